Source: an optimization exercise on an open RTL-to-GDS flow (aim: small area). Production flows keep margins and buffers that such runs may drop. RTL that was checked went through simulation tests only; none was proved equivalent to the original. Runs are listed by start time; runs that overlapped did not see each other's results, and the first one shown may already differ from the original design. Some runs may be left out. An edit can pass the tests and still lose a function that they never use. No functional check of the RTL was part of runs 3 to 6, 13, 20 and 21.

[flow/constraint.sdc]
create_clock -name core_clock -period 10.0 [get_ports {Clock}]
set_input_delay 2.0000 -clock core_clock [delete_from_list [all_inputs] [get_ports {Clock}]]
set_output_delay 2.0000 -clock core_clock [all_outputs]
set_load 0.01 [all_outputs]
[flow/run.sh]
#!/bin/bash
# synth_recipe.tcl (not shown) runs the flow's synth.tcl, then flattens the netlist and writes it again
# the make line also repeats each setting of config.mk as NAME=value (left out here)
make -C /OpenROAD-flow-scripts/flow DESIGN_CONFIG=/design/flow/config.mk WORK_HOME=/design/flow/orfs CLKGATE_MAP_FILE= SYNTH_SCRIPT=/design/flow/synth_recipe.tcl finish
[flow/design.v]
module uart_rx 
  #(parameter CLKS_PER_BIT = 87)
  (
   input        i_Clock,  
   input        i_Reset,  
   input        i_Rx_Serial,  
   output       o_Rx_DV,  
   output [7:0] o_Rx_Byte  
   );
  parameter s_IDLE         = 3'b000;
  parameter s_RX_START_BIT = 3'b001;
  parameter s_RX_DATA_BITS = 3'b010;
  parameter s_RX_STOP_BIT  = 3'b011;
  parameter s_CLEANUP      = 3'b100;
  reg           r_Rx_Data_R;
  reg           r_Rx_Data;
  reg [7:0]     r_Clock_Count;
  reg [2:0]     r_Bit_Index;  
  reg [7:0]     r_Rx_Byte;
  reg           r_Rx_DV;  
  reg [2:0]     r_SM_Main;  
  always @(posedge i_Clock)
    begin
      if (i_Reset)
        begin
          r_Rx_Data_R <= 1'b1;
          r_Rx_Data   <= 1'b1;
        end
      else
        begin
          r_Rx_Data_R <= i_Rx_Serial;
          r_Rx_Data   <= r_Rx_Data_R;
        end
    end
  always @(posedge i_Clock)
    begin
      if (i_Reset)
        begin
          r_Clock_Count <= 0;
          r_Bit_Index   <= 0;
          r_Rx_Byte     <= 0;
          r_Rx_DV       <= 1'b0;
          r_SM_Main     <= s_IDLE;
        end
      else
      case (r_SM_Main)
        s_IDLE :
          begin
            r_Rx_DV       <= 1'b0;
            r_Clock_Count <= 0;
            r_Bit_Index   <= 0;
            if (r_Rx_Data == 1'b0)           
              r_SM_Main <= s_RX_START_BIT;
            else
              r_SM_Main <= s_IDLE;
          end
        s_RX_START_BIT :
          begin
            if (r_Clock_Count == (CLKS_PER_BIT-1)/2)
              begin
                if (r_Rx_Data == 1'b0)
                  begin
                    r_Clock_Count <= 0;   
                    r_SM_Main     <= s_RX_DATA_BITS;
                  end
                else
                  r_SM_Main <= s_IDLE;
              end
            else
              begin
                r_Clock_Count <= r_Clock_Count + 1;
                r_SM_Main     <= s_RX_START_BIT;
              end
          end  
        s_RX_DATA_BITS :
          begin
            if (r_Clock_Count < CLKS_PER_BIT-1)
              begin
                r_Clock_Count <= r_Clock_Count + 1;
                r_SM_Main     <= s_RX_DATA_BITS;
              end
            else
              begin
                r_Clock_Count          <= 0;
                r_Rx_Byte[r_Bit_Index] <= r_Rx_Data;
                if (r_Bit_Index < 7)
                  begin
                    r_Bit_Index <= r_Bit_Index + 1;
                    r_SM_Main   <= s_RX_DATA_BITS;
                  end
                else
                  begin
                    r_Bit_Index <= 0;
                    r_SM_Main   <= s_RX_STOP_BIT;
                  end
              end
          end  
        s_RX_STOP_BIT :
          begin
            if (r_Clock_Count < CLKS_PER_BIT-1)
              begin
                r_Clock_Count <= r_Clock_Count + 1;
                r_SM_Main     <= s_RX_STOP_BIT;
              end
            else
              begin
                r_Rx_DV       <= 1'b1;
                r_Clock_Count <= 0;
                r_SM_Main     <= s_CLEANUP;
              end
          end  
        s_CLEANUP :
          begin
            r_SM_Main <= s_IDLE;
            r_Rx_DV   <= 1'b0;
          end
        default :
          r_SM_Main <= s_IDLE;
      endcase
    end   
  assign o_Rx_DV   = r_Rx_DV;
  assign o_Rx_Byte = r_Rx_Byte;
endmodule  
module uart_tx 
  #(parameter CLKS_PER_BIT = 87)
  (
   input       i_Clock,
   input       i_Reset,  
   input       i_Tx_DV,  
   input [7:0] i_Tx_Byte, 
   output      o_Tx_Active,
   output reg  o_Tx_Serial,
   output      o_Tx_Done
   );
  parameter s_IDLE         = 3'b000;
  parameter s_TX_START_BIT = 3'b001;
  parameter s_TX_DATA_BITS = 3'b010;
  parameter s_TX_STOP_BIT  = 3'b011;
  parameter s_CLEANUP      = 3'b100;
  reg [2:0]    r_SM_Main;
  reg [7:0]    r_Clock_Count;
  reg [2:0]    r_Bit_Index;
  reg [7:0]    r_Tx_Data;
  reg          r_Tx_Done;
  reg          r_Tx_Active;
  always @(posedge i_Clock)
    begin
      if (i_Reset)
        begin
          o_Tx_Serial   <= 1'b1;
          r_SM_Main     <= s_IDLE;
          r_Clock_Count <= 0;
          r_Bit_Index   <= 0;
          r_Tx_Data     <= 0;
          r_Tx_Done     <= 1'b0;
          r_Tx_Active   <= 1'b0;
        end
      else
      case (r_SM_Main)
        s_IDLE :
          begin
            o_Tx_Serial   <= 1'b1;          
            r_Tx_Done     <= 1'b0;
            r_Clock_Count <= 0;
            r_Bit_Index   <= 0;
            if (i_Tx_DV == 1'b1)
              begin
                r_Tx_Active <= 1'b1;
                r_Tx_Data   <= i_Tx_Byte;
                r_SM_Main   <= s_TX_START_BIT;
              end
            else
              r_SM_Main <= s_IDLE;
          end  
        s_TX_START_BIT :
          begin
            o_Tx_Serial <= 1'b0;
            if (r_Clock_Count < CLKS_PER_BIT-1)
              begin
                r_Clock_Count <= r_Clock_Count + 1;
                r_SM_Main     <= s_TX_START_BIT;
              end
            else
              begin
                r_Clock_Count <= 0;
                r_SM_Main     <= s_TX_DATA_BITS;
              end
          end  
        s_TX_DATA_BITS :
          begin
            o_Tx_Serial <= r_Tx_Data[r_Bit_Index];
            if (r_Clock_Count < CLKS_PER_BIT-1)
              begin
                r_Clock_Count <= r_Clock_Count + 1;
                r_SM_Main     <= s_TX_DATA_BITS;
              end
            else
              begin
                r_Clock_Count <= 0;
                if (r_Bit_Index < 7)
                  begin
                    r_Bit_Index <= r_Bit_Index + 1;
                    r_SM_Main   <= s_TX_DATA_BITS;
                  end
                else
                  begin
                    r_Bit_Index <= 0;
                    r_SM_Main   <= s_TX_STOP_BIT;
                  end
              end
          end  
        s_TX_STOP_BIT :
          begin
            o_Tx_Serial <= 1'b1;
            if (r_Clock_Count < CLKS_PER_BIT-1)
              begin
                r_Clock_Count <= r_Clock_Count + 1;
                r_SM_Main     <= s_TX_STOP_BIT;
              end
            else
              begin
                r_Tx_Done     <= 1'b1;
                r_Clock_Count <= 0;
                r_SM_Main     <= s_CLEANUP;
                r_Tx_Active   <= 1'b0;
              end
          end  
        s_CLEANUP :
          begin
            r_Tx_Done <= 1'b1;
            r_SM_Main <= s_IDLE;
          end
        default :
          r_SM_Main <= s_IDLE;
      endcase
    end
  assign o_Tx_Active = r_Tx_Active;
  assign o_Tx_Done   = r_Tx_Done;
endmodule
`timescale 1ns / 1ps
module synq_fifo #(parameter data_width = 8, depth = 32)
    (clk, rst, wr_en, wr_data, rd_en, rd_data, f_empty, f_full);
    input clk;
    input rst;
    input wr_en;
    input [data_width-1:0] wr_data;
    input rd_en;
    output [data_width-1:0] rd_data; 
    output f_empty;
    output f_full;
    reg [data_width-1:0] r_rd_data;
    reg [$clog2(depth)-1:0] wr_ptr, rd_ptr;
    reg [data_width-1:0] fifo [depth-1:0];
    integer count;
    always @(posedge clk)
    begin
        if(rst)
        begin
            r_rd_data <= 0;
            wr_ptr <= 0;
            rd_ptr <= 0;
            count <= 0;
        end
        else if(wr_en && !f_full && rd_en && !f_empty)
        begin
            fifo[wr_ptr] <= wr_data;
            wr_ptr <= wr_ptr+1;
            count <= count;
            r_rd_data <= fifo[rd_ptr];
            rd_ptr <= rd_ptr+1;
            fifo[rd_ptr] <= 0;
        end
        else if(wr_en && !f_full)
        begin
            fifo[wr_ptr] <= wr_data;
            wr_ptr <= wr_ptr+1;
            count <= count + 1'b1;
        end
        else if(rd_en && !f_empty)
        begin
            r_rd_data <= fifo[rd_ptr];
            rd_ptr <= rd_ptr+1;
            count <= count - 1'b1;
            fifo[rd_ptr] <= 0;
        end
        else
            r_rd_data <= 0;
    end
    assign rd_data = r_rd_data;
    assign f_full = (count == depth);
    assign f_empty = (count ==0);
endmodule
module control_logic(
    input i_Clock,
    input i_Reset,
    input [7:0] i_Byte,
    input i_DV,
    output o_wr_en,
    output o_rd_en,
    output [7:0] o_wr_Byte
    );
    reg [7:0] r_i_Byte;
    reg r_wr_en;
    reg r_rd_en;
    reg [7:0] r_wr_Byte;
    always @(posedge i_Clock)
    begin
        if (i_Reset)
        begin
            r_i_Byte  <= 0;
            r_wr_en   <= 0;
            r_rd_en   <= 0;
            r_wr_Byte <= 0;
        end
        else begin
        r_i_Byte[7:0] <= i_Byte[7:0];
        if(!i_DV)
        begin
            r_wr_en <= 0;
            r_rd_en <= 0;
            r_wr_Byte <= 0;
        end
        else begin
            if (r_i_Byte[7:0] == 8'h5C)
            begin
                r_rd_en <= 1;
            end
            else begin
                r_wr_en <= 1;
                r_wr_Byte <= i_Byte;
            end
        end
        end
     end
    assign o_wr_en = r_wr_en;
    assign o_rd_en = r_rd_en;
    assign o_wr_Byte = r_wr_Byte;
endmodule
module top(
    input Clock,
    input Reset,
    input Rx_Serial,
    output f_full,
    output f_empty,
    output Tx_Active,
    output Tx_Serial,
    output Tx_Done
    );
    wire DV,rd,wr;
    wire [7:0] Byte,rd_dt,wr_dt;
    reg tx_dv;
    always @(posedge Clock)
        if (Reset) tx_dv <= 1'b0;
        else       tx_dv <= rd;
uart_rx uart_rx_inst(
   .i_Clock(Clock),
   .i_Reset(Reset),
   .i_Rx_Serial(Rx_Serial), 
   .o_Rx_DV(DV), 
   .o_Rx_Byte(Byte) 
   );
uart_tx uart_tx_inst(
   .i_Clock(Clock),
   .i_Reset(Reset),
   .i_Tx_DV(tx_dv),
   .i_Tx_Byte(rd_dt), 
   .o_Tx_Active(Tx_Active),
   .o_Tx_Serial(Tx_Serial),
   .o_Tx_Done(Tx_Done)
   );
synq_fifo synq_fifo_inst(
    .clk(Clock), 
    .rst(Reset), 
    .wr_en(wr), 
    .wr_data(wr_dt), 
    .rd_en(rd), 
    .rd_data(rd_dt), 
    .f_empty(f_empty), 
    .f_full(f_full)
    );
control_logic control_logic_inst(
    .i_Clock(Clock),
   .i_Reset(Reset),
    .i_Byte(Byte),
    .i_DV(DV),
    .o_wr_en(wr),
    .o_rd_en(rd),
    .o_wr_Byte(wr_dt)
    ); 
endmodule
[flow/config.mk]
export PLATFORM = sky130hd
export DESIGN_NAME = top
export DESIGN_NICKNAME = top
export VERILOG_FILES = /design/flow/design.v
export SDC_FILE = /design/flow/constraint.sdc
export NUM_CORES = 4
export LEC_CHECK = 0
export CAP_MARGIN = 20
export CORE_MARGIN = 2
export CORE_UTILIZATION = 40
export SLEW_MARGIN = 20
==> results of run 1 <==
## synth_stat cells, types with 3 or more instances
cell / instances
nand3b_1: 10
xor2_1: 22
a22oi_1: 6
and2_1: 4
nand4_1: 20
nor4_1: 7
a211oi_2: 6
clkbuf_1: 84
nor2b_1: 13
nor2_1: 160
o21bai_1: 4
xnor2_1: 19
a311oi_1: 3
nand3_1: 25
a21o_1: 21
a211oi_1: 3
a31oi_1: 9
buf_1: 42
nand2b_1: 3
and3_1: 9
nand2_1: 369
inv_1: 18
nor4b_1: 5
nor3_1: 12
or3b_2: 4
dfxtp_1: 380
buf_6: 5
o21ai_0: 284
or3_1: 8
ha_1: 45
mux4_2: 82
o211ai_1: 4
o31ai_1: 3
mux2i_1: 22
a21oi_1: 341
buf_2: 16
nor2_2: 4
## cell type report
| class | instances | area share, % |
|---|---|---|
| multi-input combinational | 1555 | 48.55 |
| sequential | 380 | 38.56 |
| tap | 592 | 3.751 |
| clock buffer | 61 | 6.463 |
| timing repair buffer | 29 | 1.198 |
| inverter | 19 | 0.3675 |
| clock inverter | 15 | 1.115 |
## flip-flops by register name, summed over array words and instances, names as in the netlist, 3 cells and up, named ones only
register                      flops
uart_rx_inst.r_Rx_Byte            8
uart_tx_inst.r_SM_Main            3
control_logic_inst.r_i_Byte       8
synq_fifo_inst.rd_ptr             5
uart_rx_inst.r_Clock_Count        8
synq_fifo_inst.wr_ptr             5
uart_rx_inst.r_Bit_Index          3
uart_tx_inst.r_Clock_Count        8
synq_fifo_inst.r_rd_data          8
control_logic_inst.r_wr_Byte      8
uart_tx_inst.r_Tx_Data            8
uart_rx_inst.r_SM_Main            3
synq_fifo_inst.fifo             256
synq_fifo_inst.count             32
uart_tx_inst.r_Bit_Index          3
## metrics by stage
step	setup WS (ns)	instances	area [sq um]	hold WS, ns
2_1_floorplan	6.141	2101	17870	0.3895
3_3_place_gp	5.461	2574	18240	0.3914
3_5_place_dp	5.399	2574	18240	0.3933
4_1_cts	5.160	2650	19730	0.4076
5_1_grt	4.830	2651	19750	0.4368
6_report	5.187	2651	19750	0.4054
## per-layer routing
metal / routed length [microns] / vias up / GRT usage, %
met1: 22160 / 7195 / 28.07
met4: 1192 / 0 / 6.621
met3: 2856 / 77 / 3.609
li1: - / 7288 / -
met5: 0 / - / 0
met2: 21390 / 427 / 32.14
## worst paths after layout
| path | slack, ns | from | end |
|---|---|---|---|
| max | 5.19 | synq_fifo_inst.count[14] | f_empty |
| min | 0.41 | uart_rx_inst.r_Rx_Data_R | uart_rx_inst.r_Rx_Data |
| max reg2reg | 5.33 | synq_fifo_inst.count[14] | synq_fifo_inst.count[29] |
| min reg2reg | 0.41 | uart_rx_inst.r_Rx_Data_R | uart_rx_inst.r_Rx_Data |
## cells by family after synthesis
| logic type | share of synthesized area, % |
|---|---|
| flops | 42.58 |
| fa+ha+maj | 3.264 |
| mux | 11.57 |
| simple gates | 16.01 |
| compound gates | 20.75 |
| xor+xnor | 2.010 |
| buf+inv | 3.817 |
==> results.yml, run 1 <==
hold_path:
  min_path_cells: 1
  hold_path_class: "flip-flop to flip-flop"
floorplanning:
  die_w_microns: 215.3
  rows: 77
  io_pins: 8
  chipHeight_microns: 215.3
  coreArea_sq_mm: 0.04412
  initial_utilization_pct: 40.49
  dieArea_sq_mm: 0.04637
timing:
  setup_violations: 0
  grt_setup_unrepaired: "false"
  fin_crit_ns: 4.813
  finalMaxSlewViolations: 0
  finalSetupTns_ns: 0
  min_period_over_period_pct: 48.13
  worst_pin_slew_ns: 1.006
  fin_skew_ns: 0.02401
  hold_viol: 0
  max_freq_mhz: 207.8
  timing.slew.headroom_pct: 32.91
final_layout:
  finalCoreUtilization_pct: 44.75
  fillerInstances: 4293
  layout_commonest_cell: "dfxtp_1"
  insertedDiodeCount: 0
  layout_common_cells: "377 x dfxtp_1, 365 x nand2_1, 341 x a21oi_1"
  seqCellArea_sq_mm: 0.007614
  syn2layout_area_growth_pct: 10.53
  multi_input_area_sq_mm: 0.009587
  layout-drive-gt1-share_pct: 9.811
  layout.nets: 2076
setup_path:
  critPathCaptureType: "primary output"
  crit_buf_inv: 1
  cpMaxStageDelayCell: "clkdlybuf4s50_1"
  rr_worst_depth: 15
  crit_chain: "nor4_1 -> nand4_1 -> nor4_2 -> clkdlybuf4s50_1"
  path_max_fanout: 3
  crit_required_ns: 8.00
  arrival_ns: 2.81
  path_depth: 4
  slowest_delay_ns: 0.65
  critPathLaunchType: "flip-flop"
  critPathKind: "flip-flop to primary output"
  crit_family: "simple AND/OR/NAND/NOR gates"
cts:
  h-tree-depth: 2
  clk_path_buf_depth: 3
  cts_setup_buffers: 0
  numCtsBuffers: 42
  post_cts_resized: 0
  worstSkewPairLatency_ns: 0.58
  cts.clk_slew.worst_paths_ns: 0.06
  cts_tree: "done"
  cts.sink_count: 380
  cts_root_buffer: "clkbuf_16"
  hold_buffers: 0
global_routing:
  grt_pass1_wl_microns: 76900
  antenna_found_initial: 0
  grt_max_degree: 73
  grt_usage_pct: 20.30
  grt_pass1_vias: 14150
  grt-ovfl-total: 0
detailed_routing:
  drt_pass1_iterations: 5
  drtAntennaViolNets: 0
  wirelength_microns: 47590
  num_vias: 14990
  drc_errors: 0
  drt-vias-per-instance: 5.653
  wl_per_cell_microns: 17.95
  dr.first_iter.drc_count: 1490
logic_synthesis:
  yosysUniqueCellTypes: 56
  synth_edf_count: 0
  ys.flop_type: "dfxtp_1"
  synth_top_area_share_pct: 42.58
  synth_warnings: 5
  syn-mean-instance-area_sq_um: 8.504
  synthArstFlopShare_pct: 0
  ys_ff_latch: 380
  ys_top_cells_by_area: "dfxtp_1 43%, mux4_2 10%, a21oi_1 9.6%"
  synth_area_sq_mm: 0.01787
  ys_seq_area_share_pct: 42.58
  synth_fp_nets: 2150
  syn_inst: 2101
  yosysTopAreaCell: "dfxtp_1"
placed_design:
  routabilityCongestion: 0.8433
  hpwl_microns: 29840
  io_buffers: 7
flow_run:
  cap_violations: 0
status:
  outcome: "complete, no violations"
Power of run 1 is not shown: the default activity estimate is doubtful for this run.
==> inputs of run 2 (changes only) <==
==> flow/design.v (replaced) <==
module uart_rx (
   input        i_Clock,
   input        i_Reset,
   input        i_Rx_Serial,
   output       o_Cmd,       
   output       o_Pop,       
   output       o_Hold,      
   output       o_Wr_Win,    
   output [7:0] o_Lane       
   );
  localparam s_IDLE  = 3'b000;
  localparam s_CMD   = 3'b001;   
  localparam s_CLEAN = 3'b010;   
  localparam s_START = 3'b100;
  localparam s_DATA  = 3'b101;
  localparam s_STOP  = 3'b110;
  reg       r_Rx_Data_R;
  reg       r_Rx_Data;
  reg [2:0] r_SM;
  reg [6:0] r_Cnt;
  reg [2:0] r_Idx;
  reg       r_Hold;
  reg       r_Miss;
  wire w_Busy  = r_SM[2];
  wire w_Data  = (r_SM == s_DATA);
  wire w_Half  = r_Cnt[5] & r_Cnt[3] & r_Cnt[1] & r_Cnt[0];    
  wire w_Full  = r_Cnt[6] & r_Cnt[4] & r_Cnt[2] & r_Cnt[1];    
  wire w_Start = (r_SM == s_START);
  wire w_End   = w_Start ? w_Half : w_Full;
  wire w_Samp  = w_Data & w_Full;
  wire [7:0] c_Cmd = 8'h5C;
  wire w_Exp = c_Cmd[r_Idx];
  always @(posedge i_Clock)
    begin
      if (i_Reset)
        begin
          r_Rx_Data_R <= 1'b1;
          r_Rx_Data   <= 1'b1;
        end
      else
        begin
          r_Rx_Data_R <= i_Rx_Serial;
          r_Rx_Data   <= r_Rx_Data_R;
        end
    end
  always @(posedge i_Clock)
    begin
      if (!w_Busy || w_End)
        r_Cnt <= 0;
      else
        r_Cnt <= r_Cnt + 1;
      if (w_Samp)
        begin
          r_Hold <= r_Rx_Data;
          r_Miss <= ((r_Idx != 0) & r_Miss) | (r_Rx_Data ^ w_Exp);
        end
    end
  always @(posedge i_Clock)
    begin
      if (i_Reset)
        begin
          r_SM  <= s_IDLE;
          r_Idx <= 0;
        end
      else
        begin
          if (w_Samp)
            r_Idx <= r_Idx + 1;
          case (r_SM)
            s_START :
              if (w_Half)
                r_SM <= r_Rx_Data ? s_IDLE : s_DATA;
            s_DATA :
              if (w_Full && r_Idx == 7)
                r_SM <= s_STOP;
            s_STOP :
              if (w_Full)
                r_SM <= s_CLEAN;
            s_CLEAN :
              r_SM <= s_CMD;
            default :
              r_SM <= r_Rx_Data ? s_IDLE : s_START;
          endcase
        end
    end
  assign o_Cmd    = (r_SM == s_CMD);
  assign o_Pop    = !r_Miss;
  assign o_Hold   = r_Hold;
  assign o_Wr_Win = (r_Cnt[6:5] == 2'b00) &
                    ((w_Data & (r_Idx != 0)) | (r_SM == s_STOP));
  genvar g;
  generate
    for (g = 0; g < 8; g = g + 1)
      begin : lane
        assign o_Lane[g] = (r_Idx == ((g + 1) % 8));
      end
  endgenerate
endmodule
module uart_tx (
   input        i_Clock,
   input        i_Reset,
   input        i_Tx_DV,
   input        i_Zero,      
   input        i_Hit,       
   input        i_Bit,       
   output [2:0] o_Lane,
   output       o_Tx_Active,
   output reg   o_Tx_Serial,
   output       o_Tx_Done
   );
  localparam s_IDLE  = 3'b000;
  localparam s_IDLED = 3'b001;   
  localparam s_CLEAN = 3'b011;
  localparam s_START = 3'b100;
  localparam s_DATA  = 3'b101;
  localparam s_STOP  = 3'b110;
  reg [2:0] r_SM;
  reg [6:0] r_Cnt;
  reg [2:0] r_Idx;    
  reg       r_Next;
  reg       r_Zero;
  wire w_Busy  = r_SM[2];
  wire w_Idle  = ~r_SM[2] & ~r_SM[1];
  wire w_Data  = (r_SM == s_DATA);
  wire w_Full  = r_Cnt[6] & r_Cnt[4] & r_Cnt[2] & r_Cnt[1];    
  wire w_Fetch = (r_SM == s_START || w_Data) && (r_Cnt[6:5] == 2'b01) && i_Hit;
  always @(posedge i_Clock)
    begin
      if (!w_Busy || w_Full)
        r_Cnt <= 0;
      else
        r_Cnt <= r_Cnt + 1;
      if (w_Fetch)
        r_Next <= i_Bit;
      if (w_Idle)
        r_Zero <= i_Zero;
    end
  always @(posedge i_Clock)
    begin
      if (i_Reset)
        begin
          r_SM        <= s_IDLE;
          r_Idx       <= 0;
          o_Tx_Serial <= 1'b1;
        end
      else
        begin
          if (w_Full && (r_SM == s_START || (w_Data && r_Idx != 0)))
            r_Idx <= r_Idx + 1;
          if (r_SM == s_START)
            o_Tx_Serial <= 1'b0;
          else if (w_Data)
            begin
              if (r_Cnt == 0)
                o_Tx_Serial <= r_Next & ~r_Zero;
            end
          else
            o_Tx_Serial <= 1'b1;
          case (r_SM)
            s_START :
              if (w_Full)
                r_SM <= s_DATA;
            s_DATA :
              if (w_Full && r_Idx == 0)
                r_SM <= s_STOP;
            s_STOP :
              if (w_Full)
                r_SM <= s_CLEAN;
            s_CLEAN :
              r_SM <= s_IDLED;
            default :
              r_SM <= i_Tx_DV ? s_START : s_IDLE;
          endcase
        end
    end
  assign o_Lane      = r_Idx;
  assign o_Tx_Active = r_SM[2];
  assign o_Tx_Done   = ~r_SM[2] & r_SM[0];
endmodule
module synq_fifo (
    input        clk,
    input        rst,
    input        wr_en,      
    input        rd_en,      
    input        lane_wr,    
    input  [7:0] lane_sel,
    input        lane_bit,
    input  [2:0] rd_lane,    
    output       rd_hit,     
    output       rd_bit,
    output       f_empty,
    output       f_full
    );
    reg [7:0] r_Ring [0:31];
    reg [4:0] a_pos, b_pos;
    reg       r_full;
    wire w_eq   = (a_pos == b_pos);
    wire w_pop  = rd_en & ~f_empty;
    wire w_push = wr_en & ~r_full;
    wire w_wr   = lane_wr & (b_pos == 5'd0) & ~r_full;
    integer i;
    always @(posedge clk)
    begin
        for (i = 0; i < 31; i = i + 1)
            r_Ring[i] <= r_Ring[i+1];
        r_Ring[31] <= (w_wr ? lane_sel : 8'h00) & {8{lane_bit}} |
                      (w_wr ? ~lane_sel : 8'hFF) & r_Ring[0];
    end
    always @(posedge clk)
    begin
        if (rst)
        begin
            a_pos  <= 0;
            b_pos  <= 0;
            r_full <= 0;
        end
        else
        begin
            if (!w_pop)
                a_pos <= a_pos - 1;
            if (!w_push)
                b_pos <= b_pos - 1;
            if (w_pop)
                r_full <= 0;
            else if (w_push)
                r_full <= (a_pos == b_pos + 5'd1);
        end
    end
    assign rd_hit  = (a_pos == 5'd1);
    assign rd_bit  = r_Ring[0][rd_lane];
    assign f_empty = w_eq & ~r_full;
    assign f_full  = r_full;
endmodule
module control_logic(
    input  i_Clock,
    input  i_Reset,
    input  i_Cmd,
    input  i_Pop,
    input  i_Empty,
    output o_wr_en,
    output o_rd_en,
    output o_Tx_DV,
    output o_Tx_Zero
    );
    reg r_Tx_DV;
    reg r_Zero;
    always @(posedge i_Clock)
    begin
        if (i_Reset)
            r_Tx_DV <= 1'b0;
        else
            r_Tx_DV <= i_Cmd & i_Pop;
        r_Zero <= i_Empty;
    end
    assign o_wr_en   = i_Cmd & ~i_Pop;
    assign o_rd_en   = i_Cmd & i_Pop;
    assign o_Tx_DV   = r_Tx_DV;
    assign o_Tx_Zero = r_Zero;
endmodule
module top(
    input Clock,
    input Reset,
    input Rx_Serial,
    output f_full,
    output f_empty,
    output Tx_Active,
    output Tx_Serial,
    output Tx_Done
    );
    wire       cmd, pop, hold, wr_win, rd, wr, tx_dv, tx_zero, hit, rbit;
    wire [7:0] lane;
    wire [2:0] tx_lane;
uart_rx uart_rx_inst(
   .i_Clock(Clock),
   .i_Reset(Reset),
   .i_Rx_Serial(Rx_Serial),
   .o_Cmd(cmd),
   .o_Pop(pop),
   .o_Hold(hold),
   .o_Wr_Win(wr_win),
   .o_Lane(lane)
   );
control_logic control_logic_inst(
    .i_Clock(Clock),
    .i_Reset(Reset),
    .i_Cmd(cmd),
    .i_Pop(pop),
    .i_Empty(f_empty),
    .o_wr_en(wr),
    .o_rd_en(rd),
    .o_Tx_DV(tx_dv),
    .o_Tx_Zero(tx_zero)
    );
synq_fifo synq_fifo_inst(
    .clk(Clock),
    .rst(Reset),
    .wr_en(wr),
    .rd_en(rd),
    .lane_wr(wr_win),
    .lane_sel(lane),
    .lane_bit(hold),
    .rd_lane(tx_lane),
    .rd_hit(hit),
    .rd_bit(rbit),
    .f_empty(f_empty),
    .f_full(f_full)
    );
uart_tx uart_tx_inst(
   .i_Clock(Clock),
   .i_Reset(Reset),
   .i_Tx_DV(tx_dv),
   .i_Zero(tx_zero),
   .i_Hit(hit),
   .i_Bit(rbit),
   .o_Lane(tx_lane),
   .o_Tx_Active(Tx_Active),
   .o_Tx_Serial(Tx_Serial),
   .o_Tx_Done(Tx_Done)
   );
endmodule
==> results.yml, run 2 <==
status:
  outcome: "complete, no violations"
final_layout:
  syn2layout_area_growth_pct: 15.84
  largest_register: "synq_fifo_inst.r_Ring"
  layout.nets: 580
  largest_reg_flops: 256
  layout_commonest_cell: "dfxtp_1"
  insertedDiodeCount: 0
  layout_common_cells: "298 x dfxtp_1, 38 x nor2_1, 29 x clkbuf_16"
  finalCoreUtilization_pct: 47.49
  layout-drive-gt1-share_pct: 10.69
  largestRegisters: "synq_fifo_inst.r_Ring (256), uart_rx_inst.r_Cnt (7), uart_tx_inst.r_Cnt (7)"
  fillerInstances: 1637
floorplanning:
  rows: 50
  die_w_microns: 142.7
  chipHeight_microns: 142.7
  initial_utilization_pct: 40.99
  io_pins: 8
  coreArea_sq_mm: 0.01877
  dieArea_sq_mm: 0.02036
cts:
  clk_path_buf_depth: 3
  hold_buffers: 0
  worstSkewPairLatency_ns: 0.51
  cts.clk_slew.worst_paths_ns: 0.06
  cts_root_buffer: "clkbuf_16"
  numCtsBuffers: 27
  cts.sink_count: 302
  cts_tree: "done"
  h-tree-depth: 1
  post_cts_resized: 0
  cts_setup_buffers: 0
setup_path:
  r2r_end: "synq_fifo_inst.r_Ring[31][3]"
  r2r_setup_slack_ns: 8.00
  critPathKind: "flip-flop to primary output"
  rr_startpoint: "synq_fifo_inst.r_full"
  path_max_fanout: 7
  arrival_ns: 2.31
  rr_worst_depth: 4
  critPathLaunchType: "flip-flop"
  critPathCaptureType: "primary output"
  crit_required_ns: 8.00
logic_synthesis:
  ys_seq_area_share_pct: 79.10
  ys.flop_type: "dfxtp_1"
  synth_warnings: 5
  synth_area_sq_mm: 0.007694
  yosysUniqueCellTypes: 45
  synth_most_common_cell: "dfxtp_1"
  yosysTopAreaCell: "dfxtp_1"
  syn-mean-instance-area_sq_um: 14.38
  ys_top_cells_by_area: "dfxtp_1 78%, ha_1 2.6%, xnor2_1 1.9%"
  synthArstFlopShare_pct: 0
  synth_fp_nets: 554
  synth_edf_count: 4
  ys_ff_latch: 302
  ys_top_cells_by_count: "298 x dfxtp_1, 38 x nor2_1, 17 x xnor2_1"
  synth_top_area_share_pct: 77.54
  syn_inst: 535
global_routing:
  antenna_found_initial: 0
  grt_pass1_wl_microns: 17240
  grt_max_degree: 33
  grt_pass1_vias: 3669
  grt_usage_pct: 10.26
  grt-ovfl-total: 0
timing:
  timing.slew.headroom_pct: 40.63
  fin_skew_ns: 0.01149
  min_period_over_period_pct: 43.06
  worst_pin_slew_ns: 0.8767
  grt_setup_unrepaired: "false"
  hold_viol: 0
  fin_crit_ns: 4.306
  setup_violations: 0
  fin_hold_ws_ns: 0.3179
  max_freq_mhz: 232.2
  finalMaxSlewViolations: 0
  finalSetupTns_ns: 0
  worst_slack_ns: 5.694
detailed_routing:
  num_vias: 3621
  drt_pass1_iterations: 4
  drtAntennaViolNets: 0
  drc_errors: 0
  drt-vias-per-instance: 4.448
  wirelength_microns: 9933
  wl_per_cell_microns: 12.20
  dr.first_iter.drc_count: 170
hold_path:
  worstHoldStart: "synq_fifo_inst.r_Ring[9][1]"
  min_to: "synq_fifo_inst.r_Ring[8][1]"
  min_path_cells: 0
  hold_path_class: "flip-flop to flip-flop"
placed_design:
  routabilityCongestion: 0.7672
  post-place-ws_ns: 6.227
  hpwl_microns: 5734
  io_buffers: 7
flow_run:
  cap_violations: 0
## run 2: cell types whose count changed in the layout (fill, tap and decap cells not counted), moves of 10 or more
| cell | previous run | this run |
|---|---|---|
| xor2_1 | 22 | 11 |
| nand4_1 | 20 | 10 |
| nor2_1 | 160 | 38 |
| o21ai_0 | 284 | 8 |
| a21oi_1 | 341 | 6 |
| mux2i_1 | 22 | 3 |
| buf_4 | 22 | 0 |
| nand2_1 | 365 | 10 |
| clkbuf_16 | 45 | 29 |
| mux4_2 | 82 | 2 |
| dfxtp_1 | 377 | 298 |
| ha_1 | 45 | 16 |
| a21o_1 | 21 | 1 |
## run 2: metal layers
metal,routed length [microns],global-route usage [%],vias up
met2,4093,14.78,58
li1,-,-,1814
met1,5066,14.48,1717
met4,389,4.429,0
met3,384,2.817,32
met5,0,0,-
## run 2: logic make-up (layout without fill, tap and decap cells)
logic type / after synthesis / count (layout) / synth area share [%]
DFF: 302 / 302 / 79.10
and+or+nand+nor: 116 / 116 / 8.229
AOI/OAI and AO/OA: 28 / 28 / 2.375
xor gates and xnor gates: 28 / 28 / 3.187
buffers and inverters: 26 / 71 / 1.480
muxes: 19 / 19 / 3.025
adders and majority gates: 16 / 16 / 2.602
## run 2: layout make-up
type / instances / area [sq um] / share of cell area, %
Clock buffer: 39 / 813.3 / 9.125
Multi-Input combinational cell: 207 / 1494 / 16.76
Sequential cell: 302 / 6086 / 68.29
Timing Repair Buffer: 7 / 65.06 / 0.7300
Tap cell: 234 / 292.8 / 3.285
Inverter: 16 / 60.06 / 0.6739
Clock inverter: 9 / 101.3 / 1.137
## run 2: worst max-delay path by stage
stage | from | endpoint | cells after the start
after global routing | synq_fifo_inst.b_pos[2] | f_empty | 4
final | synq_fifo_inst.b_pos[2] | f_empty | 4
after global placement | Reset | synq_fifo_inst.a_pos[4] | 3
after detailed placement | Reset | synq_fifo_inst.a_pos[3] | 3
after CTS | synq_fifo_inst.b_pos[2] | f_empty | 4
after floorplan | synq_fifo_inst.b_pos[2] | f_empty | 4
## run 2: worst max-delay path, stage by stage, from the launching register on
cell and delay, ns:
dfxtp_1 0.47, xnor2_1 0.20, nand4_1 0.24, nor3_1 0.29
clkdlybuf4s50_1 0.59
## run 2: stage by stage
step                instance area [sq um]  std cells
floorplan                            7694        535
global placement                     8003        766
detailed placement                   8003        766
CTS                                  8917        814
global route                         8912        814
finish                               8912        814
Power of run 2 is not shown: the default activity estimate is doubtful for this run.
==> inputs of run 3 (changes only) <==
--- a/flow/design.v
+++ b/flow/design.v
@@ -99,8 +99,8 @@
 module uart_tx (
    input        i_Clock,
    input        i_Reset,
-   input        i_Tx_DV,
-   input        i_Zero,      
+   input        i_Rd,        
+   input        i_Empty,     
    input        i_Hit,       
    input        i_Bit,       
    output [2:0] o_Lane,
@@ -110,20 +110,23 @@
    );
   localparam s_IDLE  = 3'b000;
   localparam s_IDLED = 3'b001;   
-  localparam s_CLEAN = 3'b011;
-  localparam s_START = 3'b100;
+  localparam s_CLEAN = 3'b010;
+  localparam s_PRED  = 3'b011;
+  localparam s_PRE   = 3'b100;
   localparam s_DATA  = 3'b101;
-  localparam s_STOP  = 3'b110;
+  localparam s_START = 3'b110;
+  localparam s_STOP  = 3'b111;
   reg [2:0] r_SM;
   reg [6:0] r_Cnt;
   reg [2:0] r_Idx;    
   reg       r_Next;
   reg       r_Zero;
-  wire w_Busy  = r_SM[2];
-  wire w_Idle  = ~r_SM[2] & ~r_SM[1];
+  wire w_Busy  = r_SM[2] & (r_SM[1] | r_SM[0]);
+  wire w_Ready = ~r_SM[2] & ~(r_SM[1] & r_SM[0]);
   wire w_Data  = (r_SM == s_DATA);
+  wire w_Start = (r_SM == s_START);
   wire w_Full  = r_Cnt[6] & r_Cnt[4] & r_Cnt[2] & r_Cnt[1];    
-  wire w_Fetch = (r_SM == s_START || w_Data) && (r_Cnt[6:5] == 2'b01) && i_Hit;
+  wire w_Fetch = (w_Start | w_Data) & (r_Cnt[6:5] == 2'b01) & i_Hit;
   always @(posedge i_Clock)
     begin
       if (!w_Busy || w_Full)
@@ -132,8 +135,8 @@
         r_Cnt <= r_Cnt + 1;
       if (w_Fetch)
         r_Next <= i_Bit;
-      if (w_Idle)
-        r_Zero <= i_Zero;
+      if (w_Ready & i_Rd)
+        r_Zero <= i_Empty;
     end
   always @(posedge i_Clock)
     begin
@@ -145,9 +148,9 @@
         end
       else
         begin
-          if (w_Full && (r_SM == s_START || (w_Data && r_Idx != 0)))
+          if (w_Full && (w_Start || (w_Data && r_Idx != 0)))
             r_Idx <= r_Idx + 1;
-          if (r_SM == s_START)
+          if (w_Start)
             o_Tx_Serial <= 1'b0;
           else if (w_Data)
             begin
@@ -157,6 +160,12 @@
           else
             o_Tx_Serial <= 1'b1;
           case (r_SM)
+            s_IDLE, s_IDLED :
+              r_SM <= i_Rd ? s_PRE : s_IDLE;
+            s_CLEAN :
+              r_SM <= i_Rd ? s_PRED : s_IDLED;
+            s_PRE, s_PRED :
+              r_SM <= s_START;
             s_START :
               if (w_Full)
                 r_SM <= s_DATA;
@@ -166,16 +175,12 @@
             s_STOP :
               if (w_Full)
                 r_SM <= s_CLEAN;
-            s_CLEAN :
-              r_SM <= s_IDLED;
-            default :
-              r_SM <= i_Tx_DV ? s_START : s_IDLE;
           endcase
         end
     end
   assign o_Lane      = r_Idx;
-  assign o_Tx_Active = r_SM[2];
-  assign o_Tx_Done   = ~r_SM[2] & r_SM[0];
+  assign o_Tx_Active = w_Busy;
+  assign o_Tx_Done   = ~r_SM[2] & (r_SM[1] | r_SM[0]);
 endmodule
 module synq_fifo (
     input        clk,
@@ -193,11 +198,11 @@
     );
     reg [7:0] r_Ring [0:31];
     reg [4:0] a_pos, b_pos;
-    reg       r_full;
+    reg       r_last_push;    
     wire w_eq   = (a_pos == b_pos);
     wire w_pop  = rd_en & ~f_empty;
-    wire w_push = wr_en & ~r_full;
-    wire w_wr   = lane_wr & (b_pos == 5'd0) & ~r_full;
+    wire w_push = wr_en & ~f_full;
+    wire w_wr   = lane_wr & (b_pos == 5'd0) & ~f_full;
     integer i;
     always @(posedge clk)
     begin
@@ -212,7 +217,7 @@
         begin
             a_pos  <= 0;
             b_pos  <= 0;
-            r_full <= 0;
+            r_last_push <= 0;
         end
         else
         begin
@@ -221,41 +226,24 @@
             if (!w_push)
                 b_pos <= b_pos - 1;
             if (w_pop)
-                r_full <= 0;
+                r_last_push <= 0;
             else if (w_push)
-                r_full <= (a_pos == b_pos + 5'd1);
+                r_last_push <= 1;
         end
     end
     assign rd_hit  = (a_pos == 5'd1);
     assign rd_bit  = r_Ring[0][rd_lane];
-    assign f_empty = w_eq & ~r_full;
-    assign f_full  = r_full;
+    assign f_empty = w_eq & ~r_last_push;
+    assign f_full  = w_eq & r_last_push;
 endmodule
 module control_logic(
-    input  i_Clock,
-    input  i_Reset,
     input  i_Cmd,
     input  i_Pop,
-    input  i_Empty,
     output o_wr_en,
-    output o_rd_en,
-    output o_Tx_DV,
-    output o_Tx_Zero
+    output o_rd_en
     );
-    reg r_Tx_DV;
-    reg r_Zero;
-    always @(posedge i_Clock)
-    begin
-        if (i_Reset)
-            r_Tx_DV <= 1'b0;
-        else
-            r_Tx_DV <= i_Cmd & i_Pop;
-        r_Zero <= i_Empty;
-    end
-    assign o_wr_en   = i_Cmd & ~i_Pop;
-    assign o_rd_en   = i_Cmd & i_Pop;
-    assign o_Tx_DV   = r_Tx_DV;
-    assign o_Tx_Zero = r_Zero;
+    assign o_wr_en = i_Cmd & ~i_Pop;
+    assign o_rd_en = i_Cmd & i_Pop;
 endmodule
 module top(
     input Clock,
@@ -267,7 +255,7 @@
     output Tx_Serial,
     output Tx_Done
     );
-    wire       cmd, pop, hold, wr_win, rd, wr, tx_dv, tx_zero, hit, rbit;
+    wire       cmd, pop, hold, wr_win, rd, wr, hit, rbit;
     wire [7:0] lane;
     wire [2:0] tx_lane;
 uart_rx uart_rx_inst(
@@ -281,15 +269,10 @@
    .o_Lane(lane)
    );
 control_logic control_logic_inst(
-    .i_Clock(Clock),
-    .i_Reset(Reset),
     .i_Cmd(cmd),
     .i_Pop(pop),
-    .i_Empty(f_empty),
     .o_wr_en(wr),
-    .o_rd_en(rd),
-    .o_Tx_DV(tx_dv),
-    .o_Tx_Zero(tx_zero)
+    .o_rd_en(rd)
     );
 synq_fifo synq_fifo_inst(
     .clk(Clock),
@@ -308,8 +291,8 @@
 uart_tx uart_tx_inst(
    .i_Clock(Clock),
    .i_Reset(Reset),
-   .i_Tx_DV(tx_dv),
-   .i_Zero(tx_zero),
+   .i_Rd(rd),
+   .i_Empty(f_empty),
    .i_Hit(hit),
    .i_Bit(rbit),
    .o_Lane(tx_lane),
--- a/flow/config.mk
+++ b/flow/config.mk
@@ -7,5 +7,8 @@
 export LEC_CHECK = 0
 export CAP_MARGIN = 20
 export CORE_MARGIN = 2
-export CORE_UTILIZATION = 40
+export CORE_UTILIZATION = 60
+export CTS_BUF_LIST = sky130_fd_sc_hd__clkbuf_8
+export CTS_CLUSTER_DIAMETER = 50
+export CTS_CLUSTER_SIZE = 15
 export SLEW_MARGIN = 20
==> results.yml, run 3 <==
status:
  outcome: "complete, no violations"
detailed_routing:
  num_vias: 3432
  drt_pass1_iterations: 6
  drt-vias-per-instance: 4.708
  wl_per_cell_microns: 12.19
  drc_errors: 0
  dr.first_iter.drc_count: 175
  wirelength_microns: 8884
  drtAntennaViolNets: 0
global_routing:
  grt_pass1_wl_microns: 15080
  grt_usage_pct: 13.73
  antenna_found_initial: 0
  grt_pass1_vias: 3283
  grt_max_degree: 33
  grt-ovfl-total: 0
timing:
  grt_setup_unrepaired: "false"
  hold_viol: 0
  fin_skew_ns: 0.01115
  worst_pin_slew_ns: 0.7806
  fin_crit_ns: 4.210
  timing.slew.headroom_pct: 47.14
  min_period_over_period_pct: 42.10
  finalSetupTns_ns: 0
  worst_slack_ns: 5.790
  setup_violations: 0
  finalMaxSlewViolations: 0
  max_freq_mhz: 237.5
setup_path:
  path_max_fanout: 5
  arrival_ns: 2.21
  crit_buf_inv: 1
  crit_chain: "xnor2_1 -> nand4_1 -> nor3_1 -> clkdlybuf4s50_1"
  crit_required_ns: 8.00
  critPathKind: "flip-flop to primary output"
  critPathLaunchType: "flip-flop"
  cpMaxStageDelayCell: "clkdlybuf4s50_1"
  slowest_delay_ns: 0.61
  critPathCaptureType: "primary output"
  r2r_setup_slack_ns: 8.05
  crit_end: "f_empty"
  r2r_end: "synq_fifo_inst.r_Ring[31][3]"
  rr_startpoint: "uart_rx_inst.r_Idx[0]"
  path_depth: 4
  crit_start: "synq_fifo_inst.a_pos[0]"
  crit_family: "buffers and inverters"
  rr_worst_depth: 7
logic_synthesis:
  ys.flop_type: "dfxtp_1"
  ys_ff_latch: 300
  ys_seq_area_share_pct: 79.93
  synth_most_common_cell: "dfxtp_1"
  ys_top_cells_by_count: "296 x dfxtp_1, 43 x nor2_1, 17 x inv_1"
  yosysUniqueCellTypes: 50
  ys_top_cells_by_area: "dfxtp_1 78%, ha_1 2.5%, nor2_1 2.1%"
  syn-mean-instance-area_sq_um: 14.35
  syn_inst: 527
  synth_area_sq_mm: 0.007564
  synth_fp_nets: 545
  synth_top_area_share_pct: 78.35
  synthArstFlopShare_pct: 0
  synth_warnings: 4
  synth_edf_count: 4
  yosysTopAreaCell: "dfxtp_1"
floorplanning:
  rows: 41
  io_pins: 8
  coreArea_sq_mm: 0.01247
  initial_utilization_pct: 60.67
  chipHeight_microns: 116.3
  dieArea_sq_mm: 0.01352
  die_w_microns: 116.3
final_layout:
  largest_register: "synq_fifo_inst.r_Ring"
  largest_reg_flops: 256
  layout_commonest_cell: "dfxtp_1"
  largestRegisters: "synq_fifo_inst.r_Ring (256), uart_rx_inst.r_Cnt (7), uart_tx_inst.r_Cnt (7)"
  layout-drive-gt1-share_pct: 8.977
  fillerInstances: 916
  layout_common_cells: "296 x dfxtp_1, 43 x nor2_1, 25 x clkbuf_8"
  insertedDiodeCount: 0
  layout.nets: 570
  syn2layout_area_growth_pct: 8.718
flow_run:
  cap_violations: 0
placed_design:
  routabilityCongestion: 0.7692
  io_buffers: 7
  post-place-ws_ns: 6.195
  hpwl_microns: 5191
cts:
  cts.sink_count: 300
  hold_buffers: 0
  cts_tree: "done"
  cts_setup_buffers: 0
  clk_path_buf_depth: 3
  worstSkewPairLatency_ns: 0.52
  h-tree-depth: 1
  numCtsBuffers: 25
  cts.clk_slew.worst_paths_ns: 0.08
  post_cts_resized: 0
  cts_root_buffer: "clkbuf_8"
hold_path:
  hold_path_class: "flip-flop to flip-flop"
-- run 3: final cells by class --
class,count,area (sq um),share of cell area [%]
Sequential cell,300,6046,73.52
Clock inverter,7,76.32,0.9282
Clock buffer,25,344.1,4.184
Tap cell,172,215.2,2.617
Multi-Input combinational cell,201,1413,17.18
Inverter,17,63.81,0.7760
Timing Repair Buffer,7,65.06,0.7912
-- run 3: worst min path at each step --
stage	startpoint	endpoint	slack, ns	cells after the start
floorplan	synq_fifo_inst.r_Ring[1][0]	synq_fifo_inst.r_Ring[0][0]	0.31	0
global placement	synq_fifo_inst.r_Ring[5][2]	synq_fifo_inst.r_Ring[4][2]	0.31	0
detailed placement	synq_fifo_inst.r_Ring[12][1]	synq_fifo_inst.r_Ring[11][1]	0.31	0
CTS	synq_fifo_inst.r_Ring[13][2]	synq_fifo_inst.r_Ring[12][2]	0.32	0
global route	synq_fifo_inst.r_Ring[15][2]	synq_fifo_inst.r_Ring[14][2]	0.33	0
finish	synq_fifo_inst.r_Ring[1][6]	synq_fifo_inst.r_Ring[0][6]	0.33	0
-- run 3: through the flow --
step                      hold slack (ns)  utilization (%)  instance area, sq um  cells
after global placement             0.3101            62.63                  7807    697
after CTS                          0.3245            66.00                  8228    729
after global routing               0.3267            65.96                  8223    729
final                              0.3261            65.96                  8223    729
after floorplan                    0.3096                -                  7564    527
after detailed placement           0.3121            62.63                  7807    697
-- run 3: per-layer routing --
metal / routed length, microns / global-route usage, %
met1: 4780 / 20.05
met2: 3624 / 20.04
met3: 244 / 3.010
met4: 235 / 5.476
met5: 0 / 0
-- run 3: kinds of logic (layout without fill, tap and decap cells) --
family	Yosys count	in the layout	synth area share, %
simple gates	114	114	7.891
xor+xnor	21	21	2.531
flops	300	300	79.93
buf+inv	26	56	1.389
compound gates	38	38	3.573
mux	13	13	2.200
fa+ha+maj	15	15	2.481
Power of run 3 is not shown: the default activity estimate is doubtful for this run.
==> inputs of run 4 (changes only) <==
--- a/flow/config.mk
+++ b/flow/config.mk
@@ -8,7 +8,7 @@
 export CAP_MARGIN = 20
 export CORE_MARGIN = 2
 export CORE_UTILIZATION = 60
-export CTS_BUF_LIST = sky130_fd_sc_hd__clkbuf_8
-export CTS_CLUSTER_DIAMETER = 50
-export CTS_CLUSTER_SIZE = 15
+export CTS_BUF_LIST = sky130_fd_sc_hd__clkbuf_4
+export CTS_CLUSTER_DIAMETER = 30
+export CTS_CLUSTER_SIZE = 8
 export SLEW_MARGIN = 20
==> results.yml, run 4 <==
status:
  outcome: "complete, no violations"
setup_path:
  rr_worst_depth: 7
  path_max_fanout: 5
  crit_required_ns: 8.00
  critPathKind: "flip-flop to primary output"
  rr_startpoint: "uart_rx_inst.r_Idx[0]"
  crit_chain: "xnor2_1 -> nand4_1 -> nor3_1 -> clkdlybuf4s50_1"
  cpMaxStageDelayCell: "clkdlybuf4s50_1"
  r2r_end: "synq_fifo_inst.r_Ring[31][3]"
  slowest_delay_ns: 0.60
  critPathCaptureType: "primary output"
  arrival_ns: 2.29
  critPathLaunchType: "flip-flop"
  r2r_setup_slack_ns: 8.06
cts:
  hold_buffers: 0
  worstSkewPairLatency_ns: 0.61
  numCtsBuffers: 48
  cts.clk_slew.worst_paths_ns: 0.08
  cts_root_buffer: "clkbuf_4"
  h-tree-depth: 2
  post_cts_resized: 0
  cts_tree: "done"
  cts_setup_buffers: 0
  cts.sink_count: 300
  clk_path_buf_depth: 3
logic_synthesis:
  syn_inst: 527
  yosysUniqueCellTypes: 50
  ys_ff_latch: 300
  synth_edf_count: 4
  syn-mean-instance-area_sq_um: 14.35
  ys.flop_type: "dfxtp_1"
  yosysTopAreaCell: "dfxtp_1"
  ys_top_cells_by_area: "dfxtp_1 78%, ha_1 2.5%, nor2_1 2.1%"
  ys_top_cells_by_count: "296 x dfxtp_1, 43 x nor2_1, 17 x inv_1"
  synth_area_sq_mm: 0.007564
  synth_most_common_cell: "dfxtp_1"
  synth_fp_nets: 545
  synth_top_area_share_pct: 78.35
  ys_seq_area_share_pct: 79.93
  synthArstFlopShare_pct: 0
  synth_warnings: 4
final_layout:
  layout_commonest_cell: "dfxtp_1"
  layout_common_cells: "296 x dfxtp_1, 50 x clkbuf_4, 43 x nor2_1"
  syn2layout_area_growth_pct: 10.06
  largest_reg_flops: 256
  fillerInstances: 917
  largestRegisters: "synq_fifo_inst.r_Ring (256), uart_rx_inst.r_Cnt (7), uart_tx_inst.r_Cnt (7)"
  seqCellArea_sq_mm: 0.006046
  largest_register: "synq_fifo_inst.r_Ring"
  layout.nets: 593
  layout-drive-gt1-share_pct: 13.78
  multi_input_area_sq_mm: 0.001413
  insertedDiodeCount: 0
global_routing:
  grt_pass1_wl_microns: 15630
  antenna_found_initial: 0
  grt-ovfl-total: 0
  grt_usage_pct: 14.50
  grt_pass1_vias: 3494
  grt_max_degree: 33
placed_design:
  routabilityCongestion: 0.7692
  hpwl_microns: 5191
  io_buffers: 7
hold_path:
  min_path_cells: 0
  worstHoldStart: "synq_fifo_inst.r_Ring[15][2]"
  hold_path_class: "flip-flop to flip-flop"
  min_to: "synq_fifo_inst.r_Ring[14][2]"
detailed_routing:
  drt-vias-per-instance: 4.707
  drt_pass1_iterations: 4
  num_vias: 3577
  drc_errors: 0
  wl_per_cell_microns: 11.99
  dr.first_iter.drc_count: 175
  drtAntennaViolNets: 0
  wirelength_microns: 9112
timing:
  fin_skew_ns: 0.01735
  max_freq_mhz: 233.2
  fin_crit_ns: 4.288
  grt_setup_unrepaired: "false"
  hold_viol: 0
  setup_violations: 0
  worst_pin_slew_ns: 0.7872
  finalSetupTns_ns: 0
  finalMaxSlewViolations: 0
  timing.slew.headroom_pct: 46.69
  min_period_over_period_pct: 42.88
floorplanning:
  chipHeight_microns: 116.3
  io_pins: 8
  die_w_microns: 116.3
  coreArea_sq_mm: 0.01247
  dieArea_sq_mm: 0.01352
  rows: 41
  initial_utilization_pct: 60.67
flow_run:
  cap_violations: 0
==> run 4: area by class of cell <==
class / count / area share (%)
clock buffer: 50 / 4.509
clock inverter: 13 / 1.759
inverter: 17 / 0.7666
multi-input combinational: 201 / 16.97
sequential: 300 / 72.63
tap: 172 / 2.585
timing repair buffer: 7 / 0.7816
==> run 4: cell families (layout without fill, tap and decap cells) <==
| group | count (synthesis) | after routing | synth area share (%) |
|---|---|---|---|
| flip-flops | 300 | 300 | 79.93 |
| AND/OR/NAND/NOR | 114 | 114 | 7.891 |
| adder cells (fa/ha/maj) | 15 | 15 | 2.481 |
| multiplexers | 13 | 13 | 2.200 |
| AO/OA/AOI/OAI | 38 | 38 | 3.573 |
| buffers and inverters | 26 | 87 | 1.389 |
| XOR/XNOR | 21 | 21 | 2.531 |
==> run 4: stage by stage <==
step           cell area (sq um)  hold slack, ns  setup slack (ns)  std cells  util [%]
6_report                    8324          0.3201             5.712        760     66.78
5_1_grt                     8324          0.3101             5.546        760     66.78
4_1_cts                     8329          0.3177             5.654        760     66.82
3_5_place_dp                7807          0.3121             6.195        697     62.63
3_3_place_gp                7807          0.3101             6.240        697     62.63
2_1_floorplan               7564          0.3096             6.962        527         -
==> run 4: worst max-delay path by stage <==
stage / slack (ns) / to / startpoint
floorplan: 6.96 / f_empty / synq_fifo_inst.a_pos[0]
global placement: 6.24 / synq_fifo_inst.a_pos[3] / Reset
detailed placement: 6.19 / synq_fifo_inst.a_pos[3] / Reset
CTS: 5.65 / f_empty / synq_fifo_inst.a_pos[0]
global route: 5.55 / f_empty / synq_fifo_inst.a_pos[0]
finish: 5.71 / f_empty / synq_fifo_inst.a_pos[0]
==> run 4: per-layer routing <==
layer | vias to the layer above | part of all wire [%] | track usage, %
met5 | - | 0 | 0
met4 | 0 | 2.2 | 7.302
met3 | 21 | 4.5 | 5.034
met2 | 59 | 40 | 20.23
met1 | 1661 | 53 | 20.12
li1 | 1836 | - | -
==> run 4: critical path: cells and delay by family (launching register included) <==
kind,cells,cell delay (ns)
XOR/XNOR,1,0.17
buffers and inverters,1,0.60
flip-flops,1,0.44
AND/OR/NAND/NOR,2,0.46
Power of run 4 is not shown: the default activity estimate is doubtful for this run.
==> inputs of run 5 (changes only) <==
--- a/flow/design.v
+++ b/flow/design.v
@@ -8,13 +8,14 @@
    output       o_Wr_Win,    
    output [7:0] o_Lane       
    );
-  localparam s_IDLE  = 3'b000;
-  localparam s_CMD   = 3'b001;   
-  localparam s_CLEAN = 3'b010;   
-  localparam s_START = 3'b100;
-  localparam s_DATA  = 3'b101;
-  localparam s_STOP  = 3'b110;
-  reg       r_Rx_Data_R;
+  localparam s_IDLE   = 3'b000;
+  localparam s_CMD2   = 3'b001;   
+  localparam s_CLEAN  = 3'b010;   
+  localparam s_CMD1   = 3'b011;   
+  localparam s_START  = 3'b100;
+  localparam s_STARTC = 3'b101;   
+  localparam s_STOP   = 3'b110;
+  localparam s_DATA   = 3'b111;
   reg       r_Rx_Data;
   reg [2:0] r_SM;
   reg [6:0] r_Cnt;
@@ -22,10 +23,10 @@
   reg       r_Hold;
   reg       r_Miss;
   wire w_Busy  = r_SM[2];
+  wire w_Start = r_SM[2] & ~r_SM[1];
   wire w_Data  = (r_SM == s_DATA);
   wire w_Half  = r_Cnt[5] & r_Cnt[3] & r_Cnt[1] & r_Cnt[0];    
   wire w_Full  = r_Cnt[6] & r_Cnt[4] & r_Cnt[2] & r_Cnt[1];    
-  wire w_Start = (r_SM == s_START);
   wire w_End   = w_Start ? w_Half : w_Full;
   wire w_Samp  = w_Data & w_Full;
   wire [7:0] c_Cmd = 8'h5C;
@@ -33,15 +34,9 @@
   always @(posedge i_Clock)
     begin
       if (i_Reset)
-        begin
-          r_Rx_Data_R <= 1'b1;
-          r_Rx_Data   <= 1'b1;
-        end
+        r_Rx_Data <= 1'b1;
       else
-        begin
-          r_Rx_Data_R <= i_Rx_Serial;
-          r_Rx_Data   <= r_Rx_Data_R;
-        end
+        r_Rx_Data <= i_Rx_Serial;
     end
   always @(posedge i_Clock)
     begin
@@ -67,9 +62,11 @@
           if (w_Samp)
             r_Idx <= r_Idx + 1;
           case (r_SM)
-            s_START :
+            s_START, s_STARTC :
               if (w_Half)
                 r_SM <= r_Rx_Data ? s_IDLE : s_DATA;
+              else
+                r_SM <= s_START;
             s_DATA :
               if (w_Full && r_Idx == 7)
                 r_SM <= s_STOP;
@@ -77,13 +74,15 @@
               if (w_Full)
                 r_SM <= s_CLEAN;
             s_CLEAN :
-              r_SM <= s_CMD;
+              r_SM <= s_CMD1;
+            s_CMD1 :
+              r_SM <= r_Rx_Data ? s_CMD2 : s_STARTC;
             default :
               r_SM <= r_Rx_Data ? s_IDLE : s_START;
           endcase
         end
     end
-  assign o_Cmd    = (r_SM == s_CMD);
+  assign o_Cmd    = r_SM[0] & ~r_SM[1];
   assign o_Pop    = !r_Miss;
   assign o_Hold   = r_Hold;
   assign o_Wr_Win = (r_Cnt[6:5] == 2'b00) &
==> flow/config.mk (replaced) <==
export PLATFORM = sky130hd
export DESIGN_NAME = top
export DESIGN_NICKNAME = top
export VERILOG_FILES = /design/flow/design.v
export SDC_FILE = /design/flow/constraint.sdc
export NUM_CORES = 4
export LEC_CHECK = 0
export CAP_MARGIN = 20
export CORE_MARGIN = 2
export CORE_UTILIZATION = 70
export CTS_BUF_LIST = sky130_fd_sc_hd__clkbuf_8
export CTS_CLUSTER_DIAMETER = 40
export CTS_CLUSTER_SIZE = 25
export PLACE_DENSITY = 0.85
export SLEW_MARGIN = 20
==> results.yml, run 5 <==
cts:
  cts_setup_buffers: 0
  worstSkewPairLatency_ns: 0.54
  cts_tree: "done"
  post_cts_resized: 0
  cts.sink_count: 299
  cts.clk_slew.worst_paths_ns: 0.09
  hold_buffers: 0
  h-tree-depth: 1
  numCtsBuffers: 25
  clk_path_buf_depth: 3
  cts_root_buffer: "clkbuf_8"
final_layout:
  fillerInstances: 617
  layout_common_cells: "295 x dfxtp_1, 38 x nor2_1, 26 x clkbuf_8"
  largest_register: "synq_fifo_inst.r_Ring"
  largest_reg_flops: 256
  layout-drive-gt1-share_pct: 11.71
  largestRegisters: "synq_fifo_inst.r_Ring (256), uart_rx_inst.r_Cnt (7), uart_tx_inst.r_Cnt (7)"
  seqCellArea_sq_mm: 0.006026
  layout.nets: 588
  multi_input_area_sq_mm: 0.001530
  layout_commonest_cell: "dfxtp_1"
  insertedDiodeCount: 0
  syn2layout_area_growth_pct: 10.05
detailed_routing:
  drt_pass1_iterations: 4
  drtAntennaViolNets: 0
  wl_per_cell_microns: 14.66
  wirelength_microns: 10690
  drt-vias-per-instance: 5.014
  dr.first_iter.drc_count: 243
  drc_errors: 0
  num_vias: 3655
logic_synthesis:
  ys.flop_type: "dfxtp_1"
  synth_top_area_share_pct: 77.12
  ys_ff_latch: 299
  synth_fp_nets: 564
  synth_edf_count: 4
  ys_top_cells_by_area: "dfxtp_1 77%, mux2_2 2.5%, ha_1 2.5%"
  syn_inst: 546
  synthArstFlopShare_pct: 0
  syn-mean-instance-area_sq_um: 14.02
  synth_most_common_cell: "dfxtp_1"
  synth_warnings: 4
  ys_seq_area_share_pct: 78.69
  yosysUniqueCellTypes: 42
  synth_area_sq_mm: 0.007657
  ys_top_cells_by_count: "295 x dfxtp_1, 38 x nor2_1, 20 x nand2_1"
  yosysTopAreaCell: "dfxtp_1"
timing:
  grt_setup_unrepaired: "false"
  max_freq_mhz: 218.5
  hold_viol: 0
  worst_pin_slew_ns: 0.6196
  setup_violations: 0
  fin_crit_ns: 4.576
  fin_skew_ns: 0.02217
  min_period_over_period_pct: 45.76
  timing.slew.headroom_pct: 58.70
  finalSetupTns_ns: 0
  finalMaxSlewViolations: 0
floorplanning:
  dieArea_sq_mm: 0.01179
  die_w_microns: 108.6
  coreArea_sq_mm: 0.01075
  chipHeight_microns: 108.6
  io_pins: 8
  initial_utilization_pct: 71.26
  rows: 38
placed_design:
  hpwl_microns: 6823
  io_buffers: 7
  routabilityCongestion: 0.8124
hold_path:
  min_path_cells: 0
  hold_path_class: "flip-flop to flip-flop"
  worstHoldStart: "synq_fifo_inst.r_Ring[1][6]"
  min_to: "synq_fifo_inst.r_Ring[0][6]"
setup_path:
  rr_startpoint: "synq_fifo_inst.b_pos[0]"
  rr_worst_depth: 6
  critPathCaptureType: "primary output"
  crit_chain: "xnor2_1 -> nand3_1 -> nor3_1 -> clkdlybuf4s50_1"
  arrival_ns: 2.58
  crit_buf_inv: 1
  cpMaxStageDelayCell: "clkdlybuf4s50_1"
  slowest_delay_ns: 0.60
  r2r_setup_slack_ns: 7.79
  r2r_end: "synq_fifo_inst.r_Ring[31][1]"
  crit_family: "simple AND/OR/NAND/NOR gates"
  crit_required_ns: 8.00
  critPathLaunchType: "flip-flop"
  critPathKind: "flip-flop to primary output"
  path_max_fanout: 18
flow_run:
  cap_violations: 0
status:
  outcome: "complete, no violations"
global_routing:
  grt_max_degree: 36
  grt_pass1_vias: 3562
  grt_pass1_wl_microns: 17640
  grt-ovfl-total: 0
  grt_usage_pct: 19.21
  antenna_found_initial: 0
-- run 5: cell type report --
class	count	share of cell area (%)
clock inverter	20	2.480
clock buffer	26	4.246
sequential	299	71.51
timing repair buffer	7	0.7721
inverter	17	0.7572
tap	140	2.079
multi-input combinational	220	18.16
-- run 5: per-stage QoR --
| stage | hold slack [ns] | util (%) | setup slack, ns | std cells | instance area (sq um) |
|---|---|---|---|---|---|
| after floorplan | 0.3096 | - | 6.725 | 546 | 7657 |
| after global placement | 0.3106 | 73.20 | 6.057 | 683 | 7865 |
| after detailed placement | 0.3121 | 73.20 | 6.014 | 683 | 7865 |
| after CTS | 0.3228 | 78.47 | 5.427 | 729 | 8432 |
| after global routing | 0.3208 | 78.42 | 5.208 | 729 | 8427 |
| final | 0.3205 | 78.42 | 5.424 | 729 | 8427 |
-- run 5: how the worst max path moves through the flow --
stage,from,end,slack [ns],cells after the start
final,synq_fifo_inst.b_pos[3],f_empty,5.42,4
after floorplan,synq_fifo_inst.b_pos[3],f_empty,6.73,4
after global routing,synq_fifo_inst.a_pos[3],f_empty,5.21,4
after CTS,synq_fifo_inst.b_pos[3],f_empty,5.43,4
after detailed placement,synq_fifo_inst.b_pos[3],f_empty,6.01,4
after global placement,synq_fifo_inst.b_pos[3],f_empty,6.06,4
-- run 5: layer usage --
layer  vias to the layer above  part of all wire, %  global-route usage [%]
li1                       1857                    -                       -
met1                      1710                   48                   27.39
met2                        71                   46                   30.04
met3                        17                  4.1                   4.039
met4                         0                  1.6                   5.311
met5                         -                    0                       0
-- run 5: logic make-up after synthesis --
family,count (synthesis),synth area share [%]
buffers and inverters,27,1.323
xor gates and xnor gates,17,1.944
DFF,299,78.69
muxes,22,3.513
AOI/OAI and AO/OA,45,3.938
and+or+nand+nor,121,8.137
adders and majority gates,15,2.451
Power of run 5 is not shown: the default activity estimate is doubtful for this run.
==> inputs of run 6 (changes only) <==
--- a/flow/config.mk
+++ b/flow/config.mk
@@ -9,7 +9,7 @@
 export CORE_MARGIN = 2
 export CORE_UTILIZATION = 70
 export CTS_BUF_LIST = sky130_fd_sc_hd__clkbuf_8
-export CTS_CLUSTER_DIAMETER = 40
-export CTS_CLUSTER_SIZE = 25
+export CTS_CLUSTER_DIAMETER = 50
+export CTS_CLUSTER_SIZE = 20
 export PLACE_DENSITY = 0.85
 export SLEW_MARGIN = 20
==> results.yml, run 6 <==
status:
  outcome: "complete, no violations"
timing:
  setup_violations: 0
  finalMaxSlewViolations: 0
  timing.slew.headroom_pct: 59.71
  max_freq_mhz: 219.5
  hold_viol: 0
  worst_pin_slew_ns: 0.6027
  fin_crit_ns: 4.555
  worst_slack_ns: 5.445
  grt_setup_unrepaired: "false"
  min_period_over_period_pct: 45.55
  finalSetupTns_ns: 0
  fin_skew_ns: 0.01214
setup_path:
  critPathLaunchType: "flip-flop"
  crit_buf_inv: 1
  critPathKind: "flip-flop to primary output"
  crit_family: "simple AND/OR/NAND/NOR gates"
  r2r_setup_slack_ns: 7.80
  cpMaxStageDelayCell: "clkdlybuf4s50_1"
  crit_required_ns: 8.00
  crit_end: "f_empty"
  crit_chain: "xnor2_1 -> nand3_1 -> nor3_1 -> clkdlybuf4s50_1"
  critPathCaptureType: "primary output"
  arrival_ns: 2.56
  path_depth: 4
  crit_start: "synq_fifo_inst.b_pos[3]"
  r2r_end: "synq_fifo_inst.r_Ring[31][1]"
  rr_startpoint: "synq_fifo_inst.b_pos[0]"
  slowest_delay_ns: 0.60
  rr_worst_depth: 6
  path_max_fanout: 18
final_layout:
  layout-drive-gt1-share_pct: 8.787
  largestRegisters: "synq_fifo_inst.r_Ring (256), uart_rx_inst.r_Cnt (7), uart_tx_inst.r_Cnt (7)"
  insertedDiodeCount: 0
  largest_reg_flops: 256
  layout_commonest_cell: "dfxtp_1"
  syn2layout_area_growth_pct: 6.961
  largest_register: "synq_fifo_inst.r_Ring"
  layout_common_cells: "295 x dfxtp_1, 38 x nor2_1, 20 x nand2_1"
  layout.nets: 582
placed_design:
  io_buffers: 7
  hpwl_microns: 6823
  post-place-ws_ns: 6.014
  routabilityCongestion: 0.8124
logic_synthesis:
  synthSimpleGateAreaFrac_pct: 8.137
  synth_area_sq_mm: 0.007657
  synth_top_area_share_pct: 77.12
  yosysTopAreaCell: "dfxtp_1"
  synthArstFlopShare_pct: 0
  synth_top_family_by_area: "simple AND/OR/NAND/NOR gates"
  synth-compound-area-share_pct: 3.938
  synth_warnings: 4
  synth_edf_count: 4
  ys_top_cells_by_count: "295 x dfxtp_1, 38 x nor2_1, 20 x nand2_1"
  synth_most_common_cell: "dfxtp_1"
  ys_top_cells_by_area: "dfxtp_1 77%, mux2_2 2.5%, ha_1 2.5%"
  ys.flop_type: "dfxtp_1"
  syn-mean-instance-area_sq_um: 14.02
  synth.area.mux_share_pct: 3.513
  synth_fp_nets: 564
  yosysUniqueCellTypes: 42
  synthAdderAreaFrac_pct: 2.451
  ys_ff_latch: 299
  ys_seq_area_share_pct: 78.69
  synth_xor_area_share_pct: 1.944
  syn_inst: 546
detailed_routing:
  drt-vias-per-instance: 5.151
  drtAntennaViolNets: 0
  wl_per_cell_microns: 15.37
  dr.first_iter.drc_count: 233
  drc_errors: 0
  num_vias: 3652
  wirelength_microns: 10900
  drt_pass1_iterations: 4
cts:
  worstSkewPairLatency_ns: 0.51
  cts_tree: "done"
  hold_buffers: 0
  cts_root_buffer: "clkbuf_8"
  clk_path_buf_depth: 3
  numCtsBuffers: 19
  cts.clk_slew.worst_paths_ns: 0.11
  cts.sink_count: 299
  cts_setup_buffers: 0
  h-tree-depth: 1
  post_cts_resized: 0
floorplanning:
  chipHeight_microns: 108.6
  initial_utilization_pct: 71.26
  rows: 38
  die_w_microns: 108.6
  io_pins: 8
  dieArea_sq_mm: 0.01179
  coreArea_sq_mm: 0.01075
global_routing:
  grt_max_degree: 36
  grt-ovfl-total: 0
  grt_pass1_wl_microns: 17720
  grt_pass1_vias: 3587
  grt_usage_pct: 19.40
  antenna_found_initial: 0
flow_run:
  cap_violations: 0
hold_path:
  hold_path_class: "flip-flop to flip-flop"
[run 6: cell counts after synthesis]
No cell type changed its count.
[run 6: area by class of cell]
cell class | instances | area [sq um]
sequential | 299 | 6026
fill | 638 | 2555
multi-input combinational | 220 | 1530
clock buffer | 19 | 261.5
tap | 140 | 175.2
clock inverter | 7 | 68.82
timing repair buffer | 7 | 65.06
inverter | 17 | 63.81
[run 6: kinds of logic (layout without fill, tap and decap cells)]
group / count (synthesis) / in the layout
flip-flops: 299 / 299
AND/OR/NAND/NOR: 121 / 121
AO/OA/AOI/OAI: 45 / 45
buffers and inverters: 27 / 50
multiplexers: 22 / 22
XOR/XNOR: 17 / 17
adder cells (fa/ha/maj): 15 / 15
[run 6: per-layer routing]
metal | track usage (%) | share of wire [%] | up-vias | wire [microns]
met5 | 0 | 0 | - | 0
met4 | 5.128 | 1.7 | 0 | 189
met3 | 3.978 | 4.2 | 23 | 453
met2 | 31.56 | 47 | 87 | 5151
met1 | 26.73 | 47 | 1717 | 5106
li1 | - | - | 1825 | -
[run 6: how the worst min path moves through the flow]
stage                                             from                      endpoint  depth (start not counted)
after floorplan            synq_fifo_inst.r_Ring[1][0]   synq_fifo_inst.r_Ring[0][0]                          0
after global placement    synq_fifo_inst.r_Ring[26][0]  synq_fifo_inst.r_Ring[25][0]                          0
after detailed placement  synq_fifo_inst.r_Ring[15][0]  synq_fifo_inst.r_Ring[14][0]                          0
after CTS                 synq_fifo_inst.r_Ring[18][7]  synq_fifo_inst.r_Ring[17][7]                          0
after global routing       synq_fifo_inst.r_Ring[1][6]   synq_fifo_inst.r_Ring[0][6]                          0
final                     synq_fifo_inst.r_Ring[18][7]  synq_fifo_inst.r_Ring[17][7]                          0
[run 6: through the flow]
stage,std cells,utilization [%],hold WS [ns],instance area (sq um)
after global routing,709,76.22,0.3357,8190
after detailed placement,683,73.20,0.3121,7865
final,709,76.22,0.3318,8190
after CTS,709,76.27,0.3317,8195
after global placement,683,73.20,0.3106,7865
after floorplan,546,-,0.3096,7657
[run 6: worst reg2reg max path, delay by kind of cell (launching register included)]
kind                       cells  cell delay [ns]
AOI/OAI and AO/OA              2             0.66
adders and majority gates      1             0.15
muxes                          1             0.35
buffers and inverters          1             0.11
DFF                            1             0.36
and+or+nand+nor                1             0.48
Power of run 6 is not shown: the default activity estimate is doubtful for this run.
==> inputs of run 7 (changes only) <==
--- a/flow/design.v
+++ b/flow/design.v
@@ -31,6 +31,15 @@
   wire w_Samp  = w_Data & w_Full;
   wire [7:0] c_Cmd = 8'h5C;
   wire w_Exp = c_Cmd[r_Idx];
+  wire [7:0] w_Cry;
+  assign w_Cry[0] = 1'b1;
+  genvar c;
+  generate
+    for (c = 0; c < 7; c = c + 1)
+      begin : inc
+        assign w_Cry[c+1] = w_Cry[c] & r_Cnt[c];
+      end
+  endgenerate
   always @(posedge i_Clock)
     begin
       if (i_Reset)
@@ -40,10 +49,7 @@
     end
   always @(posedge i_Clock)
     begin
-      if (!w_Busy || w_End)
-        r_Cnt <= 0;
-      else
-        r_Cnt <= r_Cnt + 1;
+      r_Cnt <= {7{w_Busy & ~w_End}} & (r_Cnt ^ w_Cry[6:0]);
       if (w_Samp)
         begin
           r_Hold <= r_Rx_Data;
@@ -126,12 +132,18 @@
   wire w_Start = (r_SM == s_START);
   wire w_Full  = r_Cnt[6] & r_Cnt[4] & r_Cnt[2] & r_Cnt[1];    
   wire w_Fetch = (w_Start | w_Data) & (r_Cnt[6:5] == 2'b01) & i_Hit;
+  wire [7:0] w_Cry;
+  assign w_Cry[0] = 1'b1;
+  genvar c;
+  generate
+    for (c = 0; c < 7; c = c + 1)
+      begin : inc
+        assign w_Cry[c+1] = w_Cry[c] & r_Cnt[c];
+      end
+  endgenerate
   always @(posedge i_Clock)
     begin
-      if (!w_Busy || w_Full)
-        r_Cnt <= 0;
-      else
-        r_Cnt <= r_Cnt + 1;
+      r_Cnt <= {7{w_Busy & ~w_Full}} & (r_Cnt ^ w_Cry[6:0]);
       if (w_Fetch)
         r_Next <= i_Bit;
       if (w_Ready & i_Rd)
@@ -202,6 +214,17 @@
     wire w_pop  = rd_en & ~f_empty;
     wire w_push = wr_en & ~f_full;
     wire w_wr   = lane_wr & (b_pos == 5'd0) & ~f_full;
+    wire [5:0] a_bor, b_bor;
+    assign a_bor[0] = ~w_pop;
+    assign b_bor[0] = ~w_push;
+    genvar g;
+    generate
+        for (g = 0; g < 5; g = g + 1)
+        begin : dec
+            assign a_bor[g+1] = a_bor[g] & ~a_pos[g];
+            assign b_bor[g+1] = b_bor[g] & ~b_pos[g];
+        end
+    endgenerate
     integer i;
     always @(posedge clk)
     begin
@@ -220,10 +243,8 @@
         end
         else
         begin
-            if (!w_pop)
-                a_pos <= a_pos - 1;
-            if (!w_push)
-                b_pos <= b_pos - 1;
+            a_pos <= a_pos ^ a_bor[4:0];
+            b_pos <= b_pos ^ b_bor[4:0];
             if (w_pop)
                 r_last_push <= 0;
             else if (w_push)
--- a/flow/config.mk
+++ b/flow/config.mk
@@ -8,8 +8,8 @@
 export CAP_MARGIN = 20
 export CORE_MARGIN = 2
 export CORE_UTILIZATION = 70
-export CTS_BUF_LIST = sky130_fd_sc_hd__clkbuf_8
-export CTS_CLUSTER_DIAMETER = 50
-export CTS_CLUSTER_SIZE = 20
+export CTS_BUF_LIST = sky130_fd_sc_hd__clkbuf_16
+export CTS_CLUSTER_DIAMETER = 60
+export CTS_CLUSTER_SIZE = 35
 export PLACE_DENSITY = 0.85
 export SLEW_MARGIN = 20
==> results.yml, run 7 <==
floorplanning:
  io_pins: 8
  dieArea_sq_mm: 0.01155
  coreArea_sq_mm: 0.01037
  chipHeight_microns: 107.5
  die_w_microns: 107.5
  initial_utilization_pct: 72.25
  rows: 37
cts:
  cts.clk_slew.worst_paths_ns: 0.12
  cts_setup_buffers: 0
  h-tree-depth: 1
  cts_tree: "done"
  worstSkewPairLatency_ns: 0.48
  numCtsBuffers: 13
  post_cts_resized: 0
  clk_path_buf_depth: 3
  cts_root_buffer: "clkbuf_16"
  cts.sink_count: 299
  hold_buffers: 0
logic_synthesis:
  synth_edf_count: 4
  ys_ff_latch: 299
  synth_most_common_cell: "dfxtp_1"
  synth_area_sq_mm: 0.007492
  yosysUniqueCellTypes: 42
  syn-mean-instance-area_sq_um: 14.66
  synth_top_area_share_pct: 78.82
  ys.flop_type: "dfxtp_1"
  syn_inst: 511
  ys_top_cells_by_area: "dfxtp_1 79%, ha_1 4.5%, edfxtp_1 1.6%"
  synth_fp_nets: 541
  synth_warnings: 4
  yosysTopAreaCell: "dfxtp_1"
  ys_top_cells_by_count: "295 x dfxtp_1, 27 x ha_1, 25 x inv_1"
  ys_seq_area_share_pct: 80.43
  synthArstFlopShare_pct: 0
final_layout:
  largest_reg_flops: 256
  largest_register: "synq_fifo_inst.r_Ring"
  fillerInstances: 589
  insertedDiodeCount: 0
  layout.nets: 553
  layout_commonest_cell: "dfxtp_1"
  layout-drive-gt1-share_pct: 4.373
  layout_common_cells: "295 x dfxtp_1, 27 x ha_1, 26 x inv_1"
  largestRegisters: "synq_fifo_inst.r_Ring (256), uart_rx_inst.r_Cnt (7), uart_tx_inst.r_Cnt (7)"
  final_cells: 662
  syn2layout_area_growth_pct: 7.782
placed_design:
  io_buffers: 7
  dp.cells: 644
  routabilityCongestion: 0.8316
  hpwl_microns: 6664
  post-place-ws_ns: 5.961
hold_path:
  hold_path_class: "flip-flop to flip-flop"
  worstHoldStart: "synq_fifo_inst.r_Ring[14][3]"
  min_path_cells: 0
timing:
  grt_setup_unrepaired: "false"
  setup_violations: 0
  fin_crit_ns: 4.623
  max_freq_mhz: 216.3
  worst_pin_slew_ns: 0.9794
  fin_hold_ws_ns: 0.3268
  finalSetupTns_ns: 0
  fin_skew_ns: 0.01803
  min_period_over_period_pct: 46.23
  worst_slack_ns: 5.377
  finalMaxSlewViolations: 0
  timing.slew.headroom_pct: 34.50
  hold_viol: 0
detailed_routing:
  wirelength_microns: 10780
  drt-vias-per-instance: 5.242
  drtAntennaViolNets: 0
  drc_errors: 0
  dr.first_iter.drc_count: 192
  wl_per_cell_microns: 16.28
  drt_pass1_iterations: 4
  num_vias: 3470
setup_path:
  r2r_end: "synq_fifo_inst.b_pos[4]"
  critPathKind: "flip-flop to primary output"
  crit_required_ns: 8.00
  rr_startpoint: "synq_fifo_inst.b_pos[1]"
  arrival_ns: 2.62
  r2r_setup_slack_ns: 7.38
  rr_worst_depth: 10
  crit_start: "synq_fifo_inst.b_pos[1]"
  critPathLaunchType: "flip-flop"
  path_max_fanout: 9
  crit_end: "f_empty"
  critPathCaptureType: "primary output"
status:
  outcome: "complete, no violations"
global_routing:
  grt_pass1_vias: 3495
  grt-ovfl-total: 0
  antenna_found_initial: 1
  grt_pass1_wl_microns: 17610
  grt_usage_pct: 19.63
  grt_max_degree: 37
flow_run:
  cap_violations: 0
-- run 7: changes by cell type in the layout (fill, tap and decap cells not counted), moves of 7 or more --
cell / previous run / this run
ha_1: 15 / 27
nand3_1: 13 / 4
clkbuf_8: 19 / 0
mux2_2: 17 / 1
clkbuf_16: 0 / 13
inv_1: 19 / 26
and2_1: 2 / 13
a311oi_1: 0 / 8
nor2_1: 38 / 23
-- run 7: worst min path at each step --
stage	endpoint	slack [ns]
finish	synq_fifo_inst.r_Ring[13][3]	0.33
global route	synq_fifo_inst.r_Ring[22][7]	0.33
CTS	synq_fifo_inst.r_Ring[22][7]	0.33
detailed placement	synq_fifo_inst.r_Ring[0][4]	0.31
global placement	synq_fifo_inst.r_Ring[0][2]	0.31
floorplan	synq_fifo_inst.r_Ring[0][0]	0.31
-- run 7: critical path, stage by stage, from the launching register on --
cell and delay, ns:
dfxtp_1 0.43, inv_1 0.10, a221oi_2 0.65, nand2_1 0.23
nor2_1 0.19, clkdlybuf4s50_1 0.56
-- run 7: stage by stage --
stage	utilization (%)	cell area (sq um)
floorplan	-	7492
global placement	74.14	7689
detailed placement	74.14	7689
CTS	77.87	8075
global route	77.87	8075
finish	77.87	8075
-- run 7: kinds of logic (layout without fill, tap and decap cells) --
family                   after synthesis  count (layout)  synth area share [%]
AO/OA/AOI/OAI                         44              44                 4.125
AND/OR/NAND/NOR                       85              85                 5.962
multiplexers                          12              12                 2.088
flip-flops                           299             299                 80.43
adder cells (fa/ha/maj)               27              27                 4.509
XOR/XNOR                               9               9                 1.052
buffers and inverters                 35              50                 1.837
-- run 7: cell type report --
cell class | instances | area (sq um) | share of cell area, %
clock buffer | 13 | 325.3 | 4.029
clock inverter | 5 | 61.31 | 0.7592
inverter | 25 | 93.84 | 1.162
multi-input combinational | 177 | 1329 | 16.45
sequential | 299 | 6026 | 74.62
tap | 136 | 170.2 | 2.107
timing repair buffer | 7 | 70.07 | 0.8677
-- run 7: per-layer routing --
layer,vias to the layer above,wire length [microns],part of all wire [%],GRT usage [%]
met1,1695,5006,46,26.32
met2,55,5172,48,33.00
met4,2,286,2.7,5.769
met5,-,13,0.12,0
met3,24,300,2.8,3.571
li1,1694,-,-,-
Power of run 7 is not shown: the default activity estimate is doubtful for this run.
==> inputs of run 8 (changes only) <==
==> flow/flow/run.sh (new file) <==
#!/bin/bash
# Standard layout, with the clock tree built without dummy loads.
cat standard.sh > standard_sh_copy.log
export CTS_ARGS="-sink_clustering_enable -repair_clock_nets -sink_clustering_size 22 -sink_clustering_max_diameter 45 -buf_list sky130_fd_sc_hd__clkbuf_8 -dont_use_dummy_load"
bash standard.sh > standard.log 2>&1
==> flow/standard.sh (new file) <==
#!/bin/bash
# synth_recipe.tcl (not shown) runs the flow's synth.tcl, then flattens the netlist and writes it again
# the make line also repeats each setting of config.mk as NAME=value (left out here)
make -C /OpenROAD-flow-scripts/flow DESIGN_CONFIG=/design/flow/config.mk WORK_HOME=/design/flow/orfs CLKGATE_MAP_FILE= SYNTH_SCRIPT=/design/flow/synth_recipe.tcl "${@:-finish}"
--- a/flow/config.mk
+++ b/flow/config.mk
@@ -8,8 +8,8 @@
 export CAP_MARGIN = 20
 export CORE_MARGIN = 2
 export CORE_UTILIZATION = 70
-export CTS_BUF_LIST = sky130_fd_sc_hd__clkbuf_16
-export CTS_CLUSTER_DIAMETER = 60
-export CTS_CLUSTER_SIZE = 35
+export CTS_BUF_LIST = sky130_fd_sc_hd__clkbuf_8
+export CTS_CLUSTER_DIAMETER = 45
+export CTS_CLUSTER_SIZE = 22
 export PLACE_DENSITY = 0.85
 export SLEW_MARGIN = 20
removed: flow/run.sh
==> results.yml, run 8 <==
floorplanning:
  die_w_microns: 107.5
  dieArea_sq_mm: 0.01155
  chipHeight_microns: 107.5
  initial_utilization_pct: 72.25
  io_pins: 8
  rows: 37
  coreArea_sq_mm: 0.01037
final_layout:
  layout-drive-gt1-share_pct: 4.744
  largestRegisters: "synq_fifo_inst.r_Ring (256), uart_rx_inst.r_Cnt (7), uart_tx_inst.r_Cnt (7)"
  largest_reg_flops: 256
  insertedDiodeCount: 0
  layout.nets: 559
  layout_commonest_cell: "dfxtp_1"
  largest_register: "synq_fifo_inst.r_Ring"
  syn2layout_area_growth_pct: 6.112
  fillerInstances: 614
  layout_common_cells: "295 x dfxtp_1, 27 x ha_1, 25 x inv_1"
  multi_input_area_sq_mm: 0.001329
  seqCellArea_sq_mm: 0.006026
logic_synthesis:
  synth_top_area_share_pct: 78.82
  synth_area_sq_mm: 0.007492
  synth_fp_nets: 541
  ys_top_cells_by_count: "295 x dfxtp_1, 27 x ha_1, 25 x inv_1"
  ys_ff_latch: 299
  yosysUniqueCellTypes: 42
  ys.flop_type: "dfxtp_1"
  syn_inst: 511
  synthArstFlopShare_pct: 0
  synth_most_common_cell: "dfxtp_1"
  synth_warnings: 4
  syn-mean-instance-area_sq_um: 14.66
  yosysTopAreaCell: "dfxtp_1"
  ys_top_cells_by_area: "dfxtp_1 79%, ha_1 4.5%, edfxtp_1 1.6%"
  synth_edf_count: 4
  ys_seq_area_share_pct: 80.43
global_routing:
  grt-ovfl-total: 0
  grt_usage_pct: 18.94
  antenna_found_initial: 1
  grt_pass1_vias: 3520
  grt_pass1_wl_microns: 17050
  grt_max_degree: 26
flow_run:
  cap_violations: 0
setup_path:
  arrival_ns: 2.62
  critPathCaptureType: "primary output"
  path_max_fanout: 9
  crit_required_ns: 8.00
  critPathKind: "flip-flop to primary output"
  critPathLaunchType: "flip-flop"
  crit_buf_inv: 2
  cpMaxStageDelayCell: "a221oi_2"
  crit_chain: "inv_1 -> a221oi_2 -> nand2_1 -> nor2_1 -> clkdlybuf4s50_1"
  slowest_delay_ns: 0.64
  crit_family: "buffers and inverters"
detailed_routing:
  drt_pass1_iterations: 4
  drt-vias-per-instance: 5.201
  dr.first_iter.drc_count: 160
  drc_errors: 0
  wl_per_cell_microns: 15.52
  drtAntennaViolNets: 0
  wirelength_microns: 10290
  num_vias: 3448
timing:
  hold_viol: 0
  fin_crit_ns: 4.621
  min_period_over_period_pct: 46.21
  fin_skew_ns: 0.04246
  timing.slew.headroom_pct: 38.45
  worst_pin_slew_ns: 0.9203
  grt_setup_unrepaired: "false"
  finalSetupTns_ns: 0
  setup_violations: 0
  finalMaxSlewViolations: 0
  max_freq_mhz: 216.4
cts:
  clk_path_buf_depth: 3
  numCtsBuffers: 19
  cts.clk_slew.worst_paths_ns: 0.11
  hold_buffers: 0
  h-tree-depth: 1
  cts.sink_count: 299
  worstSkewPairLatency_ns: 0.51
  cts_setup_buffers: 0
  cts_root_buffer: "clkbuf_8"
  cts_tree: "done"
  post_cts_resized: 0
placed_design:
  hpwl_microns: 6664
  routabilityCongestion: 0.8316
  io_buffers: 7
status:
  outcome: "complete, no violations"
hold_path:
  hold_path_class: "flip-flop to flip-flop"
-- run 8: cell counts after synthesis --
Identical to the previous run, type by type.
-- run 8: cell type report --
cell class / count / area share (%)
inverters: 25 / 1.180
clock buffers: 19 / 3.289
multi-input cells: 177 / 16.71
well taps: 136 / 2.140
flip-flops and latches: 299 / 75.79
repair buffers: 7 / 0.8813
-- run 8: path summary, 6_finish.rpt --
| check | startpoint | slack (ns) | cells after the start | end |
|---|---|---|---|---|
| worst max register to register | synq_fifo_inst.b_pos[1] | 7.38 | 10 | synq_fifo_inst.b_pos[4] |
| worst max-delay path | synq_fifo_inst.b_pos[1] | 5.38 | 5 | f_empty |
| worst min-delay path | synq_fifo_inst.r_Ring[25][0] | 0.29 | 0 | synq_fifo_inst.r_Ring[24][0] |
| worst min register to register | synq_fifo_inst.r_Ring[25][0] | 0.29 | 0 | synq_fifo_inst.r_Ring[24][0] |
-- run 8: stage by stage --
| stage | area (sq um) | util, % | hold slack, ns | setup slack (ns) | cells |
|---|---|---|---|---|---|
| final | 7950 | 76.67 | 0.2879 | 5.379 | 663 |
| after global routing | 7950 | 76.67 | 0.2932 | 5.187 | 663 |
| after CTS | 7950 | 76.67 | 0.2860 | 5.363 | 663 |
| after detailed placement | 7689 | 74.14 | 0.3121 | 5.961 | 644 |
| after global placement | 7689 | 74.14 | 0.3112 | 6.107 | 644 |
| after floorplan | 7492 | - | 0.3096 | 6.672 | 511 |
-- run 8: metal layers --
metal  vias to the layer above  wire, microns  track usage (%)
li1                       1687              -                -
met1                      1666           4740            25.12
met2                        64           4850            31.28
met3                        29            412            3.935
met4                         2            272            6.502
met5                         -             13                0
-- run 8: cell families (layout without fill, tap and decap cells) --
kind of cell / count (synthesis) / after routing / synth area share [%]
simple gates: 85 / 85 / 5.962
fa+ha+maj: 27 / 27 / 4.509
buf+inv: 35 / 51 / 1.837
xor+xnor: 9 / 9 / 1.052
flops: 299 / 299 / 80.43
mux: 12 / 12 / 2.088
compound gates: 44 / 44 / 4.125
Power of run 8 is not shown: the default activity estimate is doubtful for this run.
==> inputs of run 9 (changes only) <==
==> flow/run.sh (new file) <==
#!/bin/bash
# synth_recipe.tcl (not shown) runs the flow's synth.tcl, then flattens the netlist and writes it again
# the make line also repeats each setting of config.mk as NAME=value (left out here)
make -C /OpenROAD-flow-scripts/flow DESIGN_CONFIG=/design/flow/config.mk WORK_HOME=/design/flow/orfs CLKGATE_MAP_FILE= SYNTH_SCRIPT=/design/flow/synth_recipe.tcl finish
--- a/flow/config.mk
+++ b/flow/config.mk
@@ -9,7 +9,7 @@
 export CORE_MARGIN = 2
 export CORE_UTILIZATION = 70
 export CTS_BUF_LIST = sky130_fd_sc_hd__clkbuf_8
-export CTS_CLUSTER_DIAMETER = 45
-export CTS_CLUSTER_SIZE = 22
+export CTS_CLUSTER_DIAMETER = 50
+export CTS_CLUSTER_SIZE = 20
 export PLACE_DENSITY = 0.85
 export SLEW_MARGIN = 20
removed: flow/flow/run.sh
removed: flow/standard.sh
==> results.yml, run 9 <==
logic_synthesis:
  ys_top_cells_by_count: "295 x dfxtp_1, 27 x ha_1, 25 x inv_1"
  ys.flop_type: "dfxtp_1"
  syn_inst: 511
  yosysUniqueCellTypes: 42
  synth_most_common_cell: "dfxtp_1"
  ys_top_cells_by_area: "dfxtp_1 79%, ha_1 4.5%, edfxtp_1 1.6%"
  synth_edf_count: 4
  synth_warnings: 4
  ys_ff_latch: 299
  synth_top_area_share_pct: 78.82
  yosysTopAreaCell: "dfxtp_1"
  ys_seq_area_share_pct: 80.43
  synth_area_sq_mm: 0.007492
  synth_fp_nets: 541
  syn-mean-instance-area_sq_um: 14.66
  synthArstFlopShare_pct: 0
setup_path:
  arrival_ns: 2.62
  critPathCaptureType: "primary output"
  crit_required_ns: 8.00
  rr_startpoint: "synq_fifo_inst.b_pos[1]"
  r2r_end: "synq_fifo_inst.b_pos[4]"
  path_max_fanout: 9
  crit_start: "synq_fifo_inst.b_pos[1]"
  critPathKind: "flip-flop to primary output"
  r2r_setup_slack_ns: 7.43
  rr_worst_depth: 10
  critPathLaunchType: "flip-flop"
timing:
  worst_pin_slew_ns: 0.9366
  setup_violations: 0
  hold_viol: 0
  min_period_over_period_pct: 46.24
  timing.slew.headroom_pct: 37.36
  fin_crit_ns: 4.624
  max_freq_mhz: 216.3
  grt_setup_unrepaired: "false"
  finalSetupTns_ns: 0
  fin_skew_ns: 0.01305
  finalMaxSlewViolations: 0
final_layout:
  largest_register: "synq_fifo_inst.r_Ring"
  layout_commonest_cell: "dfxtp_1"
  final_cells: 669
  syn2layout_area_growth_pct: 6.981
  insertedDiodeCount: 0
  final_area_sq_mm: 0.008015
  layout-drive-gt1-share_pct: 5.441
  layout_common_cells: "295 x dfxtp_1, 27 x inv_1, 27 x ha_1"
  largestRegisters: "synq_fifo_inst.r_Ring (256), uart_rx_inst.r_Cnt (7), uart_tx_inst.r_Cnt (7)"
  largest_reg_flops: 256
  layout.nets: 559
cts:
  cts.clk_slew.worst_paths_ns: 0.11
  cts_root_buffer: "clkbuf_8"
  cts.sink_count: 299
  clk_path_buf_depth: 3
  worstSkewPairLatency_ns: 0.51
  h-tree-depth: 1
  post_cts_resized: 0
  hold_buffers: 0
  cts_tree: "done"
  numCtsBuffers: 19
  cts_setup_buffers: 0
detailed_routing:
  drt_pass1_iterations: 4
  wirelength_microns: 10170
  wl_per_cell_microns: 15.20
  dr.first_iter.drc_count: 153
  drtAntennaViolNets: 0
  drt-vias-per-instance: 5.132
  num_vias: 3433
  drc_errors: 0
placed_design:
  routabilityCongestion: 0.8316
  io_buffers: 7
  hpwl_microns: 6664
  dp.cells: 644
  placed_area_sq_mm: 0.007689
global_routing:
  grt-ovfl-total: 0
  antenna_found_initial: 1
  grt_pass1_wl_microns: 16850
  grt_max_degree: 26
  grt_pass1_vias: 3486
  grt_usage_pct: 18.71
floorplanning:
  die_w_microns: 107.5
  rows: 37
  io_pins: 8
  coreArea_sq_mm: 0.01037
  initial_utilization_pct: 72.25
  dieArea_sq_mm: 0.01155
  chipHeight_microns: 107.5
hold_path:
  min_path_cells: 0
  worstHoldStart: "synq_fifo_inst.r_Ring[13][7]"
  min_to: "synq_fifo_inst.r_Ring[12][7]"
  hold_path_class: "flip-flop to flip-flop"
status:
  outcome: "complete, no violations"
flow_run:
  cap_violations: 0
==> run 9: final cells by class <==
cell class | count | area, sq um
Clock buffer | 19 | 261.5
Multi-Input combinational cell | 177 | 1329
Clock inverter | 6 | 65.06
Fill cell | 610 | 2355
Tap cell | 136 | 170.2
Sequential cell | 299 | 6026
Timing Repair Buffer | 7 | 70.07
Inverter | 25 | 93.84
==> run 9: cells by family (layout without fill, tap and decap cells) <==
| kind of cell | after synthesis | in the layout | synth area share, % |
|---|---|---|---|
| fa+ha+maj | 27 | 27 | 4.509 |
| simple gates | 85 | 85 | 5.962 |
| xor+xnor | 9 | 9 | 1.052 |
| buf+inv | 35 | 57 | 1.837 |
| mux | 12 | 12 | 2.088 |
| compound gates | 44 | 44 | 4.125 |
| flops | 299 | 299 | 80.43 |
==> run 9: worst max-delay path by stage <==
stage	to	slack (ns)	cells after the start
CTS	f_empty	5.36	5
detailed placement	f_empty	5.96	5
finish	f_empty	5.38	5
global route	f_empty	5.20	5
global placement	f_empty	6.11	5
floorplan	f_empty	6.67	4
==> run 9: worst max-delay path: stages, from the launching register on <==
cell and delay [ns]:
dfxtp_1 0.43, inv_1 0.11, a221oi_2 0.60, nand2_1 0.22, nor2_1 0.19, clkdlybuf4s50_1 0.56
==> run 9: per-stage QoR <==
step / hold slack, ns / util [%] / setup slack (ns)
finish: 0.3184 / 77.29 / 5.376
global route: 0.3207 / 77.29 / 5.196
CTS: 0.3196 / 77.29 / 5.356
detailed placement: 0.3121 / 74.14 / 5.961
global placement: 0.3112 / 74.14 / 6.107
floorplan: 0.3096 / - / 6.672
==> run 9: routing by layer <==
| layer | up-vias | global-route usage [%] | routed length [microns] |
|---|---|---|---|
| met1 | 1642 | 24.87 | 4816 |
| met2 | 59 | 30.15 | 4648 |
| met5 | - | 0 | 13 |
| met4 | 2 | 7.875 | 336 |
| li1 | 1699 | - | - |
| met3 | 31 | 3.874 | 351 |
Power of run 9 is not shown: the default activity estimate is doubtful for this run.
==> inputs of run 10 (changes only) <==
--- a/flow/design.v
+++ b/flow/design.v
@@ -25,9 +25,7 @@
   wire w_Busy  = r_SM[2];
   wire w_Start = r_SM[2] & ~r_SM[1];
   wire w_Data  = (r_SM == s_DATA);
-  wire w_Half  = r_Cnt[5] & r_Cnt[3] & r_Cnt[1] & r_Cnt[0];    
   wire w_Full  = r_Cnt[6] & r_Cnt[4] & r_Cnt[2] & r_Cnt[1];    
-  wire w_End   = w_Start ? w_Half : w_Full;
   wire w_Samp  = w_Data & w_Full;
   wire [7:0] c_Cmd = 8'h5C;
   wire w_Exp = c_Cmd[r_Idx];
@@ -49,7 +47,7 @@
     end
   always @(posedge i_Clock)
     begin
-      r_Cnt <= {7{w_Busy & ~w_End}} & (r_Cnt ^ w_Cry[6:0]);
+      r_Cnt <= w_Busy ? ({7{~w_Full}} & (r_Cnt ^ w_Cry[6:0])) : 7'd43;
       if (w_Samp)
         begin
           r_Hold <= r_Rx_Data;
@@ -69,7 +67,7 @@
             r_Idx <= r_Idx + 1;
           case (r_SM)
             s_START, s_STARTC :
-              if (w_Half)
+              if (w_Full)
                 r_SM <= r_Rx_Data ? s_IDLE : s_DATA;
               else
                 r_SM <= s_START;
@@ -165,7 +163,7 @@
             o_Tx_Serial <= 1'b0;
           else if (w_Data)
             begin
-              if (r_Cnt == 0)
+              if (r_Cnt[6:5] == 2'b00)
                 o_Tx_Serial <= r_Next & ~r_Zero;
             end
           else
==> results.yml, run 10 <==
global_routing:
  antenna_found_initial: 0
  grt-ovfl-total: 0
  grt_pass1_vias: 3317
  grt_max_degree: 26
  grt_usage_pct: 18.16
  grt_pass1_wl_microns: 16200
cts:
  worstSkewPairLatency_ns: 0.51
  cts_root_buffer: "clkbuf_8"
  cts_tree: "done"
  cts_setup_buffers: 0
  clk_path_buf_depth: 3
  post_cts_resized: 0
  h-tree-depth: 1
  hold_buffers: 0
  cts.clk_slew.worst_paths_ns: 0.11
  cts.sink_count: 299
  numCtsBuffers: 19
setup_path:
  crit_required_ns: 8.00
  r2r_end: "synq_fifo_inst.a_pos[4]"
  path_max_fanout: 11
  crit_chain: "xnor2_1 -> nand3_1 -> nand3b_1 -> nor2_1 -> clkdlybuf4s50_1"
  rr_worst_depth: 8
  r2r_setup_slack_ns: 7.60
  cpMaxStageDelayCell: "clkdlybuf4s50_1"
  slowest_delay_ns: 0.56
  rr_startpoint: "uart_rx_inst.r_SM[0]"
  critPathLaunchType: "flip-flop"
  critPathCaptureType: "primary output"
  critPathKind: "flip-flop to primary output"
  arrival_ns: 2.35
detailed_routing:
  dr.first_iter.drc_count: 157
  num_vias: 3264
  drc_errors: 0
  drtAntennaViolNets: 0
  drt_pass1_iterations: 5
  drt-vias-per-instance: 4.998
  wirelength_microns: 9753
  wl_per_cell_microns: 14.94
final_layout:
  insertedDiodeCount: 0
  largest_register: "synq_fifo_inst.r_Ring"
  layout-drive-gt1-share_pct: 6.383
  largest_reg_flops: 256
  layout.nets: 543
  layout_common_cells: "295 x dfxtp_1, 26 x ha_1, 22 x nor2_1, 22 x inv_1, 19 x clkbuf_8"
  layout_commonest_cell: "dfxtp_1"
  largestRegisters: "synq_fifo_inst.r_Ring (256), uart_rx_inst.r_Cnt (7), uart_tx_inst.r_Cnt (7)"
  syn2layout_area_growth_pct: 7.192
  finalCoreUtilization_pct: 77.11
floorplanning:
  io_pins: 8
  coreArea_sq_mm: 0.01028
  dieArea_sq_mm: 0.01140
  rows: 37
  chipHeight_microns: 106.8
  die_w_microns: 106.8
  initial_utilization_pct: 71.94
logic_synthesis:
  ys_top_cells_by_count: "295 x dfxtp_1, 26 x ha_1, 22 x nor2_1"
  synthArstFlopShare_pct: 0
  yosysUniqueCellTypes: 40
  ys_seq_area_share_pct: 81.50
  ys.flop_type: "dfxtp_1"
  synth_edf_count: 4
  syn-mean-instance-area_sq_um: 14.94
  synth_area_sq_mm: 0.007393
  ys_top_cells_by_area: "dfxtp_1 80%, ha_1 4.4%, edfxtp_1 1.6%"
  syn_inst: 495
  ys_ff_latch: 299
  yosysTopAreaCell: "dfxtp_1"
  synth_most_common_cell: "dfxtp_1"
  synth_fp_nets: 524
  synth_top_area_share_pct: 79.88
  synth_warnings: 4
timing:
  timing.slew.headroom_pct: 40.47
  hold_viol: 0
  grt_setup_unrepaired: "false"
  min_period_over_period_pct: 43.46
  setup_violations: 0
  worst_pin_slew_ns: 0.8901
  finalSetupTns_ns: 0
  max_freq_mhz: 230.1
  fin_skew_ns: 0.01454
  fin_crit_ns: 4.346
  finalMaxSlewViolations: 0
placed_design:
  routabilityCongestion: 0.7669
  hpwl_microns: 6116
  io_buffers: 7
hold_path:
  worstHoldStart: "synq_fifo_inst.r_Ring[13][6]"
  min_path_cells: 0
  hold_path_class: "flip-flop to flip-flop"
  min_to: "synq_fifo_inst.r_Ring[12][6]"
flow_run:
  cap_violations: 0
status:
  outcome: "complete, no violations"
[run 10: changes by cell type after synthesis, moves of 4 or more]
cell,change
a21oi_1,-4
nor2b_1,-4
a311oi_1,-8
o2111ai_1,+4
clkbuf_1,+4
and2_1,-6
xnor2_1,+5
inv_1,-4
[run 10: worst max path at each step]
stage                                  startpoint      end  slack, ns  depth (start not counted)
after floorplan           synq_fifo_inst.b_pos[4]  f_empty       6.87                          5
after detailed placement  synq_fifo_inst.b_pos[4]  f_empty       6.19                          5
after global routing      synq_fifo_inst.b_pos[4]  f_empty       5.46                          5
after CTS                 synq_fifo_inst.b_pos[4]  f_empty       5.63                          5
after global placement    synq_fifo_inst.b_pos[0]  f_empty       6.27                          5
final                     synq_fifo_inst.b_pos[4]  f_empty       5.65                          5
[run 10: cells by family (layout without fill, tap and decap cells)]
group,after synthesis,count (layout),synth area share [%]
adder cells (fa/ha/maj),26,26,4.400
flip-flops,299,299,81.50
buffers and inverters,30,52,1.523
AND/OR/NAND/NOR,74,74,5.229
XOR/XNOR,11,11,1.303
multiplexers,12,12,2.115
AO/OA/AOI/OAI,43,43,3.926
[run 10: per-stage QoR]
stage          setup WS (ns)  cell area [sq um]  std cells  hold slack [ns]
2_1_floorplan          6.867               7393        495           0.3096
4_1_cts                5.635               7925        653           0.3173
3_3_place_gp           6.266               7600        629           0.3107
6_report               5.654               7925        653           0.3233
3_5_place_dp           6.187               7600        629           0.3121
5_1_grt                5.457               7925        653           0.3174
[run 10: worst max-delay path: cells and delay by family (launching register included)]
family | cells | cell delay [ns]
simple gates | 3 | 0.75
buf+inv | 1 | 0.56
flops | 1 | 0.40
xor+xnor | 1 | 0.14
[run 10: layout make-up]
| class | instances | area, sq um |
|---|---|---|
| Sequential cell | 299 | 6026 |
| Timing Repair Buffer | 7 | 70.07 |
| Clock inverter | 5 | 63.81 |
| Tap cell | 136 | 170.2 |
| Inverter | 21 | 78.83 |
| Clock buffer | 19 | 261.5 |
| Multi-Input combinational cell | 166 | 1255 |
| Fill cell | 595 | 2352 |
[run 10: layer usage]
metal	vias up	routed length, microns	GRT usage, %
met1	1538	4409	24.09
met5	-	0	0
li1	1646	-	-
met2	53	4734	30.25
met4	0	300	6.308
met3	27	310	3.404
Power of run 10 is not shown: the default activity estimate is doubtful for this run.
==> inputs of run 11 (changes only) <==
==> flow/flow/run.sh (new file) <==
#!/bin/bash
# Standard layout; the clock tree is built without dummy loads and the
# ports get the smallest buffer.
export CTS_ARGS="-sink_clustering_enable -repair_clock_nets -sink_clustering_size 40 -sink_clustering_max_diameter 50 -buf_list sky130_fd_sc_hd__clkbuf_16 -dont_use_dummy_load"
export BUFFER_PORTS_ARGS="-buffer_cell sky130_fd_sc_hd__buf_1"
bash standard.sh > standard.log 2>&1
==> flow/standard.sh (new file) <==
#!/bin/bash
# synth_recipe.tcl (not shown) runs the flow's synth.tcl, then flattens the netlist and writes it again
# the make line also repeats each setting of config.mk as NAME=value (left out here)
make -C /OpenROAD-flow-scripts/flow DESIGN_CONFIG=/design/flow/config.mk WORK_HOME=/design/flow/orfs CLKGATE_MAP_FILE= SYNTH_SCRIPT=/design/flow/synth_recipe.tcl "${@:-finish}"
removed: flow/run.sh
==> results.yml, run 11 <==
logic_synthesis:
  yosysUniqueCellTypes: 40
  synth_area_sq_mm: 0.007393
  synth_warnings: 4
  synth_edf_count: 4
  syn_inst: 495
  ys_seq_area_share_pct: 81.50
  synth_top_area_share_pct: 79.88
  synth_fp_nets: 524
  ys.flop_type: "dfxtp_1"
  ys_top_cells_by_area: "dfxtp_1 80%, ha_1 4.4%, edfxtp_1 1.6%"
  synth_most_common_cell: "dfxtp_1"
  ys_ff_latch: 299
  syn-mean-instance-area_sq_um: 14.94
  synthArstFlopShare_pct: 0
  yosysTopAreaCell: "dfxtp_1"
  ys_top_cells_by_count: "295 x dfxtp_1, 26 x ha_1, 22 x nor2_1"
placed_design:
  routabilityCongestion: 0.7732
  hpwl_microns: 6204
  io_buffers: 7
global_routing:
  antenna_found_initial: 0
  grt_pass1_vias: 3314
  grt_usage_pct: 18.62
  grt-ovfl-total: 0
  grt_pass1_wl_microns: 16580
  grt_max_degree: 41
detailed_routing:
  drtAntennaViolNets: 0
  drc_errors: 0
  drt_pass1_iterations: 4
  dr.first_iter.drc_count: 118
  wl_per_cell_microns: 15.57
  wirelength_microns: 10030
  drt-vias-per-instance: 5.006
  num_vias: 3224
final_layout:
  insertedDiodeCount: 0
  layout.nets: 539
  layout-drive-gt1-share_pct: 4.921
  layout_commonest_cell: "dfxtp_1"
  fillerInstances: 602
  syn2layout_area_growth_pct: 7.277
  multi_input_area_sq_mm: 0.001255
  seqCellArea_sq_mm: 0.006026
  layout_common_cells: "295 x dfxtp_1, 26 x ha_1, 22 x nor2_1"
  largest_reg_flops: 256
  largest_register: "synq_fifo_inst.r_Ring"
  largestRegisters: "synq_fifo_inst.r_Ring (256), uart_rx_inst.r_Cnt (7), uart_tx_inst.r_Cnt (7)"
setup_path:
  rr_startpoint: "uart_rx_inst.r_SM[0]"
  critPathKind: "flip-flop to primary output"
  r2r_end: "synq_fifo_inst.a_pos[4]"
  crit_end: "f_empty"
  rr_worst_depth: 8
  r2r_setup_slack_ns: 7.68
  crit_start: "synq_fifo_inst.a_pos[3]"
  crit_required_ns: 8.00
  critPathCaptureType: "primary output"
  critPathLaunchType: "flip-flop"
  path_max_fanout: 11
  arrival_ns: 1.86
cts:
  cts.clk_slew.worst_paths_ns: 0.13
  cts_setup_buffers: 0
  cts.sink_count: 299
  h-tree-depth: 1
  numCtsBuffers: 15
  cts_root_buffer: "clkbuf_16"
  post_cts_resized: 0
  hold_buffers: 0
  clk_path_buf_depth: 3
  worstSkewPairLatency_ns: 0.49
  cts_tree: "done"
timing:
  timing.slew.headroom_pct: 27.99
  fin_crit_ns: 3.858
  hold_viol: 0
  finalSetupTns_ns: 0
  worst_pin_slew_ns: 1.080
  setup_violations: 0
  max_freq_mhz: 259.2
  finalMaxSlewViolations: 0
  fin_skew_ns: 0.06267
  grt_setup_unrepaired: "false"
  min_period_over_period_pct: 38.58
status:
  outcome: "complete, no violations"
floorplanning:
  initial_utilization_pct: 71.94
  rows: 37
  io_pins: 8
  die_w_microns: 106.8
  dieArea_sq_mm: 0.01140
  chipHeight_microns: 106.8
  coreArea_sq_mm: 0.01028
flow_run:
  cap_violations: 0
hold_path:
  hold_path_class: "flip-flop to flip-flop"
## run 11: how the worst min path moves through the flow
stage	cells past startpoint	start	endpoint
detailed placement	0	synq_fifo_inst.r_Ring[21][7]	synq_fifo_inst.r_Ring[20][7]
CTS	0	synq_fifo_inst.r_Ring[30][1]	synq_fifo_inst.r_Ring[29][1]
global placement	0	synq_fifo_inst.r_Ring[3][2]	synq_fifo_inst.r_Ring[2][2]
global route	0	synq_fifo_inst.r_Ring[30][1]	synq_fifo_inst.r_Ring[29][1]
finish	0	synq_fifo_inst.r_Ring[31][7]	synq_fifo_inst.r_Ring[30][7]
floorplan	0	synq_fifo_inst.r_Ring[1][0]	synq_fifo_inst.r_Ring[0][0]
## run 11: final cells by class
type,count,share of cell area (%)
inverters,21,0.9938
clock buffers,15,4.733
repair buffers,7,0.3313
well taps,136,2.145
multi-input cells,166,15.82
flip-flops and latches,299,75.97
## run 11: cell families after synthesis
logic type | synth area share [%]
xor gates and xnor gates | 1.303
adders and majority gates | 4.400
DFF | 81.50
and+or+nand+nor | 5.229
muxes | 2.115
AOI/OAI and AO/OA | 3.926
buffers and inverters | 1.523
## run 11: metrics by stage
| stage | util [%] | setup slack [ns] | hold WS, ns | instance area, sq um | instances |
|---|---|---|---|---|---|
| after global routing | 77.17 | 5.955 | 0.2967 | 7931 | 644 |
| after floorplan | - | 6.867 | 0.3096 | 7393 | 495 |
| after detailed placement | 73.52 | 6.600 | 0.3121 | 7556 | 629 |
| final | 77.17 | 6.142 | 0.2928 | 7931 | 644 |
| after CTS | 77.17 | 6.114 | 0.3015 | 7931 | 644 |
| after global placement | 73.52 | 6.653 | 0.3105 | 7556 | 629 |
## run 11: worst max-delay path: stages (launching register included)
cell,delay (ns)
dfxtp_1,0.38
xnor2_1,0.15
nand3_1,0.32
nand3b_1,0.29
nor2_1,0.13
buf_1,0.16
## run 11: routing by layer
metal,global-route usage (%),up-vias,part of all wire [%]
met5,0,-,0
met4,5.009,0,2.2
met3,2.979,17,2.6
met2,32.62,38,49
met1,24.21,1540,46
li1,-,1629,-
Power of run 11 is not shown: the default activity estimate is doubtful for this run.
==> inputs of run 12 (changes only) <==
==> flow/flow/run.sh (replaced) <==
#!/bin/bash
# Standard layout; the clock tree is built without dummy loads and the
# ports get the smallest buffer.
export CTS_ARGS="-sink_clustering_enable -repair_clock_nets -sink_clustering_size 20 -sink_clustering_max_diameter 50 -buf_list sky130_fd_sc_hd__clkbuf_8 -dont_use_dummy_load"
export BUFFER_PORTS_ARGS="-buffer_cell sky130_fd_sc_hd__buf_1"
bash standard.sh > standard.log 2>&1
==> results.yml, run 12 <==
status:
  outcome: "complete, no violations"
cts:
  numCtsBuffers: 19
  cts.sink_count: 299
  post_cts_resized: 0
  worstSkewPairLatency_ns: 0.49
  cts_setup_buffers: 0
  h-tree-depth: 1
  hold_buffers: 0
  cts_tree: "done"
  clk_path_buf_depth: 3
  cts_root_buffer: "clkbuf_8"
  cts.clk_slew.worst_paths_ns: 0.11
logic_synthesis:
  synth_edf_count: 4
  ys_top_cells_by_count: "295 x dfxtp_1, 26 x ha_1, 22 x nor2_1"
  ys_top_cells_by_area: "dfxtp_1 80%, ha_1 4.4%, edfxtp_1 1.6%"
  synth_fp_nets: 524
  yosysUniqueCellTypes: 40
  synth_warnings: 4
  synth_area_sq_mm: 0.007393
  ys_seq_area_share_pct: 81.50
  synthArstFlopShare_pct: 0
  syn-mean-instance-area_sq_um: 14.94
  synth_top_area_share_pct: 79.88
  ys.flop_type: "dfxtp_1"
  ys_ff_latch: 299
  synth_most_common_cell: "dfxtp_1"
  syn_inst: 495
  yosysTopAreaCell: "dfxtp_1"
final_layout:
  seqCellArea_sq_mm: 0.006026
  layout.nets: 544
  layout_commonest_cell: "dfxtp_1"
  multi_input_area_sq_mm: 0.001255
  finalCoreUtilization_pct: 76.17
  final_cells: 649
  insertedDiodeCount: 0
  largest_reg_flops: 256
  largest_register: "synq_fifo_inst.r_Ring"
  layout_common_cells: "295 x dfxtp_1, 26 x ha_1, 22 x nor2_1"
  fillerInstances: 615
  largestRegisters: "synq_fifo_inst.r_Ring (256), uart_rx_inst.r_Cnt (7), uart_tx_inst.r_Cnt (7)"
  syn2layout_area_growth_pct: 5.889
  layout-drive-gt1-share_pct: 5.848
global_routing:
  grt_max_degree: 26
  grt_use_met2_pct: 31.48
  grt_pass1_wl_microns: 16210
  use_met1_pct: 23.60
  antenna_found_initial: 0
  grt_usage_pct: 18.18
  busiest_layer: "met2"
  gr-usage-met3_pct: 3.465
  grt-ovfl-total: 0
  grt_pass1_vias: 3340
floorplanning:
  dieArea_sq_mm: 0.01140
  die_w_microns: 106.8
  chipHeight_microns: 106.8
  coreArea_sq_mm: 0.01028
  initial_utilization_pct: 71.94
  io_pins: 8
  rows: 37
hold_path:
  min_to: "synq_fifo_inst.r_Ring[22][7]"
  worstHoldStart: "synq_fifo_inst.r_Ring[23][7]"
  min_path_cells: 0
  hold_path_class: "flip-flop to flip-flop"
setup_path:
  arrival_ns: 1.90
  rr_startpoint: "uart_rx_inst.r_Idx[0]"
  critPathCaptureType: "primary output"
  rr_worst_depth: 6
  r2r_setup_slack_ns: 7.73
  critPathLaunchType: "flip-flop"
  path_max_fanout: 11
  crit_required_ns: 8.00
  critPathKind: "flip-flop to primary output"
  r2r_end: "synq_fifo_inst.r_Ring[31][6]"
timing:
  finalMaxSlewViolations: 0
  hold_viol: 0
  min_period_over_period_pct: 38.98
  max_freq_mhz: 256.5
  grt_setup_unrepaired: "false"
  worst_slack_ns: 6.102
  fin_skew_ns: 0.03784
  worst_pin_slew_ns: 0.7149
  finalSetupTns_ns: 0
  setup_violations: 0
  timing.slew.headroom_pct: 51.84
  fin_crit_ns: 3.898
detailed_routing:
  drtAntennaViolNets: 0
  drc_errors: 0
  dr.first_iter.drc_count: 124
  wl_per_cell_microns: 15.06
  drt-vias-per-instance: 5.059
  drt_pass1_iterations: 4
  wirelength_microns: 9776
  num_vias: 3283
placed_design:
  dp.cells: 629
  post-place-ws_ns: 6.600
  routabilityCongestion: 0.7732
  hpwl_microns: 6204
  io_buffers: 7
flow_run:
  cap_violations: 0
## run 12: cell counts after synthesis
No cell type changed its count.
## run 12: logic make-up (layout without fill, tap and decap cells)
family | after synthesis | in the layout | share of synthesized area, %
compound gates | 43 | 43 | 3.926
mux | 12 | 12 | 2.115
buf+inv | 30 | 48 | 1.523
flops | 299 | 299 | 81.50
xor+xnor | 11 | 11 | 1.303
fa+ha+maj | 26 | 26 | 4.400
simple gates | 74 | 74 | 5.229
## run 12: layout make-up
type / instances / share of cell area, %
inverters: 21 / 1.007
clock buffers: 19 / 3.340
multi-input cells: 166 / 16.03
well taps: 136 / 2.174
repair buffers: 8 / 0.4795
flip-flops and latches: 299 / 76.97
## run 12: worst max-delay path by stage
stage / start / to / slack (ns) / depth (start not counted)
2_1_floorplan: synq_fifo_inst.b_pos[4] / f_empty / 6.87 / 5
3_3_place_gp: synq_fifo_inst.b_pos[0] / f_empty / 6.65 / 5
3_5_place_dp: synq_fifo_inst.b_pos[4] / f_empty / 6.60 / 5
4_1_cts: synq_fifo_inst.b_pos[4] / f_empty / 6.06 / 5
5_1_grt: synq_fifo_inst.a_pos[4] / f_empty / 5.88 / 5
6_report: synq_fifo_inst.b_pos[4] / f_empty / 6.10 / 5
## run 12: stage by stage
step / hold WS (ns) / cell area [sq um]
2_1_floorplan: 0.3096 / 7393
3_3_place_gp: 0.3105 / 7556
3_5_place_dp: 0.3121 / 7556
4_1_cts: 0.2884 / 7818
5_1_grt: 0.2988 / 7829
6_report: 0.2855 / 7829
## run 12: critical path, stage by stage, from the launching register on
cell	delay [ns]
dfxtp_1	0.40
xnor2_1	0.13
nand3_1	0.30
nand3b_1	0.28
nor2_1	0.13
buf_1	0.16
## run 12: layer usage
layer  routed length, microns  vias up
met1                     4564     1589
met2                     4789       38
met5                        0        -
met3                      278       17
li1                         -     1639
met4                      143        0
Power of run 12 is not shown: the default activity estimate is doubtful for this run.
==> inputs of run 13 (changes only) <==
--- a/flow/design.v
+++ b/flow/design.v
@@ -8,27 +8,32 @@
    output       o_Wr_Win,    
    output [7:0] o_Lane       
    );
-  localparam s_IDLE   = 3'b000;
-  localparam s_CMD2   = 3'b001;   
-  localparam s_CLEAN  = 3'b010;   
-  localparam s_CMD1   = 3'b011;   
-  localparam s_START  = 3'b100;
-  localparam s_STARTC = 3'b101;   
-  localparam s_STOP   = 3'b110;
-  localparam s_DATA   = 3'b111;
+  localparam s_STOP   = 4'd0;
+  localparam s_CLEAN  = 4'd1;    
+  localparam s_CMD1   = 4'd2;    
+  localparam s_CMD2   = 4'd3;    
+  localparam s_IDLE   = 4'd4;
+  localparam s_STARTC = 4'd6;    
+  localparam s_START  = 4'd7;
+  localparam s_DATA0  = 4'd8;    
   reg       r_Rx_Data;
-  reg [2:0] r_SM;
+  reg [3:0] r_SM;
   reg [6:0] r_Cnt;
-  reg [2:0] r_Idx;
   reg       r_Hold;
   reg       r_Miss;
-  wire w_Busy  = r_SM[2];
-  wire w_Start = r_SM[2] & ~r_SM[1];
-  wire w_Data  = (r_SM == s_DATA);
-  wire w_Full  = r_Cnt[6] & r_Cnt[4] & r_Cnt[2] & r_Cnt[1];    
-  wire w_Samp  = w_Data & w_Full;
-  wire [7:0] c_Cmd = 8'h5C;
-  wire w_Exp = c_Cmd[r_Idx];
+  wire       w_Data  = r_SM[3];
+  wire       w_Low0  = (r_SM[2:0] == 3'd0);
+  wire       w_Busy  = r_SM[3] | (r_SM[2] & r_SM[1]) | (w_Low0 & ~r_SM[3]);
+  wire       w_Full  = r_Cnt[6] & r_Cnt[4] & r_Cnt[2] & r_Cnt[1];    
+  wire       w_Samp  = w_Data & w_Full;
+  wire [2:0] k = r_SM[2:0];
+  wire       w_Exp   = (~k[2] & k[1]) | (k[2] & ~k[0]);
+  wire [4:0] w_SCry;
+  assign w_SCry[0] = 1'b1;
+  assign w_SCry[1] = r_SM[0];
+  assign w_SCry[2] = r_SM[0] & r_SM[1];
+  assign w_SCry[3] = r_SM[0] & r_SM[1] & r_SM[2];
+  wire [3:0] w_SInc = r_SM ^ w_SCry[3:0];
   wire [7:0] w_Cry;
   assign w_Cry[0] = 1'b1;
   genvar c;
@@ -51,51 +56,38 @@
       if (w_Samp)
         begin
           r_Hold <= r_Rx_Data;
-          r_Miss <= ((r_Idx != 0) & r_Miss) | (r_Rx_Data ^ w_Exp);
+          r_Miss <= (~w_Low0 & r_Miss) | (r_Rx_Data ^ w_Exp);
         end
     end
   always @(posedge i_Clock)
     begin
       if (i_Reset)
-        begin
-          r_SM  <= s_IDLE;
-          r_Idx <= 0;
-        end
+        r_SM <= s_IDLE;
       else
-        begin
-          if (w_Samp)
-            r_Idx <= r_Idx + 1;
-          case (r_SM)
-            s_START, s_STARTC :
-              if (w_Full)
-                r_SM <= r_Rx_Data ? s_IDLE : s_DATA;
-              else
-                r_SM <= s_START;
-            s_DATA :
-              if (w_Full && r_Idx == 7)
-                r_SM <= s_STOP;
-            s_STOP :
-              if (w_Full)
-                r_SM <= s_CLEAN;
-            s_CLEAN :
-              r_SM <= s_CMD1;
-            s_CMD1 :
-              r_SM <= r_Rx_Data ? s_CMD2 : s_STARTC;
-            default :
-              r_SM <= r_Rx_Data ? s_IDLE : s_START;
-          endcase
-        end
+        case (r_SM)
+          s_CLEAN, s_STARTC :
+            r_SM <= w_SInc;
+          s_CMD1 :
+            r_SM <= r_Rx_Data ? s_CMD2 : s_STARTC;
+          s_CMD2, s_IDLE, 4'd5 :
+            r_SM <= r_Rx_Data ? s_IDLE : s_START;
+          s_START :
+            if (w_Full)
+              r_SM <= r_Rx_Data ? s_IDLE : s_DATA0;
+          default :
+            if (w_Full)
+              r_SM <= w_SInc;
+        endcase
     end
-  assign o_Cmd    = r_SM[0] & ~r_SM[1];
+  assign o_Cmd    = (r_SM == s_CMD2) | (r_SM == s_STARTC);
   assign o_Pop    = !r_Miss;
   assign o_Hold   = r_Hold;
-  assign o_Wr_Win = (r_Cnt[6:5] == 2'b00) &
-                    ((w_Data & (r_Idx != 0)) | (r_SM == s_STOP));
+  assign o_Wr_Win = (r_SM[3] ^ w_Low0) & (r_Cnt[6:5] == 2'b00);
   genvar g;
   generate
     for (g = 0; g < 8; g = g + 1)
       begin : lane
-        assign o_Lane[g] = (r_Idx == ((g + 1) % 8));
+        assign o_Lane[g] = (r_SM[2:0] == ((g + 1) % 8));
       end
   endgenerate
 endmodule
@@ -111,25 +103,29 @@
    output reg   o_Tx_Serial,
    output       o_Tx_Done
    );
-  localparam s_IDLE  = 3'b000;
-  localparam s_IDLED = 3'b001;   
-  localparam s_CLEAN = 3'b010;
-  localparam s_PRED  = 3'b011;
-  localparam s_PRE   = 3'b100;
-  localparam s_DATA  = 3'b101;
-  localparam s_START = 3'b110;
-  localparam s_STOP  = 3'b111;
-  reg [2:0] r_SM;
+  localparam s_STOP  = 4'd0;
+  localparam s_CLEAN = 4'd1;
+  localparam s_IDLE  = 4'd2;
+  localparam s_IDLED = 4'd3;   
+  localparam s_PRED  = 4'd5;
+  localparam s_PRE   = 4'd6;
+  localparam s_START = 4'd7;   
+  reg [3:0] r_SM;
   reg [6:0] r_Cnt;
-  reg [2:0] r_Idx;    
   reg       r_Next;
   reg       r_Zero;
-  wire w_Busy  = r_SM[2] & (r_SM[1] | r_SM[0]);
-  wire w_Ready = ~r_SM[2] & ~(r_SM[1] & r_SM[0]);
-  wire w_Data  = (r_SM == s_DATA);
+  wire w_Data  = r_SM[3];
   wire w_Start = (r_SM == s_START);
+  wire w_Busy  = r_SM[3] | w_Start | (r_SM == s_STOP);
+  wire w_Ready = ~r_SM[3] & ~r_SM[2] & (r_SM[1] | r_SM[0]);   
   wire w_Full  = r_Cnt[6] & r_Cnt[4] & r_Cnt[2] & r_Cnt[1];    
-  wire w_Fetch = (w_Start | w_Data) & (r_Cnt[6:5] == 2'b01) & i_Hit;
+  wire w_Fetch = w_Busy & (r_Cnt[6:5] == 2'b01) & i_Hit;
+  wire [4:0] w_SCry;
+  assign w_SCry[0] = 1'b1;
+  assign w_SCry[1] = r_SM[0];
+  assign w_SCry[2] = r_SM[0] & r_SM[1];
+  assign w_SCry[3] = r_SM[0] & r_SM[1] & r_SM[2];
+  wire [3:0] w_SInc = r_SM ^ w_SCry[3:0];
   wire [7:0] w_Cry;
   assign w_Cry[0] = 1'b1;
   genvar c;
@@ -152,13 +148,10 @@
       if (i_Reset)
         begin
           r_SM        <= s_IDLE;
-          r_Idx       <= 0;
           o_Tx_Serial <= 1'b1;
         end
       else
         begin
-          if (w_Full && (w_Start || (w_Data && r_Idx != 0)))
-            r_Idx <= r_Idx + 1;
           if (w_Start)
             o_Tx_Serial <= 1'b0;
           else if (w_Data)
@@ -169,27 +162,21 @@
           else
             o_Tx_Serial <= 1'b1;
           case (r_SM)
-            s_IDLE, s_IDLED :
-              r_SM <= i_Rd ? s_PRE : s_IDLE;
             s_CLEAN :
               r_SM <= i_Rd ? s_PRED : s_IDLED;
-            s_PRE, s_PRED :
+            s_IDLED, s_IDLE, 4'd4 :
+              r_SM <= i_Rd ? s_PRE : s_IDLE;
+            s_PRED, s_PRE :
               r_SM <= s_START;
-            s_START :
-              if (w_Full)
-                r_SM <= s_DATA;
-            s_DATA :
-              if (w_Full && r_Idx == 0)
-                r_SM <= s_STOP;
-            s_STOP :
+            default :
               if (w_Full)
-                r_SM <= s_CLEAN;
+                r_SM <= w_SInc;
           endcase
         end
     end
-  assign o_Lane      = r_Idx;
+  assign o_Lane      = r_SM[2:0] + 3'd1;
   assign o_Tx_Active = w_Busy;
-  assign o_Tx_Done   = ~r_SM[2] & (r_SM[1] | r_SM[0]);
+  assign o_Tx_Done   = ~r_SM[3] & r_SM[0] & ~(r_SM[2] & r_SM[1]);   
 endmodule
 module synq_fifo (
     input        clk,
==> results.yml, run 13 <==
status:
  outcome: "complete, no violations"
detailed_routing:
  num_vias: 3468
  dr.first_iter.drc_count: 192
  drt_pass1_iterations: 4
  wl_per_cell_microns: 16.32
  wirelength_microns: 10770
  drt-vias-per-instance: 5.255
  drtAntennaViolNets: 0
  drc_errors: 0
global_routing:
  grt_max_degree: 21
  grt_pass1_vias: 3461
  antenna_found_initial: 0
  grt-ovfl-total: 0
  grt_pass1_wl_microns: 17480
  grt_usage_pct: 19.62
final_layout:
  fillerInstances: 608
  seqCellArea_sq_mm: 0.005946
  final_cells: 660
  layout-drive-gt1-share_pct: 6.107
  largest_reg_flops: 256
  layout_common_cells: "291 x dfxtp_1, 30 x ha_1, 26 x nor2_1"
  largestRegisters: "synq_fifo_inst.r_Ring (256), uart_rx_inst.r_Cnt (7), uart_tx_inst.r_Cnt (7)"
  final_area_sq_mm: 0.007930
  insertedDiodeCount: 0
  layout_commonest_cell: "dfxtp_1"
  layout.nets: 559
  multi_input_area_sq_mm: 0.001455
  largest_register: "synq_fifo_inst.r_Ring"
  syn2layout_area_growth_pct: 5.387
setup_path:
  rr_worst_depth: 8
  slowest_delay_ns: 0.47
  cpMaxStageDelayCell: "or3_1"
  critPathLaunchType: "flip-flop"
  crit_start: "synq_fifo_inst.a_pos[2]"
  arrival_ns: 2.11
  path_max_fanout: 11
  rr_startpoint: "uart_rx_inst.r_SM[1]"
  critPathCaptureType: "primary output"
  r2r_setup_slack_ns: 7.08
  r2r_end: "synq_fifo_inst.r_Ring[31][4]"
  crit_chain: "xnor2_1 -> nand3_1 -> or3_1 -> nor2_1 -> buf_1"
  crit_end: "f_empty"
  critPathKind: "flip-flop to primary output"
  crit_required_ns: 8.00
logic_synthesis:
  synth_warnings: 4
  synth_fp_nets: 543
  ys.flop_type: "dfxtp_1"
  yosysTopAreaCell: "dfxtp_1"
  ys_top_cells_by_area: "dfxtp_1 77%, ha_1 5.0%, edfxtp_1 1.6%"
  yosysUniqueCellTypes: 48
  syn_inst: 510
  synth_most_common_cell: "dfxtp_1"
  synth_area_sq_mm: 0.007525
  syn-mean-instance-area_sq_um: 14.75
  ys_top_cells_by_count: "291 x dfxtp_1, 30 x ha_1, 26 x nor2_1"
  synth_top_area_share_pct: 77.42
  synth_edf_count: 4
  ys_ff_latch: 295
  synthArstFlopShare_pct: 0
  ys_seq_area_share_pct: 79.02
placed_design:
  hpwl_microns: 7071
  placed_area_sq_mm: 0.007669
  dp.cells: 641
  io_buffers: 7
  post-place-ws_ns: 6.427
  routabilityCongestion: 0.7547
floorplanning:
  io_pins: 8
  dieArea_sq_mm: 0.01160
  rows: 37
  initial_utilization_pct: 72.56
  chipHeight_microns: 107.7
  die_w_microns: 107.7
  coreArea_sq_mm: 0.01037
timing:
  finalSetupTns_ns: 0
  max_freq_mhz: 243.4
  fin_crit_ns: 4.108
  setup_violations: 0
  hold_viol: 0
  worst_slack_ns: 5.892
  worst_pin_slew_ns: 0.7565
  min_period_over_period_pct: 41.08
  timing.slew.headroom_pct: 49.56
  fin_skew_ns: 0.02865
  grt_setup_unrepaired: "false"
  finalMaxSlewViolations: 0
hold_path:
  hold_path_class: "flip-flop to flip-flop"
flow_run:
  cap_violations: 0
cts:
  cts.clk_slew.worst_paths_ns: 0.11
  clk_path_buf_depth: 3
  cts_tree: "done"
  cts.sink_count: 295
  cts_root_buffer: "clkbuf_8"
  cts_setup_buffers: 0
  worstSkewPairLatency_ns: 0.50
  hold_buffers: 0
  numCtsBuffers: 19
  h-tree-depth: 1
  post_cts_resized: 0
run 13: cell types whose count changed in the layout (fill, tap and decap cells not counted), sizes merged, moves of 4 or more:
cell,previous run,this run
a21o,1,6
nor2,22,27
and2,7,2
nand2,12,5
mux2i,1,5
o21bai,0,4
nand3,7,2
dfxtp,295,291
ha,26,30
run 13: metrics by stage:
step | hold WS, ns | utilization [%]
finish | 0.3140 | 76.47
global route | 0.3207 | 76.47
CTS | 0.3177 | 76.47
detailed placement | 0.3121 | 73.95
global placement | 0.3101 | 73.95
floorplan | 0.3096 | -
run 13: layer usage:
metal	vias to the layer above	wire (microns)	global-route usage, %
met3	18	462	3.148
met2	76	5160	31.31
li1	1716	-	-
met1	1658	4916	27.38
met4	0	228	7.143
met5	-	0	0
run 13: worst min-delay path by stage:
stage,start,endpoint,slack [ns],depth (start not counted)
6_report,synq_fifo_inst.r_Ring[22][4],synq_fifo_inst.r_Ring[21][4],0.31,0
5_1_grt,synq_fifo_inst.r_Ring[19][6],synq_fifo_inst.r_Ring[18][6],0.32,0
4_1_cts,synq_fifo_inst.r_Ring[6][3],synq_fifo_inst.r_Ring[5][3],0.32,0
3_5_place_dp,synq_fifo_inst.r_Ring[21][7],synq_fifo_inst.r_Ring[20][7],0.31,0
3_3_place_gp,synq_fifo_inst.r_Ring[5][2],synq_fifo_inst.r_Ring[4][2],0.31,0
2_1_floorplan,synq_fifo_inst.r_Ring[1][0],synq_fifo_inst.r_Ring[0][0],0.31,0
run 13: critical path, delay by kind of cell, from the launching register on:
family,cells,cell delay (ns)
buf+inv,1,0.17
xor+xnor,1,0.13
simple gates,3,0.91
flops,1,0.39
run 13: cell type report:
class | instances | share of cell area [%]
Clock buffer | 19 | 3.298
Tap cell | 136 | 2.146
Timing Repair Buffer | 7 | 0.3313
Multi-Input combinational cell | 184 | 18.35
Inverter | 19 | 0.8993
Sequential cell | 295 | 74.98
run 13: cell families after synthesis:
family | share of synthesized area, %
flops | 79.02
simple gates | 5.204
compound gates | 5.138
buf+inv | 1.646
fa+ha+maj | 4.988
mux | 2.610
xor+xnor | 1.397
Power of run 13 is not shown: the default activity estimate is doubtful for this run.
==> inputs of run 14 (changes only) <==
==> flow/design.v: back to that of run 10 <==
==> flow/flow/run.sh (replaced) <==
#!/bin/bash
# Standard layout; the clock tree is built without dummy loads and the
# ports get the smallest buffer.
export CTS_ARGS="-sink_clustering_enable -repair_clock_nets -sink_clustering_size 12 -sink_clustering_max_diameter 35 -buf_list sky130_fd_sc_hd__clkbuf_4 -dont_use_dummy_load"
export BUFFER_PORTS_ARGS="-buffer_cell sky130_fd_sc_hd__buf_1"
bash standard.sh > standard.log 2>&1
==> results.yml, run 14 <==
timing:
  finalMaxSlewViolations: 0
  fin_crit_ns: 4.025
  finalSetupTns_ns: 0
  fin_skew_ns: 0.07479
  timing.slew.headroom_pct: 51.59
  setup_violations: 0
  min_period_over_period_pct: 40.25
  max_freq_mhz: 248.5
  worst_pin_slew_ns: 0.7185
  grt_setup_unrepaired: "false"
  hold_viol: 0
  worst_slack_ns: 5.975
setup_path:
  r2r_setup_slack_ns: 7.75
  crit_chain: "xnor2_1 -> nand3_1 -> nand3b_1 -> nor2_1 -> buf_1"
  critPathLaunchType: "flip-flop"
  critPathCaptureType: "primary output"
  rr_startpoint: "uart_rx_inst.r_Idx[0]"
  crit_end: "f_empty"
  critPathKind: "flip-flop to primary output"
  path_max_fanout: 11
  cpMaxStageDelayCell: "dfxtp_1"
  arrival_ns: 2.02
  crit_buf_inv: 1
  slowest_delay_ns: 0.39
  crit_start: "synq_fifo_inst.b_pos[4]"
  crit_required_ns: 8.00
  path_depth: 5
  crit_family: "simple AND/OR/NAND/NOR gates"
  rr_worst_depth: 6
  r2r_end: "synq_fifo_inst.r_Ring[31][6]"
final_layout:
  largestRegisters: "synq_fifo_inst.r_Ring (256), uart_rx_inst.r_Cnt (7), uart_tx_inst.r_Cnt (7)"
  fillerInstances: 634
  final_cells: 661
  largest_reg_flops: 256
  layout_common_cells: "295 x dfxtp_1, 31 x clkbuf_4, 26 x ha_1"
  layout.nets: 556
  insertedDiodeCount: 0
  syn2layout_area_growth_pct: 5.500
  finalCoreUtilization_pct: 75.89
  largest_register: "synq_fifo_inst.r_Ring"
  layout_commonest_cell: "dfxtp_1"
  layout-drive-gt1-share_pct: 8.000
cts:
  cts_tree: "done"
  hold_buffers: 0
  h-tree-depth: 1
  cts_setup_buffers: 0
  cts.clk_slew.worst_paths_ns: 0.10
  worstSkewPairLatency_ns: 0.63
  post_cts_resized: 0
  cts_root_buffer: "clkbuf_4"
  cts.sink_count: 299
  numCtsBuffers: 31
  clk_path_buf_depth: 3
global_routing:
  grt_pass1_vias: 3419
  grt_usage_pct: 17.86
  grt_max_degree: 26
  grt-ovfl-total: 0
  antenna_found_initial: 0
  grt_pass1_wl_microns: 16120
hold_path:
  hold_path_class: "flip-flop to flip-flop"
status:
  outcome: "complete, no violations"
logic_synthesis:
  synth_fp_nets: 524
  syn_inst: 495
  synth_warnings: 4
  synth_top_area_share_pct: 79.88
  ys_ff_latch: 299
  ys_top_cells_by_count: "295 x dfxtp_1, 26 x ha_1, 22 x nor2_1"
  synthArstFlopShare_pct: 0
  yosysTopAreaCell: "dfxtp_1"
  synth_most_common_cell: "dfxtp_1"
  ys.flop_type: "dfxtp_1"
  syn-mean-instance-area_sq_um: 14.94
  synth_area_sq_mm: 0.007393
  ys_top_cells_by_area: "dfxtp_1 80%, ha_1 4.4%, edfxtp_1 1.6%"
  synth_edf_count: 4
  yosysUniqueCellTypes: 40
  ys_seq_area_share_pct: 81.50
detailed_routing:
  dr.first_iter.drc_count: 118
  drt_pass1_iterations: 4
  wirelength_microns: 9552
  drt-vias-per-instance: 5.038
  drc_errors: 0
  wl_per_cell_microns: 14.45
  num_vias: 3330
  drtAntennaViolNets: 0
floorplanning:
  chipHeight_microns: 106.8
  die_w_microns: 106.8
  io_pins: 8
  coreArea_sq_mm: 0.01028
  rows: 37
  initial_utilization_pct: 71.94
  dieArea_sq_mm: 0.01140
placed_design:
  post-place-ws_ns: 6.600
  hpwl_microns: 6204
  io_buffers: 7
  routabilityCongestion: 0.7732
  dp.cells: 629
flow_run:
  cap_violations: 0
## run 14: final cells by class
type                    count  area (sq um)  area share, %
flip-flops and latches    299          6026          77.25
well taps                 136         170.2          2.182
multi-input cells         166          1255          16.09
clock buffers              31         232.7          2.984
inverters                  21         78.83          1.011
repair buffers              8         37.54         0.4812
## run 14: worst register-to-register path, stage by stage (launching register included)
cell       delay (ns)
dfxtp_1          0.42
inv_1            0.09
ha_1             0.22
and2b_2          0.23
a2111oi_4        0.55
o211ai_1         0.20
mux2_1           0.40
## run 14: per-layer routing
layer	track usage (%)	share of wire, %
met5	0	0
met4	5.473	1.4
met3	3.769	2.9
met2	30.03	49
met1	23.46	47
## run 14: worst min path at each step
stage | slack [ns] | cells after the start | endpoint | startpoint
after global placement | 0.31 | 0 | synq_fifo_inst.r_Ring[2][2] | synq_fifo_inst.r_Ring[3][2]
after CTS | 0.30 | 0 | synq_fifo_inst.r_Ring[18][7] | synq_fifo_inst.r_Ring[19][7]
after global routing | 0.31 | 0 | synq_fifo_inst.r_Ring[14][6] | synq_fifo_inst.r_Ring[15][6]
after detailed placement | 0.31 | 0 | synq_fifo_inst.r_Ring[20][7] | synq_fifo_inst.r_Ring[21][7]
final | 0.30 | 0 | synq_fifo_inst.r_Ring[18][7] | synq_fifo_inst.r_Ring[19][7]
after floorplan | 0.31 | 0 | synq_fifo_inst.r_Ring[0][0] | synq_fifo_inst.r_Ring[1][0]
## run 14: cell families after synthesis
logic type                 after synthesis  share of synthesized area [%]
AOI/OAI and AO/OA                       43                          3.926
xor gates and xnor gates                11                          1.303
adders and majority gates               26                          4.400
buffers and inverters                   30                          1.523
DFF                                    299                          81.50
muxes                                   12                          2.115
and+or+nand+nor                         74                          5.229
## run 14: stage by stage
step	hold WS, ns	area (sq um)
finish	0.2981	7800
global route	0.3061	7800
CTS	0.2955	7789
detailed placement	0.3121	7556
global placement	0.3105	7556
floorplan	0.3096	7393
Power of run 14 is not shown: the default activity estimate is doubtful for this run.
==> inputs of run 15 (changes only) <==
==> flow/flow/run.sh (replaced) <==
#!/bin/bash
# Standard layout; the clock tree is built without dummy loads and the
# ports get the smallest buffer.
export CTS_ARGS="-sink_clustering_enable -repair_clock_nets -sink_clustering_size 14 -sink_clustering_max_diameter 30 -buf_list sky130_fd_sc_hd__clkbuf_4 -dont_use_dummy_load"
export BUFFER_PORTS_ARGS="-buffer_cell sky130_fd_sc_hd__buf_1"
bash standard.sh > standard.log 2>&1
==> results.yml, run 15 <==
final_layout:
  largest_reg_flops: 256
  layout-drive-gt1-share_pct: 8.868
  largest_register: "synq_fifo_inst.r_Ring"
  finalCoreUtilization_pct: 76.26
  largestRegisters: "synq_fifo_inst.r_Ring (256), uart_rx_inst.r_Cnt (7), uart_tx_inst.r_Cnt (7)"
  syn2layout_area_growth_pct: 6.008
  insertedDiodeCount: 0
  layout.nets: 561
  layout_common_cells: "295 x dfxtp_1, 36 x clkbuf_4, 26 x ha_1"
  fillerInstances: 627
  layout_commonest_cell: "dfxtp_1"
timing:
  finalSetupTns_ns: 0
  setup_violations: 0
  hold_viol: 0
  min_period_over_period_pct: 39.58
  fin_crit_ns: 3.958
  fin_skew_ns: 0.07915
  max_freq_mhz: 252.7
  timing.slew.headroom_pct: 50.84
  worst_pin_slew_ns: 0.7298
  finalMaxSlewViolations: 0
  grt_setup_unrepaired: "false"
setup_path:
  critPathLaunchType: "flip-flop"
  path_max_fanout: 11
  critPathCaptureType: "primary output"
  arrival_ns: 1.96
  critPathKind: "flip-flop to primary output"
  crit_required_ns: 8.00
logic_synthesis:
  ys_top_cells_by_area: "dfxtp_1 80%, ha_1 4.4%, edfxtp_1 1.6%"
  synth_edf_count: 4
  synth_top_area_share_pct: 79.88
  yosysTopAreaCell: "dfxtp_1"
  syn_inst: 495
  synthArstFlopShare_pct: 0
  synth_area_sq_mm: 0.007393
  synth_most_common_cell: "dfxtp_1"
  ys_ff_latch: 299
  synth_warnings: 4
  ys_top_cells_by_count: "295 x dfxtp_1, 26 x ha_1, 22 x nor2_1"
  ys_seq_area_share_pct: 81.50
  syn-mean-instance-area_sq_um: 14.94
  synth_fp_nets: 524
  ys.flop_type: "dfxtp_1"
  yosysUniqueCellTypes: 40
floorplanning:
  dieArea_sq_mm: 0.01140
  rows: 37
  initial_utilization_pct: 71.94
  io_pins: 8
  die_w_microns: 106.8
  chipHeight_microns: 106.8
  coreArea_sq_mm: 0.01028
flow_run:
  cap_violations: 0
cts:
  post_cts_resized: 0
  cts.clk_slew.worst_paths_ns: 0.12
  clk_path_buf_depth: 3
  numCtsBuffers: 36
  worstSkewPairLatency_ns: 0.58
  hold_buffers: 0
  cts.sink_count: 299
  cts_root_buffer: "clkbuf_4"
  h-tree-depth: 2
  cts_tree: "done"
  cts_setup_buffers: 0
global_routing:
  grt_pass1_wl_microns: 16190
  grt_usage_pct: 18.10
  grt_pass1_vias: 3436
  grt-ovfl-total: 0
  grt_max_degree: 26
  antenna_found_initial: 0
detailed_routing:
  drc_errors: 0
  drt-vias-per-instance: 5.030
  drtAntennaViolNets: 0
  num_vias: 3350
  drt_pass1_iterations: 4
  wl_per_cell_microns: 14.45
  dr.first_iter.drc_count: 103
  wirelength_microns: 9626
placed_design:
  io_buffers: 7
  routabilityCongestion: 0.7732
  hpwl_microns: 6204
status:
  outcome: "complete, no violations"
hold_path:
  hold_path_class: "flip-flop to flip-flop"
[run 15: worst paths after layout]
check,from,to,slack (ns),depth (start not counted)
worst max-delay path,synq_fifo_inst.b_pos[3],f_empty,6.04,5
worst min-delay path,synq_fifo_inst.r_Ring[8][4],synq_fifo_inst.r_Ring[7][4],0.27,0
worst max register to register,uart_rx_inst.r_Idx[1],synq_fifo_inst.r_Ring[31][6],7.73,6
worst min register to register,synq_fifo_inst.r_Ring[8][4],synq_fifo_inst.r_Ring[7][4],0.27,0
[run 15: cells by family after synthesis]
logic type               after synthesis  share of synthesized area [%]
adder cells (fa/ha/maj)               26                          4.400
buffers and inverters                 30                          1.523
AND/OR/NAND/NOR                       74                          5.229
XOR/XNOR                              11                          1.303
AO/OA/AOI/OAI                         43                          3.926
multiplexers                          12                          2.115
flip-flops                           299                          81.50
[run 15: area by class of cell]
cell class	instances	area, sq um	share of cell area, %
inverter	21	78.83	1.006
clock buffer	36	270.3	3.448
timing repair buffer	8	37.54	0.4789
multi-input combinational	166	1255	16.01
tap	136	170.2	2.171
sequential	299	6026	76.88
[run 15: metrics by stage]
step	cells	hold slack (ns)	setup slack [ns]	area (sq um)
after detailed placement	629	0.3121	6.600	7556
after global placement	629	0.3105	6.653	7556
after global routing	666	0.2583	5.809	7838
after CTS	665	0.2672	6.016	7826
after floorplan	495	0.3096	6.867	7393
final	666	0.2690	6.042	7838
[run 15: critical path, cell delays in order (launching register included)]
cell      delay, ns
dfxtp_1        0.38
xnor2_1        0.14
nand3_1        0.31
nand3b_1       0.29
nor2_1         0.13
buf_1          0.17
[run 15: layer usage]
layer	GRT usage (%)	part of all wire, %	vias up
li1	-	-	1687
met4	6.308	1.5	0
met1	23.14	47	1590
met3	4.863	3.9	16
met2	29.98	48	57
met5	0	0	-
Power of run 15 is not shown: the default activity estimate is doubtful for this run.
==> inputs of run 16 (changes only) <==
==> flow/flow/run.sh (replaced) <==
#!/bin/bash
# Standard layout; the clock tree is built without dummy loads and the
# ports get the smallest buffer.
export CTS_ARGS="-sink_clustering_enable -repair_clock_nets -sink_clustering_size 12 -sink_clustering_max_diameter 45 -buf_list sky130_fd_sc_hd__clkbuf_4 -dont_use_dummy_load"
export BUFFER_PORTS_ARGS="-buffer_cell sky130_fd_sc_hd__buf_1"
bash standard.sh > standard.log 2>&1
==> results.yml, run 16 <==
status:
  outcome: "complete, no violations"
logic_synthesis:
  synth_warnings: 4
  synth_area_sq_mm: 0.007393
  synthSimpleGateAreaFrac_pct: 5.229
  syn-mean-instance-area_sq_um: 14.94
  synth_edf_count: 4
  ys.flop_type: "dfxtp_1"
  synth_top_family_by_area: "simple AND/OR/NAND/NOR gates"
  yosysTopAreaCell: "dfxtp_1"
  ys_top_cells_by_area: "dfxtp_1 80%, ha_1 4.4%, edfxtp_1 1.6%"
  synth_top_area_share_pct: 79.88
  ys_ff_latch: 299
  synthArstFlopShare_pct: 0
  yosysUniqueCellTypes: 40
  ys_seq_area_share_pct: 81.50
  ys_top_cells_by_count: "295 x dfxtp_1, 26 x ha_1, 22 x nor2_1"
  synth-compound-area-share_pct: 3.926
  synth_fp_nets: 524
  synthAdderAreaFrac_pct: 4.400
  synth_most_common_cell: "dfxtp_1"
  syn_inst: 495
  synth.area.mux_share_pct: 2.115
  synth_xor_area_share_pct: 1.303
final_layout:
  largest_reg_flops: 256
  layout-drive-gt1-share_pct: 7.471
  final_area_sq_mm: 0.007777
  final_cells: 658
  largest_register: "synq_fifo_inst.r_Ring"
  layout_commonest_cell: "dfxtp_1"
  layout.nets: 553
  insertedDiodeCount: 0
  layout_common_cells: "295 x dfxtp_1, 28 x clkbuf_4, 26 x ha_1"
  largestRegisters: "synq_fifo_inst.r_Ring (256), uart_rx_inst.r_Cnt (7), uart_tx_inst.r_Cnt (7)"
  syn2layout_area_growth_pct: 5.195
detailed_routing:
  drt-vias-per-instance: 5.044
  drt_pass1_iterations: 4
  dr_wl_met3_microns: 248
  dr_wl_met2_microns: 4617
  drc_errors: 0
  wl_per_cell_microns: 14.48
  wl_met1_microns: 4539
  wirelength_microns: 9530
  drtAntennaViolNets: 0
  dr.first_iter.drc_count: 159
  top_layer: "met4"
  num_vias: 3319
cts:
  cts_tree: "done"
  cts.sink_count: 299
  worstSkewPairLatency_ns: 0.60
  clk_path_buf_depth: 3
  h-tree-depth: 1
  numCtsBuffers: 28
  cts.clk_slew.worst_paths_ns: 0.12
  post_cts_resized: 0
  cts_setup_buffers: 0
  hold_buffers: 0
  cts_root_buffer: "clkbuf_4"
floorplanning:
  io_pins: 8
  rows: 37
  chipHeight_microns: 106.8
  dieArea_sq_mm: 0.01140
  initial_utilization_pct: 71.94
  die_w_microns: 106.8
  coreArea_sq_mm: 0.01028
placed_design:
  io_buffers: 7
  hpwl_microns: 6204
  routabilityCongestion: 0.7732
  dp.cells: 629
  placed_area_sq_mm: 0.007556
global_routing:
  grt_pass1_wl_microns: 16150
  grt_usage_pct: 17.85
  grt_max_degree: 26
  antenna_found_initial: 0
  grt-ovfl-total: 0
  grt_pass1_vias: 3405
hold_path:
  hold_path_class: "flip-flop to flip-flop"
  worstHoldStart: "synq_fifo_inst.r_Ring[7][7]"
setup_path:
  rr_startpoint: "uart_rx_inst.r_Idx[0]"
  critPathKind: "flip-flop to primary output"
  crit_required_ns: 8.00
  critPathLaunchType: "flip-flop"
  arrival_ns: 2.02
  critPathCaptureType: "primary output"
  crit_start: "synq_fifo_inst.b_pos[4]"
  path_max_fanout: 11
timing:
  finalSetupTns_ns: 0
  fin_skew_ns: 0.01718
  timing.slew.headroom_pct: 51.66
  max_freq_mhz: 248.8
  setup_violations: 0
  grt_setup_unrepaired: "false"
  worst_pin_slew_ns: 0.7175
  finalMaxSlewViolations: 0
  min_period_over_period_pct: 40.19
  hold_viol: 0
  fin_crit_ns: 4.019
flow_run:
  cap_violations: 0
run 16: layer usage:
layer,vias up,track usage [%]
li1,1665,-
met2,54,30.16
met5,-,0
met1,1585,23.58
met3,15,3.100
met4,0,5.844
run 16: worst paths after layout:
path / end / slack, ns / depth (start not counted)
max reg2reg: synq_fifo_inst.r_Ring[31][6] / 7.73 / 6
max: f_empty / 5.98 / 5
min reg2reg: synq_fifo_inst.r_Ring[6][7] / 0.33 / 0
min: synq_fifo_inst.r_Ring[6][7] / 0.33 / 0
run 16: logic make-up (layout without fill, tap and decap cells):
| group | count (synthesis) | after routing |
|---|---|---|
| simple gates | 74 | 74 |
| flops | 299 | 299 |
| fa+ha+maj | 26 | 26 |
| mux | 12 | 12 |
| buf+inv | 30 | 57 |
| xor+xnor | 11 | 11 |
| compound gates | 43 | 43 |
run 16: critical path: stages (launching register included):
cell and delay (ns):
dfxtp_1 0.40, xnor2_1 0.13, nand3_1 0.31, nand3b_1 0.29, nor2_1 0.13, buf_1 0.16
run 16: cell type report:
class / instances / area (sq um)
multi-input combinational: 166 / 1255
fill: 635 / 2500
clock buffer: 28 / 210.2
sequential: 299 / 6026
inverter: 21 / 78.83
timing repair buffer: 8 / 37.54
tap: 136 / 170.2
run 16: metrics by stage:
step	setup WS, ns	hold slack, ns	utilization, %
5_1_grt	5.738	0.3277	75.68
3_5_place_dp	6.600	0.3121	73.52
4_1_cts	5.929	0.3324	75.57
3_3_place_gp	6.653	0.3105	73.52
6_report	5.981	0.3286	75.68
2_1_floorplan	6.867	0.3096	-
Power of run 16 is not shown: the default activity estimate is doubtful for this run.
==> inputs of run 17 (changes only) <==
==> flow/flow/run.sh (replaced) <==
#!/bin/bash
# Standard layout; the clock tree is built without dummy loads and the
# ports get the smallest buffer.
export CTS_ARGS="-sink_clustering_enable -repair_clock_nets -sink_clustering_size 13 -sink_clustering_max_diameter 40 -buf_list sky130_fd_sc_hd__clkbuf_4 -dont_use_dummy_load"
export BUFFER_PORTS_ARGS="-buffer_cell sky130_fd_sc_hd__buf_1"
bash standard.sh > standard.log 2>&1
--- a/flow/config.mk
+++ b/flow/config.mk
@@ -7,9 +7,9 @@
 export LEC_CHECK = 0
 export CAP_MARGIN = 20
 export CORE_MARGIN = 2
-export CORE_UTILIZATION = 70
+export CORE_UTILIZATION = 80
 export CTS_BUF_LIST = sky130_fd_sc_hd__clkbuf_8
 export CTS_CLUSTER_DIAMETER = 50
 export CTS_CLUSTER_SIZE = 20
-export PLACE_DENSITY = 0.85
+export PLACE_DENSITY = 0.92
 export SLEW_MARGIN = 20
==> results.yml, run 17 <==
detailed_routing:
  dr_wl_met2_microns: 5370
  dr_wl_met3_microns: 537
  wl_per_cell_microns: 17.44
  top_layer: "met4"
  drtAntennaViolNets: 0
  drt-vias-per-instance: 5.495
  num_vias: 3473
  wirelength_microns: 11020
  drc_errors: 0
  wl_met1_microns: 4700
  dr.first_iter.drc_count: 173
  drt_pass1_iterations: 4
timing:
  grt_setup_unrepaired: "false"
  hold_viol: 0
  max_freq_mhz: 236.4
  timing.slew.headroom_pct: 58.53
  worst_pin_slew_ns: 0.6156
  min_period_over_period_pct: 42.30
  fin_skew_ns: 0.02669
  finalMaxSlewViolations: 0
  fin_crit_ns: 4.230
  finalSetupTns_ns: 0
  setup_violations: 0
  worst_slack_ns: 5.770
final_layout:
  layout_common_cells: "295 x dfxtp_1, 27 x clkbuf_4, 26 x ha_1"
  layout_commonest_cell: "dfxtp_1"
  largest_reg_flops: 256
  final_area_sq_mm: 0.007731
  layout.nets: 551
  finalCoreUtilization_pct: 84.88
  layout-drive-gt1-share_pct: 7.308
  syn2layout_area_growth_pct: 4.569
  largestRegisters: "synq_fifo_inst.r_Ring (256), uart_rx_inst.r_Cnt (7), uart_tx_inst.r_Cnt (7)"
  largest_register: "synq_fifo_inst.r_Ring"
setup_path:
  arrival_ns: 2.23
  critPathLaunchType: "flip-flop"
  crit_chain: "xnor2_1 -> nand3_1 -> nand3b_1 -> nor2_1 -> buf_1"
  rr_startpoint: "uart_rx_inst.r_Idx[0]"
  critPathKind: "flip-flop to primary output"
  crit_family: "simple AND/OR/NAND/NOR gates"
  crit_buf_inv: 1
  path_max_fanout: 11
  crit_start: "synq_fifo_inst.b_pos[4]"
  slowest_delay_ns: 0.38
  cpMaxStageDelayCell: "nand3_1"
  critPathCaptureType: "primary output"
  rr_worst_depth: 6
  path_depth: 5
  r2r_end: "synq_fifo_inst.r_Ring[31][6]"
  crit_required_ns: 8.00
  crit_end: "f_empty"
  r2r_setup_slack_ns: 7.57
placed_design:
  post-place-ws_ns: 6.515
  routabilityCongestion: 0.8042
  io_buffers: 7
  placed_area_sq_mm: 0.007525
  hpwl_microns: 7140
floorplanning:
  die_w_microns: 100.1
  dieArea_sq_mm: 0.01003
  chipHeight_microns: 100.1
  coreArea_sq_mm: 0.009109
  rows: 35
  io_pins: 8
  initial_utilization_pct: 81.17
logic_synthesis:
  ys_ff_latch: 299
  ys_top_cells_by_count: "295 x dfxtp_1, 26 x ha_1, 22 x nor2_1"
  synthArstFlopShare_pct: 0
  synth_edf_count: 4
  syn-mean-instance-area_sq_um: 14.94
  synth_fp_nets: 524
  yosysTopAreaCell: "dfxtp_1"
  syn_inst: 495
  ys.flop_type: "dfxtp_1"
  synth_area_sq_mm: 0.007393
  ys_top_cells_by_area: "dfxtp_1 80%, ha_1 4.4%, edfxtp_1 1.6%"
  synth_top_area_share_pct: 79.88
  synth_warnings: 4
  ys_seq_area_share_pct: 81.50
  synth_most_common_cell: "dfxtp_1"
  yosysUniqueCellTypes: 40
global_routing:
  grt-ovfl-total: 0
  grt_pass1_vias: 3615
  grt_usage_pct: 23.09
  grt_max_degree: 26
  antenna_found_initial: 2
  grt_pass1_wl_microns: 17910
flow_run:
  cap_violations: 0
cts:
  numCtsBuffers: 27
  cts_setup_buffers: 0
  clk_path_buf_depth: 3
  cts_tree: "done"
  hold_buffers: 0
  cts_root_buffer: "clkbuf_4"
  worstSkewPairLatency_ns: 0.61
  post_cts_resized: 0
  h-tree-depth: 1
  cts.sink_count: 299
  cts.clk_slew.worst_paths_ns: 0.13
status:
  outcome: "complete, no violations"
hold_path:
  hold_path_class: "flip-flop to flip-flop"
## run 17: how the worst min path moves through the flow
| stage | startpoint | slack (ns) | cells past startpoint | to |
|---|---|---|---|---|
| 4_1_cts | synq_fifo_inst.r_Ring[5][6] | 0.32 | 0 | synq_fifo_inst.r_Ring[4][6] |
| 5_1_grt | synq_fifo_inst.r_Ring[2][3] | 0.33 | 0 | synq_fifo_inst.r_Ring[1][3] |
| 3_3_place_gp | synq_fifo_inst.r_Ring[2][2] | 0.31 | 0 | synq_fifo_inst.r_Ring[1][2] |
| 6_report | synq_fifo_inst.r_Ring[5][6] | 0.32 | 0 | synq_fifo_inst.r_Ring[4][6] |
| 2_1_floorplan | synq_fifo_inst.r_Ring[1][0] | 0.31 | 0 | synq_fifo_inst.r_Ring[0][0] |
| 3_5_place_dp | synq_fifo_inst.r_Ring[21][3] | 0.31 | 0 | synq_fifo_inst.r_Ring[20][3] |
## run 17: worst reg2reg max path: cells and delay by family, from the launching register on
| family | cells | cell delay, ns |
|---|---|---|
| DFF | 1 | 0.48 |
| adders and majority gates | 1 | 0.23 |
| and+or+nand+nor | 1 | 0.25 |
| muxes | 1 | 0.40 |
| buffers and inverters | 1 | 0.11 |
| AOI/OAI and AO/OA | 2 | 0.84 |
## run 17: logic make-up after synthesis
| family | share of synthesized area (%) |
|---|---|
| XOR/XNOR | 1.303 |
| adder cells (fa/ha/maj) | 4.400 |
| buffers and inverters | 1.523 |
| AND/OR/NAND/NOR | 5.229 |
| AO/OA/AOI/OAI | 3.926 |
| flip-flops | 81.50 |
| multiplexers | 2.115 |
## run 17: per-stage QoR
stage,instances,hold WS [ns]
5_1_grt,631,0.3274
2_1_floorplan,495,0.3096
3_3_place_gp,604,0.3102
6_report,632,0.3220
3_5_place_dp,604,0.3121
4_1_cts,631,0.3150
## run 17: final cells by class
type                    instances  area (sq um)
flip-flops and latches        299          6026
well taps                     111         138.9
multi-input cells             166          1255
diodes                          1         2.502
fillers                       406          1378
clock buffers                  27         202.7
inverters                      21         78.83
repair buffers                  7         27.53
## run 17: metal layers
| metal | global-route usage [%] | vias to the layer above |
|---|---|---|
| li1 | - | 1671 |
| met1 | 29.40 | 1657 |
| met3 | 5.084 | 37 |
| met4 | 11.06 | 0 |
| met5 | 0 | - |
| met2 | 37.89 | 108 |
Power of run 17 is not shown: the default activity estimate is doubtful for this run.
==> inputs of run 18 (changes only) <==
==> flow/flow/run.sh (replaced) <==
#!/bin/bash
# Standard layout; the clock tree is built without dummy loads and the
# ports get the smallest buffer.
export CTS_ARGS="-sink_clustering_enable -repair_clock_nets -sink_clustering_size 12 -sink_clustering_max_diameter 40 -buf_list sky130_fd_sc_hd__clkbuf_4 -dont_use_dummy_load"
export BUFFER_PORTS_ARGS="-buffer_cell sky130_fd_sc_hd__buf_1"
bash standard.sh > standard.log 2>&1
==> results.yml, run 18 <==
timing:
  fin_crit_ns: 4.211
  hold_viol: 0
  timing.slew.headroom_pct: 58.48
  setup_violations: 0
  grt_setup_unrepaired: "false"
  worst_pin_slew_ns: 0.6163
  fin_skew_ns: 0.05687
  finalSetupTns_ns: 0
  finalMaxSlewViolations: 0
  max_freq_mhz: 237.5
  min_period_over_period_pct: 42.11
detailed_routing:
  drtAntennaViolNets: 0
  num_vias: 3474
  drt_pass1_iterations: 7
  wl_per_cell_microns: 17.59
  wirelength_microns: 11130
  drc_errors: 0
  drt-vias-per-instance: 5.488
  dr.first_iter.drc_count: 186
final_layout:
  largest_reg_flops: 256
  largest_register: "synq_fifo_inst.r_Ring"
  fillerInstances: 408
  largestRegisters: "synq_fifo_inst.r_Ring (256), uart_rx_inst.r_Cnt (7), uart_tx_inst.r_Cnt (7)"
  layout.nets: 553
  layout-drive-gt1-share_pct: 7.663
  layout_common_cells: "295 x dfxtp_1, 29 x clkbuf_4, 26 x ha_1"
  syn2layout_area_growth_pct: 4.739
  insertedDiodeCount: 0
  layout_commonest_cell: "dfxtp_1"
  final_cells: 633
global_routing:
  grt_max_degree: 26
  use_met1_pct: 29.36
  gr-usage-met3_pct: 4.875
  grt_usage_pct: 23.12
  grt_pass1_wl_microns: 17920
  grt_use_met2_pct: 37.84
  antenna_found_initial: 0
  grt-ovfl-total: 0
  grt_pass1_vias: 3636
  busiest_layer: "met2"
placed_design:
  dp.cells: 604
  routabilityCongestion: 0.8042
  hpwl_microns: 7140
  io_buffers: 7
setup_path:
  path_max_fanout: 11
  r2r_setup_slack_ns: 7.49
  rr_startpoint: "uart_rx_inst.r_Idx[0]"
  arrival_ns: 2.21
  critPathLaunchType: "flip-flop"
  critPathKind: "flip-flop to primary output"
  r2r_end: "synq_fifo_inst.r_Ring[31][6]"
  crit_required_ns: 8.00
  rr_worst_depth: 6
  critPathCaptureType: "primary output"
floorplanning:
  initial_utilization_pct: 81.17
  chipHeight_microns: 100.1
  rows: 35
  io_pins: 8
  dieArea_sq_mm: 0.01003
  die_w_microns: 100.1
  coreArea_sq_mm: 0.009109
cts:
  cts_tree: "done"
  hold_buffers: 0
  post_cts_resized: 0
  numCtsBuffers: 29
  cts_setup_buffers: 0
  h-tree-depth: 1
  cts.sink_count: 299
  clk_path_buf_depth: 3
  cts.clk_slew.worst_paths_ns: 0.12
  cts_root_buffer: "clkbuf_4"
  worstSkewPairLatency_ns: 0.64
logic_synthesis:
  ys_top_cells_by_count: "295 x dfxtp_1, 26 x ha_1, 22 x nor2_1"
  synth_fp_nets: 524
  synthArstFlopShare_pct: 0
  synth_edf_count: 4
  ys_seq_area_share_pct: 81.50
  ys_top_cells_by_area: "dfxtp_1 80%, ha_1 4.4%, edfxtp_1 1.6%"
  yosysUniqueCellTypes: 40
  ys.flop_type: "dfxtp_1"
  synth_area_sq_mm: 0.007393
  syn_inst: 495
  syn-mean-instance-area_sq_um: 14.94
  synth_most_common_cell: "dfxtp_1"
  synth_top_area_share_pct: 79.88
  yosysTopAreaCell: "dfxtp_1"
  synth_warnings: 4
  ys_ff_latch: 299
hold_path:
  min_path_cells: 0
  worstHoldStart: "synq_fifo_inst.r_Ring[29][4]"
  min_to: "synq_fifo_inst.r_Ring[28][4]"
  hold_path_class: "flip-flop to flip-flop"
flow_run:
  cap_violations: 0
status:
  outcome: "complete, no violations"
-- run 18: cells by family after synthesis --
family,share of synthesized area (%)
XOR/XNOR,1.303
multiplexers,2.115
adder cells (fa/ha/maj),4.400
buffers and inverters,1.523
AND/OR/NAND/NOR,5.229
AO/OA/AOI/OAI,3.926
flip-flops,81.50
-- run 18: final cells by class --
class | instances | area [sq um] | area share, %
Inverter | 21 | 78.83 | 1.018
Clock buffer | 29 | 217.7 | 2.811
Sequential cell | 299 | 6026 | 77.82
Timing Repair Buffer | 7 | 27.53 | 0.3555
Tap cell | 111 | 138.9 | 1.794
Multi-Input combinational cell | 166 | 1255 | 16.21
-- run 18: worst max-delay path by stage --
stage / slack, ns / start / cells after the start / end
2_1_floorplan: 6.87 / synq_fifo_inst.b_pos[4] / 5 / f_empty
3_3_place_gp: 6.67 / synq_fifo_inst.b_pos[4] / 5 / f_empty
3_5_place_dp: 6.52 / synq_fifo_inst.b_pos[4] / 5 / f_empty
4_1_cts: 5.76 / synq_fifo_inst.a_pos[4] / 5 / f_empty
5_1_grt: 5.61 / synq_fifo_inst.a_pos[4] / 5 / f_empty
6_report: 5.79 / synq_fifo_inst.a_pos[4] / 5 / f_empty
-- run 18: critical path: stages, from the launching register on --
cell	delay, ns
dfxtp_1	0.41
xnor2_1	0.15
nand3_1	0.38
nand3b_1	0.31
nor2_1	0.14
buf_1	0.18
-- run 18: metal layers --
layer  wire length [microns]  vias up  share of wire (%)
li1                        -     1675                  -
met1                    4764     1657                 43
met2                    5453      111                 49
met3                     550       31                4.9
met4                     363        0                3.3
met5                       0        -                  0
-- run 18: metrics by stage --
stage                     worst slack (ns)  area, sq um  hold slack, ns  utilization (%)
after floorplan                      6.867         7393          0.3096                -
after global placement               6.667         7525          0.3102            82.61
after detailed placement             6.515         7525          0.3121            82.61
after CTS                            5.757         7742          0.2849            85.00
after global routing                 5.612         7744          0.2956            85.01
final                                5.789         7744          0.2927            85.01
Power of run 18 is not shown: the default activity estimate is doubtful for this run.
==> inputs of run 19 (changes only) <==
==> flow/flow/run.sh (replaced) <==
#!/bin/bash
# Standard layout; the clock tree is built without dummy loads and the
# ports get the smallest buffer. Every tool writes its output to standard.log.
export CTS_ARGS="-sink_clustering_enable -repair_clock_nets -sink_clustering_size 12 -sink_clustering_max_diameter 40 -buf_list sky130_fd_sc_hd__clkbuf_4 -dont_use_dummy_load"
export BUFFER_PORTS_ARGS="-buffer_cell sky130_fd_sc_hd__buf_1"
bash standard.sh > standard.log 2>&1
==> results.yml, run 19 <==
timing:
  setup_violations: 0
  fin_skew_ns: 0.05687
  grt_setup_unrepaired: "false"
  finalMaxSlewViolations: 0
  worst_pin_slew_ns: 0.6163
  max_freq_mhz: 237.5
  worst_slack_ns: 5.789
  fin_crit_ns: 4.211
  finalSetupTns_ns: 0
  timing.slew.headroom_pct: 58.48
  hold_viol: 0
  min_period_over_period_pct: 42.11
final_layout:
  layout_commonest_cell: "dfxtp_1"
  layout_common_cells: "295 x dfxtp_1, 29 x clkbuf_4, 26 x ha_1"
  insertedDiodeCount: 0
  final_area_sq_mm: 0.007744
  syn2layout_area_growth_pct: 4.739
  largest_reg_flops: 256
  largest_register: "synq_fifo_inst.r_Ring"
  layout.nets: 553
  layout-drive-gt1-share_pct: 7.663
  final_cells: 633
  fillerInstances: 408
  largestRegisters: "synq_fifo_inst.r_Ring (256), uart_rx_inst.r_Cnt (7), uart_tx_inst.r_Cnt (7)"
global_routing:
  grt-ovfl-total: 0
  antenna_found_initial: 0
  grt_usage_pct: 23.12
  grt_max_degree: 26
  grt_pass1_wl_microns: 17920
  grt_pass1_vias: 3636
setup_path:
  arrival_ns: 2.21
  critPathCaptureType: "primary output"
  rr_startpoint: "uart_rx_inst.r_Idx[0]"
  slowest_delay_ns: 0.41
  crit_family: "simple AND/OR/NAND/NOR gates"
  critPathLaunchType: "flip-flop"
  cpMaxStageDelayCell: "dfxtp_1"
  crit_buf_inv: 1
  crit_start: "synq_fifo_inst.a_pos[4]"
  path_max_fanout: 11
  crit_chain: "xnor2_1 -> nand3_1 -> nand3b_1 -> nor2_1 -> buf_1"
  critPathKind: "flip-flop to primary output"
  crit_required_ns: 8.00
hold_path:
  hold_path_class: "flip-flop to flip-flop"
  worstHoldStart: "synq_fifo_inst.r_Ring[29][4]"
logic_synthesis:
  synth_warnings: 4
  ys_top_cells_by_count: "295 x dfxtp_1, 26 x ha_1, 22 x nor2_1"
  synth_top_area_share_pct: 79.88
  ys_seq_area_share_pct: 81.50
  synth_fp_nets: 524
  synth_edf_count: 4
  ys_top_cells_by_area: "dfxtp_1 80%, ha_1 4.4%, edfxtp_1 1.6%"
  synthArstFlopShare_pct: 0
  yosysUniqueCellTypes: 40
  yosysTopAreaCell: "dfxtp_1"
  synth_most_common_cell: "dfxtp_1"
  synth_area_sq_mm: 0.007393
  ys_ff_latch: 299
  syn-mean-instance-area_sq_um: 14.94
  ys.flop_type: "dfxtp_1"
  syn_inst: 495
cts:
  hold_buffers: 0
  worstSkewPairLatency_ns: 0.64
  h-tree-depth: 1
  cts_setup_buffers: 0
  cts.sink_count: 299
  clk_path_buf_depth: 3
  cts_root_buffer: "clkbuf_4"
  numCtsBuffers: 29
  cts.clk_slew.worst_paths_ns: 0.12
  post_cts_resized: 0
  cts_tree: "done"
detailed_routing:
  dr.first_iter.drc_count: 186
  num_vias: 3474
  wirelength_microns: 11130
  wl_per_cell_microns: 17.59
  drt-vias-per-instance: 5.488
  drtAntennaViolNets: 0
  drt_pass1_iterations: 7
  drc_errors: 0
placed_design:
  placed_area_sq_mm: 0.007525
  routabilityCongestion: 0.8042
  post-place-ws_ns: 6.515
  dp.cells: 604
  hpwl_microns: 7140
  io_buffers: 7
floorplanning:
  dieArea_sq_mm: 0.01003
  coreArea_sq_mm: 0.009109
  die_w_microns: 100.1
  chipHeight_microns: 100.1
  initial_utilization_pct: 81.17
  rows: 35
  io_pins: 8
status:
  outcome: "complete, no violations"
flow_run:
  cap_violations: 0
[run 19: path summary, 6_finish.rpt]
| check | endpoint | slack (ns) | depth (start not counted) |
|---|---|---|---|
| max | f_empty | 5.79 | 5 |
| min | synq_fifo_inst.r_Ring[28][4] | 0.29 | 0 |
| max reg2reg | synq_fifo_inst.r_Ring[31][6] | 7.49 | 6 |
| min reg2reg | synq_fifo_inst.r_Ring[28][4] | 0.29 | 0 |
[run 19: stage by stage]
step                util [%]  hold WS [ns]
floorplan                  -        0.3096
global placement       82.61        0.3102
detailed placement     82.61        0.3121
CTS                    85.00        0.2849
global route           85.01        0.2956
finish                 85.01        0.2927
[run 19: metal layers]
layer | GRT usage (%) | vias to the layer above | wire length (microns)
met2 | 37.84 | 111 | 5453
met3 | 4.875 | 31 | 550
li1 | - | 1675 | -
met4 | 11.80 | 0 | 363
met5 | 0 | - | 0
met1 | 29.36 | 1657 | 4764
[run 19: kinds of logic after synthesis]
kind of cell | Yosys count | synth area share, %
DFF | 299 | 81.50
AOI/OAI and AO/OA | 43 | 3.926
muxes | 12 | 2.115
buffers and inverters | 30 | 1.523
xor gates and xnor gates | 11 | 1.303
and+or+nand+nor | 74 | 5.229
adders and majority gates | 26 | 4.400
[run 19: area by class of cell]
cell class / count / area [sq um] / area share (%)
sequential: 299 / 6026 / 77.82
multi-input combinational: 166 / 1255 / 16.21
clock buffer: 29 / 217.7 / 2.811
tap: 111 / 138.9 / 1.794
inverter: 21 / 78.83 / 1.018
timing repair buffer: 7 / 27.53 / 0.3555
[run 19: worst register-to-register path, cell delays in order (launching register included)]
cell	delay (ns)
dfxtp_1	0.48
inv_1	0.11
ha_1	0.25
and2b_2	0.24
a2111oi_4	0.64
o211ai_1	0.25
mux2_1	0.40
Power of run 19 is not shown: the default activity estimate is doubtful for this run.
==> inputs of run 20 (changes only) <==
--- a/flow/design.v
+++ b/flow/design.v
@@ -111,25 +111,24 @@
    output reg   o_Tx_Serial,
    output       o_Tx_Done
    );
-  localparam s_IDLE  = 3'b000;
-  localparam s_IDLED = 3'b001;   
-  localparam s_CLEAN = 3'b010;
-  localparam s_PRED  = 3'b011;
-  localparam s_PRE   = 3'b100;
-  localparam s_DATA  = 3'b101;
-  localparam s_START = 3'b110;
-  localparam s_STOP  = 3'b111;
-  reg [2:0] r_SM;
+  localparam s_CLEAN = 4'd0;
+  localparam s_IDLED = 4'd1;   
+  localparam s_IDLE  = 4'd2;
+  localparam s_PRED  = 4'd4;
+  localparam s_PRE   = 4'd5;
+  localparam s_START = 4'd6;
+  localparam s_DATA0 = 4'd7;   
+  localparam s_STOP  = 4'd15;
+  reg [3:0] r_SM;
   reg [6:0] r_Cnt;
-  reg [2:0] r_Idx;    
   reg       r_Next;
   reg       r_Zero;
-  wire w_Busy  = r_SM[2] & (r_SM[1] | r_SM[0]);
-  wire w_Ready = ~r_SM[2] & ~(r_SM[1] & r_SM[0]);
-  wire w_Data  = (r_SM == s_DATA);
+  wire w_Busy  = r_SM[3] | (r_SM[2] & r_SM[1]);           
+  wire w_Ready = ~r_SM[3] & ~r_SM[2] & ~(r_SM[1] & r_SM[0]);   
   wire w_Start = (r_SM == s_START);
+  wire w_Data  = r_SM[3] ? (r_SM != s_STOP) : (r_SM == s_DATA0);
   wire w_Full  = r_Cnt[6] & r_Cnt[4] & r_Cnt[2] & r_Cnt[1];    
-  wire w_Fetch = (w_Start | w_Data) & (r_Cnt[6:5] == 2'b01) & i_Hit;
+  wire w_Fetch = w_Busy & (r_Cnt[6:5] == 2'b01) & i_Hit;
   wire [7:0] w_Cry;
   assign w_Cry[0] = 1'b1;
   genvar c;
@@ -152,13 +151,10 @@
       if (i_Reset)
         begin
           r_SM        <= s_IDLE;
-          r_Idx       <= 0;
           o_Tx_Serial <= 1'b1;
         end
       else
         begin
-          if (w_Full && (w_Start || (w_Data && r_Idx != 0)))
-            r_Idx <= r_Idx + 1;
           if (w_Start)
             o_Tx_Serial <= 1'b0;
           else if (w_Data)
@@ -169,27 +165,21 @@
           else
             o_Tx_Serial <= 1'b1;
           case (r_SM)
-            s_IDLE, s_IDLED :
-              r_SM <= i_Rd ? s_PRE : s_IDLE;
             s_CLEAN :
               r_SM <= i_Rd ? s_PRED : s_IDLED;
-            s_PRE, s_PRED :
+            s_IDLED, s_IDLE, 4'd3 :
+              r_SM <= i_Rd ? s_PRE : s_IDLE;
+            s_PRED, s_PRE :
               r_SM <= s_START;
-            s_START :
-              if (w_Full)
-                r_SM <= s_DATA;
-            s_DATA :
-              if (w_Full && r_Idx == 0)
-                r_SM <= s_STOP;
-            s_STOP :
+            default :
               if (w_Full)
-                r_SM <= s_CLEAN;
+                r_SM <= r_SM + 1'b1;
           endcase
         end
     end
-  assign o_Lane      = r_Idx;
+  assign o_Lane      = r_SM[2:0] + 3'd2;
   assign o_Tx_Active = w_Busy;
-  assign o_Tx_Done   = ~r_SM[2] & (r_SM[1] | r_SM[0]);
+  assign o_Tx_Done   = (r_SM == s_CLEAN) | (r_SM == s_IDLED) | (r_SM == s_PRED);
 endmodule
 module synq_fifo (
     input        clk,
==> results.yml, run 20 <==
cts:
  cts.sink_count: 297
  clk_path_buf_depth: 3
  hold_buffers: 0
  cts_root_buffer: "clkbuf_4"
  h-tree-depth: 1
  cts_setup_buffers: 0
  worstSkewPairLatency_ns: 0.62
  post_cts_resized: 0
  cts_tree: "done"
  cts.clk_slew.worst_paths_ns: 0.12
  numCtsBuffers: 29
setup_path:
  arrival_ns: 2.32
  critPathKind: "flip-flop to primary output"
  slowest_delay_ns: 0.49
  critPathCaptureType: "primary output"
  crit_required_ns: 8.00
  path_max_fanout: 11
  cpMaxStageDelayCell: "or3_1"
  crit_chain: "xnor2_1 -> nand3_1 -> or3_1 -> nor2_1 -> buf_1"
  critPathLaunchType: "flip-flop"
logic_synthesis:
  synth_area_sq_mm: 0.007426
  synth_fp_nets: 532
  ys_top_cells_by_count: "293 x dfxtp_1, 29 x ha_1, 29 x nor2_1"
  syn_inst: 500
  yosysTopAreaCell: "dfxtp_1"
  synth_top_area_share_pct: 78.99
  syn-mean-instance-area_sq_um: 14.85
  ys_top_cells_by_area: "dfxtp_1 79%, ha_1 4.9%, edfxtp_1 1.6%"
  ys.flop_type: "dfxtp_1"
  synth_edf_count: 4
  ys_seq_area_share_pct: 80.61
  synth_most_common_cell: "dfxtp_1"
  synthArstFlopShare_pct: 0
  yosysUniqueCellTypes: 46
  synth_warnings: 4
  ys_ff_latch: 297
floorplanning:
  initial_utilization_pct: 81.52
  chipHeight_microns: 100.3
  coreArea_sq_mm: 0.009109
  die_w_microns: 100.3
  rows: 35
  io_pins: 8
  dieArea_sq_mm: 0.01007
detailed_routing:
  drt-vias-per-instance: 5.457
  wirelength_microns: 11560
  drtAntennaViolNets: 0
  drc_errors: 0
  dr.first_iter.drc_count: 143
  wl_per_cell_microns: 18.15
  drt_pass1_iterations: 4
  num_vias: 3476
placed_design:
  io_buffers: 7
  routabilityCongestion: 0.7973
  hpwl_microns: 7793
final_layout:
  seqCellArea_sq_mm: 0.005986
  layout.nets: 560
  largestRegisters: "synq_fifo_inst.r_Ring (256), uart_rx_inst.r_Cnt (7), uart_tx_inst.r_Cnt (7)"
  fillerInstances: 403
  insertedDiodeCount: 0
  largest_reg_flops: 256
  multi_input_area_sq_mm: 0.001335
  layout_common_cells: "293 x dfxtp_1, 29 x nor2_1, 29 x ha_1, 29 x clkbuf_4, 17 x inv_1"
  syn2layout_area_growth_pct: 4.600
  layout_commonest_cell: "dfxtp_1"
  largest_register: "synq_fifo_inst.r_Ring"
  layout-drive-gt1-share_pct: 7.224
global_routing:
  busiest_layer: "met2"
  grt_max_degree: 24
  grt_pass1_vias: 3657
  use_met1_pct: 30.41
  gr-usage-met3_pct: 4.596
  grt-ovfl-total: 0
  grt_pass1_wl_microns: 18520
  grt_use_met2_pct: 41.15
  grt_usage_pct: 24.27
  antenna_found_initial: 0
timing:
  max_freq_mhz: 231.6
  fin_crit_ns: 4.319
  finalMaxSlewViolations: 0
  hold_viol: 0
  fin_skew_ns: 0.04164
  min_period_over_period_pct: 43.19
  timing.slew.headroom_pct: 22.20
  grt_setup_unrepaired: "false"
  setup_violations: 0
  worst_pin_slew_ns: 1.167
  finalSetupTns_ns: 0
hold_path:
  hold_path_class: "flip-flop to flip-flop"
flow_run:
  cap_violations: 0
status:
  outcome: "complete, no violations"
## run 20: critical path, delay by kind of cell, from the launching register on
kind | cells | cell delay (ns)
xor+xnor | 1 | 0.22
buf+inv | 1 | 0.16
flops | 1 | 0.36
simple gates | 3 | 0.97
## run 20: cell families after synthesis
family,share of synthesized area (%)
buf+inv,1.415
xor+xnor,1.651
compound gates,3.538
mux,2.106
flops,80.61
fa+ha+maj,4.886
simple gates,5.796
## run 20: final cells by class
class | count | share of cell area (%)
Inverter | 17 | 0.8215
Clock buffer | 29 | 2.803
Timing Repair Buffer | 7 | 0.3383
Sequential cell | 297 | 77.06
Multi-Input combinational cell | 176 | 17.19
Tap cell | 111 | 1.788
## run 20: final timing paths
check        slack [ns]  cells past startpoint                      endpoint                    startpoint
max                5.68                      5                       f_empty       synq_fifo_inst.a_pos[3]
min                0.31                      0  synq_fifo_inst.r_Ring[28][0]  synq_fifo_inst.r_Ring[29][0]
max reg2reg        7.33                      8       synq_fifo_inst.a_pos[4]          uart_rx_inst.r_SM[0]
min reg2reg        0.31                      0  synq_fifo_inst.r_Ring[28][0]  synq_fifo_inst.r_Ring[29][0]
## run 20: metrics by stage
stage               utilization (%)  hold slack, ns  cells  setup WS (ns)  instance area [sq um]
floorplan                         -          0.3096    500          6.673                   7426
global placement              82.88          0.3120    608          6.502                   7550
detailed placement            82.88          0.3121    608          6.377                   7550
CTS                           85.27          0.2926    637          5.714                   7767
global route                  85.27          0.2981    637          5.541                   7767
finish                        85.27          0.3068    637          5.681                   7767
## run 20: layer usage
metal | vias up | share of wire [%]
li1 | 1683 | -
met1 | 1641 | 42
met2 | 112 | 50
met3 | 40 | 4.5
met4 | 0 | 3.5
met5 | - | 0
Power of run 20 is not shown: the default activity estimate is doubtful for this run.
==> inputs of run 21 (changes only) <==
--- a/flow/design.v
+++ b/flow/design.v
@@ -111,24 +111,25 @@
    output reg   o_Tx_Serial,
    output       o_Tx_Done
    );
-  localparam s_CLEAN = 4'd0;
-  localparam s_IDLED = 4'd1;   
-  localparam s_IDLE  = 4'd2;
-  localparam s_PRED  = 4'd4;
-  localparam s_PRE   = 4'd5;
-  localparam s_START = 4'd6;
-  localparam s_DATA0 = 4'd7;   
-  localparam s_STOP  = 4'd15;
-  reg [3:0] r_SM;
+  localparam s_IDLE  = 3'b000;
+  localparam s_IDLED = 3'b001;   
+  localparam s_CLEAN = 3'b010;
+  localparam s_PRED  = 3'b011;
+  localparam s_PRE   = 3'b100;
+  localparam s_DATA  = 3'b101;
+  localparam s_START = 3'b110;
+  localparam s_STOP  = 3'b111;
+  reg [2:0] r_SM;
   reg [6:0] r_Cnt;
+  reg [2:0] r_Idx;    
   reg       r_Next;
   reg       r_Zero;
-  wire w_Busy  = r_SM[3] | (r_SM[2] & r_SM[1]);           
-  wire w_Ready = ~r_SM[3] & ~r_SM[2] & ~(r_SM[1] & r_SM[0]);   
+  wire w_Busy  = r_SM[2] & (r_SM[1] | r_SM[0]);
+  wire w_Ready = ~r_SM[2] & ~(r_SM[1] & r_SM[0]);
+  wire w_Data  = (r_SM == s_DATA);
   wire w_Start = (r_SM == s_START);
-  wire w_Data  = r_SM[3] ? (r_SM != s_STOP) : (r_SM == s_DATA0);
   wire w_Full  = r_Cnt[6] & r_Cnt[4] & r_Cnt[2] & r_Cnt[1];    
-  wire w_Fetch = w_Busy & (r_Cnt[6:5] == 2'b01) & i_Hit;
+  wire w_Fetch = (w_Start | w_Data) & (r_Cnt[6:5] == 2'b01) & i_Hit;
   wire [7:0] w_Cry;
   assign w_Cry[0] = 1'b1;
   genvar c;
@@ -143,7 +144,7 @@
       r_Cnt <= {7{w_Busy & ~w_Full}} & (r_Cnt ^ w_Cry[6:0]);
       if (w_Fetch)
         r_Next <= i_Bit;
-      if (w_Ready & i_Rd)
+      if (w_Ready)
         r_Zero <= i_Empty;
     end
   always @(posedge i_Clock)
@@ -151,10 +152,13 @@
       if (i_Reset)
         begin
           r_SM        <= s_IDLE;
+          r_Idx       <= 0;
           o_Tx_Serial <= 1'b1;
         end
       else
         begin
+          if (w_Full && (w_Start || (w_Data && r_Idx != 0)))
+            r_Idx <= r_Idx + 1;
           if (w_Start)
             o_Tx_Serial <= 1'b0;
           else if (w_Data)
@@ -165,21 +169,27 @@
           else
             o_Tx_Serial <= 1'b1;
           case (r_SM)
+            s_IDLE, s_IDLED :
+              r_SM <= i_Rd ? s_PRE : s_IDLE;
             s_CLEAN :
               r_SM <= i_Rd ? s_PRED : s_IDLED;
-            s_IDLED, s_IDLE, 4'd3 :
-              r_SM <= i_Rd ? s_PRE : s_IDLE;
-            s_PRED, s_PRE :
+            s_PRE, s_PRED :
               r_SM <= s_START;
-            default :
+            s_START :
+              if (w_Full)
+                r_SM <= s_DATA;
+            s_DATA :
+              if (w_Full && r_Idx == 0)
+                r_SM <= s_STOP;
+            s_STOP :
               if (w_Full)
-                r_SM <= r_SM + 1'b1;
+                r_SM <= s_CLEAN;
           endcase
         end
     end
-  assign o_Lane      = r_SM[2:0] + 3'd2;
+  assign o_Lane      = r_Idx;
   assign o_Tx_Active = w_Busy;
-  assign o_Tx_Done   = (r_SM == s_CLEAN) | (r_SM == s_IDLED) | (r_SM == s_PRED);
+  assign o_Tx_Done   = ~r_SM[2] & (r_SM[1] | r_SM[0]);
 endmodule
 module synq_fifo (
     input        clk,
==> results.yml, run 21 <==
status:
  outcome: "complete, no violations"
final_layout:
  syn2layout_area_growth_pct: 4.823
  largest_register: "synq_fifo_inst.r_Ring"
  layout-drive-gt1-share_pct: 7.443
  largestRegisters: "synq_fifo_inst.r_Ring (256), uart_rx_inst.r_Cnt (7), uart_tx_inst.r_Cnt (7)"
  largest_reg_flops: 256
  fillerInstances: 388
  layout_common_cells: "295 x dfxtp_1, 29 x clkbuf_4, 26 x ha_1"
  finalCoreUtilization_pct: 85.08
  layout_commonest_cell: "dfxtp_1"
  layout.nets: 555
  insertedDiodeCount: 0
global_routing:
  antenna_found_initial: 0
  grt_pass1_wl_microns: 18830
  grt-ovfl-total: 0
  grt_pass1_vias: 3567
  grt_max_degree: 26
  grt_usage_pct: 24.76
setup_path:
  slowest_delay_ns: 0.41
  r2r_end: "synq_fifo_inst.r_Ring[31][1]"
  path_max_fanout: 11
  crit_required_ns: 8.00
  rr_worst_depth: 6
  critPathCaptureType: "primary output"
  crit_buf_inv: 1
  critPathKind: "flip-flop to primary output"
  crit_family: "simple AND/OR/NAND/NOR gates"
  r2r_setup_slack_ns: 7.57
  arrival_ns: 2.09
  crit_chain: "xnor2_1 -> nand3_1 -> nand3b_1 -> nor2_1 -> buf_1"
  rr_startpoint: "uart_rx_inst.r_Idx[0]"
  critPathLaunchType: "flip-flop"
  cpMaxStageDelayCell: "dfxtp_1"
cts:
  clk_path_buf_depth: 3
  cts_root_buffer: "clkbuf_4"
  cts_setup_buffers: 0
  post_cts_resized: 0
  cts_tree: "done"
  numCtsBuffers: 29
  cts.sink_count: 299
  hold_buffers: 0
  cts.clk_slew.worst_paths_ns: 0.12
  h-tree-depth: 1
  worstSkewPairLatency_ns: 0.60
logic_synthesis:
  synth_top_area_share_pct: 79.88
  ys_ff_latch: 299
  yosysUniqueCellTypes: 41
  ys.flop_type: "dfxtp_1"
  synth_fp_nets: 526
  syn_inst: 497
  synth_warnings: 4
  synth_most_common_cell: "dfxtp_1"
  synthArstFlopShare_pct: 0
  syn-mean-instance-area_sq_um: 14.88
  synth_area_sq_mm: 0.007393
  ys_seq_area_share_pct: 81.50
  yosysTopAreaCell: "dfxtp_1"
  ys_top_cells_by_area: "dfxtp_1 80%, ha_1 4.4%, edfxtp_1 1.6%"
  synth_edf_count: 4
  ys_top_cells_by_count: "295 x dfxtp_1, 26 x ha_1, 24 x nor2_1"
detailed_routing:
  drc_errors: 0
  wl_per_cell_microns: 18.69
  drt_pass1_iterations: 4
  wirelength_microns: 11870
  drt-vias-per-instance: 5.405
  drtAntennaViolNets: 0
  num_vias: 3432
  dr.first_iter.drc_count: 182
floorplanning:
  coreArea_sq_mm: 0.009109
  initial_utilization_pct: 81.17
  die_w_microns: 100.1
  dieArea_sq_mm: 0.01003
  io_pins: 8
  rows: 35
  chipHeight_microns: 100.1
hold_path:
  hold_path_class: "flip-flop to flip-flop"
  min_to: "synq_fifo_inst.r_Ring[11][6]"
  min_path_cells: 0
  worstHoldStart: "synq_fifo_inst.r_Ring[12][6]"
timing:
  worst_pin_slew_ns: 0.5962
  worst_slack_ns: 5.905
  finalSetupTns_ns: 0
  max_freq_mhz: 244.2
  hold_viol: 0
  grt_setup_unrepaired: "false"
  min_period_over_period_pct: 40.95
  timing.slew.headroom_pct: 60.11
  fin_skew_ns: 0.03749
  finalMaxSlewViolations: 0
  setup_violations: 0
  fin_crit_ns: 4.095
flow_run:
  cap_violations: 0
placed_design:
  hpwl_microns: 7402
  post-place-ws_ns: 6.520
  routabilityCongestion: 0.8386
  io_buffers: 7
-- run 21: metrics by stage --
stage               instances  hold slack (ns)  area, sq um
floorplan                 497           0.3096         7393
global placement          605           0.3106         7521
detailed placement        605           0.3121         7521
CTS                       634           0.2898         7739
global route              635           0.2917         7750
finish                    635           0.2869         7750
-- run 21: logic make-up (layout without fill, tap and decap cells) --
kind of cell	Yosys count	in the layout	synth area share [%]
AND/OR/NAND/NOR	73	73	5.043
multiplexers	12	12	2.115
XOR/XNOR	11	11	1.303
adder cells (fa/ha/maj)	26	26	4.400
AO/OA/AOI/OAI	45	45	4.062
buffers and inverters	31	58	1.574
flip-flops	299	299	81.50
-- run 21: per-layer routing --
| metal | GRT usage [%] | routed length (microns) | vias to the layer above |
|---|---|---|---|
| met3 | 4.387 | 503 | 12 |
| met2 | 44.30 | 6314 | 99 |
| met1 | 29.98 | 4843 | 1645 |
| met5 | 0 | 0 | - |
| met4 | 9.378 | 208 | 0 |
| li1 | - | - | 1676 |
-- run 21: worst max path at each step --
stage	start	endpoint	slack, ns	depth (start not counted)
final	synq_fifo_inst.a_pos[4]	f_empty	5.91	5
after global routing	synq_fifo_inst.a_pos[4]	f_empty	5.74	5
after detailed placement	synq_fifo_inst.a_pos[4]	f_empty	6.52	5
after CTS	synq_fifo_inst.a_pos[4]	f_empty	5.84	5
after floorplan	synq_fifo_inst.a_pos[4]	f_empty	6.86	5
after global placement	synq_fifo_inst.a_pos[4]	f_empty	6.65	5
-- run 21: area by class of cell --
class	instances	area (sq um)	share of cell area (%)
flip-flops and latches	299	6026	77.75
multi-input cells	167	1251	16.14
clock buffers	29	217.7	2.809
well taps	111	138.9	1.792
inverters	21	78.83	1.017
repair buffers	8	37.54	0.4843
Power of run 21 is not shown: the default activity estimate is doubtful for this run.

-- separate check: timing with driven ports --
In the flow no input, the clock included, has a driving cell. The finished layouts below were timed again as built, in two steps. Step 1 assumes that a clkbuf_16 drives the clock port and a buf_2 every other input. Step 2 also shifts input and output timing later by t, the mid clock arrival at the registers, as if the neighbouring blocks saw the same clock. Three values: ideal, step 1, step 2; two values: the first two.
run | shift t [ns] | setup WS [ns] | worst setup path after step 2 | cell pins on the clock port's net
run 1 | 0.625 | 5.187 / 5.127 / 5.331 | register to register | 1
run 2 | 0.548 | 5.694 / 5.651 / 6.199 | register to output | 1
run 3 | 0.548 | 5.790 / 5.753 / 6.302 | register to output | 1
run 4 | 0.631 | 5.712 / 5.681 / 6.312 | register to output | 1
run 5 | 0.561 | 5.424 / 5.388 / 5.950 | register to output | 1
run 6 | 0.542 | 5.445 / 5.410 / 5.952 | register to output | 1
run 7 | 0.507 | 5.377 / 5.337 / 5.844 | register to output | 1
run 8 | 0.522 | 5.379 / 5.344 / 5.867 | register to output | 1
run 9 | 0.539 | 5.376 / 5.340 / 5.879 | register to output | 1
run 10 | 0.537 | 5.654 / 5.621 / 6.158 | register to output | 1
run 11 | 0.500 | 6.142 / 6.105 / 6.604 | register to output | 1
run 12 | 0.516 | 6.102 / 6.067 / 6.583 | register to output | 1
run 13 | 0.524 | 5.892 / 5.855 / 6.379 | register to output | 1
run 14 | 0.621 | 5.975 / 5.944 / 6.565 | register to output | 1
run 15 | 0.576 | 6.042 / 6.011 / 6.586 | register to output | 1
run 16 | 0.620 | 5.981 / 5.953 / 6.573 | register to output | 1
run 17 | 0.627 | 5.770 / 5.738 / 6.365 | register to output | 1
run 18 | 0.635 | 5.789 / 5.756 / 6.391 | register to output | 1
run 19 | 0.635 | 5.789 / 5.756 / 6.391 | register to output | 1
run 20 | 0.639 | 5.681 / 5.647 / 6.287 | register to output | 1
run 21 | 0.622 | 5.905 / 5.871 / 6.493 | register to output | 1
After both steps setup and hold are still met in every run listed.
